Background: an optimization exercise with open tools, aiming at small area. Do not read the settings as production practice. At most, simulation tests tie the RTL to the original design; equivalence was not proved. The runs stand in the order in which they began. Some may have run side by side, so a run need not build on the results above it, and the first need not be the original design. Some runs may be left out. An edit can pass the tests and still lose a function that they never use. Only the layout flow was run in runs 1 and 3; the RTL was not checked for function there. Power and IR drop assume default switching activity.

==> design/flow/config.mk <==
export PLATFORM = sky130hd
export DESIGN_NAME = main_calc_cu
export DESIGN_NICKNAME = main_calc_cu
export VERILOG_FILES = /design/flow/design.v
export SDC_FILE = /design/flow/constraint.sdc
export NUM_CORES = 4
export LEC_CHECK = 0
export CAP_MARGIN = 20
export CORE_MARGIN = 2
export CORE_UTILIZATION = 40
export SLEW_MARGIN = 20
==> design/flow/constraint.sdc <==
create_clock -name core_clock -period 32.0 [get_ports {Clk}]
set_input_delay 6.4000 -clock core_clock [delete_from_list [all_inputs] [get_ports {Clk}]]
set_output_delay 6.4000 -clock core_clock [all_outputs]
set_load 0.01 [all_outputs]
==> design/flow/design.v <==
`timescale 1ns / 1ps
module add_module(Clk, data_in, reset, enable, textOut, next, done);
	input Clk;
	input [7:0] data_in;
	input reset;
	input enable;
	input next;
	output reg [8*32:0] textOut;
	output reg done;
	reg [8:0] data_out;
	reg [7:0] input_A, input_B;
	reg [4:0] state;
	localparam
		START			= 5'b00001,
		LOAD_A		= 5'b00010,
		LOAD_B		= 5'b00100,
		CALCULATE	= 5'b01000,
		DONE			= 5'b10000;
	always @(posedge Clk)
		begin
				if (reset)
				begin
					state <= START;
					done <= 0;
					textOut = "Addition        Adds 2 Numbers  ";
				end
				else
				begin
					case (state)
						START:
						begin
							textOut = "Addition        Adds 2 Numbers  ";
							input_A <= 0;
							input_B <= 0;
							done <= 0;
							data_out <= 0;
							if (next && enable)
								state <= LOAD_A;
						end
						LOAD_A:
						begin
							textOut = "Input 1st #     Then Press Btnc ";
							if (next)
							begin
								input_A <= data_in;
								state <= LOAD_B;
							end
						end
						LOAD_B:
						begin
							textOut = "Input 2nd #     Then Press Btnc ";
							if (next)
							begin
								input_B <= data_in;
								state <= CALCULATE;
							end
						end
						CALCULATE:
						begin
							data_out <= input_A + input_B;
							textOut = "Calculating...                  ";
							if (next)
								state <= DONE;
						end
						DONE:
						begin
							textOut = {"The Sum is:     ", bin2x({3'b000,data_out[8]}), bin2x(data_out[7:4]), bin2x(data_out[3:0]), "             "};
							done <= 1;
						end
					endcase
				end
		end
function [7:0] bin2x;
 input [3:0] data;
  begin
	case (data)
	4'h0:	bin2x = "0";4'h1:	bin2x = "1";4'h2:	bin2x = "2";4'h3:	bin2x = "3";
	4'h4:	bin2x = "4";4'h5:	bin2x = "5";4'h6:	bin2x = "6";4'h7:	bin2x = "7";
	4'h8:	bin2x = "8";4'h9:	bin2x = "9";4'hA:	bin2x = "A";4'hB:	bin2x = "B";
	4'hC:	bin2x = "C";4'hD:	bin2x = "D";4'hE:	bin2x = "E";4'hF:	bin2x = "F";
	default:bin2x = "0";
	endcase
  end
endfunction
endmodule
`timescale 1ns / 1ps
module subtract_module(Clk, data_in, reset, enable, textOut, next, done);
	input Clk;
	input [7:0] data_in;
	input reset;
	input enable;
	input next;
	output reg [8*32:0] textOut;
	output reg done;
	reg [7:0] data_out;
	reg [7:0] input_A, input_B;
	reg [4:0] state;
	localparam
		START			= 5'b00001,
		LOAD_A		= 5'b00010,
		LOAD_B		= 5'b00100,
		CALCULATE	= 5'b01000,
		DONE			= 5'b10000;
	always @(posedge Clk)
		begin
				if (reset)
				begin
					state <= START;
					done <= 0;
					textOut = "Subtraction     Subs 2 Numbers  ";
				end
				else
				begin
					case (state)
						START:
						begin
							textOut = "Subtraction     Subs 2 Numbers  ";
							input_A <= 0;
							input_B <= 0;
							done <= 0;
							data_out <= 0;
							if (next && enable)
								state <= LOAD_A;
						end
						LOAD_A:
						begin
							textOut = "Input 1st #     Then Press Btnc ";
							if (next)
							begin
								input_A <= data_in;
								state <= LOAD_B;
							end
						end
						LOAD_B:
						begin
							textOut = "Input 2nd #     Then Press Btnc ";
							if (next)
							begin
								input_B <= data_in;
								state <= CALCULATE;
							end
						end
						CALCULATE:
						begin
							if (input_A >= input_B)
								data_out <= input_A - input_B;
							else
								data_out <= input_B - input_A;
							textOut = "Calculating...                  ";
							if (next)
								state <= DONE;
						end
						DONE:
						begin
							textOut = {"The Diff is:    ", (input_B>input_A?"-":" "),bin2x(data_out[7:4]), bin2x(data_out[3:0]), "             "};
							done <= 1;
						end
					endcase
				end
		end
function [7:0] bin2x;
 input [3:0] data;
  begin
	case (data)
	4'h0:	bin2x = "0";4'h1:	bin2x = "1";4'h2:	bin2x = "2";4'h3:	bin2x = "3";
	4'h4:	bin2x = "4";4'h5:	bin2x = "5";4'h6:	bin2x = "6";4'h7:	bin2x = "7";
	4'h8:	bin2x = "8";4'h9:	bin2x = "9";4'hA:	bin2x = "A";4'hB:	bin2x = "B";
	4'hC:	bin2x = "C";4'hD:	bin2x = "D";4'hE:	bin2x = "E";4'hF:	bin2x = "F";
	default:bin2x = "0";
	endcase
  end
endfunction
endmodule
`timescale 1ns / 1ps
module mult_module(Clk, data_in, reset, enable, textOut, next, done);
	input Clk;
	input [7:0] data_in;
	input reset;
	input enable;
	input next;
	output reg [8*32:0] textOut;
	output reg done;
	reg [15:0] data_out;
	reg [7:0] input_A, input_B;
	reg [4:0] state;
	localparam
		START			= 5'b00001,
		LOAD_A		= 5'b00010,
		LOAD_B		= 5'b00100,
		CALCULATE	= 5'b01000,
		DONE			= 5'b10000;
	always @(posedge Clk)
		begin
				if (reset)
				begin
					state <= START;
					done <= 0;
					textOut = "Multiplication  *'s 2 Numbers   ";
				end
				else
				begin
					case (state)
						START:
						begin
							textOut = "Multiplication  *'s 2 Numbers   ";
							input_A <= 0;
							input_B <= 0;
							done <= 0;
							data_out <= 0;
							if (next && enable)
								state <= LOAD_A;
						end
						LOAD_A:
						begin
							textOut = "Input 1st #     Then Press Btnc ";
							if (next)
							begin
								input_A <= data_in;
								state <= LOAD_B;
							end
						end
						LOAD_B:
						begin
							textOut = "Input 2nd #     Then Press Btnc ";
							if (next)
							begin
								input_B <= data_in;
								state <= CALCULATE;
							end
						end
						CALCULATE:
						begin
							data_out <= input_A * input_B;
							textOut = "Calculating...                  ";
							if (next)
								state <= DONE;
						end
						DONE:
						begin
							textOut = {"The Product is: ", bin2x(data_out[15:12]), bin2x(data_out[11:8]), bin2x(data_out[7:4]), bin2x(data_out[3:0]), "            "};
							done <= 1;
						end
					endcase
				end
		end
function [7:0] bin2x;
 input [3:0] data;
  begin
	case (data)
	4'h0:	bin2x = "0";4'h1:	bin2x = "1";4'h2:	bin2x = "2";4'h3:	bin2x = "3";
	4'h4:	bin2x = "4";4'h5:	bin2x = "5";4'h6:	bin2x = "6";4'h7:	bin2x = "7";
	4'h8:	bin2x = "8";4'h9:	bin2x = "9";4'hA:	bin2x = "A";4'hB:	bin2x = "B";
	4'hC:	bin2x = "C";4'hD:	bin2x = "D";4'hE:	bin2x = "E";4'hF:	bin2x = "F";
	default:bin2x = "0";
	endcase
  end
endfunction
endmodule
`timescale 1ns / 1ps
module divide_module(Clk, data_in, reset, enable, textOut, next, done);
	input Clk;
	input [7:0] data_in;
	input reset;
	input enable;
	input next;
	output reg [8*32:0] textOut;
	output reg done;
	reg [15:0] data_out;
	reg [7:0] input_A, input_B;
	reg [6:0] state;
	reg Ready;
	integer i;
	integer Remainder;
	reg [15:0] out;
	localparam
		START			= 7'b0000001,
		LOAD_A		= 7'b0000010,
		LOAD_B		= 7'b0000100,
		BEGIN			= 7'b0001000,
		CALCULATE	= 7'b0010000,
		SUBTRACT		= 7'b0100000,
		DONE			= 7'b1000000;
	always @(posedge Clk)
		begin
				if (reset)
				begin
					state <= START;
					done <= 0;
					textOut = "Division        Divides 2 Nums  ";
				end
				else
				begin
					case (state)
						START:
						begin
							textOut = "Division        Divides 2 Nums  ";
							input_A <= 0;
							input_B <= 0;
							done <= 0;
							Ready <= 0;
							Remainder <= 0;
							i <= 0;
							out <= 0;
							data_out <= 0;
							if (next && enable)
								state <= LOAD_A;
						end
						LOAD_A:
						begin
							textOut = "Input 1st #     Then Press Btnc ";
							if (next)
							begin
								input_A <= data_in;
								state <= LOAD_B;
							end
						end
						LOAD_B:
						begin
							textOut = "Input 2nd #     Then Press Btnc ";
							if (next)
							begin
								input_B <= data_in;
								state <= BEGIN;
							end
						end
						BEGIN:
						begin
							data_out <= (input_B == 0) ? 16'd0 : input_A / input_B;
							Remainder <= modulus(input_A, input_B);
							textOut = {"Calculating...  ",bin2x(data_out[7:4]),bin2x(data_out[3:0]),".",bin2x(Remainder[3:0]),"             "};
							if (modulus(input_A, input_B) == 0)
								Ready <= 1;
							state <= CALCULATE;
						end
						CALCULATE:
						begin
							textOut = {"Calculating...  ",Ready?"Press Btnc      ":"                "};
							if (!Ready)
							begin
								Remainder <= Remainder << 1;
								state <= SUBTRACT;
							end
							else if (next)
								state <= DONE;
						end
						SUBTRACT: 
						begin
							textOut = {"Calculating...  ",Ready?"Press Btnc      ":"                "};
							if (!Ready)
							begin
								if (Remainder >= input_B)
								begin
									out <= (out<<1) + 1;
									Remainder <= Remainder - input_B;
								end
								else
									out <= out << 1;
								i <= i + 1;
								if (i >= 15)
									Ready <= 1;
								state <= CALCULATE;
							end
							else if (next)
								state <= DONE;
						end
						DONE:
						begin
							textOut = {"The Quotient is:", bin2x(data_out[7:4]), bin2x(data_out[3:0]), ".", bin2x(out[15:12]), bin2x(out[11:8]), bin2x(out[7:4]), bin2x(out[3:0]),"         "};
							done <= 1;
						end
					endcase
				end
		end
function [7:0] bin2x;
 input [3:0] data;
  begin
	case (data)
	4'h0:	bin2x = "0";4'h1:	bin2x = "1";4'h2:	bin2x = "2";4'h3:	bin2x = "3";
	4'h4:	bin2x = "4";4'h5:	bin2x = "5";4'h6:	bin2x = "6";4'h7:	bin2x = "7";
	4'h8:	bin2x = "8";4'h9:	bin2x = "9";4'hA:	bin2x = "A";4'hB:	bin2x = "B";
	4'hC:	bin2x = "C";4'hD:	bin2x = "D";4'hE:	bin2x = "E";4'hF:	bin2x = "F";
	default:bin2x = "0";
	endcase
  end
endfunction
function [7:0] modulus;
	input [7:0] input_X;
	input	[7:0] input_Y;
	begin
		modulus = (input_Y == 0) ? 8'd0 : input_X - input_Y*(input_X/input_Y);
	end
endfunction
endmodule
`timescale 1ns / 1ps
module gcd_module(Clk, data_in, reset, enable, textOut, next, done);
	input Clk;
	input [7:0] data_in;
	input reset;
	input enable;
	input next;
	output reg [8*32:0] textOut;
	output reg done;
	reg [15:0] data_out;
	reg [7:0] input_A, input_B;
	reg [5:0] state;
	reg Ready;
	integer i;
	reg [7:0] GCD;
	localparam
		START			= 6'b000001,
		LOAD_A		= 6'b000010,
		LOAD_B		= 6'b000100,
		SUBTRACT		= 6'b001000,
		MULTIPLY		= 6'b010000,
		DONE			= 6'b100000;
	always @(posedge Clk)
		begin
				if (reset)
				begin
					state <= START;
					done <= 0;
					textOut = "Finds the GCD   Of Two Numbers  ";
				end
				else
				begin
					case (state)
						START:
						begin
							textOut = "Finds the GCD   Of Two Numbers  ";
							input_A <= 0;
							input_B <= 0;
							done <= 0;
							Ready <= 0;
							i <= 0;
							GCD <= 0;
							data_out <= 0;
							if (next && enable)
								state <= LOAD_A;
						end
						LOAD_A:
						begin
							textOut = "Input 1st #     Then Press Btnc ";
							if (next)
							begin
								input_A <= data_in;
								state <= LOAD_B;
							end
						end
						LOAD_B:
						begin
							textOut = "Input 2nd #     Then Press Btnc ";
							if (next)
							begin
								input_B <= data_in;
								state <= SUBTRACT;
							end
						end
						SUBTRACT:
						begin
							textOut = {"Calculating...  ",Ready?"Press Btnc      ":"                "};
							if (!Ready)
								begin
								if (input_A == input_B)
								begin
									if (i == 0)
									begin
										Ready <= 1;
									end
									else
										state <= MULTIPLY;
								end
								if (input_A == input_B)
									GCD <=  input_A;		
								else if (input_A < input_B)
									begin
										input_B <= input_A;
										input_A <= input_B;
									end
								else						 
									begin	
										if (input_A[0] && input_B[0])
											input_A <= input_A-input_B;
										else if (input_A[0] && !input_B[0])
										begin
											input_B <= input_B >> 1;
										end
										else if (!input_A[0] && input_B[0])
										begin
											input_A <= input_A >> 1;
										end
										else if (!input_A[0] && !input_B[0])
										begin
											i <= i + 1;
											input_A <= input_A >> 1;
											input_B <= input_B >> 1;
									end
								end
							end
							else if (next)
								state <= DONE;
						end
						MULTIPLY:
						begin
							textOut = {"Calculating...  ",Ready?"Press Btnc      ":"                "};
							if (!Ready)
							begin
								if (i == 0)
									Ready <= 1;
								if (i != 0)
								begin
									GCD <= GCD + GCD;  
									i <= i - 1;  
								end
							end
							else if (next)
								state <= DONE;
						end
						DONE:
						begin
							textOut = {"The GCD is:     ", bin2x(GCD[7:4]), bin2x(GCD[3:0]), "              "};
							done <= 1;
						end
					endcase
				end
		end
function [7:0] bin2x;
 input [3:0] data;
  begin
	case (data)
	4'h0:	bin2x = "0";4'h1:	bin2x = "1";4'h2:	bin2x = "2";4'h3:	bin2x = "3";
	4'h4:	bin2x = "4";4'h5:	bin2x = "5";4'h6:	bin2x = "6";4'h7:	bin2x = "7";
	4'h8:	bin2x = "8";4'h9:	bin2x = "9";4'hA:	bin2x = "A";4'hB:	bin2x = "B";
	4'hC:	bin2x = "C";4'hD:	bin2x = "D";4'hE:	bin2x = "E";4'hF:	bin2x = "F";
	default:bin2x = "0";
	endcase
  end
endfunction
function [7:0] modulus;
	input [7:0] input_X;
	input	[7:0] input_Y;
	begin
		modulus = input_X - input_Y*(input_X/input_Y);
	end
endfunction
endmodule
`timescale 1ns / 1ps
module prime_module(Clk, data_in, reset, enable, textOut, next, done);
	input Clk;
	input [7:0] data_in;
	input reset;
	input enable;
	input next;
	output reg [8*32:0] textOut;
	output reg done;
	reg [15:0] data_out;
	reg [7:0] input_A;
	reg [7:0] i;
	reg [3:0] state;
	reg isNotPrime;
	reg Ready;
	localparam
		START			= 4'b0001,
		LOAD_A		= 4'b0010,
		CALCULATE	= 4'b0100,
		DONE			= 4'b1000;
	always @(posedge Clk)
		begin
				if (reset)
				begin
					state <= START;
					done <= 0;
					textOut = "Determinses if  A # is Prime    ";
				end
				else
				begin
					case (state)
						START:
						begin
							textOut = "Determinses if  A # is Prime    ";
							input_A <= 0;
							i <= 2;
							done <= 0;
							isNotPrime <= 0;
							Ready <= 0;
							data_out <= 0;
							if (next && enable)
								state <= LOAD_A;
						end
						LOAD_A:
						begin
							textOut = "Input 1st #     Then Press Btnc ";
							if (next)
							begin
								input_A <= data_in;
								state <= CALCULATE;
							end
						end
						CALCULATE:
						begin
							if (i > input_A>>1)
								Ready <= 1;
							else
							begin
								if (modulus(input_A, i) == 0)
								begin
									isNotPrime <= 1;
									Ready <= 1;
								end
								i <= i + 1;
							end
							data_out <= !isNotPrime;
							textOut = {"Calculating...  ",Ready?"Press Btnc      ":"                "};
							if (next && Ready)
								state <= DONE;
						end
						DONE:
						begin
							textOut = {"The Number is:  ", isNotPrime?"not":"   ", " Prime       "};
							done <= 1;
						end
					endcase
				end
		end
function [7:0] bin2x;
 input [3:0] data;
  begin
	case (data)
	4'h0:	bin2x = "0";4'h1:	bin2x = "1";4'h2:	bin2x = "2";4'h3:	bin2x = "3";
	4'h4:	bin2x = "4";4'h5:	bin2x = "5";4'h6:	bin2x = "6";4'h7:	bin2x = "7";
	4'h8:	bin2x = "8";4'h9:	bin2x = "9";4'hA:	bin2x = "A";4'hB:	bin2x = "B";
	4'hC:	bin2x = "C";4'hD:	bin2x = "D";4'hE:	bin2x = "E";4'hF:	bin2x = "F";
	default:bin2x = "0";
	endcase
  end
endfunction
function [7:0] modulus;
	input [7:0] input_X;
	input	[7:0] input_Y;
	begin
		modulus = input_X - input_Y*(input_X/input_Y);
	end
endfunction
endmodule
`timescale 1ns / 1ps
module pow_module(Clk, data_in, reset, enable, textOut, next, done);
	input Clk;
	input [7:0] data_in;
	input reset;
	input enable;
	input next;
	output reg [8*32:0] textOut;
	output reg done;
	integer data_out;
	reg [7:0] input_A;
	reg [7:0] input_B;
	reg [15:0] out;
	reg Ready;
	reg [4:0] state;
	localparam
		START			= 5'b00001,
		LOAD_A		= 5'b00010,
		LOAD_B		= 5'b00100,
		CALCULATE	= 5'b01000,
		DONE			= 5'b10000;
	always @(posedge Clk)
		begin
				if (reset)
				begin
					state <= START;
					done <= 0;
					textOut = "Pow             Powers a Number ";
				end
				else
				begin
					case (state)
						START:
						begin
							textOut = "Pow             Powers a Number ";
							input_A <= 0;
							done <= 0;
							data_out <= 0;
							out <= 0;
							Ready <= 0;
							if (next && enable)
								state <= LOAD_A;
						end
						LOAD_A:
						begin
							textOut = "Input 1st #     Then Press Btnc ";
							if (next)
							begin
								input_A <= data_in;
								state <= LOAD_B;
							end
						end
						LOAD_B:
						begin
							textOut = "Input 2nd #     Then Press Btnc ";
							if (next)
							begin
								input_B <= data_in;
								data_out <= 1;
								if (data_in == 0)
									Ready <= 1;
								state <= CALCULATE;
							end
						end
						CALCULATE:
						begin
							textOut = {"Calculating...  ",Ready?"Press Btnc      ":"                "};
							if (!Ready)
							begin
							data_out <= data_out * input_A;
							input_B <= input_B - 1;
							if (input_B - 1 == 0)
								Ready <= 1;
							end
							else if (next)
								state <= DONE;
						end
						DONE:
						begin
							textOut = {"The Power is:   ", bin2x(data_out[23:20]),bin2x(data_out[19:16]),bin2x(data_out[15:12]),bin2x(data_out[11:8]),bin2x(data_out[7:4]),bin2x(data_out[3:0]), "          "};
							done <= 1;
						end
					endcase
				end
		end
function [7:0] bin2x;
 input [3:0] data;
  begin
	case (data)
	4'h0:	bin2x = "0";4'h1:	bin2x = "1";4'h2:	bin2x = "2";4'h3:	bin2x = "3";
	4'h4:	bin2x = "4";4'h5:	bin2x = "5";4'h6:	bin2x = "6";4'h7:	bin2x = "7";
	4'h8:	bin2x = "8";4'h9:	bin2x = "9";4'hA:	bin2x = "A";4'hB:	bin2x = "B";
	4'hC:	bin2x = "C";4'hD:	bin2x = "D";4'hE:	bin2x = "E";4'hF:	bin2x = "F";
	default:bin2x = "0";
	endcase
  end
endfunction
endmodule
module  main_calc_cu (Clk, Reset, dataInBus, btl, btr, btd, btu, btc,
			sel1, sel2, sel3, sel4, sel5, sel6, sel7,
			add, sub, div, mult, gcd, isprime, sqrt, done,
			num1_out, num2_out,
			textOut);
input [7:0] dataInBus;
input btl, btr, btd, btu, btc;  
input Clk, Reset;
output sel1, sel2, sel3, sel4, sel5, sel6, sel7;
output add, sub, div, mult, gcd, isprime, sqrt, done;
output reg [8*32:0] textOut;
reg [15:0] line1 [7:0];
reg [15:0] line2 [7:0];
output [7:0] num1_out, num2_out;
reg [7:0] num1, num2;
reg [14:0] state;
wire [8*32:0] textOut_Add;
wire [8*32:0] textOut_Sub;
wire [8*32:0] textOut_Mult;
wire [8*32:0] textOut_Div;
wire [8*32:0] textOut_Prime;
wire [8*32:0] textOut_GCD;
wire [8*32:0] textOut_Sqrt;
wire done_Add, done_Sub, done_Mult, done_Div, done_Prime, done_GCD, done_Sqrt;
assign {sel1, sel2, sel3, sel4, sel5, sel6, sel7, add, sub, div, mult, gcd, isprime, sqrt, done} = state;
assign num1_out = num1;
assign num2_out = num2;
localparam
SEL1 	= 15'b100000000000000,
SEL2	= 15'b010000000000000,
SEL3 	= 15'b001000000000000,
SEL4 	= 15'b000100000000000,
SEL5 	= 15'b000010000000000,
SEL6 	= 15'b000001000000000,
SEL7 	= 15'b000000100000000,
ADD 	= 15'b000000010000000,
SUB 	= 15'b000000001000000,
DIV 	= 15'b000000000100000,
MULT	= 15'b000000000010000,
GCD		= 15'b000000000001000,
ISPRIME	= 15'b000000000000100,
SQRT 	= 15'b000000000000010, 
DONE 	= 15'b000000000000001;
add_module add_uut(.Clk(Clk), .data_in(dataInBus), .reset(state==SEL1), .enable(state==ADD), .textOut(textOut_Add), .next(btc), .done(done_Add));
subtract_module sub_uut(.Clk(Clk), .data_in(dataInBus), .reset(state==SEL2), .enable(state==SUB), .textOut(textOut_Sub), .next(btc), .done(done_Sub));
mult_module mult_uut(.Clk(Clk), .data_in(dataInBus), .reset(state==SEL4), .enable(state==MULT), .textOut(textOut_Mult), .next(btc), .done(done_Mult));
divide_module div_uut(.Clk(Clk), .data_in(dataInBus), .reset(state==SEL3), .enable(state==DIV), .textOut(textOut_Div), .next(btc), .done(done_Div));
prime_module prime_uut(.Clk(Clk), .data_in(dataInBus), .reset(state==SEL6), .enable(state==ISPRIME), .textOut(textOut_Prime), .next(btc), .done(done_Prime));
gcd_module gcd_uut(.Clk(Clk), .data_in(dataInBus), .reset(state==SEL5), .enable(state==GCD), .textOut(textOut_GCD), .next(btc), .done(done_GCD));
pow_module pow_uut(.Clk(Clk), .data_in(dataInBus), .reset(state==SEL7), .enable(state==SQRT), .textOut(textOut_Sqrt), .next(btc), .done(done_Sqrt));
always @(posedge Clk, posedge Reset) 
  begin  : CU_n_DU
    if (Reset)
       begin
        	state <= SEL1;
			num1 <= 8'h00;
			num2 <= 8'h00;
			textOut = "xxxxxxxxxxresetxxxxxxxxxxxxxxxxx";
		end
    else
       begin
         (* full_case, parallel_case *)
         case (state)
	        SEL1	: 
	          begin
				if (btc)
					state <= ADD;  
				else if (btd )
					state <= SEL5;
				else if (btr)
					state <= SEL2;
				else if (btl)
					state <= SEL4;	
				 textOut = "*Add Sub Div Mlt GCD isPrme Pow ";
	          end
			SEL2	: 
	          begin
				if (btc)
					state <= SUB;  
				else if (btd)
					state <= SEL6;
				else if (btr)
					state <= SEL3;
				else if (btl)
					state <= SEL1;
					textOut = " Add*Sub Div Mlt GCD isPrme Pow ";
	          end
			SEL3	: 
	          begin
			  	if (btc)
					state <= DIV;  
				else if (btd)
					state <= SEL7;
				else if (btl)
					state <= SEL2;
				else if (btr)
					state <= SEL4;
					textOut = " Add Sub*Div Mlt GCD isPrme Pow ";
	          end
			SEL4	: 
	          begin
				if (btc)
					state <= MULT;  
				else if (btd )
					state <= SEL7;
				else if (btl)
					state <= SEL3;
				else if (btr)
					state <= SEL1;
					textOut = " Add Sub Div*Mlt GCD isPrme Pow ";
	          end
			SEL5	: 
	          begin
			  	if (btc)
					state <= GCD;  
				else if (btd )
					state <= SEL1;
				else if (btl)
					state <= SEL7;
				else if (btr)
					state <= SEL6;
					textOut = " Add Sub Div Mlt*GCD isPrme Pow ";
	          end
			SEL6	: 
	          begin
				if (btc)
					state <= ISPRIME;  
				else if (btd )
					state <= SEL2;
				else if (btl)
					state <= SEL5;
				else if (btr)
					state <= SEL7; 
					textOut = " Add Sub Div Mlt GCD*isPrme Pow ";
	          end
			SEL7	: 
	          begin
			  	if (btc)
					state <= SQRT;  
				else if (btd )
					state <= SEL3;
				else if (btl)
					state <= SEL6;
				else if (btr)
					state <= SEL5;
					textOut = " Add Sub Div Mlt GCD isPrme*Pow ";
	          end
			ADD	: 
	          begin
					num1 <= 8'h0A;
					num2 <= 8'hDD;
					textOut = textOut_Add;
					if (done_Add && btc)
						state <= SEL1;
	          end 
			SUB	: 
	          begin
					textOut = textOut_Sub;
					if (done_Sub && btc)
						state <= SEL2;
	          end 
			DIV	: 
	          begin
					textOut = textOut_Div;
					if (done_Div && btc)
						state <= SEL3;
	          end 
			MULT	: 
	          begin
					textOut = textOut_Mult;
					if (done_Mult && btc)
						state <= SEL4;
	          end	
			GCD	: 
	          begin
					textOut = textOut_GCD;
					if (done_GCD && btc)
						state <= SEL5;
	          end	
			ISPRIME	: 
	          begin
					textOut = textOut_Prime;
					if (done_Prime && btc)
						state <= SEL6;
	          end 
			SQRT	: 
	          begin
					textOut = textOut_Sqrt;
					if (done_Sqrt && btc)
						state <= SEL7;
	          end 
			DONE	: 
	          begin
	          end 
		endcase
    end 
  end
endmodule  
==> design/flow/run.sh <==
#!/bin/bash
# synth_recipe.tcl (not shown) runs the flow's synth.tcl, then flattens the netlist and writes it again
# the make line also repeats each setting of config.mk as NAME=value (left out here)
make -C /OpenROAD-flow-scripts/flow DESIGN_CONFIG=/design/flow/config.mk WORK_HOME=/design/flow/orfs CLKGATE_MAP_FILE= SYNTH_SCRIPT=/design/flow/synth_recipe.tcl finish
==> results of run 1 <==
[worst paths after layout]
path / startpoint / endpoint / slack, ns / depth (start not counted)
min in group asynchronous: Reset / textOut[10]$_DFF_PP0_ / 6.14 / 2
max in group asynchronous: Reset / textOut[73]$_DFF_PP0_ / 24.40 / 3
hold / removal: flip-flop / sub_uut.textOut[107]$_SDFFE_PP0P_ / 0.43 / 2
hold reg to reg: flip-flop / sub_uut.textOut[107]$_SDFFE_PP0P_ / 0.43 / 2
setup reg to reg: div_uut.input_B[0]$_SDFFCE_PN0P_ / flip-flop / 2.28 / 127
setup / recovery: div_uut.input_B[0]$_SDFFCE_PN0P_ / flip-flop / 2.28 / 127
[Yosys cell counts, drive strengths merged (11+ instances only)]
| master | n | area, um2 |
|---|---|---|
| dfxtp | 519 | 10400 |
| a21oi | 446 | 2240 |
| a21boi | 20 | 150 |
| nor2b | 54 | 338 |
| xor2 | 72 | 631 |
| nor3b | 36 | 270 |
| nand2 | 820 | 3080 |
| a211oi | 51 | 383 |
| nor4 | 45 | 315 |
| nand2b | 40 | 250 |
| mux2 | 50 | 586 |
| buf | 104 | 686 |
| or2 | 25 | 156 |
| edfxtp | 302 | 9070 |
| nand3b | 12 | 90.1 |
| a221o | 18 | 180 |
| a222oi | 44 | 440 |
| dfstp | 110 | 2890 |
| and4 | 12 | 108 |
| and2 | 242 | 1520 |
| clkbuf | 284 | 1070 |
| a22oi | 116 | 871 |
| o21a | 92 | 691 |
| mux2i | 68 | 684 |
| xnor2 | 154 | 1350 |
| nor2 | 622 | 2340 |
| o21ai | 309 | 1550 |
| and3 | 71 | 449 |
| nand3 | 172 | 866 |
| ha | 415 | 5190 |
| dfrtp | 105 | 2630 |
| o31ai | 54 | 420 |
| o211ai | 26 | 200 |
| a31oi | 44 | 275 |
| nor3 | 160 | 801 |
| fa | 184 | 3680 |
| inv | 461 | 1730 |
| nand4 | 101 | 632 |
| o22ai | 31 | 194 |
| nand4b | 11 | 103 |
| o21bai | 37 | 278 |
| a221oi | 46 | 403 |
| a22o | 33 | 289 |
| or3 | 31 | 194 |
| a21o | 49 | 368 |
[final cells by class]
| type | count | area share |
|---|---|---|
| antenna | 5 | 0.000177 |
| clock buffer | 149 | 0.0458 |
| clock inverter | 68 | 0.0109 |
| inverter | 464 | 0.0247 |
| multi-input combinational | 4981 | 0.482 |
| sequential | 1036 | 0.353 |
| tap | 2044 | 0.0361 |
| timing repair buffer | 363 | 0.0471 |
[per-stage QoR]
stage / hold slack [ns] / setup TNS (ns) / total power [W] / cell area (um2)
global placement: 0.423 / 0 / 0.00358 / 66600
global route: 0.462 / -0.0446 / 0.00544 / 70800
finish: 0.435 / 0 / 0.00510 / 70800
floorplan: 0.383 / 0 / 0.00317 / 62300
detailed placement: 0.426 / 0 / 0.00364 / 66600
CTS: 0.424 / 0 / 0.00506 / 70600
[power breakdown]
part / internal, W / total, W / switching [W]
Clock: 0.000810 / 0.00141 / 0.000596
Combinational: 0.000917 / 0.00216 / 0.00124
Sequential: 0.00146 / 0.00153 / 0.0000775
Total: 0.00318 / 0.00510 / 0.00191
[kinds of logic after synthesis]
family / Yosys count
compound gates: 1488
buf+inv: 852
simple gates: 2486
mux: 118
other cells: 2
xor+xnor: 226
flops: 1036
fa+ha+maj: 599
[worst reg2reg max path: cells and delay by family, from the launching register on]
kind            cells  cell delay (ns)
simple gates       33             7.13
buf+inv             3             0.33
compound gates     64            13.54
fa+ha+maj          15             4.43
flops               1             0.51
mux                12             3.77
[metal layers]
metal	part of all wire	routed length (um)	global-route usage	up-vias
li1	-	-	-	24100
met1	0.43	88200	0.357	25200
met2	0.43	87300	0.375	2331
met3	0.11	21700	0.0580	362
met4	0.038	7890	0.0961	12
met5	0.00036	73	0	-
[repair_timing]
item | 4_1_cts | 5_1_grt
pin swaps | 0 | 3
resized for setup | 1 | 26
setup buffers | 0 | 6
hold buffers | 0 | 0
setup endpoints to repair | 1 | 4
endpoints found under the hold margin | 0 | 0
==> metrics.md, run 1 <==
| Metric | Value |
|---|---|
| Clock sink total | 1036 |
| # H-tree levels | 3 |
| CP top delay family | compound AO/OA/AOI/OAI gates |
| Iter 0 DRT Violations | 5984 |
| Maximum capacitance violations | 0 |
| Buffers on Ports | 246 |
| Fmax | 0.0336 GHz |
| Leak | 30.7 nW |
| Starting Density | 0.403 |
| Post-synthesis mux area share | 0.0205 |
| Final Worst Setup Slack | 2.28 ns |
| Crit path DAT | 30.37 ns |
| Routed len/inst | 22.5 um |
| Num CTS Buffers | 114 |
| Dominant synthesized flop cell | dfxtp_1 |
| Mean area per synthesized cell | around 9.1 um2 |
| Clock-pin slew on the worst setup and hold paths | 0.06 ns |
| Die Height | 398 um |
| Slew HR | 0.132 |
| Skew-Pair Late Insertion Delay | roughly 0.79 ns |
| Vias | around 52k |
| Simple-gate share of the synthesized area | 0.190 |
| Fin crit share | 0.929 |
| Peak supply drop | 0.198 mV |
| Die area | 0.158 mm2 |
| Main combinational cell family by area after synthesis | simple AND/OR/NAND/NOR gates |
| Top cell by count, worst path | o21a_1 |
| Bufs and invs on worst path | 3 |
| Number of flops mapped to enable cells by yosys | 302 |
| Detailed placement HPWL | approximately 150 mm |
| Final clock skew | 0.0740 ns |
| Critical Path End Type | flip-flop |
| Fin cells | around 9.1k |
| Distinct cells, synth | 108 |
| TritonCTS clock tree | yes |
| Max incr delay on CP | 0.51 ns |
| Final setup fails | 0 |
| Pin count of the biggest net entering global routing | 98 |
| Syn Inst Count | approximately 6.8k |
| Layout Nets | 7574 |
| Worst-margin pin slew | 1.30 ns |
| Most frequent cells in the layout | nand2_1 (818), nor2_1 (616), dfxtp_1 (519), inv_1 (457), a21oi_1 (442) |
| Ys async rst share | 0.208 |
| Placed instance count | 8882 |
| Buffer levels on the longest clock path | 3 |
| XOR/XNOR Fraction of Synth Area | 0.0319 |
| Commonest non-fill, non-tap cell in the layout | nand2_1 |
| PD cells | 72.0 mW/mm2 |
| Setup CP Type | flip-flop to flip-flop |
| Share of layout cells above drive strength 1 | 0.0847 |
| Compound-Gate Fraction of Synth Area | 0.155 |
| Worst setup SP type | flip-flop |
| Die width | ~400 um |
| DRT Pass-1 Iters | 9 |
| Vias/cell | 5.70 |
| Post-route ant nets | 0 |
| Drt drc | 0 |
| Final Wtd Congestion | 0.966 |
| Post-synthesis register bit count | 1036 |
| Post-Synthesis Cell Area | 0.0621 mm2 |
| Grt ovf | 0 |
| Post-synthesis adder-cell area fraction | 0.143 |
| Pre-CTS WS | 0.170 ns |
| Io pins | about 300 |
| Root Driver | clkbuf_16 |
| Hold Crit Class | flip-flop to flip-flop |
| Max-slew violations | 0 |
| Final Util | 0.459 |
| Maximum fanout along the worst path | 15 |
| Vias in the first global route | 48.5k |
| Total track usage | 0.253 |
| Antenna violations before repair | 25 |
| Fillcell total | 14.6k |
| Register area | 0.0250 mm2 |
| Area Growth Syn to Fin | 14.0% |
| Multi-input logic area | 0.0341 mm2 |
| Final wirelength | about 210 mm |
| Cell at the slowest stage of the critical path | edfxtp_1 |
| Status | no timing/DRC/antenna violations |
| Post-synthesis sequential area ratio | 0.402 |
| First-pass GRT wire length | 306 mm |
| Core footprint | 0.154 mm2 |
| Worst EP required | 32.65 ns |
| Site Rows | roughly 140 |
| Synth warn | 8 |
| Hold Violations, Final | 0 |
| Final worst path period need | approximately 30 ns |
==> run 2: changes to the inputs <==
==> design/flow/design.v (replaced) <==
module calc_rca(a, b, ci, s, co);
  parameter W = 8;
  input  [W-1:0] a, b;
  input          ci;
  output [W-1:0] s;
  output         co;
  wire [W:0] c;
  assign c[0] = ci;
  genvar k;
  generate for (k = 0; k < W; k = k + 1) begin : bit_
    assign s[k] = a[k] ^ b[k] ^ c[k];
    assign c[k+1] = (a[k] & b[k]) | (a[k] & c[k]) | (b[k] & c[k]);
  end endgenerate
  assign co = c[W];
endmodule
module calc_multiplier(a, b, p);
  input  [23:0] a;
  input  [7:0]  b;
  output [23:0] p;
  wire [23:0] S [7:0];
  assign S[0] = a & {24{b[0]}};
  genvar j, k;
  generate for (j = 1; j < 8; j = j + 1) begin : row
    wire [24:0] c;
    assign c[j] = 1'b0;
    assign S[j][j-1:0] = S[j-1][j-1:0];
    for (k = j; k < 24; k = k + 1) begin : bit_
      wire pp = a[k-j] & b[j];
      assign S[j][k] = S[j-1][k] ^ pp ^ c[k];
      assign c[k+1] = (S[j-1][k] & pp) | (S[j-1][k] & c[k]) | (pp & c[k]);
    end
  end endgenerate
  assign p = S[7];
endmodule
module calc_divider(A, B, dq, dr);
  input  [7:0] A, B;
  output [7:0] dq, dr;
  wire [8:0] hz;
  assign hz[8] = 1'b1;
  genvar j, b;
  generate for (j = 7; j >= 0; j = j - 1) begin : hzg
    assign hz[j] = hz[j+1] & !B[j];
  end endgenerate
  wire [7:0] P [8:0];
  assign P[8] = 8'd0;
  generate for (j = 7; j >= 0; j = j - 1) begin : st
    localparam W = 8 - j;
    wire [W-1:0] T;
    if (W == 1) begin : t1
      assign T = A[j];
    end else begin : tn
      assign T = {P[j+1][W-2:0], A[j]};
    end
    wire [W:0] br;
    wire [W-1:0] d;
    assign br[0] = 1'b0;
    for (b = 0; b < W; b = b + 1) begin : bb
      assign d[b] = T[b] ^ B[b] ^ br[b];
      assign br[b+1] = (!T[b] & (B[b] | br[b])) | (B[b] & br[b]);
    end
    wire q = hz[W] & !br[W];
    assign dq[j] = q;
    if (W < 8) begin : pad
      assign P[j][7:W] = 0;
    end
    assign P[j][W-1:0] = q ? d : T;
  end endgenerate
  assign dr = P[0];
endmodule
module  main_calc_cu (Clk, Reset, dataInBus, btl, btr, btd, btu, btc,
			sel1, sel2, sel3, sel4, sel5, sel6, sel7,
			add, sub, div, mult, gcd, isprime, sqrt, done,
			num1_out, num2_out,
			textOut);
input [7:0] dataInBus;
input btl, btr, btd, btu, btc;
input Clk, Reset;
output sel1, sel2, sel3, sel4, sel5, sel6, sel7;
output add, sub, div, mult, gcd, isprime, sqrt, done;
output [8*32:0] textOut;
output [7:0] num1_out, num2_out;
localparam K_ADD = 3'd0, K_SUB = 3'd1, K_DIV = 3'd2, K_MULT = 3'd3,
           K_GCD = 3'd4, K_PRIME = 3'd5, K_POW = 3'd6;
localparam C_TITLE = 4'd0, C_IN1 = 4'd1, C_IN2 = 4'd2, C_CALC0 = 4'd3,
           C_CALC1 = 4'd4, C_DIVB = 4'd5, C_DONE = 4'd6, C_RESET = 4'd7;
localparam E_START = 3'd0, E_LA = 3'd1, E_LB = 3'd2, E_BEGIN = 3'd3,
           E_CALC = 3'd4, E_PH2 = 3'd5, E_DONE = 3'd6;
reg       mop;      
reg [2:0] mk;
reg       numf;
reg [3:0] tcode;    
reg [2:0] scode;    
wire      edone = (scode == C_DONE[2:0]);
assign sel1 = !mop && mk == 3'd0;
assign sel2 = !mop && mk == 3'd1;
assign sel3 = !mop && mk == 3'd2;
assign sel4 = !mop && mk == 3'd3;
assign sel5 = !mop && mk == 3'd4;
assign sel6 = !mop && mk == 3'd5;
assign sel7 = !mop && mk == 3'd6;
assign add     = mop && mk == K_ADD;
assign sub     = mop && mk == K_SUB;
assign div     = mop && mk == K_DIV;
assign mult    = mop && mk == K_MULT;
assign gcd     = mop && mk == K_GCD;
assign isprime = mop && mk == K_PRIME;
assign sqrt    = mop && mk == K_POW;
assign done    = 1'b0;
assign num1_out = {4'b0000, numf, 1'b0, numf, 1'b0};
assign num2_out = {numf, numf, 1'b0, numf, numf, numf, 1'b0, numf};
reg [2:0] nk;
always @* begin
  nk = mk;
  case (mk)
    3'd0: if (btd) nk = 3'd4; else if (btr) nk = 3'd1; else if (btl) nk = 3'd3;
    3'd1: if (btd) nk = 3'd5; else if (btr) nk = 3'd2; else if (btl) nk = 3'd0;
    3'd2: if (btd) nk = 3'd6; else if (btl) nk = 3'd1; else if (btr) nk = 3'd3;
    3'd3: if (btd) nk = 3'd6; else if (btl) nk = 3'd2; else if (btr) nk = 3'd0;
    3'd4: if (btd) nk = 3'd0; else if (btl) nk = 3'd6; else if (btr) nk = 3'd5;
    3'd5: if (btd) nk = 3'd1; else if (btl) nk = 3'd4; else if (btr) nk = 3'd6;
    3'd6: if (btd) nk = 3'd2; else if (btl) nk = 3'd5; else if (btr) nk = 3'd4;
    default: nk = mk;
  endcase
end
always @(posedge Clk, posedge Reset)
  if (Reset) begin
    mop <= 1'b0;
    mk <= 3'd0;
    numf <= 1'b0;
    tcode <= C_RESET;
  end else begin
    tcode <= mop ? {1'b0, scode} : {1'b1, mk};
    if (mop && mk == K_ADD)
      numf <= 1'b1;
    if (!mop) begin
      if (btc)
        mop <= 1'b1;
      else
        mk <= nk;
    end else if (edone && btc)
      mop <= 1'b0;
  end
reg [2:0]  est;
reg        Ready, flag;
reg [7:0]  A, B, R;
reg [23:0] acc;
reg [3:0]  i;
wire       addm = (mk == K_ADD);
wire [8:0] as_sum;
calc_rca #(8) u_as(.a(A), .b(B ^ {8{!addm}}), .ci(!addm), .s(as_sum[7:0]), .co(as_sum[8]));
wire       a_lt_b = !as_sum[8];         
wire       a_eq_b = (A == B);
wire [23:0] mulp;
calc_multiplier u_mul(.a(acc), .b(A), .p(mulp));
wire [7:0] dq, dr;
calc_divider u_div(.A(A), .B(B), .dq(dq), .dr(dr));
wire bz = (B == 8'd0);
wire [7:0] ft = {R[6:0], 1'b0};
wire [7:0] fd;
wire       fco;
calc_rca #(8) u_fr(.a(ft), .b(~B), .ci(1'b1), .s(fd), .co(fco));
wire       fq = R[7] | fco;
wire [7:0] binc;
wire       binc_co;
calc_rca #(8) u_bi(.a(B), .b(8'd0), .ci(1'b1), .s(binc), .co(binc_co));
wire       idn = (est == E_PH2) && (mk == K_GCD);
wire [3:0] inext;
wire       inext_co;
calc_rca #(4) u_ic(.a(i), .b({idn, idn, idn, 1'b1}), .ci(1'b0), .s(inext), .co(inext_co));
always @(posedge Clk)
  if (!mop) begin
    est <= E_START;
    scode <= C_TITLE[2:0];
  end else begin
    case (est)
      E_START: begin
        scode <= C_TITLE[2:0];
        Ready <= 1'b0;
        flag <= 1'b0;
        i <= 4'd0;
        B <= 8'd2;
        if (btc)
          est <= E_LA;
      end
      E_LA: begin
        scode <= C_IN1[2:0];
        if (btc) begin
          A <= dataInBus;
          est <= (mk == K_PRIME) ? E_CALC : E_LB;
        end
      end
      E_LB: begin
        scode <= C_IN2[2:0];
        if (btc) begin
          B <= (mk == K_POW) ? ~dataInBus : dataInBus;
          if (mk == K_POW) begin
            acc <= 24'd1;
            Ready <= (dataInBus == 8'd0);
          end
          if (mk == K_MULT)
            acc <= {8'd0, dataInBus, 8'd0};
          est <= (mk == K_DIV) ? E_BEGIN : E_CALC;
        end
      end
      E_BEGIN: begin
        scode <= C_DIVB[2:0];
        acc <= {bz ? 8'd0 : dq, 16'd0};
        R <= dr;
        Ready <= bz || (dr == 8'd0);
        est <= E_CALC;
      end
      E_CALC: begin
        scode <= Ready ? C_CALC1[2:0] : C_CALC0[2:0];
        case (mk)
          K_ADD, K_SUB: begin
            acc[23:12] <= {3'b000, as_sum};
            if (mk == K_SUB && a_lt_b) begin
              A <= B;
              B <= A;
              flag <= 1'b1;
            end
            if (btc)
              est <= E_DONE;
          end
          K_MULT: begin
            if (!flag) begin
              acc <= mulp;
              flag <= 1'b1;
            end
            if (btc)
              est <= E_DONE;
          end
          K_POW: begin
            if (!Ready) begin
              acc <= mulp;
              B <= binc;
              if (B == 8'hFE)
                Ready <= 1'b1;
            end else if (btc)
              est <= E_DONE;
          end
          K_PRIME: begin
            if (!Ready) begin
              if (dq[7:1] == 7'd0)
                Ready <= 1'b1;
              else if (dr == 8'd0) begin
                flag <= 1'b1;
                Ready <= 1'b1;
              end
              B <= binc;
            end else if (btc)
              est <= E_DONE;
          end
          K_GCD: begin
            if (!Ready) begin
              if (a_eq_b) begin
                if (i == 4'd0)
                  Ready <= 1'b1;
                else
                  est <= E_PH2;
                acc[23:16] <= A;
              end else if (a_lt_b) begin
                A <= B;
                B <= A;
              end else begin
                case ({A[0], B[0]})
                  2'b11: A <= as_sum[7:0];
                  2'b10: B <= B >> 1;
                  2'b01: A <= A >> 1;
                  2'b00: begin
                    i <= inext;
                    A <= A >> 1;
                    B <= B >> 1;
                  end
                endcase
              end
            end else if (btc)
              est <= E_DONE;
          end
          default: begin  
            if (!Ready)
              est <= E_PH2;
            else if (btc)
              est <= E_DONE;
          end
        endcase
      end
      E_PH2: begin
        scode <= Ready ? C_CALC1[2:0] : C_CALC0[2:0];
        if (mk == K_GCD) begin
          if (!Ready) begin
            if (i == 4'd0)
              Ready <= 1'b1;
            else begin
              acc[23:16] <= {acc[22:16], 1'b0};
              i <= inext;
            end
          end else if (btc)
            est <= E_DONE;
        end else begin  
          if (!Ready) begin
            R <= fq ? fd : ft;
            acc[15:0] <= {acc[14:0], fq};
            i <= inext;
            if (i == 4'd15)
              Ready <= 1'b1;
            est <= E_CALC;
          end else if (btc)
            est <= E_DONE;
        end
      end
      default: begin  
        scode <= C_DONE[2:0];
        if (mk == K_ADD || mk == K_SUB)
          acc[23:12] <= {3'b000, as_sum};
      end
    endcase
  end
function [7:0] hx;
  input [3:0] d;
  hx = (d < 4'd10) ? (8'h30 + {4'd0, d}) : (8'h37 + {4'd0, d});
endfunction
wire [3:0] N0 = acc[23:20], N1 = acc[19:16], N2 = acc[15:12],
           N3 = acc[11:8],  N4 = acc[7:4],   N5 = acc[3:0];
reg [256:0] txt;
always @* begin
  txt = 257'd0;
  casez (tcode)
    C_RESET: txt[255:0] = "xxxxxxxxxxresetxxxxxxxxxxxxxxxxx";
    4'b1???: begin
      txt[255:0] = " Add Sub Div Mlt GCD isPrme Pow ";
      case (tcode[2:0])
        3'd0: txt[255 - 8*0  -: 8] = "*";
        3'd1: txt[255 - 8*4  -: 8] = "*";
        3'd2: txt[255 - 8*8  -: 8] = "*";
        3'd3: txt[255 - 8*12 -: 8] = "*";
        3'd4: txt[255 - 8*16 -: 8] = "*";
        3'd5: txt[255 - 8*20 -: 8] = "*";
        default: txt[255 - 8*27 -: 8] = "*";
      endcase
    end
    C_TITLE: case (mk)
      K_ADD:   txt[255:0] = "Addition        Adds 2 Numbers  ";
      K_SUB:   txt[255:0] = "Subtraction     Subs 2 Numbers  ";
      K_DIV:   txt[255:0] = "Division        Divides 2 Nums  ";
      K_MULT:  txt[255:0] = "Multiplication  *'s 2 Numbers   ";
      K_GCD:   txt[255:0] = "Finds the GCD   Of Two Numbers  ";
      K_PRIME: txt[255:0] = "Determinses if  A # is Prime    ";
      default: txt[255:0] = "Pow             Powers a Number ";
    endcase
    C_IN1:   txt[255:0] = "Input 1st #     Then Press Btnc ";
    C_IN2:   txt[255:0] = "Input 2nd #     Then Press Btnc ";
    C_CALC0: txt[255:0] = "Calculating...                  ";
    C_CALC1: txt[255:0] = "Calculating...  Press Btnc      ";
    C_DIVB:  txt = {1'b1, "alculating...  00.0             "};
    default: case (mk)  
      K_ADD:   txt[255:0] = {"The Sum is:     ", hx(N0), hx(N1), hx(N2), "             "};
      K_SUB:   txt[255:0] = {"The Diff is:    ", flag ? "-" : " ", hx(N1), hx(N2), "             "};
      K_DIV:   txt[255:0] = {"The Quotient is:", hx(N0), hx(N1), ".", hx(N2), hx(N3), hx(N4), hx(N5), "         "};
      K_MULT:  txt[255:0] = {"The Product is: ", hx(N0), hx(N1), hx(N2), hx(N3), "            "};
      K_GCD:   txt[255:0] = {"The GCD is:     ", hx(N0), hx(N1), "              "};
      K_PRIME: txt[255:0] = {"The Number is:  ", flag ? "not" : "   ", " Prime       "};
      default: txt[255:0] = {"The Power is:   ", hx(N0), hx(N1), hx(N2), hx(N3), hx(N4), hx(N5), "          "};
    endcase
  endcase
end
assign textOut = txt;
endmodule
--- a/design/flow/config.mk
+++ b/design/flow/config.mk
@@ -5,6 +5,7 @@
 export SDC_FILE = /design/flow/constraint.sdc
 export NUM_CORES = 4
 export LEC_CHECK = 0
+export ABC_AREA = 1
 export CAP_MARGIN = 20
 export CORE_MARGIN = 2
 export CORE_UTILIZATION = 40
==> run 2 against run 1 <==
Register-to-register slack gained 13 ns. Synthesized cell count shrank 70%. Utilization grew 3.0 points. Sequential share of layout area shrank 24 points.
==> metrics.md, run 2 <==
| Metric | Value |
|---|---|
| Status | no timing/DRC/antenna violations |
| Vias/cell | 5.49 |
| Clock sink total | between 60 and 70 |
| Post-synthesis sequential area ratio | 0.140 |
| Post-synthesis register bit count | 69 |
| Cts hold-fix bufs | 0 |
| Commonest non-fill, non-tap cell in the layout | nand2_1 |
| Io pins | 303 |
| Share of layout cells above drive strength 1 | 0.0556 |
| N_diodes | 0 |
| # H-tree levels | 3 |
| Cell at the slowest stage of the critical path | edfxtp_1 |
| Detailed placement HPWL | 47.2 mm |
| Pre-CTS WS | 15.29 ns |
| Crit path DAT | between 15 and 20 ns |
| Pin count of the biggest net entering global routing | between 40 and 50 |
| Post-synth top area share | 0.242 |
| Worst setup SP type | flip-flop |
| Post CTS Setup Buffer Count | 0 |
| Total negative setup slack | 0 ns |
| Die area | 0.0367 mm2 |
| TritonCTS clock tree | yes |
| Dominant synthesized flop cell | edfxtp_1 |
| Syn Inst Count | 2011 |
| Root Driver | clkbuf_16 |
| RSZ-0062 raised after global routing | false |
| Vias in the first global route | 14.1k |
| Clock-pin slew on the worst setup and hold paths | 0.06 ns |
| Synth warn | 3 |
| Max reg flops | 24 |
| Slew HR | 0.290 |
| Buffers on Ports | about 240 |
| Routed len/inst | 22.1 um |
| Worst-margin pin slew | 1.06 ns |
| Worst EP required | between 30 and 40 ns |
| Antenna violations before repair | 0 |
| Register bank with the most flops | acc |
| Hold Crit Class | flip-flop to flip-flop |
| Distinct cells, synth | between 60 and 70 |
| Final Wtd Congestion | between 1 and 1.5 |
| Ys async rst share | 0.130 |
| Die Height | 192 um |
| Number of flops mapped to enable cells by yosys | 54 |
| First-pass GRT wire length | 86.7 mm |
| Final Worst Setup Slack | about 15 ns |
| Site Rows | between 60 and 70 |
| Final setup fails | 0 |
| Post-route ant nets | 0 |
| Max incr delay on CP | 0.66 ns |
| Drt drc | 0 |
| DRT Pass-1 Iters | 6 |
| Iter 0 DRT Violations | 1392 |
| Grt ovf | 0 |
| Vias | 14.5k |
| Top-count cell post-synth | nand2_1 |
| Fmax | 0.0599 GHz |
| Post-synth top cells | nand2_1 (437), inv_1 (376), nor2_1 (185) |
| Final clock skew | 0.0141 ns |
| Max-slew violations | 0 |
| Core footprint | 0.0346 mm2 |
| Buffer levels on the longest clock path | 2 |
| Skew-Pair Late Insertion Delay | roughly 0.36 ns |
| Most frequent cells in the layout | nand2_1 (437), inv_1 (376), clkdlybuf4s50_1 (244), nor2_1 (182), fa_1 (170) |
| Final worst path period need | 16.70 ns |
| Area Growth Syn to Fin | 20.3% |
| Total track usage | 0.318 |
| Area contributors post-synth | fa_1 (24%), nand2_1 (12%), edfxtp_1 (12%) |
| Num CTS Buffers | 9 |
| Fin crit share | 0.522 |
| Critical Path End Type | flip-flop |
| Maximum fanout along the worst path | 11 |
| Layout Nets | around 2.4k |
| Die width | 192 um |
| Setup CP Type | flip-flop to flip-flop |
| Final wirelength | 58.5 mm |
| Hold Violations, Final | 0 |
| CTS resizes | 0 |
| Post-Synthesis Cell Area | 0.0141 mm2 |
| Top cell by count, worst path | fa_1 |
| Starting Density | 0.406 |
| Largest area contributor in the netlist | fa_1 |
| Maximum capacitance violations | 0 |
| Mean area per synthesized cell | 7.00 um2 |
run 2: kinds of logic after synthesis:
kind of cell / synth area share
flops: 0.140
compound gates: 0.147
simple gates: 0.244
mux: 0.00196
xor+xnor: 0.0199
buf+inv: 0.173
fa+ha+maj: 0.274
other cells: 0.000534
run 2: worst max-delay path, delay by kind of cell (launching register included):
family                   cells  cell delay (ns)
adder cells (fa/ha/maj)     28            10.79
AND/OR/NAND/NOR             24             3.14
buffers and inverters       11             1.03
AO/OA/AOI/OAI                5             0.70
flip-flops                   1             0.66
run 2: final cells by class:
type / count / area, um2
clock buffer: 15 / 289
clock inverter: 1 / 5.00
fill: 3559 / 17700
inverter: 394 / 1480
multi-input combinational: 1433 / 9900
sequential: 69 / 1970
tap: 455 / 569
timing repair buffer: 281 / 2720
run 2: routing by layer:
layer / share of wire / track usage / up-vias
li1: - / - / 6546
met1: 0.38 / 0.389 / 7021
met2: 0.48 / 0.550 / 797
met3: 0.076 / 0.0365 / 174
met4: 0.057 / 0.167 / 0
met5: 0 / 0 / -
run 2: final timing paths:
kind	from	to	slack [ns]	cells past startpoint
worst max-delay path	B[5]$_DFFE_PP_	flag$_DFFE_PP_	15.30	68
worst min-delay path	scode[2]$_SDFF_PN0_	tcode[2]$_DFF_PP1_	0.44	2
max in group asynchronous	Reset	tcode[0]$_DFF_PP1_	25.36	2
worst min register to register	scode[2]$_SDFF_PN0_	tcode[2]$_DFF_PP1_	0.44	2
min in group asynchronous	Reset	numf$_DFFE_PP0P_	6.33	2
worst max register to register	B[5]$_DFFE_PP_	flag$_DFFE_PP_	15.30	68
run 2: metrics by stage:
stage          cell area [um2]  hold slack (ns)  std cells   util
6_report                 16900            0.438       2648  0.489
5_1_grt                  16900            0.477       2648  0.489
4_1_cts                  16900            0.440       2648  0.489
3_5_place_dp             16600            0.428       2632  0.480
3_3_place_gp             16600            0.426       2632  0.480
2_1_floorplan            14300            0.407       2066      -
Power of run 2 is not shown: default switching activity piles up to over one toggle a cycle in this logic, so the estimate is an artifact.
==> run 3: changes to the inputs <==
--- a/design/flow/design.v
+++ b/design/flow/design.v
@@ -142,7 +142,7 @@
   end
 reg [2:0]  est;
 reg        Ready, flag;
-reg [7:0]  A, B, R;
+reg [7:0]  A, B;        
 reg [23:0] acc;
 reg [3:0]  i;
 wire       addm = (mk == K_ADD);
@@ -155,11 +155,11 @@
 wire [7:0] dq, dr;
 calc_divider u_div(.A(A), .B(B), .dq(dq), .dr(dr));
 wire bz = (B == 8'd0);
-wire [7:0] ft = {R[6:0], 1'b0};
+wire [7:0] ft = {A[6:0], 1'b0};
 wire [7:0] fd;
 wire       fco;
 calc_rca #(8) u_fr(.a(ft), .b(~B), .ci(1'b1), .s(fd), .co(fco));
-wire       fq = R[7] | fco;
+wire       fq = A[7] | fco;
 wire [7:0] binc;
 wire       binc_co;
 calc_rca #(8) u_bi(.a(B), .b(8'd0), .ci(1'b1), .s(binc), .co(binc_co));
@@ -205,7 +205,7 @@
       E_BEGIN: begin
         scode <= C_DIVB[2:0];
         acc <= {bz ? 8'd0 : dq, 16'd0};
-        R <= dr;
+        A <= dr;
         Ready <= bz || (dr == 8'd0);
         est <= E_CALC;
       end
@@ -258,7 +258,6 @@
                   Ready <= 1'b1;
                 else
                   est <= E_PH2;
-                acc[23:16] <= A;
               end else if (a_lt_b) begin
                 A <= B;
                 B <= A;
@@ -292,14 +291,14 @@
             if (i == 4'd0)
               Ready <= 1'b1;
             else begin
-              acc[23:16] <= {acc[22:16], 1'b0};
+              A <= ft;
               i <= inext;
             end
           end else if (btc)
             est <= E_DONE;
         end else begin  
           if (!Ready) begin
-            R <= fq ? fd : ft;
+            A <= fq ? fd : ft;
             acc[15:0] <= {acc[14:0], fq};
             i <= inext;
             if (i == 4'd15)
@@ -313,6 +312,8 @@
         scode <= C_DONE[2:0];
         if (mk == K_ADD || mk == K_SUB)
           acc[23:12] <= {3'b000, as_sum};
+        if (mk == K_GCD)
+          acc[23:16] <= A;
       end
     endcase
   end
==> design/flow/flow/run.sh (new file) <==
#!/bin/bash
# Standard layout, with small port buffers and a lean clock tree.
set -euo pipefail
# buffer every port with the smallest buffer instead of the resizer's default pick
export BUFFER_PORTS_ARGS="-buffer_cell sky130_fd_sc_hd__buf_1"
# no dummy loads on the clock tree
export CTS_ARGS="-sink_clustering_enable -repair_clock_nets -dont_use_dummy_load"
bash standard.sh > standard.log 2>&1
==> design/flow/standard.sh (new file) <==
#!/bin/bash
# synth_recipe.tcl (not shown) runs the flow's synth.tcl, then flattens the netlist and writes it again
# the make line also repeats each setting of config.mk as NAME=value (left out here)
make -C /OpenROAD-flow-scripts/flow DESIGN_CONFIG=/design/flow/config.mk WORK_HOME=/design/flow/orfs CLKGATE_MAP_FILE= SYNTH_SCRIPT=/design/flow/synth_recipe.tcl "${@:-finish}"
removed: design/flow/run.sh
==> run 3 against run 2 <==
Worst setup slack worse by 0.51 ns. Clock-buffer cell count is 6 lower. Cell area is 11% lower. First-iteration DRC count down 13%. Area after synthesis down 1.0%. Fmax decreased by 3.0%. Non-clock buffer count shrank 2. Global-route usage increased by 0.77 points. Die area shrank 1.0%.
==> metrics.md, run 3 <==
| Metric | Value |
|---|---|
| Status | no timing/DRC/antenna violations |
| Slew HR | 0.265 |
| Worst-margin pin slew | 1.10 ns |
| Post CTS Setup Buffer Count | 0 |
| DRT Pass-1 Iters | 5 |
| Cell at the slowest stage of the critical path | edfxtp_1 |
| Pre-CTS WS | 14.82 ns |
| Io pins | ~300 |
| Final Worst Setup Slack | 14.79 ns |
| Root Driver | clkbuf_16 |
| Final setup fails | 0 |
| Ys async rst share | 0.148 |
| Worst setup SP type | flip-flop |
| Buffer levels on the longest clock path | 2 |
| Final clock skew | 0.0191 ns |
| Vias in the first global route | 14.1k |
| Register bank with the most flops | acc |
| Fillcell total | 3685 |
| Placement-stage cell area | ~0.015 mm2 |
| TritonCTS clock tree | yes |
| Buffers on Ports | 244 |
| Post-synthesis register bit count | 61 |
| Hold Violations, Final | 0 |
| Top-count cell post-synth | nand2_1 |
| Synth warn | 3 |
| Clock sink total | 61 |
| Area contributors post-synth | fa_1 (24%), nand2_1 (12%), edfxtp_1 (9.9%) |
| Biggest regs | acc x24, A x8, B x8 |
| Post-synthesis sequential area ratio | 0.124 |
| Commonest non-fill, non-tap cell in the layout | nand2_1 |
| Grt ovf | 0 |
| Mean area per synthesized cell | 7.01 um2 |
| Total negative setup slack | 0 ns |
| Crit path DAT | approximately 17 ns |
| Area Growth Syn to Fin | 8.47% |
| Starting Density | 0.405 |
| Post-synth top area share | 0.244 |
| Share of layout cells above drive strength 1 | 0.0654 |
| Distinct cells, synth | 67 |
| Fmax | 0.0581 GHz |
| Largest area contributor in the netlist | fa_1 |
| Detailed placement HPWL | 48.8 mm |
| Maximum capacitance violations | 0 |
| Total track usage | 0.326 |
| Die area | 0.0363 mm2 |
| CTS resizes | 0 |
| Iter 0 DRT Violations | 1211 |
| Max reg flops | 24 |
| Num CTS Buffers | 9 |
| Final wirelength | 59.4 mm |
| Die Height | around 190 um |
| Routed len/inst | 22.8 um |
| Layout Nets | 2379 |
| Maximum fanout along the worst path | 14 |
| Max-slew violations | 0 |
| RSZ-0062 raised after global routing | false |
| Antenna violations before repair | 0 |
| Vias | 14.3k |
| Max incr delay on CP | 0.70 ns |
| Cts hold-fix bufs | 0 |
| Final Wtd Congestion | 1.01 |
| Dominant synthesized flop cell | edfxtp_1 |
| Fin crit share | 0.538 |
| Hold Crit Class | flip-flop to flip-flop |
| Post-synth top cells | nand2_1 (458), inv_1 (363), fa_1 (170) |
| Post-Synthesis Cell Area | 0.0139 mm2 |
| Top cell by count, worst path | fa_1 |
| Die width | around 190 um |
| Final Util | 0.439 |
| Post-route ant nets | 0 |
| Final worst path period need | 17.21 ns |
| Clock-pin slew on the worst setup and hold paths | about 0.060 ns |
| Number of flops mapped to enable cells by yosys | 46 |
| Worst EP required | approximately 32 ns |
| First-pass GRT wire length | 87.7 mm |
| Most frequent cells in the layout | nand2_1 (458), inv_1 (363), buf_1 (244), fa_1 (170), nor2_1 (155) |
| Setup CP Type | flip-flop to flip-flop |
| Core footprint | about 0.034 mm2 |
| Drt drc | 0 |
| Final Cell Area | between 0.015 and 0.02 mm2 |
| Skew-Pair Late Insertion Delay | approximately 0.34 ns |
| Critical Path End Type | flip-flop |
| Pin count of the biggest net entering global routing | 36 |
| Syn Inst Count | 1987 |
| # H-tree levels | 3 |
| Vias/cell | 5.48 |
| Site Rows | 68 |
run 3: path summary, 6_finish.rpt:
path | startpoint | end | slack [ns] | cells after the start
max reg2reg | B[7]$_DFFE_PP_ | flag$_DFFE_PP_ | 14.79 | 64
min | scode[1]$_SDFF_PN0_ | mop$_DFF_PP0_ | 0.42 | 1
max in group asynchronous | Reset | tcode[0]$_DFF_PP1_ | 25.72 | 2
max | B[7]$_DFFE_PP_ | flag$_DFFE_PP_ | 14.79 | 64
min reg2reg | scode[1]$_SDFF_PN0_ | mop$_DFF_PP0_ | 0.42 | 1
min in group asynchronous | Reset | mop$_DFF_PP0_ | 5.98 | 2
run 3: worst max-delay path: cells and delay by family, from the launching register on:
family	cells	cell delay, ns
flops	1	0.70
compound gates	6	1.17
simple gates	21	2.90
fa+ha+maj	28	11.26
buf+inv	9	0.84
run 3: layout make-up:
class                   count  area (um2)  share of cell area
flip-flops and latches     61        1730               0.115
inverters                 384        1440              0.0956
clock buffers               9         225              0.0149
multi-input cells        1423        9950               0.659
diodes                      1        2.50            0.000166
repair buffers            279        1180              0.0780
well taps                 455         569              0.0377
run 3: through the flow:
step	hold WS, ns	instances
CTS	0.430	2611
floorplan	0.407	2042
global route	0.441	2611
finish	0.424	2612
global placement	0.427	2602
detailed placement	0.430	2602
run 3: kinds of logic (layout without fill, tap and decap cells):
logic type | after synthesis | count (layout) | share of synthesized area
DFF | 61 | 61 | 0.124
and+or+nand+nor | 802 | 802 | 0.259
buffers and inverters | 558 | 672 | 0.176
adders and majority gates | 206 | 206 | 0.277
other | 2 | 58 | 0.000539
xor gates and xnor gates | 32 | 32 | 0.0201
AOI/OAI and AO/OA | 325 | 325 | 0.142
muxes | 1 | 1 | 0.000719
run 3: layer usage:
metal | wire, um | share of wire | GRT usage | up-vias
li1 | - | - | - | 6457
met1 | 22900 | 0.38 | 0.382 | 6975
met2 | 28600 | 0.48 | 0.569 | 704
met3 | 3550 | 0.060 | 0.0315 | 179
met4 | 4390 | 0.074 | 0.212 | 0
met5 | 0 | 0 | 0 | -
Power of run 3 is left out for the same reason.
==> run 4: changes to the inputs <==
--- a/design/flow/design.v
+++ b/design/flow/design.v
@@ -17,20 +17,27 @@
   input  [23:0] a;
   input  [7:0]  b;
   output [23:0] p;
-  wire [23:0] S [7:0];
-  assign S[0] = a & {24{b[0]}};
-  genvar j, k;
-  generate for (j = 1; j < 8; j = j + 1) begin : row
-    wire [24:0] c;
-    assign c[j] = 1'b0;
-    assign S[j][j-1:0] = S[j-1][j-1:0];
-    for (k = j; k < 24; k = k + 1) begin : bit_
-      wire pp = a[k-j] & b[j];
-      assign S[j][k] = S[j-1][k] ^ pp ^ c[k];
-      assign c[k+1] = (S[j-1][k] & pp) | (S[j-1][k] & c[k]) | (pp & c[k]);
-    end
+  wire [8:0] bb = {b, 1'b0};
+  wire [23:0] V [3:0];
+  wire [3:0] neg;
+  wire [23:0] x2 = {a[22:0], 1'b0};
+  genvar k;
+  generate for (k = 0; k < 4; k = k + 1) begin : dig
+    wire b0 = bb[2*k], b1 = bb[2*k+1], b2 = bb[2*k+2];
+    wire one = b1 ^ b0;
+    wire two = (b2 & !b1 & !b0) | (!b2 & b1 & b0);
+    assign neg[k] = b2 & !(b1 & b0);
+    assign V[k] = ((a & {24{one}}) | (x2 & {24{two}})) ^ {24{neg[k]}};
   end endgenerate
-  assign p = S[7];
+  wire [23:0] T1, T2, T3, T4;
+  calc_rca #(24) r1(.a(V[0]), .b({V[1][21:0], 2'b00}), .ci(neg[0]), .s(T1), .co());
+  assign T2[1:0] = T1[1:0];
+  calc_rca #(22) r2(.a(T1[23:2]), .b({V[2][19:0], 2'b00}), .ci(neg[1]), .s(T2[23:2]), .co());
+  assign T3[3:0] = T2[3:0];
+  calc_rca #(20) r3(.a(T2[23:4]), .b({V[3][17:0], 2'b00}), .ci(neg[2]), .s(T3[23:4]), .co());
+  assign T4[5:0] = T3[5:0];
+  calc_rca #(18) r4(.a(T3[23:6]), .b({a[15:0] & {16{b[7]}}, 2'b00}), .ci(neg[3]), .s(T4[23:6]), .co());
+  assign p = T4;
 endmodule
 module calc_divider(A, B, dq, dr);
   input  [7:0] A, B;
@@ -147,7 +154,9 @@
 reg [3:0]  i;
 wire       addm = (mk == K_ADD);
 wire [8:0] as_sum;
-calc_rca #(8) u_as(.a(A), .b(B ^ {8{!addm}}), .ci(!addm), .s(as_sum[7:0]), .co(as_sum[8]));
+wire [7:0] ft = {A[6:0], 1'b0};
+wire [7:0] asx = (mk == K_DIV) ? ft : A;
+calc_rca #(8) u_as(.a(asx), .b(B ^ {8{!addm}}), .ci(!addm), .s(as_sum[7:0]), .co(as_sum[8]));
 wire       a_lt_b = !as_sum[8];         
 wire       a_eq_b = (A == B);
 wire [23:0] mulp;
@@ -155,11 +164,7 @@
 wire [7:0] dq, dr;
 calc_divider u_div(.A(A), .B(B), .dq(dq), .dr(dr));
 wire bz = (B == 8'd0);
-wire [7:0] ft = {A[6:0], 1'b0};
-wire [7:0] fd;
-wire       fco;
-calc_rca #(8) u_fr(.a(ft), .b(~B), .ci(1'b1), .s(fd), .co(fco));
-wire       fq = A[7] | fco;
+wire       fq = A[7] | as_sum[8];
 wire [7:0] binc;
 wire       binc_co;
 calc_rca #(8) u_bi(.a(B), .b(8'd0), .ci(1'b1), .s(binc), .co(binc_co));
@@ -298,8 +303,8 @@
             est <= E_DONE;
         end else begin  
           if (!Ready) begin
-            A <= fq ? fd : ft;
-            acc[15:0] <= {acc[14:0], fq};
+            A <= fq ? as_sum[7:0] : ft;
+            acc[15:0] <= {acc[14:12], fq, acc[10:0], acc[15]};
             i <= inext;
             if (i == 4'd15)
               Ready <= 1'b1;
@@ -357,7 +362,7 @@
     default: case (mk)  
       K_ADD:   txt[255:0] = {"The Sum is:     ", hx(N0), hx(N1), hx(N2), "             "};
       K_SUB:   txt[255:0] = {"The Diff is:    ", flag ? "-" : " ", hx(N1), hx(N2), "             "};
-      K_DIV:   txt[255:0] = {"The Quotient is:", hx(N0), hx(N1), ".", hx(N2), hx(N3), hx(N4), hx(N5), "         "};
+      K_DIV:   txt[255:0] = {"The Quotient is:", hx(N0), hx(N1), ".", hx(N3), hx(N4), hx(N5), hx(N2), "         "};
       K_MULT:  txt[255:0] = {"The Product is: ", hx(N0), hx(N1), hx(N2), hx(N3), "            "};
       K_GCD:   txt[255:0] = {"The GCD is:     ", hx(N0), hx(N1), "              "};
       K_PRIME: txt[255:0] = {"The Number is:  ", flag ? "not" : "   ", " Prime       "};
==> design/flow/flow/run.sh (replaced) <==
#!/bin/bash
# Own flow: the standard layout with
#  - synthesis as the standard one, but with an area-oriented ABC script (flow/area.abc);
#    flip-flops are mapped before ABC runs, so the registers are the standard synthesis's;
#  - the smallest buffer on every port;
#  - a small clock tree without dummy loads.
set -euo pipefail
W=$(pwd)
# ORFS synth.tcl with the ABC script swapped for ours
sed 's|^  log_cmd abc {\*}\$abc_args|  set abc_args [lreplace $abc_args 1 1 '"$W"'/flow/area.abc]\n  log_cmd abc {*}$abc_args|' \
  "$FLOW_HOME/scripts/synth.tcl" > "$W/own_synth_body.tcl"
grep -q "flow/area.abc" "$W/own_synth_body.tcl"
sed "s|source \$::env(SCRIPTS_DIR)/synth.tcl|source $W/own_synth_body.tcl|" synth_recipe.tcl > "$W/own_synth.tcl"
grep -q own_synth_body "$W/own_synth.tcl"
sed "s|SYNTH_SCRIPT=[^ ]*|SYNTH_SCRIPT=$W/own_synth.tcl|" standard.sh > "$W/own_standard.sh"
grep -q own_synth.tcl "$W/own_standard.sh"
export BUFFER_PORTS_ARGS="-buffer_cell sky130_fd_sc_hd__buf_1"
export CTS_ARGS="-sink_clustering_enable -repair_clock_nets -dont_use_dummy_load -buf_list sky130_fd_sc_hd__clkbuf_8"
bash "$W/own_standard.sh" > "$W/flow.log" 2>&1
==> design/flow/flow/area.abc (new file) <==
strash
balance -l; resub -K 6 -l; rewrite -l; resub -K 6 -N 2 -l; refactor -l; resub -K 8 -l; balance -l; resub -K 8 -N 2 -l; rewrite -l; resub -K 10 -l; rewrite -z -l; resub -K 10 -N 2 -l; balance -l; resub -K 12 -l; refactor -z -l; resub -K 12 -N 2 -l; rewrite -z -l; balance -l
dch -f
map -a
strash
balance -l; resub -K 6 -l; rewrite -l; resub -K 6 -N 2 -l; refactor -l; resub -K 8 -l; balance -l; resub -K 8 -N 2 -l; rewrite -l; resub -K 10 -l; rewrite -z -l; resub -K 10 -N 2 -l; balance -l; resub -K 12 -l; refactor -z -l; resub -K 12 -N 2 -l; rewrite -z -l; balance -l
dch -f
map -a
strash
dch -f
map -a
topo
stime -c
==> run 4 against run 3 <==
Still clean. Via count decreased by 4.3%. Register-to-register slack got worse by 2.1 ns. Clock-buffer cell count unchanged. Global-route usage increased by 3.4 points. Hold slack improved by 0.0068 ns. Fmax decreased by 11%. First-iteration DRC count increased by 20%. Area after synthesis decreased by 16%. Highest routed layer unchanged.
==> metrics.md, run 4 <==
| Metric | Value |
|---|---|
| Top-count cell post-synth | nand2_1 |
| Num CTS Buffers | 9 |
| Final wirelength | 55.9 mm |
| Worst setup SP type | flip-flop |
| Number of flops mapped to enable cells by yosys | 46 |
| Total negative setup slack | 0 ns |
| TritonCTS clock tree | yes |
| Post-route ant nets | 0 |
| Worst EP required | 32.06 ns |
| Grt ovf | 0 |
| Crit path DAT | 19.41 ns |
| Vias/cell | 5.93 |
| Site Rows | 62 |
| Buffer levels on the longest clock path | 2 |
| Pre-CTS WS | ~13 ns |
| CP top delay family | adder cells |
| Routed len/inst | 24.2 um |
| Area Growth Syn to Fin | 12.0% |
| Starting Density | 0.407 |
| Cts hold-fix bufs | 0 |
| Syn Inst Count | roughly 1.7k |
| Slew HR | 0.316 |
| DRT Pass-1 Iters | 5 |
| Post CTS Setup Buffer Count | 0 |
| N_diodes | 0 |
| Biggest regs | acc x24, A x8, B x8 |
| Fmax | 0.0517 GHz |
| Setup CP Type | flip-flop to flip-flop |
| Status | no timing/DRC/antenna violations |
| Ys async rst share | 0.148 |
| # H-tree levels | 3 |
| Root Driver | clkbuf_8 |
| Distinct cells, synth | 45 |
| RSZ-0062 raised after global routing | false |
| Final Worst Setup Slack | around 13 ns |
| Post-synth top area share | 0.186 |
| Commonest non-fill, non-tap cell in the layout | nand2_1 |
| Clock-pin slew on the worst setup and hold paths | 0.08 ns |
| Register bank with the most flops | acc |
| Fin crit share | 0.605 |
| Largest area contributor in the netlist | fa_1 |
| Total track usage | 0.360 |
| Max-slew violations | 0 |
| Max reg flops | 24 |
| Vias | 13.7k |
| Drt drc | 0 |
| Final clock skew | 0.0314 ns |
| Detailed placement HPWL | 44.8 mm |
| Cell at the slowest stage of the critical path | nor4_1 |
| Final Wtd Congestion | 0.995 |
| Die area | 0.0307 mm2 |
| Post-synth top cells | nand2_1 (255), nor2_1 (240), clkinv_1 (229) |
| Buffers on Ports | 244 |
| Iter 0 DRT Violations | 1454 |
| Bufs and invs on worst path | 8 |
| Clock sink total | 61 |
| Most frequent cells in the layout | nand2_1 (255), buf_1 (244), nor2_1 (239), clkinv_1 (229), o21ai_0 (153) |
| Die Height | 175 um |
| Synth warn | 3 |
| Vias in the first global route | 13.0k |
| Share of layout cells above drive strength 1 | 0.0275 |
| Placement-stage cell area | 0.0130 mm2 |
| Die width | 175 um |
| Top cell by count, worst path | fa_1 |
| Worst-margin pin slew | 1.02 ns |
| Dominant synthesized flop cell | edfxtp_1 |
| Max incr delay on CP | 0.63 ns |
| Final worst path period need | roughly 19 ns |
| Area contributors post-synth | fa_1 (19%), edfxtp_1 (12%), nand2_1 (8.2%) |
| CTS resizes | 0 |
| Worst Hold Margin | 0.430 ns |
| Post-synthesis sequential area ratio | 0.148 |
| Mean area per synthesized cell | 7.04 um2 |
| Io pins | 303 |
| Maximum fanout along the worst path | 11 |
| First-pass GRT wire length | 82.8 mm |
| Post-synthesis register bit count | 61 |
| Skew-Pair Late Insertion Delay | ~0.38 ns |
| Core footprint | ~0.029 mm2 |
| Final setup fails | 0 |
| R2R setup slack | 12.65 ns |
| Critical Path End Type | flip-flop |
| Pin count of the biggest net entering global routing | 51 |
| Maximum capacitance violations | 0 |
| Hold Violations, Final | 0 |
| Layout Nets | ~2.1k |
| Antenna violations before repair | 0 |
| Final Cell Area | 0.0131 mm2 |
| Hold Crit Class | flip-flop to flip-flop |
| Post-Synthesis Cell Area | 0.0117 mm2 |
[run 4: cell count changes after synthesis, sizes merged, moves of 61 or more]
| cell | before | now |
|---|---|---|
| clkbuf | 70 | 0 |
| nor2 | 173 | 240 |
| nand2 | 473 | 255 |
| inv | 376 | 0 |
| clkinv | 8 | 229 |
| fa | 170 | 109 |
[run 4: layout make-up]
class,instances,area [um2]
Tap cell,384,480
Fill cell,3185,15700
Multi-Input combinational cell,1347,8740
Sequential cell,61,1730
Inverter,229,860
Timing Repair Buffer,279,1180
Clock buffer,9,124
[run 4: per-stage QoR]
step | cells | utilization
floorplan | 1717 | -
global placement | 2300 | 0.451
detailed placement | 2300 | 0.451
CTS | 2309 | 0.456
global route | 2309 | 0.456
finish | 2309 | 0.456
[run 4: worst min-delay path, cell delays in order, from the launching register on]
cell and delay, ns:
dfxtp_1 0.31, nand2_1 0.05, o21ai_0 0.06
[run 4: cells by family (layout without fill, tap and decap cells)]
logic type               Yosys count  count (layout)  synth area share
AO/OA/AOI/OAI                    429             429             0.217
XOR/XNOR                          84              84            0.0628
adder cells (fa/ha/maj)          149             149             0.229
buffers and inverters            309             517             0.123
flip-flops                        61              61             0.148
multiplexers                       2               2           0.00171
other                              2              57          0.000641
AND/OR/NAND/NOR                  626             626             0.217
[run 4: final timing paths]
check / from / endpoint / cells past startpoint
setup / recovery: B[6]$_DFFE_PP_ / flag$_DFFE_PP_ / 62
hold / removal: scode[2]$_SDFF_PN0_ / tcode[2]$_DFF_PP1_ / 2
setup reg to reg: B[6]$_DFFE_PP_ / flag$_DFFE_PP_ / 62
hold reg to reg: scode[2]$_SDFF_PN0_ / tcode[2]$_DFF_PP1_ / 2
max in group asynchronous: Reset / tcode[1]$_DFF_PP1_ / 2
min in group asynchronous: Reset / numf$_DFFE_PP0P_ / 2
[run 4: layer usage]
layer / part of all wire / GRT usage / routed length [um]
met1: 0.39 / 0.455 / 21700
met2: 0.47 / 0.586 / 26100
met3: 0.077 / 0.0446 / 4310
met4: 0.068 / 0.221 / 3780
met5: 0 / 0 / 0
Power of run 4 is left out for the same reason.
==> run 5: changes to the inputs <==
--- a/design/flow/flow/run.sh
+++ b/design/flow/flow/run.sh
@@ -15,5 +15,5 @@
 sed "s|SYNTH_SCRIPT=[^ ]*|SYNTH_SCRIPT=$W/own_synth.tcl|" standard.sh > "$W/own_standard.sh"
 grep -q own_synth.tcl "$W/own_standard.sh"
 export BUFFER_PORTS_ARGS="-buffer_cell sky130_fd_sc_hd__buf_1"
-export CTS_ARGS="-sink_clustering_enable -repair_clock_nets -dont_use_dummy_load -buf_list sky130_fd_sc_hd__clkbuf_8"
+export CTS_ARGS="-sink_clustering_enable -repair_clock_nets -dont_use_dummy_load -buf_list sky130_fd_sc_hd__clkbuf_8 -sink_clustering_size 30 -sink_clustering_max_diameter 100"
 bash "$W/own_standard.sh" > "$W/flow.log" 2>&1
==> run 5 against run 4 <==
Cell area stayed put. Register-to-register slack hardly changed. Still clean. Final cell count stayed put.
==> metrics.md, run 5 <==
| Metric | Value |
|---|---|
| Status | no timing/DRC/antenna violations |
| Hold_sp | scode[2]$_SDFF_PN0_ |
| Pin count of the biggest net entering global routing | 51 |
| Ys async rst share | 0.148 |
| Num CTS Buffers | 9 |
| Post-route ant nets | 0 |
| Drt drc | 0 |
| Vias | around 14k |
| Post-synth top cells | nand2_1 (255), nor2_1 (240), clkinv_1 (229) |
| Io pins | 303 |
| Crit path DAT | 19.41 ns |
| R2R setup slack | 12.65 ns |
| Area Growth Syn to Fin | 12.0% |
| Final worst path period need | just under 20 ns |
| Hold Violations, Final | 0 |
| Number of flops mapped to enable cells by yosys | 46 |
| DRT Pass-1 Iters | 5 |
| Pre-CTS WS | 12.76 ns |
| Routed len/inst | approximately 24 um |
| Top cell by count, worst path | fa_1 |
| Maximum fanout along the worst path | 11 |
| Post-synthesis register bit count | between 60 and 70 |
| Final Wtd Congestion | 0.995 |
| Max incr delay on CP | 0.63 ns |
| Fin crit share | 0.605 |
| Cts hold-fix bufs | 0 |
| Slew HR | 0.316 |
| Buffers on Ports | 244 |
| Register bank with the most flops | acc |
| Starting Density | 0.407 |
| RSZ-0062 raised after global routing | false |
| Most frequent cells in the layout | nand2_1 (255), buf_1 (244), nor2_1 (239), clkinv_1 (229), o21ai_0 (153) |
| Placed instance count | between 2k and 2.5k |
| Die Height | between 150 and 200 um |
| Die width | around 180 um |
| Buffer levels on the longest clock path | 2 |
| Setup CP Type | flip-flop to flip-flop |
| Cell at the slowest stage of the critical path | nor4_1 |
| Max reg flops | 24 |
| Post-synthesis sequential area ratio | 0.148 |
| # H-tree levels | 3 |
| Vias/cell | 5.93 |
| Layout Nets | approximately 2.1k |
| GRT met1 Usage | 0.455 |
| Met3 usage | 0.0446 |
| Hold Crit Class | flip-flop to flip-flop |
| CTS resizes | 0 |
| Largest area contributor in the netlist | fa_1 |
| First-pass GRT wire length | ~83 mm |
| Core footprint | 0.0288 mm2 |
| Mean area per synthesized cell | 7.04 um2 |
| Detailed placement HPWL | 44.8 mm |
| Clock sink total | between 60 and 70 |
| Max-slew violations | 0 |
| Total negative setup slack | 0 ns |
| Dominant synthesized flop cell | edfxtp_1 |
| Site Rows | 62 |
| Syn Inst Count | 1662 |
| Commonest non-fill, non-tap cell in the layout | nand2_1 |
| Antenna violations before repair | 0 |
| Share of layout cells above drive strength 1 | 0.0275 |
| Iter 0 DRT Violations | 1454 |
| Synth warn | 3 |
| Final setup fails | 0 |
| Critical Path End Type | flip-flop |
| Final wirelength | about 56 mm |
| CP Launch Point | B[6]$_DFFE_PP_ |
| Grt ovf | 0 |
| Root Driver | clkbuf_8 |
| Distinct cells, synth | 45 |
| Maximum capacitance violations | 0 |
| N_diodes | 0 |
| Worst EP required | 32.06 ns |
| Total track usage | 0.360 |
| Skew-Pair Late Insertion Delay | 0.38 ns |
| Gr busiest metal | met2 |
| Top-count cell post-synth | nand2_1 |
| TritonCTS clock tree | yes |
| Post-synth top area share | 0.186 |
| Fmax | between 0.05 and 0.06 GHz |
| Area contributors post-synth | fa_1 (19%), edfxtp_1 (12%), nand2_1 (8.2%) |
| Final Worst Setup Slack | 12.65 ns |
| Fin cells | 2309 |
| Final clock skew | 0.0314 ns |
| Die area | a little over 0.03 mm2 |
| Biggest regs | acc x24, A x8, B x8 |
| Post-Synthesis Cell Area | 0.0117 mm2 |
| Global Route met2 Usage | 0.586 |
| Worst-margin pin slew | roughly 1.0 ns |
| Vias in the first global route | between 10k and 15k |
| RR Startpoint | B[6]$_DFFE_PP_ |
| Worst setup SP type | flip-flop |
| Post CTS Setup Buffer Count | 0 |
| Clock-pin slew on the worst setup and hold paths | 0.08 ns |
[run 5: cell type report]
cell class / count / area, um2
tap: 384 / 480
timing repair buffer: 279 / 1180
fill: 3185 / 15700
clock buffer: 9 / 124
sequential: 61 / 1730
inverter: 229 / 860
multi-input combinational: 1347 / 8740
[run 5: metal layers]
| layer | wire length (um) | vias to the layer above |
|---|---|---|
| met5 | 0 | - |
| met4 | 3780 | 0 |
| met3 | 4310 | 172 |
| met2 | 26100 | 855 |
| met1 | 21700 | 6573 |
| li1 | - | 6100 |
[run 5: kinds of logic (layout without fill, tap and decap cells)]
logic type / count (synthesis) / after routing / synth area share
muxes: 2 / 2 / 0.00171
xor gates and xnor gates: 84 / 84 / 0.0628
adders and majority gates: 149 / 149 / 0.229
and+or+nand+nor: 626 / 626 / 0.217
other: 2 / 57 / 0.000641
buffers and inverters: 309 / 517 / 0.123
AOI/OAI and AO/OA: 429 / 429 / 0.217
DFF: 61 / 61 / 0.148
[run 5: worst paths after layout]
check | end | cells past startpoint
min in group asynchronous | numf$_DFFE_PP0P_ | 2
worst min register to register | tcode[2]$_DFF_PP1_ | 2
max in group asynchronous | tcode[1]$_DFF_PP1_ | 2
worst max register to register | flag$_DFFE_PP_ | 62
worst min-delay path | tcode[2]$_DFF_PP1_ | 2
worst max-delay path | flag$_DFFE_PP_ | 62
[run 5: per-stage QoR]
| step | util | hold WS (ns) | instance area (um2) |
|---|---|---|---|
| after global routing | 0.456 | 0.466 | 13100 |
| after global placement | 0.451 | 0.424 | 13000 |
| after floorplan | - | 0.405 | 11900 |
| final | 0.456 | 0.430 | 13100 |
| after CTS | 0.456 | 0.432 | 13100 |
| after detailed placement | 0.451 | 0.420 | 13000 |
[run 5: worst max-delay path, delay by kind of cell (launching register included)]
family,cells,cell delay (ns)
flops,1,0.62
buf+inv,8,1.71
simple gates,20,4.81
compound gates,7,1.43
fa+ha+maj,26,10.30
mux,1,0.15
Power of run 5 is left out for the same reason.
==> run 6: changes to the inputs <==
--- a/design/flow/design.v
+++ b/design/flow/design.v
@@ -98,13 +98,13 @@
 reg [3:0] tcode;    
 reg [2:0] scode;    
 wire      edone = (scode == C_DONE[2:0]);
-assign sel1 = !mop && mk == 3'd0;
-assign sel2 = !mop && mk == 3'd1;
-assign sel3 = !mop && mk == 3'd2;
-assign sel4 = !mop && mk == 3'd3;
-assign sel5 = !mop && mk == 3'd4;
-assign sel6 = !mop && mk == 3'd5;
-assign sel7 = !mop && mk == 3'd6;
+assign sel1 = !mop && mk == K_ADD;
+assign sel2 = !mop && mk == K_SUB;
+assign sel3 = !mop && mk == K_DIV;
+assign sel4 = !mop && mk == K_MULT;
+assign sel5 = !mop && mk == K_GCD;
+assign sel6 = !mop && mk == K_PRIME;
+assign sel7 = !mop && mk == K_POW;
 assign add     = mop && mk == K_ADD;
 assign sub     = mop && mk == K_SUB;
 assign div     = mop && mk == K_DIV;
@@ -119,20 +119,20 @@
 always @* begin
   nk = mk;
   case (mk)
-    3'd0: if (btd) nk = 3'd4; else if (btr) nk = 3'd1; else if (btl) nk = 3'd3;
-    3'd1: if (btd) nk = 3'd5; else if (btr) nk = 3'd2; else if (btl) nk = 3'd0;
-    3'd2: if (btd) nk = 3'd6; else if (btl) nk = 3'd1; else if (btr) nk = 3'd3;
-    3'd3: if (btd) nk = 3'd6; else if (btl) nk = 3'd2; else if (btr) nk = 3'd0;
-    3'd4: if (btd) nk = 3'd0; else if (btl) nk = 3'd6; else if (btr) nk = 3'd5;
-    3'd5: if (btd) nk = 3'd1; else if (btl) nk = 3'd4; else if (btr) nk = 3'd6;
-    3'd6: if (btd) nk = 3'd2; else if (btl) nk = 3'd5; else if (btr) nk = 3'd4;
+    K_ADD: if (btd) nk = K_GCD; else if (btr) nk = K_SUB; else if (btl) nk = K_MULT;
+    K_SUB: if (btd) nk = K_PRIME; else if (btr) nk = K_DIV; else if (btl) nk = K_ADD;
+    K_DIV: if (btd) nk = K_POW; else if (btl) nk = K_SUB; else if (btr) nk = K_MULT;
+    K_MULT: if (btd) nk = K_POW; else if (btl) nk = K_DIV; else if (btr) nk = K_ADD;
+    K_GCD: if (btd) nk = K_ADD; else if (btl) nk = K_POW; else if (btr) nk = K_PRIME;
+    K_PRIME: if (btd) nk = K_SUB; else if (btl) nk = K_GCD; else if (btr) nk = K_POW;
+    K_POW: if (btd) nk = K_DIV; else if (btl) nk = K_PRIME; else if (btr) nk = K_GCD;
     default: nk = mk;
   endcase
 end
 always @(posedge Clk, posedge Reset)
   if (Reset) begin
     mop <= 1'b0;
-    mk <= 3'd0;
+    mk <= K_ADD;
     numf <= 1'b0;
     tcode <= C_RESET;
   end else begin
@@ -151,12 +151,12 @@
 reg        Ready, flag;
 reg [7:0]  A, B;        
 reg [23:0] acc;
-reg [3:0]  i;
+reg [2:0]  i;        
 wire       addm = (mk == K_ADD);
 wire [8:0] as_sum;
 wire [7:0] ft = {A[6:0], 1'b0};
 wire [7:0] asx = (mk == K_DIV) ? ft : A;
-calc_rca #(8) u_as(.a(asx), .b(B ^ {8{!addm}}), .ci(!addm), .s(as_sum[7:0]), .co(as_sum[8]));
+calc_rca #(8) u_as(.a(asx), .b(~B), .ci(!addm), .s(as_sum[7:0]), .co(as_sum[8]));
 wire       a_lt_b = !as_sum[8];         
 wire       a_eq_b = (A == B);
 wire [23:0] mulp;
@@ -168,10 +168,10 @@
 wire [7:0] binc;
 wire       binc_co;
 calc_rca #(8) u_bi(.a(B), .b(8'd0), .ci(1'b1), .s(binc), .co(binc_co));
-wire       idn = (est == E_PH2) && (mk == K_GCD);
-wire [3:0] inext;
+wire       idn = (est == E_PH2);
+wire [2:0] inext;
 wire       inext_co;
-calc_rca #(4) u_ic(.a(i), .b({idn, idn, idn, 1'b1}), .ci(1'b0), .s(inext), .co(inext_co));
+calc_rca #(3) u_ic(.a(i), .b({idn, idn, 1'b1}), .ci(1'b0), .s(inext), .co(inext_co));
 always @(posedge Clk)
   if (!mop) begin
     est <= E_START;
@@ -182,7 +182,7 @@
         scode <= C_TITLE[2:0];
         Ready <= 1'b0;
         flag <= 1'b0;
-        i <= 4'd0;
+        i <= 3'd0;
         B <= 8'd2;
         if (btc)
           est <= E_LA;
@@ -197,7 +197,7 @@
       E_LB: begin
         scode <= C_IN2[2:0];
         if (btc) begin
-          B <= (mk == K_POW) ? ~dataInBus : dataInBus;
+          B <= (mk == K_POW || mk == K_ADD) ? ~dataInBus : dataInBus;
           if (mk == K_POW) begin
             acc <= 24'd1;
             Ready <= (dataInBus == 8'd0);
@@ -209,7 +209,7 @@
       end
       E_BEGIN: begin
         scode <= C_DIVB[2:0];
-        acc <= {bz ? 8'd0 : dq, 16'd0};
+        acc <= {bz ? 8'd0 : dq, 3'd0, !(bz || dr == 8'd0), 12'd0};
         A <= dr;
         Ready <= bz || (dr == 8'd0);
         est <= E_CALC;
@@ -259,7 +259,7 @@
           K_GCD: begin
             if (!Ready) begin
               if (a_eq_b) begin
-                if (i == 4'd0)
+                if (i == 3'd0)
                   Ready <= 1'b1;
                 else
                   est <= E_PH2;
@@ -293,7 +293,7 @@
         scode <= Ready ? C_CALC1[2:0] : C_CALC0[2:0];
         if (mk == K_GCD) begin
           if (!Ready) begin
-            if (i == 4'd0)
+            if (i == 3'd0)
               Ready <= 1'b1;
             else begin
               A <= ft;
@@ -305,8 +305,7 @@
           if (!Ready) begin
             A <= fq ? as_sum[7:0] : ft;
             acc[15:0] <= {acc[14:12], fq, acc[10:0], acc[15]};
-            i <= inext;
-            if (i == 4'd15)
+            if (acc[11])
               Ready <= 1'b1;
             est <= E_CALC;
           end else if (btc)
@@ -336,13 +335,14 @@
     4'b1???: begin
       txt[255:0] = " Add Sub Div Mlt GCD isPrme Pow ";
       case (tcode[2:0])
-        3'd0: txt[255 - 8*0  -: 8] = "*";
-        3'd1: txt[255 - 8*4  -: 8] = "*";
-        3'd2: txt[255 - 8*8  -: 8] = "*";
-        3'd3: txt[255 - 8*12 -: 8] = "*";
-        3'd4: txt[255 - 8*16 -: 8] = "*";
-        3'd5: txt[255 - 8*20 -: 8] = "*";
-        default: txt[255 - 8*27 -: 8] = "*";
+        K_ADD: txt[255 - 8*0 -: 8] = "*";
+        K_SUB: txt[255 - 8*4 -: 8] = "*";
+        K_DIV: txt[255 - 8*8 -: 8] = "*";
+        K_MULT: txt[255 - 8*12 -: 8] = "*";
+        K_GCD: txt[255 - 8*16 -: 8] = "*";
+        K_PRIME: txt[255 - 8*20 -: 8] = "*";
+        K_POW: txt[255 - 8*27 -: 8] = "*";
+        default: ;
       endcase
     end
     C_TITLE: case (mk)
--- a/design/flow/flow/run.sh
+++ b/design/flow/flow/run.sh
@@ -3,7 +3,10 @@
 #  - synthesis as the standard one, but with an area-oriented ABC script (flow/area.abc);
 #    flip-flops are mapped before ABC runs, so the registers are the standard synthesis's;
 #  - the smallest buffer on every port;
-#  - a small clock tree without dummy loads.
+#  - a small clock tree without dummy loads;
+#  - synthesis buffers removed before placement, placement not timing driven
+#    (GPL_TIMING_DRIVEN 0 in config.mk), and power recovery (downsizing) after routing.
+# Each tool's output goes to flow.log here and to ORFS's own logs under orfs/logs.
 set -euo pipefail
 W=$(pwd)
 # ORFS synth.tcl with the ABC script swapped for ours
@@ -16,4 +19,8 @@
 grep -q own_synth.tcl "$W/own_standard.sh"
 export BUFFER_PORTS_ARGS="-buffer_cell sky130_fd_sc_hd__buf_1"
 export CTS_ARGS="-sink_clustering_enable -repair_clock_nets -dont_use_dummy_load -buf_list sky130_fd_sc_hd__clkbuf_8 -sink_clustering_size 30 -sink_clustering_max_diameter 100"
+# downsize cells on paths with slack to spare, after global routing
+export RECOVER_POWER=100
+# remove the synthesis buffers before placement (timing-driven placement, which would, is off)
+export PRE_GLOBAL_PLACE_TCL="$W/flow/pre_gpl.tcl"
 bash "$W/own_standard.sh" > "$W/flow.log" 2>&1
==> design/flow/flow/area.abc (replaced) <==
strash
&get -n
&deepsyn -T 60
&put
dch -f
map -a
strash
dch -f
map -a
topo
stime -c
==> design/flow/flow/pre_gpl.tcl (new file) <==
remove_buffers
--- a/design/flow/config.mk
+++ b/design/flow/config.mk
@@ -9,4 +9,5 @@
 export CAP_MARGIN = 20
 export CORE_MARGIN = 2
 export CORE_UTILIZATION = 40
+export GPL_TIMING_DRIVEN = 0
 export SLEW_MARGIN = 20
==> run 6 against run 5 <==
The layout now fails its checks (capacitance limit, slew limit). Clock skew up 0.013 ns. Via count down 0.20%. Final cell count down 2.9%. Register-to-register slack better by 0.27 ns. Routed wire length up 2.8%. Non-clock buffer count down 29. Critical path depth down 4. Utilization down 0.44 points. Cell area down 3.9%. Fmax up 1.4%. Critical endpoint unchanged. Largest cell class unchanged.
==> metrics.md, run 6 <==
| Metric | Value |
|---|---|
| Worst R2R Path Depth | between 50 and 60 |
| Multi-input logic area | 0.00838 mm2 |
| Final Worst Setup Slack | 12.92 ns |
| Pre-CTS WS | between 10 and 15 ns |
| Register area | between 0.0015 and 0.002 mm2 |
| Max-slew violations | 17 |
| Io pins | 303 |
| N_diodes | 0 |
| Crit Reg-Reg Endpoint | flag$_DFFE_PP_ |
| Total negative setup slack | 0 ns |
| Grt ovf | 0 |
| # H-tree levels | 3 |
| Most frequent cells in the layout | nor2_1 (258), clkinv_1 (252), buf_1 (242), nand2_1 (207), o21ai_0 (123) |
| Fin cells | ~2.2k |
| Skew-Pair Late Insertion Delay | 0.39 ns |
| Slew HR | -0.0707 |
| Site Rows | between 60 and 70 |
| Root Driver | clkbuf_8 |
| Starting Density | 0.408 |
| Placement-stage cell area | roughly 0.013 mm2 |
| Vias/cell | between 6 and 7 |
| Placed instance count | roughly 2.2k |
| Setup CP Type | flip-flop to flip-flop |
| Maximum fanout along the worst path | 19 |
| Hold Violations, Final | 0 |
| Synth warn | 3 |
| Post-synth top cells | nor2_1 (263), clkinv_1 (252), nand2_1 (207) |
| Buffers on Ports | 244 |
| Post-route ant nets | 0 |
| RSZ-0062 raised after global routing | false |
| Drt drc | 0 |
| Area contributors post-synth | fa_1 (19%), edfxtp_1 (12%), nor2_1 (8.7%) |
| Worst EP required | 32.02 ns |
| Worst Setup EP | flag$_DFFE_PP_ |
| Hold Crit Class | flip-flop to flip-flop |
| RR Startpoint | A[7]$_DFFE_PP_ |
| Layout Nets | roughly 2k |
| Fin crit share | 0.596 |
| Total track usage | 0.378 |
| Final Wtd Congestion | 1.06 |
| DRT Pass-1 Iters | 6 |
| R2R setup slack | 12.92 ns |
| Num CTS Buffers | 9 |
| Final wirelength | between 50 and 60 mm |
| Status | complete, but fails checks |
| Pin count of the biggest net entering global routing | 30 |
| Mean area per synthesized cell | 7.00 um2 |
| Critical Path End Type | flip-flop |
| Post-Synthesis Cell Area | 0.0114 mm2 |
| Ys async rst share | 0.150 |
| Final setup fails | 0 |
| Max incr delay on CP | 0.73 ns |
| Vias in the first global route | 13.0k |
| Final worst path period need | 19.08 ns |
| Core footprint | between 0.02 and 0.03 mm2 |
| Crit path DAT | 19.10 ns |
| Die area | 0.0299 mm2 |
| Biggest regs | acc x24, A x8, B x8 |
| Die width | ~170 um |
| Top-count cell post-synth | nor2_1 |
| Register bank with the most flops | acc |
| Post-synth top area share | 0.191 |
| Final Cell Area | approximately 0.013 mm2 |
| Clock sink total | 60 |
| Dominant synthesized flop cell | edfxtp_1 |
| Detailed placement HPWL | between 40 and 50 mm |
| Clock-pin slew on the worst setup and hold paths | about 0.10 ns |
| Maximum capacitance violations | 1 |
| Top cell by count, worst path | fa_1 |
| Post-synthesis register bit count | 60 |
| Number of flops mapped to enable cells by yosys | 45 |
| Share of layout cells above drive strength 1 | 0.0150 |
| First-pass GRT wire length | 85.3 mm |
| Die Height | 173 um |
| SO Viols | capacitance limit, slew limit |
| Largest area contributor in the netlist | fa_1 |
| Syn Inst Count | 1629 |
| Post CTS Setup Buffer Count | 0 |
| TritonCTS clock tree | yes |
| Cts hold-fix bufs | 0 |
| Fillcell total | 3070 |
| Area Growth Syn to Fin | 10.6% |
| Vias | 13.7k |
| Final clock skew | about 0.044 ns |
| Worst-margin pin slew | 1.60 ns |
| Routed len/inst | 25.7 um |
| CTS resizes | 0 |
| Antenna violations before repair | 1 |
| Cell at the slowest stage of the critical path | clkinv_1 |
| Post-synthesis sequential area ratio | 0.149 |
| Fmax | 0.0524 GHz |
| Iter 0 DRT Violations | 1717 |
| Commonest non-fill, non-tap cell in the layout | nor2_1 |
| Max reg flops | 24 |
| Buffer levels on the longest clock path | 2 |
| Worst setup SP type | flip-flop |
| Distinct cells, synth | 37 |
| CP Launch Point | A[7]$_DFFE_PP_ |
-- run 6: cells by family (layout without fill, tap and decap cells) --
| family | after synthesis | count (layout) | synth area share |
|---|---|---|---|
| simple gates | 607 | 607 | 0.218 |
| compound gates | 429 | 429 | 0.224 |
| flops | 60 | 60 | 0.149 |
| xor+xnor | 50 | 50 | 0.0384 |
| fa+ha+maj | 149 | 149 | 0.235 |
| buf+inv | 332 | 511 | 0.134 |
| other cells | 2 | 57 | 0.000659 |
-- run 6: worst min path at each step --
stage,cells after the start,endpoint,from
after global routing,2,tcode[0]$_DFF_PP1_,scode[0]$_SDFF_PN0_
after detailed placement,1,mop$_DFF_PP0_,scode[1]$_SDFF_PN0_
after floorplan,1,mop$_DFF_PP0_,scode[1]$_SDFF_PN0_
after CTS,1,mop$_DFF_PP0_,scode[1]$_SDFF_PN0_
after global placement,1,mop$_DFF_PP0_,scode[1]$_SDFF_PN0_
final,2,tcode[1]$_DFF_PP1_,scode[1]$_SDFF_PN0_
-- run 6: layout make-up --
class | instances | share of cell area
clock buffer | 9 | 0.00983
tap | 378 | 0.0375
sequential | 60 | 0.135
inverter | 252 | 0.0750
multi-input combinational | 1292 | 0.665
timing repair buffer | 250 | 0.0777
-- run 6: routing by layer --
layer,vias to the layer above,wire (um),global-route usage
met2,930,26600,0.620
li1,5942,-,-
met5,-,18,0
met3,207,5200,0.0721
met1,6592,22000,0.472
met4,2,3710,0.206
-- run 6: worst max-delay path, delay by kind of cell (launching register included) --
family          cells  cell delay (ns)
buf+inv             5             1.71
fa+ha+maj          27            10.87
simple gates       17             3.67
compound gates      9             1.74
flops               1             0.72
-- run 6: metrics by stage --
| step | hold slack [ns] | utilization |
|---|---|---|
| after floorplan | 0.407 | - |
| after global placement | 0.428 | 0.444 |
| after detailed placement | 0.437 | 0.448 |
| after CTS | 0.450 | 0.452 |
| after global routing | 0.493 | 0.451 |
| final | 0.463 | 0.451 |
Power of run 6 is left out for the same reason.
==> run 7: changes to the inputs <==
--- a/design/flow/flow/run.sh
+++ b/design/flow/flow/run.sh
@@ -21,6 +21,7 @@
 export CTS_ARGS="-sink_clustering_enable -repair_clock_nets -dont_use_dummy_load -buf_list sky130_fd_sc_hd__clkbuf_8 -sink_clustering_size 30 -sink_clustering_max_diameter 100"
 # downsize cells on paths with slack to spare, after global routing
 export RECOVER_POWER=100
+export SKIP_REPAIR_TIE_FANOUT=1
 # remove the synthesis buffers before placement (timing-driven placement, which would, is off)
 export PRE_GLOBAL_PLACE_TCL="$W/flow/pre_gpl.tcl"
 bash "$W/own_standard.sh" > "$W/flow.log" 2>&1
==> run 7 against run 6 <==
Still fails the layout checks on capacitance limit, slew limit. Hold slack lost 0.024 ns. Global-route usage shrank 1.2 points. Register-to-register slack gained 0.27 ns. Area after synthesis is the same. Via count shrank 2.5%. Sequential share of layout area grew 0.26 points. Utilization shrank 0.87 points. Clock-buffer cell count is the same. Die area is the same. Clock skew shrank 0.014 ns. Worst setup slack gained 0.27 ns. Critical path type unchanged. Critical endpoint unchanged. Highest routed layer unchanged.
==> metrics.md, run 7 <==
| Metric | Value |
|---|---|
| Fillcell total | about 3.0k |
| Total negative setup slack | 0 ns |
| Iter 0 DRT Violations | 1511 |
| Pin count of the biggest net entering global routing | 46 |
| CTS resizes | 0 |
| Hold Crit Class | flip-flop to flip-flop |
| Layout Nets | 1971 |
| Setup CP Type | flip-flop to flip-flop |
| Worst setup SP type | flip-flop |
| Post CTS Setup Buffer Count | 0 |
| Cell at the slowest stage of the critical path | clkinv_1 |
| Core footprint | 0.0279 mm2 |
| Drt drc | 0 |
| Buffers on Ports | roughly 240 |
| Final worst path period need | 18.81 ns |
| Most frequent cells in the layout | nor2_1 (259), clkinv_1 (252), buf_1 (242), nand2_1 (207), o21ai_0 (123) |
| Crit path DAT | 18.85 ns |
| Worst Hold Margin | 0.439 ns |
| Register bank with the most flops | acc |
| Synth warn | 3 |
| Syn Inst Count | 1629 |
| Maximum capacitance violations | 2 |
| Clock sink total | 60 |
| Worst-margin pin slew | between 1.5 and 2 ns |
| Post-synthesis register bit count | 60 |
| Fmax | approximately 0.053 GHz |
| Antenna violations before repair | 2 |
| Vias | between 10k and 15k |
| Worst EP required | 32.03 ns |
| Max-slew violations | 20 |
| TritonCTS clock tree | yes |
| Clock-pin slew on the worst setup and hold paths | 0.06 ns |
| Area contributors post-synth | fa_1 (19%), edfxtp_1 (12%), nor2_1 (8.7%) |
| Commonest non-fill, non-tap cell in the layout | nor2_1 |
| Site Rows | 61 |
| Number of flops mapped to enable cells by yosys | 45 |
| First-pass GRT wire length | ~83 mm |
| Skew-Pair Late Insertion Delay | around 0.37 ns |
| Fin crit share | 0.588 |
| # H-tree levels | 3 |
| Vias in the first global route | 12.9k |
| Starting Density | 0.408 |
| Total track usage | 0.367 |
| Distinct cells, synth | 37 |
| Post-synth top area share | 0.191 |
| Root Driver | clkbuf_8 |
| Post-synth top cells | nor2_1 (263), clkinv_1 (252), nand2_1 (207) |
| Io pins | around 300 |
| Dominant synthesized flop cell | edfxtp_1 |
| Final Wtd Congestion | 1.06 |
| Final Cell Area | between 0.01 and 0.015 mm2 |
| Detailed placement HPWL | between 40 and 50 mm |
| N_diodes | 0 |
| Cts hold-fix bufs | 0 |
| Mean area per synthesized cell | about 7.0 um2 |
| Register area | between 0.0015 and 0.002 mm2 |
| Share of layout cells above drive strength 1 | 0.0139 |
| Hold Violations, Final | 0 |
| Post-Synthesis Cell Area | between 0.01 and 0.015 mm2 |
| Routed len/inst | 25.5 um |
| Critical Path End Type | flip-flop |
| Top cell by count, worst path | fa_1 |
| Largest area contributor in the netlist | fa_1 |
| Die Height | 173 um |
| Biggest regs | acc x24, A x8, B x8 |
| Max incr delay on CP | ~0.76 ns |
| Slew HR | -0.0259 |
| Vias/cell | 6.11 |
| Top-count cell post-synth | nor2_1 |
| Grt ovf | 0 |
| Ys async rst share | 0.150 |
| RSZ-0062 raised after global routing | false |
| Final wirelength | 55.7 mm |
| Multi-input logic area | a little over 0.008 mm2 |
| Die area | 0.0299 mm2 |
| Max reg flops | 24 |
| Die width | 173 um |
| Maximum fanout along the worst path | 19 |
| Placement-stage cell area | 0.0123 mm2 |
| Final setup fails | 0 |
| Buffer levels on the longest clock path | 2 |
| Post-synthesis sequential area ratio | 0.149 |
| Num CTS Buffers | 9 |
| Final clock skew | 0.0302 ns |
| DRT Pass-1 Iters | 5 |
| Status | complete, but fails checks |
| SO Viols | capacitance limit, slew limit |
| Post-route ant nets | 0 |
| Area Growth Syn to Fin | 8.49% |
## run 7: changes by cell type in the layout (fill, tap and decap cells not counted), sizes merged
cell,change
buf,-2
clkbuf,-1
conb,-55
## run 7: cell type report
| type | count | area share |
|---|---|---|
| tap | 378 | 0.0383 |
| timing repair buffer | 247 | 0.0765 |
| inverter | 252 | 0.0765 |
| clock buffer | 9 | 0.0100 |
| sequential | 60 | 0.138 |
| multi-input combinational | 1237 | 0.661 |
## run 7: path summary, 6_finish.rpt
kind                                     start            endpoint  slack (ns)  depth (start not counted)
min in group asynchronous                Reset    numf$_DFFE_PP0P_        5.92                          2
setup / recovery                A[7]$_DFFE_PP_      flag$_DFFE_PP_       13.19                         58
hold reg to reg            scode[1]$_SDFF_PN0_       mop$_DFF_PP0_        0.44                          1
max in group asynchronous                Reset  tcode[2]$_DFF_PP1_       25.80                          2
setup reg to reg                A[7]$_DFFE_PP_      flag$_DFFE_PP_       13.19                         58
hold / removal             scode[1]$_SDFF_PN0_       mop$_DFF_PP0_        0.44                          1
## run 7: worst max-delay path: cells and delay by family, from the launching register on
| family | cells | cell delay (ns) |
|---|---|---|
| and+or+nand+nor | 17 | 3.56 |
| AOI/OAI and AO/OA | 9 | 1.76 |
| buffers and inverters | 5 | 1.69 |
| adders and majority gates | 27 | 10.73 |
| DFF | 1 | 0.73 |
## run 7: through the flow
stage,worst slack (ns),util,instances
2_1_floorplan,15.86,-,1629
3_3_place_gp,13.45,0.437,2171
3_5_place_dp,13.35,0.439,2174
4_1_cts,13.27,0.443,2183
5_1_grt,12.03,0.443,2183
6_report,13.19,0.443,2183
## run 7: kinds of logic after synthesis
family,after synthesis,synth area share
buffers and inverters,332,0.134
XOR/XNOR,50,0.0384
adder cells (fa/ha/maj),149,0.235
AO/OA/AOI/OAI,429,0.224
flip-flops,60,0.149
AND/OR/NAND/NOR,607,0.218
other,2,0.000659
## run 7: per-layer routing
metal  up-vias  share of wire  track usage
met5         -        0.00023            0
met4         2          0.055        0.181
met3       151          0.086       0.0541
met2       864           0.47        0.609
met1      6427           0.39        0.467
li1       5884              -            -
Power of run 7 is left out for the same reason.
==> run 8: changes to the inputs <==
--- a/design/flow/flow/run.sh
+++ b/design/flow/flow/run.sh
@@ -5,7 +5,7 @@
 #  - the smallest buffer on every port;
 #  - a small clock tree without dummy loads;
 #  - synthesis buffers removed before placement, placement not timing driven
-#    (GPL_TIMING_DRIVEN 0 in config.mk), and power recovery (downsizing) after routing.
+#    (GPL_TIMING_DRIVEN 0 in config.mk).
 # Each tool's output goes to flow.log here and to ORFS's own logs under orfs/logs.
 set -euo pipefail
 W=$(pwd)
@@ -19,9 +19,6 @@
 grep -q own_synth.tcl "$W/own_standard.sh"
 export BUFFER_PORTS_ARGS="-buffer_cell sky130_fd_sc_hd__buf_1"
 export CTS_ARGS="-sink_clustering_enable -repair_clock_nets -dont_use_dummy_load -buf_list sky130_fd_sc_hd__clkbuf_8 -sink_clustering_size 30 -sink_clustering_max_diameter 100"
-# downsize cells on paths with slack to spare, after global routing
-export RECOVER_POWER=100
-export SKIP_REPAIR_TIE_FANOUT=1
 # remove the synthesis buffers before placement (timing-driven placement, which would, is off)
 export PRE_GLOBAL_PLACE_TCL="$W/flow/pre_gpl.tcl"
 bash "$W/own_standard.sh" > "$W/flow.log" 2>&1
--- a/design/flow/config.mk
+++ b/design/flow/config.mk
@@ -6,8 +6,8 @@
 export NUM_CORES = 4
 export LEC_CHECK = 0
 export ABC_AREA = 1
-export CAP_MARGIN = 20
+export CAP_MARGIN = 40
 export CORE_MARGIN = 2
 export CORE_UTILIZATION = 40
 export GPL_TIMING_DRIVEN = 0
-export SLEW_MARGIN = 20
+export SLEW_MARGIN = 40
==> run 8 against run 7 <==
The run now finishes clean. Via count grew 2.8%. Area after synthesis unchanged. Hold slack gained 0.0017 ns. Register-to-register slack got worse by 0.29 ns. Die area is the same. Clock skew up 0.017 ns. Worst setup slack got worse by 0.29 ns. Clock-buffer cell count stayed put. Routed wire length up 2.8%. Cell area rose by 2.4%. Utilization is 1.1 points higher. Synthesized cell count did not move.
==> metrics.md, run 8 <==
| Metric | Value |
|---|---|
| Status | no timing/DRC/antenna violations |
| Maximum fanout along the worst path | 19 |
| DRT Pass-1 Iters | 6 |
| Buffer levels on the longest clock path | 2 |
| Core footprint | 0.0279 mm2 |
| Worst setup SP type | flip-flop |
| Top-count cell post-synth | nor2_1 |
| Maximum capacitance violations | 0 |
| Area contributors post-synth | fa_1 (19%), edfxtp_1 (12%), nor2_1 (8.7%) |
| Detailed placement HPWL | 46.4 mm |
| Post-synthesis register bit count | 60 |
| Io pins | 303 |
| Distinct cells, synth | 37 |
| TritonCTS clock tree | yes |
| Drt drc | 0 |
| Starting Density | 0.408 |
| Post-synth top cells | nor2_1 (263), clkinv_1 (252), nand2_1 (207) |
| Vias/cell | 6.11 |
| Die area | 0.0299 mm2 |
| Hold Violations, Final | 0 |
| CTS resizes | 0 |
| Buffers on Ports | roughly 240 |
| CP top delay family | adder cells |
| Ys async rst share | 0.150 |
| Final setup fails | 0 |
| Mean area per synthesized cell | 7.00 um2 |
| Post-synth top area share | 0.191 |
| Final Cell Area | between 0.01 and 0.015 mm2 |
| Number of flops mapped to enable cells by yosys | 45 |
| Max incr delay on CP | 0.76 ns |
| # H-tree levels | 3 |
| Biggest regs | acc x24, A x8, B x8 |
| Clock sink total | 60 |
| First-pass GRT wire length | 85.0 mm |
| Most frequent cells in the layout | clkinv_1 (251), nor2_1 (251), buf_1 (244), nand2_1 (206), o21ai_0 (123) |
| Bufs and invs on worst path | 5 |
| Setup CP Type | flip-flop to flip-flop |
| Post CTS Setup Buffer Count | 0 |
| Post-synthesis sequential area ratio | 0.149 |
| Final wirelength | 57.2 mm |
| Crit path DAT | 19.12 ns |
| Root Driver | clkbuf_8 |
| Cell at the slowest stage of the critical path | clkinv_1 |
| Top cell by count, worst path | fa_1 |
| Syn Inst Count | between 1.5k and 2k |
| Share of layout cells above drive strength 1 | 0.0226 |
| Max reg flops | 24 |
| Routed len/inst | 25.5 um |
| Final Util | 0.453 |
| Antenna violations before repair | 0 |
| Pin count of the biggest net entering global routing | 30 |
| RSZ-0062 raised after global routing | false |
| Synth warn | 3 |
| Iter 0 DRT Violations | 1695 |
| Hold Crit Class | flip-flop to flip-flop |
| Vias | 13.7k |
| Num CTS Buffers | 9 |
| Critical Path End Type | flip-flop |
| Worst-margin pin slew | 0.947 ns |
| Total track usage | 0.377 |
| Slew HR | 0.361 |
| Grt ovf | 0 |
| Register bank with the most flops | acc |
| Worst Hold Margin | approximately 0.44 ns |
| Worst EP required | 32.02 ns |
| Post-route ant nets | 0 |
| Layout Nets | slightly above 2k |
| Fmax | about 0.052 GHz |
| Total negative setup slack | 0 ns |
| Die Height | ~170 um |
| Clock-pin slew on the worst setup and hold paths | 0.09 ns |
| Die width | 173 um |
| Skew-Pair Late Insertion Delay | 0.39 ns |
| Final clock skew | 0.0476 ns |
| Post-Synthesis Cell Area | about 0.011 mm2 |
| Dominant synthesized flop cell | edfxtp_1 |
| Area Growth Syn to Fin | 11.1% |
| Placement-stage cell area | 0.0125 mm2 |
| Final worst path period need | approximately 19 ns |
| Largest area contributor in the netlist | fa_1 |
| Final Wtd Congestion | approximately 1.1 |
| Max-slew violations | 0 |
| Vias in the first global route | between 10k and 15k |
| Cts hold-fix bufs | 0 |
| Fin crit share | 0.597 |
| Site Rows | 61 |
-- run 8: cell count changes in the layout (fill, tap and decap cells not counted), moves of 2 or more --
cell      change
clkbuf_1      -3
buf_1         +2
nor2_4        +6
conb_1       +55
buf_2         +2
nor2_1        -8
nor2_2        +2
-- run 8: cells by family (layout without fill, tap and decap cells) --
kind of cell	after synthesis	count (layout)	share of synthesized area
AND/OR/NAND/NOR	607	607	0.218
AO/OA/AOI/OAI	429	429	0.224
buffers and inverters	332	510	0.134
adder cells (fa/ha/maj)	149	149	0.235
flip-flops	60	60	0.149
XOR/XNOR	50	50	0.0384
other	2	58	0.000659
-- run 8: stage by stage --
step / worst slack [ns] / instances
global route: 11.86 / 2240
floorplan: 15.86 / 1684
finish: 12.90 / 2241
CTS: 13.01 / 2239
detailed placement: 13.08 / 2230
global placement: 13.39 / 2226
-- run 8: cell type report --
| type | instances | area [um2] |
|---|---|---|
| antenna | 1 | 2.50 |
| multi-input combinational | 1292 | 8450 |
| inverter | 252 | 947 |
| clock buffer | 9 | 124 |
| sequential | 60 | 1700 |
| fill | 3060 | 15300 |
| tap | 378 | 473 |
| timing repair buffer | 249 | 963 |
-- run 8: final timing paths --
| check | start | endpoint | slack (ns) | depth (start not counted) |
|---|---|---|---|---|
| min reg2reg | scode[1]$_SDFF_PN0_ | mop$_DFF_PP0_ | 0.44 | 1 |
| max in group asynchronous | Reset | tcode[1]$_DFF_PP1_ | 25.82 | 2 |
| max | A[7]$_DFFE_PP_ | flag$_DFFE_PP_ | 12.90 | 58 |
| min in group asynchronous | Reset | numf$_DFFE_PP0P_ | 5.93 | 2 |
| min | scode[1]$_SDFF_PN0_ | mop$_DFF_PP0_ | 0.44 | 1 |
| max reg2reg | A[7]$_DFFE_PP_ | flag$_DFFE_PP_ | 12.90 | 58 |
-- run 8: routing by layer --
layer	routed length, um	global-route usage	part of all wire
met1	21800	0.472	0.38
met2	26500	0.620	0.46
met3	5380	0.0695	0.094
met4	3610	0.203	0.063
met5	0	0	0
Power of run 8 is left out for the same reason.
==> run 9: changes to the inputs <==
--- a/design/flow/flow/run.sh
+++ b/design/flow/flow/run.sh
@@ -21,4 +21,6 @@
 export CTS_ARGS="-sink_clustering_enable -repair_clock_nets -dont_use_dummy_load -buf_list sky130_fd_sc_hd__clkbuf_8 -sink_clustering_size 30 -sink_clustering_max_diameter 100"
 # remove the synthesis buffers before placement (timing-driven placement, which would, is off)
 export PRE_GLOBAL_PLACE_TCL="$W/flow/pre_gpl.tcl"
+# one tie cell for the constant outputs
+export SKIP_REPAIR_TIE_FANOUT=1
 bash "$W/own_standard.sh" > "$W/flow.log" 2>&1
==> run 9 against run 8 <==
Still clean on timing, DRC and antenna. Die area stayed put. Cell area down 1.7%. Worst setup slack better by 0.28 ns. Area after synthesis did not move. Clock-buffer cell count unchanged. Fmax grew 1.5%. Critical endpoint unchanged. Highest routed layer unchanged.
==> metrics.md, run 9 <==
| Metric | Value |
|---|---|
| Fin crit share | 0.588 |
| Share of layout cells above drive strength 1 | 0.0227 |
| Core footprint | about 0.028 mm2 |
| Slew HR | 0.405 |
| Register bank with the most flops | acc |
| Area contributors post-synth | fa_1 (19%), edfxtp_1 (12%), nor2_1 (8.7%) |
| Max incr delay on CP | 0.76 ns |
| Clock-pin slew on the worst setup and hold paths | 0.06 ns |
| Biggest regs | acc x24, A x8, B x8 |
| Post-Synthesis Cell Area | 0.0114 mm2 |
| Most frequent cells in the layout | clkinv_1 (251), nor2_1 (250), buf_1 (244), nand2_1 (207), o21ai_0 (123) |
| Post-synth top area share | 0.191 |
| Root Driver | clkbuf_8 |
| Vias | about 13k |
| Synth warn | 3 |
| Final wirelength | 55.7 mm |
| Final worst path period need | 18.82 ns |
| Vias/cell | 6.16 |
| Cts hold-fix bufs | 0 |
| Crit path DAT | 18.86 ns |
| RSZ-0062 raised after global routing | false |
| Setup CP Type | flip-flop to flip-flop |
| Num CTS Buffers | 9 |
| Buffer levels on the longest clock path | 2 |
| TritonCTS clock tree | yes |
| Buffers on Ports | 244 |
| Post CTS Setup Buffer Count | 0 |
| Worst setup SP type | flip-flop |
| Final Wtd Congestion | 1.06 |
| Worst Hold Depth | 1 |
| Hold Violations, Final | 0 |
| Total track usage | 0.364 |
| Area Growth Syn to Fin | 9.18% |
| Total negative setup slack | 0 ns |
| Iter 0 DRT Violations | 1444 |
| Fmax | 0.0531 GHz |
| Clock sink total | 60 |
| N_diodes | 0 |
| # H-tree levels | 3 |
| Largest area contributor in the netlist | fa_1 |
| Mean area per synthesized cell | 7.00 um2 |
| Top cell by count, worst path | fa_1 |
| Cell at the slowest stage of the critical path | clkinv_1 |
| Worst R2R Path Depth | 58 |
| Site Rows | around 60 |
| Maximum capacitance violations | 0 |
| Max-slew violations | 0 |
| Routed len/inst | 25.5 um |
| Post-synth top cells | nor2_1 (263), clkinv_1 (252), nand2_1 (207) |
| Worst EP required | about 32 ns |
| Number of flops mapped to enable cells by yosys | 45 |
| Detailed placement HPWL | 44.9 mm |
| Worst-margin pin slew | 0.890 ns |
| Hold Crit Class | flip-flop to flip-flop |
| Vias in the first global route | 13.0k |
| Final setup fails | 0 |
| Post-synthesis register bit count | 60 |
| DRT Pass-1 Iters | 5 |
| Status | no timing/DRC/antenna violations |
| Pin count of the biggest net entering global routing | 46 |
| Io pins | slightly above 300 |
| Distinct cells, synth | 37 |
| CTS resizes | 0 |
| Die area | 0.0299 mm2 |
| Critical Path End Type | flip-flop |
| Die Height | ~170 um |
| Commonest non-fill, non-tap cell in the layout | clkinv_1 |
| Grt ovf | 0 |
| Top-count cell post-synth | nor2_1 |
| Final clock skew | 0.0276 ns |
| Skew-Pair Late Insertion Delay | 0.37 ns |
| Antenna violations before repair | 0 |
| Post-synthesis sequential area ratio | 0.149 |
| Starting Density | 0.408 |
| Die width | 173 um |
| First-pass GRT wire length | 82.9 mm |
| Syn Inst Count | 1629 |
| Max reg flops | 24 |
| Ys async rst share | 0.150 |
| Maximum fanout along the worst path | 19 |
| Drt drc | 0 |
| Dominant synthesized flop cell | edfxtp_1 |
| Post-route ant nets | 0 |
| Layout Nets | 1972 |
[run 9: cell counts after synthesis]
No cell type changed its count.
[run 9: per-layer routing]
layer	GRT usage	part of all wire	vias to the layer above
met5	0	0	-
met3	0.0598	0.092	177
met2	0.603	0.46	892
met1	0.454	0.38	6492
li1	-	-	5886
met4	0.202	0.062	0
[run 9: worst max-delay path, delay by kind of cell, from the launching register on]
family | cells | cell delay (ns)
buf+inv | 5 | 1.70
flops | 1 | 0.73
simple gates | 17 | 3.55
fa+ha+maj | 27 | 10.73
compound gates | 9 | 1.71
[run 9: cells by family after synthesis]
logic type | synth area share
compound gates | 0.224
xor+xnor | 0.0384
fa+ha+maj | 0.235
buf+inv | 0.134
flops | 0.149
other cells | 0.000659
simple gates | 0.218
[run 9: through the flow]
stage                     setup WS (ns)  utilization  cell area (um2)  hold slack, ns  cells
after detailed placement          13.31        0.440            12300           0.434   2175
final                             13.18        0.445            12400           0.439   2184
after floorplan                   15.86            -            11400           0.407   1629
after global routing              11.93        0.445            12400           0.471   2184
after CTS                         13.27        0.445            12400           0.442   2184
after global placement            13.45        0.437            12200           0.434   2171
[run 9: path summary, 6_finish.rpt]
path	slack (ns)	endpoint	start
worst max-delay path	13.18	flag$_DFFE_PP_	A[7]$_DFFE_PP_
worst min-delay path	0.44	mop$_DFF_PP0_	scode[1]$_SDFF_PN0_
worst max register to register	13.18	flag$_DFFE_PP_	A[7]$_DFFE_PP_
worst min register to register	0.44	mop$_DFF_PP0_	scode[1]$_SDFF_PN0_
max in group asynchronous	25.80	tcode[0]$_DFF_PP1_	Reset
min in group asynchronous	5.92	numf$_DFFE_PP0P_	Reset
[run 9: layout make-up]
cell class / count / area (um2)
multi-input cells: 1237 / 8240
fillers: 3083 / 15500
inverters: 252 / 947
clock buffers: 9 / 124
well taps: 378 / 473
flip-flops and latches: 60 / 1700
repair buffers: 248 / 958
Power of run 9 is left out for the same reason.
==> run 10: changes to the inputs <==
--- a/design/flow/flow/run.sh
+++ b/design/flow/flow/run.sh
@@ -5,7 +5,9 @@
 #  - the smallest buffer on every port;
 #  - a small clock tree without dummy loads;
 #  - synthesis buffers removed before placement, placement not timing driven
-#    (GPL_TIMING_DRIVEN 0 in config.mk).
+#    (GPL_TIMING_DRIVEN 0 in config.mk; SLEW_MARGIN and CAP_MARGIN 40 so that repair
+#    buffers the high-fanout nets this leaves);
+#  - one tie cell each for the constant-0 and constant-1 outputs.
 # Each tool's output goes to flow.log here and to ORFS's own logs under orfs/logs.
 set -euo pipefail
 W=$(pwd)
==> run 10 against run 9 <==
Routed wire length did not move. Non-clock buffer count did not move. Register-to-register slack barely moved. Sequential share of layout area did not move. Clock skew did not move. Critical path depth did not move. Hold slack did not move. Clock-buffer cell count did not move. Worst setup slack did not move. Via count did not move. Utilization did not move.
==> metrics.md, run 10 <==
| Metric | Value |
|---|---|
| Status | no timing/DRC/antenna violations |
| CTS resizes | 0 |
| Detailed placement HPWL | 44.9 mm |
| Share of layout cells above drive strength 1 | 0.0227 |
| Total track usage | 0.364 |
| XOR/XNOR Fraction of Synth Area | 0.0384 |
| Hold Crit Class | flip-flop to flip-flop |
| Die Height | 173 um |
| Site Rows | 61 |
| Maximum capacitance violations | 0 |
| Post-synth top area share | 0.191 |
| Pre-CTS WS | around 13 ns |
| Mean area per synthesized cell | 7.00 um2 |
| Biggest regs | acc x24, A x8, B x8 |
| Final setup fails | 0 |
| R2R setup slack | 13.18 ns |
| Worst setup SP type | flip-flop |
| RSZ-0062 raised after global routing | false |
| Fillcell total | ~3.1k |
| Maximum fanout along the worst path | 19 |
| Iter 0 DRT Violations | 1444 |
| Fin crit share | 0.588 |
| Compound-Gate Fraction of Synth Area | 0.224 |
| RR Startpoint | A[7]$_DFFE_PP_ |
| Total negative setup slack | 0 ns |
| Cell at the slowest stage of the critical path | clkinv_1 |
| Ys async rst share | 0.150 |
| Starting Density | 0.408 |
| Setup CP Type | flip-flop to flip-flop |
| Pin count of the biggest net entering global routing | 46 |
| Hold Violations, Final | 0 |
| N_diodes | 0 |
| Syn Inst Count | 1629 |
| Vias/cell | 6.16 |
| Core footprint | 0.0279 mm2 |
| Worst Hold Margin | 0.439 ns |
| Clock-pin slew on the worst setup and hold paths | 0.06 ns |
| Fmax | 0.0531 GHz |
| Post CTS Setup Buffer Count | 0 |
| Buffers on Ports | 244 |
| Layout Nets | 1972 |
| Crit Reg-Reg Endpoint | flag$_DFFE_PP_ |
| Die area | 0.0299 mm2 |
| Max incr delay on CP | 0.76 ns |
| Skew-Pair Late Insertion Delay | between 0.3 and 0.4 ns |
| Vias in the first global route | ~13k |
| Post-synth top cells | nor2_1 (263), clkinv_1 (252), nand2_1 (207) |
| Worst-margin pin slew | 0.890 ns |
| Cts hold-fix bufs | 0 |
| Post-Synthesis Cell Area | 0.0114 mm2 |
| Synth warn | 3 |
| First-pass GRT wire length | 82.9 mm |
| Routed len/inst | 25.5 um |
| Most frequent cells in the layout | clkinv_1 (251), nor2_1 (250), buf_1 (244), nand2_1 (207), o21ai_0 (123) |
| Largest area contributor in the netlist | fa_1 |
| Post-synthesis sequential area ratio | 0.149 |
| Final Worst Setup Slack | 13.18 ns |
| Worst Setup EP | flag$_DFFE_PP_ |
| Final wirelength | 55.7 mm |
| Drt drc | 0 |
| Main combinational cell family by area after synthesis | adder cells |
| Post-synthesis mux area share | 0 |
| Max reg flops | 24 |
| Root Driver | clkbuf_8 |
| Max-slew violations | 0 |
| Clock sink total | 60 |
| Register bank with the most flops | acc |
| Critical Path End Type | flip-flop |
| Dominant synthesized flop cell | edfxtp_1 |
| Commonest non-fill, non-tap cell in the layout | clkinv_1 |
| Post-route ant nets | 0 |
| Vias | 13.4k |
| DRT Pass-1 Iters | 5 |
| CP Launch Point | A[7]$_DFFE_PP_ |
| Top-count cell post-synth | nor2_1 |
| Post-synthesis register bit count | 60 |
| Final worst path period need | 18.82 ns |
| Area contributors post-synth | fa_1 (19%), edfxtp_1 (12%), nor2_1 (8.7%) |
| Worst R2R Path Depth | 58 |
| Die width | about 170 um |
| Hold_sp | scode[1]$_SDFF_PN0_ |
| Num CTS Buffers | 9 |
| Grt ovf | 0 |
| TritonCTS clock tree | yes |
| Io pins | between 300 and 400 |
| Antenna violations before repair | 0 |
| Worst EP required | 32.04 ns |
| Area Growth Syn to Fin | 9.18% |
| Post-synthesis adder-cell area fraction | 0.235 |
| Buffer levels on the longest clock path | 2 |
| Simple-gate share of the synthesized area | 0.218 |
| Top cell by count, worst path | fa_1 |
| Distinct cells, synth | 37 |
| Final clock skew | 0.0276 ns |
| Slew HR | 0.405 |
| # H-tree levels | 3 |
| Crit path DAT | about 19 ns |
| Final Wtd Congestion | 1.06 |
| Number of flops mapped to enable cells by yosys | 45 |
==> run 10: how the worst min path moves through the flow <==
stage                    endpoint  cells past startpoint
global route        mop$_DFF_PP0_                      1
finish              mop$_DFF_PP0_                      1
detailed placement  mop$_DFF_PP0_                      1
CTS                 mop$_DFF_PP0_                      1
global placement    mop$_DFF_PP0_                      1
floorplan           mop$_DFF_PP0_                      1
==> run 10: logic make-up (layout without fill, tap and decap cells) <==
kind of cell | count (synthesis) | in the layout
simple gates | 607 | 607
compound gates | 429 | 429
buf+inv | 332 | 509
fa+ha+maj | 149 | 149
flops | 60 | 60
xor+xnor | 50 | 50
other cells | 2 | 2
==> run 10: layer usage <==
layer  GRT usage  wire length, um  vias to the layer above
met5           0                0                        -
met4       0.202             3470                        0
met3      0.0598             5140                      177
met2       0.603            25800                      892
met1       0.454            21200                     6492
li1            -                -                     5886
==> run 10: metrics by stage <==
step / utilization / cell area, um2 / instances
finish: 0.445 / 12400 / 2184
global route: 0.445 / 12400 / 2184
CTS: 0.445 / 12400 / 2184
detailed placement: 0.440 / 12300 / 2175
global placement: 0.437 / 12200 / 2171
floorplan: - / 11400 / 1629
==> run 10: area by class of cell <==
cell class	count	area, um2	area share
Inverter	252	947	0.0761
Tap cell	378	473	0.0380
Clock buffer	9	124	0.00996
Multi-Input combinational cell	1237	8240	0.662
Sequential cell	60	1700	0.137
Timing Repair Buffer	248	958	0.0770
==> run 10: worst max-delay path, delay by kind of cell, from the launching register on <==
kind	cells	cell delay (ns)
AOI/OAI and AO/OA	9	1.71
adders and majority gates	27	10.73
buffers and inverters	5	1.70
DFF	1	0.73
and+or+nand+nor	17	3.55
Power of run 10 is left out for the same reason.
==> run 11: changes to the inputs <==
--- a/design/flow/design.v
+++ b/design/flow/design.v
@@ -86,12 +86,12 @@
 output add, sub, div, mult, gcd, isprime, sqrt, done;
 output [8*32:0] textOut;
 output [7:0] num1_out, num2_out;
-localparam K_ADD = 3'd0, K_SUB = 3'd1, K_DIV = 3'd2, K_MULT = 3'd3,
-           K_GCD = 3'd4, K_PRIME = 3'd5, K_POW = 3'd6;
-localparam C_TITLE = 4'd0, C_IN1 = 4'd1, C_IN2 = 4'd2, C_CALC0 = 4'd3,
-           C_CALC1 = 4'd4, C_DIVB = 4'd5, C_DONE = 4'd6, C_RESET = 4'd7;
-localparam E_START = 3'd0, E_LA = 3'd1, E_LB = 3'd2, E_BEGIN = 3'd3,
-           E_CALC = 3'd4, E_PH2 = 3'd5, E_DONE = 3'd6;
+localparam K_ADD = 3'd7, K_SUB = 3'd2, K_DIV = 3'd5, K_MULT = 3'd4,
+           K_GCD = 3'd6, K_PRIME = 3'd0, K_POW = 3'd1;
+localparam C_TITLE = 4'd0, C_IN1 = 4'd2, C_IN2 = 4'd3, C_CALC0 = 4'd6,
+           C_CALC1 = 4'd5, C_DIVB = 4'd4, C_DONE = 4'd7, C_RESET = 4'd1;
+localparam E_START = 3'd2, E_LA = 3'd3, E_LB = 3'd7, E_BEGIN = 3'd1,
+           E_CALC = 3'd5, E_PH2 = 3'd0, E_DONE = 3'd6;
 reg       mop;      
 reg [2:0] mk;
 reg       numf;
==> run 11 against run 10 <==
Non-clock buffer count grew 2. Sequential share of layout area grew 0.18 points. Critical path depth did not move. Utilization decreased by 0.18 points. Still clean. Critical endpoint unchanged. First-iteration DRC count is 6.0% lower. Highest routed layer is now met5. Sequential cell count unchanged.
==> metrics.md, run 11 <==
| Metric | Value |
|---|---|
| Top-count cell post-synth | nor2_1 |
| Fmax | 0.0517 GHz |
| Total negative setup slack | 0 ns |
| Critical Path End Type | flip-flop |
| DRT Pass-1 Iters | 6 |
| Global Route met2 Usage | 0.595 |
| Clock-pin slew on the worst setup and hold paths | approximately 0.090 ns |
| GRT met1 Usage | 0.477 |
| Top cell by count, worst path | fa_1 |
| Cell at the slowest stage of the critical path | edfxtp_1 |
| Num CTS Buffers | 9 |
| Worst-margin pin slew | 0.857 ns |
| Worst EP required | about 32 ns |
| Syn Inst Count | 1567 |
| Iter 0 DRT Violations | 1358 |
| Vias in the first global route | roughly 12k |
| Mean area per synthesized cell | a little over 7 um2 |
| Worst Hold Depth | 2 |
| Max incr delay on CP | 0.68 ns |
| Skew-Pair Late Insertion Delay | around 0.38 ns |
| Starting Density | 0.404 |
| Number of flops mapped to enable cells by yosys | 45 |
| Final wirelength | 55.1 mm |
| Detailed placement HPWL | 44.5 mm |
| Post CTS Setup Buffer Count | 0 |
| RR Startpoint | A[7]$_DFFE_PP_ |
| Dominant synthesized flop cell | edfxtp_1 |
| Clock sink total | 60 |
| R2R setup slack | 12.66 ns |
| Hold Path Sink | tcode[0]$_DFF_PP1_ |
| Post-synthesis sequential area ratio | 0.152 |
| Layout Nets | 1908 |
| Placement-stage cell area | 0.0121 mm2 |
| RSZ-0062 raised after global routing | false |
| Die width | 171 um |
| Routed len/inst | 25.9 um |
| CP top delay family | adder cells |
| Share of layout cells above drive strength 1 | 0.0246 |
| Slew HR | 0.427 |
| Maximum capacitance violations | 0 |
| Met3 usage | 0.0596 |
| Max reg flops | 24 |
| First-pass GRT wire length | 80.0 mm |
| Biggest regs | acc x24, A x8, B x8 |
| Grt ovf | 0 |
| Gr busiest metal | met2 |
| Worst setup SP type | flip-flop |
| Cts hold-fix bufs | 0 |
| Most frequent cells in the layout | clkinv_1 (245), buf_1 (244), nor2_1 (240), nand2_1 (199), fa_1 (109) |
| Maximum fanout along the worst path | 17 |
| Register bank with the most flops | acc |
| Final clock skew | 0.0325 ns |
| Buffers on Ports | 244 |
| Post-synth top area share | 0.195 |
| Status | no timing/DRC/antenna violations |
| Buffer levels on the longest clock path | 2 |
| Post-synthesis register bit count | 60 |
| Hold Crit Class | flip-flop to flip-flop |
| Total track usage | 0.370 |
| Commonest non-fill, non-tap cell in the layout | clkinv_1 |
| Register area | 0.00170 mm2 |
| Area contributors post-synth | fa_1 (19%), edfxtp_1 (12%), nor2_1 (8.4%) |
| Hold Violations, Final | 0 |
| Pin count of the biggest net entering global routing | 46 |
| Largest area contributor in the netlist | fa_1 |
| Bufs and invs on worst path | 9 |
| Max-slew violations | 0 |
| Multi-input logic area | 0.00808 mm2 |
| Vias/cell | between 6 and 7 |
| Hold_sp | scode[0]$_SDFF_PN0_ |
| Final Wtd Congestion | 1.02 |
| Area Growth Syn to Fin | 9.69% |
| Fin crit share | 0.604 |
| Post-synth top cells | nor2_1 (252), clkinv_1 (246), nand2_1 (200) |
| Ys async rst share | 0.150 |
| Final Cell Area | 0.0123 mm2 |
| Final setup fails | 0 |
| CTS resizes | 0 |
| Distinct cells, synth | 42 |
| N_diodes | 0 |
| Drt drc | 0 |
| Io pins | 303 |
| Crit path DAT | 19.41 ns |
| Worst R2R Path Depth | 58 |
| Site Rows | 61 |
| Post-route ant nets | 0 |
| TritonCTS clock tree | yes |
| Die area | 0.0294 mm2 |
| Synth warn | 3 |
| # H-tree levels | 3 |
| Die Height | around 170 um |
| Fillcell total | 3020 |
| Crit Reg-Reg Endpoint | flag$_DFFE_PP_ |
| Setup CP Type | flip-flop to flip-flop |
| Vias | 13.1k |
| Final worst path period need | 19.34 ns |
| Antenna violations before repair | 1 |
| Root Driver | clkbuf_8 |
| Core footprint | 0.0277 mm2 |
| Post-Synthesis Cell Area | 0.0112 mm2 |
run 11: changes by cell type after synthesis, moves of 7 or more:
cell	delta
xor2_1	+22
o22ai_1	+15
o21ai_0	-18
nand3_1	-16
nand2_1	-7
o2111ai_1	+7
nor2_1	-11
a21oi_1	-28
run 11: per-layer routing:
layer	part of all wire	vias up	wire, um
met3	0.086	180	4750
met4	0.061	2	3350
met5	0.00020	-	11
met2	0.46	818	25300
met1	0.39	6387	21600
li1	-	5665	-
run 11: worst reg2reg max path: cells and delay by family (launching register included):
kind,cells,cell delay [ns]
AO/OA/AOI/OAI,6,1.16
adder cells (fa/ha/maj),26,10.08
buffers and inverters,9,2.59
flip-flops,1,0.68
multiplexers,1,0.31
AND/OR/NAND/NOR,16,4.24
run 11: cell type report:
class	count	area share
Inverter	246	0.0752
Multi-Input combinational cell	1181	0.658
Sequential cell	60	0.139
Tap cell	378	0.0385
Timing Repair Buffer	250	0.0800
Clock buffer	9	0.0101
run 11: worst max path at each step:
stage	start	endpoint	slack, ns	depth (start not counted)
floorplan	B[7]$_DFFE_PP_	flag$_DFFE_PP_	15.18	58
global placement	A[7]$_DFFE_PP_	flag$_DFFE_PP_	12.53	56
detailed placement	A[7]$_DFFE_PP_	flag$_DFFE_PP_	12.38	57
CTS	A[7]$_DFFE_PP_	flag$_DFFE_PP_	12.31	57
global route	B[7]$_DFFE_PP_	flag$_DFFE_PP_	11.56	59
finish	A[7]$_DFFE_PP_	flag$_DFFE_PP_	12.66	58
run 11: stage by stage:
step                instances   util  setup WS (ns)  hold slack (ns)
floorplan                1567      -          15.18            0.422
global placement         2109  0.433          12.53            0.484
detailed placement       2111  0.437          12.38            0.485
CTS                      2120  0.441          12.31            0.497
global route             2124  0.444          11.56            0.517
finish                   2124  0.444          12.66            0.499
run 11: kinds of logic after synthesis:
family	Yosys count	synth area share
AND/OR/NAND/NOR	560	0.202
buffers and inverters	326	0.135
XOR/XNOR	72	0.0563
AO/OA/AOI/OAI	398	0.216
flip-flops	60	0.152
adder cells (fa/ha/maj)	145	0.235
other	2	0.000670
multiplexers	4	0.00357
Power of run 11 is left out for the same reason.
==> run 12: changes to the inputs <==
--- a/design/flow/design.v
+++ b/design/flow/design.v
@@ -151,7 +151,6 @@
 reg        Ready, flag;
 reg [7:0]  A, B;        
 reg [23:0] acc;
-reg [2:0]  i;        
 wire       addm = (mk == K_ADD);
 wire [8:0] as_sum;
 wire [7:0] ft = {A[6:0], 1'b0};
@@ -168,6 +167,7 @@
 wire [7:0] binc;
 wire       binc_co;
 calc_rca #(8) u_bi(.a(B), .b(8'd0), .ci(1'b1), .s(binc), .co(binc_co));
+wire [2:0] i = acc[2:0];
 wire       idn = (est == E_PH2);
 wire [2:0] inext;
 wire       inext_co;
@@ -182,7 +182,6 @@
         scode <= C_TITLE[2:0];
         Ready <= 1'b0;
         flag <= 1'b0;
-        i <= 3'd0;
         B <= 8'd2;
         if (btc)
           est <= E_LA;
@@ -202,7 +201,7 @@
             acc <= 24'd1;
             Ready <= (dataInBus == 8'd0);
           end
-          if (mk == K_MULT)
+          if (mk == K_MULT || mk == K_GCD)    
             acc <= {8'd0, dataInBus, 8'd0};
           est <= (mk == K_DIV) ? E_BEGIN : E_CALC;
         end
@@ -272,7 +271,7 @@
                   2'b10: B <= B >> 1;
                   2'b01: A <= A >> 1;
                   2'b00: begin
-                    i <= inext;
+                    acc[2:0] <= inext;
                     A <= A >> 1;
                     B <= B >> 1;
                   end
@@ -297,7 +296,7 @@
               Ready <= 1'b1;
             else begin
               A <= ft;
-              i <= inext;
+              acc[2:0] <= inext;
             end
           end else if (btc)
             est <= E_DONE;
--- a/design/flow/flow/run.sh
+++ b/design/flow/flow/run.sh
@@ -1,6 +1,7 @@
 #!/bin/bash
 # Own flow: the standard layout with
-#  - synthesis as the standard one, but with an area-oriented ABC script (flow/area.abc);
+#  - synthesis as the standard one, but with an area-oriented ABC script (flow/area.abc:
+#    deepsyn, then choice computation and amap);
 #    flip-flops are mapped before ABC runs, so the registers are the standard synthesis's;
 #  - the smallest buffer on every port;
 #  - a small clock tree without dummy loads;
==> design/flow/flow/area.abc (replaced) <==
strash
&get -n
&deepsyn -T 60
&put
dch -f
amap
topo
stime -c
==> run 12 against run 11 <==
Cell area shrank 3.3%. Die area down 3.5%. Clock-buffer cell count stayed put. Synthesized cell count down 6.3%. Worst setup slack got worse by 0.40 ns.
==> metrics.md, run 12 <==
| Metric | Value |
|---|---|
| Worst R2R Path Depth | 55 |
| Die Height | 168 um |
| Setup CP Type | flip-flop to flip-flop |
| Skew-Pair Late Insertion Delay | 0.37 ns |
| Ys async rst share | 0.158 |
| Worst-margin pin slew | around 1 ns |
| Site Rows | 60 |
| Die width | 168 um |
| Top cell by count, worst path | fa_1 |
| Most frequent cells in the layout | nor2_1 (270), buf_1 (244), clkinv_1 (209), o21ai_0 (116) |
| Final clock skew | 0.0195 ns |
| Maximum fanout along the worst path | 12 |
| Total negative setup slack | 0 ns |
| Layout Nets | 1811 |
| Detailed placement HPWL | between 40 and 50 mm |
| Area Growth Syn to Fin | 10.0% |
| Routed len/inst | ~27 um |
| Top-count cell post-synth | nor2_1 |
| Crit path DAT | between 15 and 20 ns |
| Max incr delay on CP | 0.71 ns |
| Buffer levels on the longest clock path | 2 |
| Post-synthesis register bit count | 57 |
| Vias/cell | 6.54 |
| Status | no timing/DRC/antenna violations |
| Register bank with the most flops | acc |
| Pin count of the biggest net entering global routing | 46 |
| Synth warn | 3 |
| Core footprint | 0.0267 mm2 |
| Vias in the first global route | 12.2k |
| Final setup fails | 0 |
| Hold Crit Class | flip-flop to flip-flop |
| # H-tree levels | 3 |
| Drt drc | 0 |
| Share of layout cells above drive strength 1 | 0.0249 |
| Critical Path End Type | flip-flop |
| Antenna violations before repair | 3 |
| Maximum capacitance violations | 0 |
| Hold Violations, Final | 0 |
| Worst Hold Depth | 2 |
| Cell at the slowest stage of the critical path | edfxtp_1 |
| Io pins | a little over 300 |
| Crit Reg-Reg Endpoint | flag$_DFFE_PP_ |
| Worst EP required | 32.05 ns |
| Final worst path period need | 19.74 ns |
| N_diodes | 0 |
| Final Wtd Congestion | 1.01 |
| Cts hold-fix bufs | 0 |
| Largest area contributor in the netlist | fa_1 |
| Area contributors post-synth | fa_1 (20%), edfxtp_1 (12%), nor2_1 (9.8%) |
| Syn Inst Count | 1468 |
| Post-synth top cells | nor2_1 (281), clkinv_1 (211), o21ai_0 (121) |
| Post-Synthesis Cell Area | 0.0108 mm2 |
| Slew HR | 0.329 |
| Number of flops mapped to enable cells by yosys | 42 |
| Die area | 0.0283 mm2 |
| CTS resizes | 0 |
| Fmax | 0.0506 GHz |
| R2R setup slack | 12.26 ns |
| Clock-pin slew on the worst setup and hold paths | roughly 0.080 ns |
| Num CTS Buffers | 9 |
| Root Driver | clkbuf_8 |
| Commonest non-fill, non-tap cell in the layout | nor2_1 |
| Post-route ant nets | 0 |
| Hold_sp | scode[0]$_SDFF_PN0_ |
| Max reg flops | 24 |
| Grt ovf | 0 |
| Fin crit share | 0.617 |
| Iter 0 DRT Violations | 1861 |
| Vias | roughly 13k |
| Worst setup SP type | flip-flop |
| RSZ-0062 raised after global routing | false |
| RR Startpoint | B[5]$_DFFE_PP_ |
| Starting Density | 0.404 |
| Post CTS Setup Buffer Count | 0 |
| Mean area per synthesized cell | 7.36 um2 |
| Post-synthesis sequential area ratio | 0.149 |
| Clock sink total | 57 |
| Final wirelength | roughly 54 mm |
| Dominant synthesized flop cell | edfxtp_1 |
| TritonCTS clock tree | yes |
| Post-synth top area share | 0.202 |
| First-pass GRT wire length | approximately 79 mm |
| Buffers on Ports | around 240 |
| Hold Path Sink | tcode[0]$_DFF_PP1_ |
| Total track usage | 0.373 |
| Max-slew violations | 0 |
| DRT Pass-1 Iters | 9 |
| Distinct cells, synth | 55 |
| Biggest regs | acc x24, A x8, B x8 |
## run 12: critical path, delay by kind of cell, from the launching register on
kind | cells | cell delay (ns)
AO/OA/AOI/OAI | 8 | 2.18
adder cells (fa/ha/maj) | 28 | 10.82
buffers and inverters | 5 | 0.84
flip-flops | 1 | 0.71
AND/OR/NAND/NOR | 14 | 4.82
## run 12: cell families (layout without fill, tap and decap cells)
| kind of cell | Yosys count | count (layout) | synth area share |
|---|---|---|---|
| DFF | 57 | 57 | 0.149 |
| AOI/OAI and AO/OA | 463 | 463 | 0.279 |
| buffers and inverters | 291 | 470 | 0.128 |
| other | 2 | 2 | 0.000695 |
| and+or+nand+nor | 508 | 508 | 0.197 |
| adders and majority gates | 147 | 147 | 0.246 |
## run 12: area by class of cell
type	count	area (um2)
flip-flops and latches	57	1610
fillers	2886	14800
clock buffers	9	124
well taps	341	427
inverters	211	795
multi-input cells	1120	7940
repair buffers	250	995
## run 12: worst max path at each step
stage	slack (ns)	depth (start not counted)	end	startpoint
floorplan	14.14	54	acc[12]$_DFFE_PP_	B[5]$_DFFE_PP_
global placement	12.09	55	flag$_DFFE_PP_	B[5]$_DFFE_PP_
detailed placement	12.42	55	flag$_DFFE_PP_	B[5]$_DFFE_PP_
CTS	12.38	55	flag$_DFFE_PP_	B[5]$_DFFE_PP_
global route	11.03	55	flag$_DFFE_PP_	B[5]$_DFFE_PP_
finish	12.26	55	flag$_DFFE_PP_	B[5]$_DFFE_PP_
## run 12: per-layer routing
metal / global-route usage / routed length, um / share of wire
met1: 0.478 / 20100 / 0.37
met2: 0.591 / 24400 / 0.46
met3: 0.0755 / 5620 / 0.10
met4: 0.204 / 3500 / 0.065
met5: 0 / 9 / 0.00017
## run 12: per-stage QoR
step	hold WS (ns)	std cells	utilization	setup WS, ns	cell area, um2
after floorplan	0.395	1468	-	14.14	10800
after global placement	0.411	1973	0.433	12.09	11600
after detailed placement	0.414	1977	0.439	12.42	11700
after CTS	0.427	1986	0.444	12.38	11900
after global routing	0.453	1988	0.445	11.03	11900
final	0.431	1988	0.445	12.26	11900
Power of run 12 is left out for the same reason.
==> run 13: changes to the inputs <==
--- a/design/flow/config.mk
+++ b/design/flow/config.mk
@@ -8,6 +8,6 @@
 export ABC_AREA = 1
 export CAP_MARGIN = 40
 export CORE_MARGIN = 2
-export CORE_UTILIZATION = 40
+export CORE_UTILIZATION = 65
 export GPL_TIMING_DRIVEN = 0
 export SLEW_MARGIN = 40
==> run 13 against run 12 <==
Critical path type unchanged. Worst setup slack got worse by 0.66 ns. Clock skew is 0.0063 ns lower. Highest routed layer unchanged. Fmax decreased by 3.2%. Synthesized cell count stayed put.
==> metrics.md, run 13 <==
| Metric | Value |
|---|---|
| Status | no timing/DRC/antenna violations |
| Max-slew violations | 0 |
| Die Height | between 100 and 150 um |
| DRT Pass-1 Iters | 13 |
| Io pins | about 300 |
| Register area | 0.00161 mm2 |
| Post-Synthesis Cell Area | 0.0108 mm2 |
| Drt drc | 0 |
| RSZ-0062 raised after global routing | false |
| Fmax | 0.0490 GHz |
| Synth warn | 3 |
| Final Worst Setup Slack | 11.60 ns |
| CP top delay family | adder cells |
| Cell at the slowest stage of the critical path | edfxtp_1 |
| Post CTS Setup Buffer Count | 0 |
| Most frequent cells in the layout | nor2_1 (271), buf_1 (244), clkinv_1 (209), o21ai_0 (118) |
| Iter 0 DRT Violations | 2810 |
| CTS resizes | 0 |
| Die width | 133 um |
| Post-synthesis sequential area ratio | 0.149 |
| Hold Crit Class | flip-flop to flip-flop |
| Placement-stage cell area | 0.0115 mm2 |
| Routed len/inst | 27.3 um |
| Share of layout cells above drive strength 1 | 0.0249 |
| Num CTS Buffers | 9 |
| Maximum capacitance violations | 0 |
| Root Driver | clkbuf_8 |
| Starting Density | 0.659 |
| Detailed placement HPWL | 38.6 mm |
| Vias | 14.0k |
| Vias/cell | 7.46 |
| Post-synth top cells | nor2_1 (281), clkinv_1 (211), o21ai_0 (121) |
| Post-synthesis register bit count | 57 |
| Final setup fails | 0 |
| Grt ovf | 0 |
| Critical Path End Type | flip-flop |
| Final clock skew | ~0.013 ns |
| Area contributors post-synth | fa_1 (20%), edfxtp_1 (12%), nor2_1 (9.8%) |
| Pre-CTS WS | about 12 ns |
| First-pass GRT wire length | 76.6 mm |
| Layout Nets | 1811 |
| Setup CP Type | flip-flop to flip-flop |
| Final Wtd Congestion | between 1 and 1.5 |
| Buffers on Ports | between 200 and 250 |
| Bufs and invs on worst path | 4 |
| Max incr delay on CP | 0.73 ns |
| Die area | roughly 0.018 mm2 |
| Ys async rst share | 0.158 |
| Buffer levels on the longest clock path | 2 |
| Max reg flops | 24 |
| Fin cells | 1870 |
| Fin crit share | 0.638 |
| Total track usage | 0.571 |
| Worst EP required | 32.10 ns |
| Top-count cell post-synth | nor2_1 |
| # H-tree levels | 3 |
| Biggest regs | acc x24, A x8, B x8 |
| Worst setup SP type | flip-flop |
| Crit path DAT | 20.50 ns |
| Maximum fanout along the worst path | 12 |
| Dominant synthesized flop cell | edfxtp_1 |
| Site Rows | 47 |
| Area Growth Syn to Fin | 8.73% |
| Hold Violations, Final | 0 |
| Top cell by count, worst path | fa_1 |
| Core footprint | between 0.015 and 0.02 mm2 |
| Multi-input logic area | 0.00795 mm2 |
| Largest area contributor in the netlist | fa_1 |
| Antenna violations before repair | 4 |
| TritonCTS clock tree | yes |
| Fillcell total | 1372 |
| Syn Inst Count | 1468 |
| Post-synth top area share | 0.202 |
| Number of flops mapped to enable cells by yosys | 42 |
| Register bank with the most flops | acc |
| Final wirelength | 51.1 mm |
| Post-route ant nets | 0 |
| Vias in the first global route | 13.1k |
| Placed instance count | approximately 1.9k |
| Distinct cells, synth | 55 |
| Clock-pin slew on the worst setup and hold paths | 0.07 ns |
| Final worst path period need | between 20 and 25 ns |
| Worst-margin pin slew | 0.930 ns |
| Mean area per synthesized cell | 7.36 um2 |
| Commonest non-fill, non-tap cell in the layout | nor2_1 |
| Clock sink total | 57 |
| Pin count of the biggest net entering global routing | 46 |
| Slew HR | 0.378 |
| Cts hold-fix bufs | 0 |
| Skew-Pair Late Insertion Delay | 0.36 ns |
| Total negative setup slack | 0 ns |
| Final Cell Area | between 0.01 and 0.015 mm2 |
[run 13: layer usage]
| metal | global-route usage | part of all wire | vias up |
|---|---|---|---|
| li1 | - | - | 5572 |
| met3 | 0.234 | 0.16 | 499 |
| met4 | 0.402 | 0.10 | 6 |
| met1 | 0.670 | 0.32 | 6318 |
| met2 | 0.848 | 0.42 | 1561 |
| met5 | 0.0278 | 0.0022 | - |
[run 13: final timing paths]
kind	to	from	slack, ns	cells past startpoint
setup / recovery	Ready$_DFFE_PP_	B[5]$_DFFE_PP_	11.60	55
setup reg to reg	Ready$_DFFE_PP_	B[5]$_DFFE_PP_	11.60	55
hold / removal	tcode[0]$_DFF_PP1_	scode[0]$_SDFF_PN0_	0.43	2
min in group asynchronous	tcode[1]$_DFF_PP0_	Reset	5.92	2
max in group asynchronous	mk[0]$_DFFE_PP1P_	Reset	25.81	2
hold reg to reg	tcode[0]$_DFF_PP1_	scode[0]$_SDFF_PN0_	0.43	2
[run 13: kinds of logic (layout without fill, tap and decap cells)]
family          Yosys count  in the layout  share of synthesized area
buf+inv                 291            470                      0.128
simple gates            508            508                      0.197
flops                    57             57                      0.149
other cells               2              5                   0.000695
compound gates          463            463                      0.279
fa+ha+maj               147            147                      0.246
[run 13: layout make-up]
type	count	share of cell area
Inverter	211	0.0676
Antenna cell	3	0.000639
Timing Repair Buffer	250	0.0841
Sequential cell	57	0.137
Tap cell	220	0.0234
Multi-Input combinational cell	1120	0.676
Clock buffer	9	0.0105
[run 13: worst register-to-register path, delay by kind of cell (launching register included)]
family                     cells  cell delay [ns]
adders and majority gates     28            11.25
and+or+nand+nor               14             4.78
AOI/OAI and AO/OA              9             2.71
DFF                            1             0.73
buffers and inverters          4             0.71
[run 13: metrics by stage]
stage          utilization  hold WS (ns)
2_1_floorplan            -         0.395
3_3_place_gp         0.695         0.408
3_5_place_dp         0.702         0.410
4_1_cts              0.709         0.422
5_1_grt              0.716         0.458
6_report             0.716         0.427
Power of run 13 is left out for the same reason.
==> run 14: changes to the inputs <==
--- a/design/flow/config.mk
+++ b/design/flow/config.mk
@@ -8,6 +8,6 @@
 export ABC_AREA = 1
 export CAP_MARGIN = 40
 export CORE_MARGIN = 2
-export CORE_UTILIZATION = 65
+export CORE_UTILIZATION = 55
 export GPL_TIMING_DRIVEN = 0
 export SLEW_MARGIN = 40
==> run 14 against run 13 <==
Still clean. First-iteration DRC count shrank 32%. Routed wire length up 1.8%. Via count down 4.2%. Worst setup slack better by 0.64 ns. Utilization decreased by 11 points. Clock skew is 0.0085 ns higher. Synthesized cell count did not move. Critical path depth is 1 lower. Sequential cell count unchanged.
==> metrics.md, run 14 <==
| Metric | Value |
|---|---|
| Status | no timing/DRC/antenna violations |
| Syn Inst Count | 1468 |
| Compound-Gate Fraction of Synth Area | 0.279 |
| Setup CP Type | flip-flop to flip-flop |
| Simple-gate share of the synthesized area | 0.197 |
| Drt drc | 0 |
| Max-slew violations | 0 |
| Total negative setup slack | 0 ns |
| Skew-Pair Late Insertion Delay | 0.37 ns |
| Dominant synthesized flop cell | edfxtp_1 |
| Fin crit share | 0.618 |
| Distinct cells, synth | 55 |
| Final wirelength | about 52 mm |
| Pin count of the biggest net entering global routing | 46 |
| Grt ovf | 0 |
| Total track usage | 0.498 |
| Clock sink total | 57 |
| CTS resizes | 0 |
| Post-synth top area share | 0.202 |
| Detailed placement HPWL | 40.2 mm |
| Final clock skew | 0.0218 ns |
| Final Cell Area | 0.0118 mm2 |
| Die Height | 144 um |
| Max incr delay on CP | 0.71 ns |
| Top-count cell post-synth | nor2_1 |
| TritonCTS clock tree | yes |
| Layout Nets | 1811 |
| Area contributors post-synth | fa_1 (20%), edfxtp_1 (12%), nor2_1 (9.8%) |
| Die area | 0.0208 mm2 |
| Share of layout cells above drive strength 1 | 0.0279 |
| Post-Synthesis Cell Area | 0.0108 mm2 |
| Num CTS Buffers | 9 |
| Register bank with the most flops | acc |
| Site Rows | 51 |
| Starting Density | 0.557 |
| Final setup fails | 0 |
| Post-route ant nets | 0 |
| Placement-stage cell area | between 0.01 and 0.015 mm2 |
| Largest area contributor in the netlist | fa_1 |
| Synth warn | 3 |
| Maximum fanout along the worst path | 12 |
| XOR/XNOR Fraction of Synth Area | 0 |
| Fillcell total | 1891 |
| Routed len/inst | 27.2 um |
| Max reg flops | 24 |
| Area Growth Syn to Fin | 9.30% |
| Die width | 144 um |
| Vias | 13.4k |
| Vias in the first global route | roughly 13k |
| Ys async rst share | 0.158 |
| Post-synthesis mux area share | 0 |
| Post-synthesis register bit count | 57 |
| Main combinational cell family by area after synthesis | compound AO/OA/AOI/OAI gates |
| Io pins | 303 |
| DRT Pass-1 Iters | 8 |
| RSZ-0062 raised after global routing | false |
| Worst setup SP type | flip-flop |
| Buffer levels on the longest clock path | 2 |
| # H-tree levels | 3 |
| Cts hold-fix bufs | 0 |
| Commonest non-fill, non-tap cell in the layout | nor2_1 |
| Iter 0 DRT Violations | about 1.9k |
| Fmax | around 0.05 GHz |
| Slew HR | 0.368 |
| Buffers on Ports | 244 |
| Maximum capacitance violations | 0 |
| Most frequent cells in the layout | nor2_1 (267), buf_1 (244), clkinv_1 (209), o21ai_0 (117) |
| Worst Hold Margin | about 0.42 ns |
| First-pass GRT wire length | between 70 and 80 mm |
| Clock-pin slew on the worst setup and hold paths | 0.06 ns |
| Post-synth top cells | nor2_1 (281), clkinv_1 (211), o21ai_0 (121) |
| Root Driver | clkbuf_8 |
| Hold Crit Class | flip-flop to flip-flop |
| Placed instance count | roughly 1.9k |
| Worst-margin pin slew | 0.945 ns |
| Mean area per synthesized cell | 7.36 um2 |
| Worst EP required | between 30 and 40 ns |
| Core footprint | 0.0194 mm2 |
| Critical Path End Type | flip-flop |
| Hold Violations, Final | 0 |
| Final Wtd Congestion | between 1 and 1.5 |
| Antenna violations before repair | 1 |
| Crit path DAT | 19.86 ns |
| Post CTS Setup Buffer Count | 0 |
| Top cell by count, worst path | fa_1 |
| Final worst path period need | 19.76 ns |
| Number of flops mapped to enable cells by yosys | 42 |
| Vias/cell | 6.99 |
| Fin cells | 1913 |
| Cell at the slowest stage of the critical path | edfxtp_1 |
| Post-synthesis sequential area ratio | 0.149 |
| Biggest regs | acc x24, A x8, B x8 |
| Post-synthesis adder-cell area fraction | 0.246 |
## run 14: cell counts after synthesis
Identical to the previous run, type by type.
## run 14: metal layers
layer  GRT usage  wire length (um)  part of all wire  vias to the layer above
met4       0.371              4870             0.093                        4
met5      0.0576               142            0.0027                        -
met3       0.175              6910              0.13                      335
met1       0.581             17500              0.34                     6222
li1            -                 -                 -                     5582
met2       0.751             22600              0.44                     1222
## run 14: metrics by stage
step                       util  setup WS [ns]
after floorplan               -          14.14
after global placement    0.591          12.18
after detailed placement  0.600          12.54
after CTS                 0.606          12.48
after global routing      0.609          11.13
final                     0.609          12.24
## run 14: worst paths after layout
kind | start | end | slack [ns] | cells past startpoint
setup reg to reg | B[5]$_DFFE_PP_ | acc[12]$_DFFE_PP_ | 12.24 | 54
min in group asynchronous | Reset | numf$_DFFE_PP0P_ | 5.91 | 2
hold reg to reg | scode[0]$_SDFF_PN0_ | tcode[0]$_DFF_PP1_ | 0.42 | 2
hold / removal | scode[0]$_SDFF_PN0_ | tcode[0]$_DFF_PP1_ | 0.42 | 2
setup / recovery | B[5]$_DFFE_PP_ | acc[12]$_DFFE_PP_ | 12.24 | 54
max in group asynchronous | Reset | mk[1]$_DFFE_PP1P_ | 25.82 | 2
## run 14: final cells by class
type | count | area [um2] | area share
Multi-Input combinational cell | 1120 | 7950 | 0.673
Antenna cell | 1 | 2.50 | 0.000212
Inverter | 211 | 795 | 0.0673
Timing Repair Buffer | 250 | 995 | 0.0842
Clock buffer | 9 | 124 | 0.0105
Tap cell | 265 | 332 | 0.0281
Sequential cell | 57 | 1610 | 0.137
## run 14: cell families (layout without fill, tap and decap cells)
kind of cell,Yosys count,count (layout)
buf+inv,291,470
flops,57,57
fa+ha+maj,147,147
other cells,2,3
compound gates,463,463
simple gates,508,508
## run 14: critical path, delay by kind of cell, from the launching register on
kind                       cells  cell delay, ns
and+or+nand+nor               12            4.53
DFF                            1            0.71
buffers and inverters          5            0.82
adders and majority gates     28           10.93
AOI/OAI and AO/OA              9            2.50
Power of run 14 is left out for the same reason.
==> run 15: changes to the inputs <==
--- a/design/flow/config.mk
+++ b/design/flow/config.mk
@@ -6,8 +6,8 @@
 export NUM_CORES = 4
 export LEC_CHECK = 0
 export ABC_AREA = 1
-export CAP_MARGIN = 40
+export CAP_MARGIN = 30
 export CORE_MARGIN = 2
-export CORE_UTILIZATION = 55
+export CORE_UTILIZATION = 40
 export GPL_TIMING_DRIVEN = 0
-export SLEW_MARGIN = 40
+export SLEW_MARGIN = 30
==> run 15 against run 14 <==
Register-to-register slack better by 0.11 ns. Fmax rose by 0.54%. Area after synthesis did not move. Non-clock buffer count unchanged. Via count fell by 3.6%. Final cell count increased by 3.9%. Critical path depth is 1 higher. Clock skew shrank 0.0026 ns. Largest cell class unchanged.
==> metrics.md, run 15 <==
| Metric | Value |
|---|---|
| Max reg flops | 24 |
| CP top delay family | adder cells |
| Die Height | 168 um |
| Cts hold-fix bufs | 0 |
| Num CTS Buffers | 9 |
| Vias/cell | between 6 and 7 |
| Cell at the slowest stage of the critical path | edfxtp_1 |
| Detailed placement HPWL | 43.1 mm |
| Post-Synthesis Cell Area | about 0.011 mm2 |
| Pin count of the biggest net entering global routing | 46 |
| Worst setup SP type | flip-flop |
| R2R setup slack | 12.35 ns |
| Crit Reg-Reg Endpoint | flag$_DFFE_PP_ |
| First-pass GRT wire length | 78.3 mm |
| Setup CP Type | flip-flop to flip-flop |
| Post-synthesis sequential area ratio | 0.149 |
| Post-synth top cells | nor2_1 (281), clkinv_1 (211), o21ai_0 (121) |
| Root Driver | clkbuf_8 |
| Buffers on Ports | 244 |
| Grt ovf | 0 |
| Slew HR | 0.321 |
| Register bank with the most flops | acc |
| Hold Crit Class | flip-flop to flip-flop |
| Post CTS Setup Buffer Count | 0 |
| Hold Violations, Final | 0 |
| Top-count cell post-synth | nor2_1 |
| # H-tree levels | 3 |
| Worst R2R Path Depth | 55 |
| Most frequent cells in the layout | nor2_1 (272), buf_1 (244), clkinv_1 (209), o21ai_0 (118) |
| Final Wtd Congestion | 1.01 |
| Worst EP required | approximately 32 ns |
| Final setup fails | 0 |
| Worst Hold Depth | 2 |
| Crit path DAT | roughly 20 ns |
| Distinct cells, synth | 55 |
| Buffer levels on the longest clock path | 2 |
| RR Startpoint | B[5]$_DFFE_PP_ |
| Drt drc | 0 |
| RSZ-0062 raised after global routing | false |
| Site Rows | 60 |
| CTS resizes | 0 |
| Maximum fanout along the worst path | 12 |
| Status | no timing/DRC/antenna violations |
| Top cell by count, worst path | fa_1 |
| Post-synth top area share | 0.202 |
| Largest area contributor in the netlist | fa_1 |
| Biggest regs | acc x24, A x8, B x8 |
| Synth warn | 3 |
| Io pins | 303 |
| Fin crit share | 0.614 |
| Post-route ant nets | 0 |
| Iter 0 DRT Violations | between 2k and 2.5k |
| Total track usage | 0.369 |
| Share of layout cells above drive strength 1 | 0.0225 |
| Clock-pin slew on the worst setup and hold paths | 0.07 ns |
| Routed len/inst | 26.8 um |
| Die area | ~0.028 mm2 |
| Die width | 168 um |
| Total negative setup slack | 0 ns |
| Vias | roughly 13k |
| Final worst path period need | 19.66 ns |
| Vias in the first global route | 12.1k |
| Hold_sp | scode[0]$_SDFF_PN0_ |
| Area contributors post-synth | fa_1 (20%), edfxtp_1 (12%), nor2_1 (9.8%) |
| Mean area per synthesized cell | around 7.4 um2 |
| Number of flops mapped to enable cells by yosys | 42 |
| Ys async rst share | 0.158 |
| Layout Nets | 1811 |
| Final wirelength | 53.2 mm |
| Fmax | ~0.051 GHz |
| Area Growth Syn to Fin | 9.46% |
| Bufs and invs on worst path | 5 |
| Syn Inst Count | 1468 |
| Worst-margin pin slew | 0.993 ns |
| Max incr delay on CP | 0.72 ns |
| Hold Path Sink | tcode[0]$_DFF_PP1_ |
| Skew-Pair Late Insertion Delay | 0.38 ns |
| N_diodes | 0 |
| Final clock skew | approximately 0.019 ns |
| Starting Density | 0.404 |
| Post-synthesis register bit count | 57 |
| Clock sink total | 57 |
| Critical Path End Type | flip-flop |
| DRT Pass-1 Iters | 8 |
| Commonest non-fill, non-tap cell in the layout | nor2_1 |
| Max-slew violations | 0 |
| Core footprint | approximately 0.027 mm2 |
| Antenna violations before repair | 0 |
| Fillcell total | 2875 |
| Maximum capacitance violations | 0 |
| Dominant synthesized flop cell | edfxtp_1 |
| TritonCTS clock tree | yes |
## run 15: layer usage
layer  part of all wire  vias up  global-route usage
met5                  0        -                   0
met4              0.067        0               0.214
met3              0.096      170              0.0599
met2               0.45      909               0.583
met1               0.38     6237               0.480
li1                   -     5574                   -
## run 15: kinds of logic (layout without fill, tap and decap cells)
group           count (synthesis)  in the layout  share of synthesized area
simple gates                  508            508                      0.197
compound gates                463            463                      0.279
buf+inv                       291            470                      0.128
fa+ha+maj                     147            147                      0.246
flops                          57             57                      0.149
other cells                     2              2                   0.000695
## run 15: how the worst max path moves through the flow
stage	startpoint	endpoint	slack (ns)	cells past startpoint
2_1_floorplan	B[5]$_DFFE_PP_	acc[12]$_DFFE_PP_	14.14	54
3_3_place_gp	B[5]$_DFFE_PP_	flag$_DFFE_PP_	12.09	55
3_5_place_dp	B[5]$_DFFE_PP_	flag$_DFFE_PP_	12.11	55
4_1_cts	B[5]$_DFFE_PP_	flag$_DFFE_PP_	12.07	55
5_1_grt	B[5]$_DFFE_PP_	flag$_DFFE_PP_	11.09	55
6_report	B[5]$_DFFE_PP_	flag$_DFFE_PP_	12.35	55
## run 15: layout make-up
type | instances | area [um2] | share of cell area
multi-input cells | 1120 | 7890 | 0.667
flip-flops and latches | 57 | 1610 | 0.136
repair buffers | 250 | 983 | 0.0832
inverters | 211 | 793 | 0.0671
well taps | 341 | 427 | 0.0361
clock buffers | 9 | 124 | 0.0105
## run 15: worst min-delay path: stages, from the launching register on
cell	delay [ns]
dfxtp_1	0.30
clkinv_1	0.05
o22ai_1	0.07
## run 15: per-stage QoR
step / utilization / hold WS (ns) / setup WS (ns) / instance area (um2) / instances
after floorplan: - / 0.395 / 14.14 / 10800 / 1468
after global placement: 0.433 / 0.411 / 12.09 / 11600 / 1973
after detailed placement: 0.437 / 0.413 / 12.11 / 11700 / 1979
after CTS: 0.442 / 0.425 / 12.07 / 11800 / 1988
after global routing: 0.443 / 0.446 / 11.09 / 11800 / 1988
final: 0.443 / 0.428 / 12.35 / 11800 / 1988
Power of run 15 is left out for the same reason.
==> run 16: changes to the inputs <==
--- a/design/flow/flow/run.sh
+++ b/design/flow/flow/run.sh
@@ -6,7 +6,7 @@
 #  - the smallest buffer on every port;
 #  - a small clock tree without dummy loads;
 #  - synthesis buffers removed before placement, placement not timing driven
-#    (GPL_TIMING_DRIVEN 0 in config.mk; SLEW_MARGIN and CAP_MARGIN 40 so that repair
+#    (GPL_TIMING_DRIVEN 0 in config.mk; SLEW_MARGIN and CAP_MARGIN 30 so that repair
 #    buffers the high-fanout nets this leaves);
 #  - one tie cell each for the constant-0 and constant-1 outputs.
 # Each tool's output goes to flow.log here and to ORFS's own logs under orfs/logs.
==> run 16 against run 15 <==
Synthesized cell count did not move. Global-route usage unchanged. Clock-buffer cell count did not move. Hold slack unchanged. Non-clock buffer count unchanged. Critical path depth stayed put. Final cell count is the same. Routed wire length did not move.
==> metrics.md, run 16 <==
| Metric | Value |
|---|---|
| Distinct cells, synth | 55 |
| Hold_sp | scode[0]$_SDFF_PN0_ |
| Final worst path period need | slightly below 20 ns |
| Num CTS Buffers | 9 |
| Final Wtd Congestion | between 1 and 1.5 |
| Biggest regs | acc x24, A x8, B x8 |
| Critical Path End Type | flip-flop |
| Top cell by count, worst path | fa_1 |
| Max reg flops | 24 |
| CTS resizes | 0 |
| R2R setup slack | around 12 ns |
| DRT Pass-1 Iters | 8 |
| Max incr delay on CP | 0.72 ns |
| Io pins | 303 |
| Max-slew violations | 0 |
| Grt ovf | 0 |
| Root Driver | clkbuf_8 |
| Cell at the slowest stage of the critical path | edfxtp_1 |
| Pin count of the biggest net entering global routing | 46 |
| Post-synth top cells | nor2_1 (281), clkinv_1 (211), o21ai_0 (121) |
| Skew-Pair Late Insertion Delay | 0.38 ns |
| Layout Nets | 1811 |
| Routed len/inst | 26.8 um |
| Area Growth Syn to Fin | 9.46% |
| Slew HR | 0.321 |
| Hold Crit Class | flip-flop to flip-flop |
| Final wirelength | 53.2 mm |
| Dominant synthesized flop cell | edfxtp_1 |
| Worst Hold Margin | roughly 0.43 ns |
| Status | no timing/DRC/antenna violations |
| Register bank with the most flops | acc |
| Core footprint | 0.0267 mm2 |
| Syn Inst Count | 1468 |
| Mean area per synthesized cell | 7.36 um2 |
| Vias in the first global route | 12.1k |
| # H-tree levels | 3 |
| Post CTS Setup Buffer Count | 0 |
| Share of layout cells above drive strength 1 | 0.0225 |
| Worst R2R Path Depth | 55 |
| Fmax | 0.0509 GHz |
| Vias/cell | approximately 6.5 |
| Buffers on Ports | 244 |
| Top-count cell post-synth | nor2_1 |
| Total negative setup slack | 0 ns |
| Worst setup SP type | flip-flop |
| Post-route ant nets | 0 |
| N_diodes | 0 |
| Final setup fails | 0 |
| Most frequent cells in the layout | nor2_1 (272), buf_1 (244), clkinv_1 (209), o21ai_0 (118) |
| Total track usage | 0.369 |
| RR Startpoint | B[5]$_DFFE_PP_ |
| Ys async rst share | 0.158 |
| Crit path DAT | 19.71 ns |
| Synth warn | 3 |
| Final clock skew | 0.0192 ns |
| Site Rows | 60 |
| Crit Reg-Reg Endpoint | flag$_DFFE_PP_ |
| Iter 0 DRT Violations | between 2k and 2.5k |
| Worst-margin pin slew | 0.993 ns |
| Die width | 168 um |
| Commonest non-fill, non-tap cell in the layout | nor2_1 |
| RSZ-0062 raised after global routing | false |
| Starting Density | 0.404 |
| Vias | between 10k and 15k |
| Buffer levels on the longest clock path | 2 |
| Number of flops mapped to enable cells by yosys | 42 |
| Clock sink total | 57 |
| TritonCTS clock tree | yes |
| Cts hold-fix bufs | 0 |
| Fin crit share | 0.614 |
| Worst Hold Depth | 2 |
| Die area | ~0.028 mm2 |
| Post-Synthesis Cell Area | roughly 0.011 mm2 |
| First-pass GRT wire length | 78.3 mm |
| Largest area contributor in the netlist | fa_1 |
| Maximum fanout along the worst path | 12 |
| Hold Violations, Final | 0 |
| Hold Path Sink | tcode[0]$_DFF_PP1_ |
| Clock-pin slew on the worst setup and hold paths | 0.07 ns |
| Worst EP required | 32.06 ns |
| Antenna violations before repair | 0 |
| Drt drc | 0 |
| Post-synthesis sequential area ratio | 0.149 |
| Die Height | 168 um |
| Post-synthesis register bit count | 57 |
| Detailed placement HPWL | 43.1 mm |
| Area contributors post-synth | fa_1 (20%), edfxtp_1 (12%), nor2_1 (9.8%) |
| Maximum capacitance violations | 0 |
| Post-synth top area share | 0.202 |
| Setup CP Type | flip-flop to flip-flop |
[run 16: cell counts after synthesis]
No cell type changed its count.
[run 16: worst max path at each step]
stage,cells after the start,startpoint,end
floorplan,54,B[5]$_DFFE_PP_,acc[12]$_DFFE_PP_
global placement,55,B[5]$_DFFE_PP_,flag$_DFFE_PP_
detailed placement,55,B[5]$_DFFE_PP_,flag$_DFFE_PP_
CTS,55,B[5]$_DFFE_PP_,flag$_DFFE_PP_
global route,55,B[5]$_DFFE_PP_,flag$_DFFE_PP_
finish,55,B[5]$_DFFE_PP_,flag$_DFFE_PP_
[run 16: critical path: cells and delay by family (launching register included)]
| family | cells | cell delay (ns) |
|---|---|---|
| DFF | 1 | 0.72 |
| buffers and inverters | 5 | 0.82 |
| AOI/OAI and AO/OA | 8 | 2.15 |
| and+or+nand+nor | 14 | 4.81 |
| adders and majority gates | 28 | 10.81 |
[run 16: final cells by class]
cell class / instances / area [um2]
multi-input cells: 1120 / 7890
inverters: 211 / 793
repair buffers: 250 / 983
clock buffers: 9 / 124
fillers: 2875 / 14900
flip-flops and latches: 57 / 1610
well taps: 341 / 427
[run 16: kinds of logic (layout without fill, tap and decap cells)]
group           Yosys count  in the layout  share of synthesized area
simple gates            508            508                      0.197
other cells               2              2                   0.000695
compound gates          463            463                      0.279
buf+inv                 291            470                      0.128
flops                    57             57                      0.149
fa+ha+maj               147            147                      0.246
[run 16: metal layers]
metal	vias to the layer above	share of wire	GRT usage
li1	5574	-	-
met1	6237	0.38	0.480
met2	909	0.45	0.583
met3	170	0.096	0.0599
met4	0	0.067	0.214
met5	-	0	0
[run 16: stage by stage]
step | instance area [um2] | util | worst slack (ns) | std cells
after detailed placement | 11700 | 0.437 | 12.11 | 1979
after CTS | 11800 | 0.442 | 12.07 | 1988
after floorplan | 10800 | - | 14.14 | 1468
after global routing | 11800 | 0.443 | 11.09 | 1988
after global placement | 11600 | 0.433 | 12.09 | 1973
final | 11800 | 0.443 | 12.35 | 1988
Power of run 16 is left out for the same reason.

[port drivers added, routing unchanged]
The results above use ideal ports. As a check the final layouts listed here were re-extracted and re-timed, cells and wires unchanged. Step 1 assumes that a clkbuf_16 drives the clock port and a buf_2 every other input. Step 2 times the ports against the registers' clock, not the clock port: input delays grow and output delays shrink by t, the midpoint of the rising clock arrivals with the driver on. a / b / c = no drivers / after step 1 / after step 2; a / b = the first two.
| run | t (ns) | setup WS [ns] | hold slack, ns |
|---|---|---|---|
| run 1 | 0.832 | 2.282 / 2.282 / 2.282 | 0.435 / 0.435 / 0.435 |
| run 2 | 0.401 | 15.304 / 15.304 / 15.304 | 0.438 / 0.438 / 0.438 |
| run 3 | 0.370 | 14.794 / 14.794 / 14.794 | 0.424 / 0.424 / 0.424 |
| run 4 | 0.404 | 12.646 / 12.646 / 12.646 | 0.430 / 0.430 / 0.430 |
| run 5 | 0.404 | 12.646 / 12.646 / 12.646 | 0.430 / 0.430 / 0.430 |
| run 6 | 0.413 | 12.920 / 12.920 / 12.920 | 0.463 / 0.463 / 0.463 |
| run 7 | 0.391 | 13.186 / 13.186 / 13.186 | 0.439 / 0.439 / 0.439 |
| run 8 | 0.412 | 12.899 / 12.899 / 12.899 | 0.440 / 0.440 / 0.440 |
| run 9 | 0.393 | 13.183 / 13.183 / 13.183 | 0.439 / 0.439 / 0.439 |
| run 10 | 0.393 | 13.183 / 13.183 / 13.183 | 0.439 / 0.439 / 0.439 |
| run 11 | 0.404 | 12.660 / 12.660 / 12.660 | 0.499 / 0.499 / 0.499 |
| run 12 | 0.400 | 12.255 / 12.255 / 12.255 | 0.431 / 0.431 / 0.431 |
| run 13 | 0.390 | 11.598 / 11.598 / 11.598 | 0.427 / 0.427 / 0.427 |
| run 14 | 0.402 | 12.239 / 12.239 / 12.239 | 0.421 / 0.421 / 0.421 |
| run 15 | 0.402 | 12.345 / 12.345 / 12.345 | 0.428 / 0.428 / 0.428 |
| run 16 | 0.402 | 12.345 / 12.345 / 12.345 | 0.428 / 0.428 / 0.428 |
